From an optimization exercise on the open Yosys and OpenROAD flow, aimed at small area, a short achievable clock period and few clock cycles per item; shortcuts taken in it are not production practice.
Where RTL was checked, it was by simulation tests only, not by an equivalence proof against the original.
The runs stand in the order in which they began. Some may have run side by side, so a run need not build on the results above it, and the first need not be the original design.
Not every run is shown, and edits may drop behaviour that the tests do not exercise.
The RTL of runs 2 to 8, 11 to 14 and 25 was laid out without a check of its function.

[design.v]
`timescale  1ns/1ps
module ascon_round (
	input  wire [7:0]   rc,
	input  wire [319:0] s_i,
	output wire [319:0] s_o
);
	wire [63:0] x0 = s_i[319:256];
	wire [63:0] x1 = s_i[255:192];
	wire [63:0] x2 = s_i[191:128] ^ {56'h0, rc};
	wire [63:0] x3 = s_i[127:64];
	wire [63:0] x4 = s_i[63:0];
	wire [63:0] a0 = x0 ^ x4;
	wire [63:0] a4 = x4 ^ x3;
	wire [63:0] a2 = x2 ^ x1;
	wire [63:0] t0 = a0 ^ (~x1 & a2);
	wire [63:0] t1 = x1 ^ (~a2 & x3);
	wire [63:0] t2 = a2 ^ (~x3 & a4);
	wire [63:0] t3 = x3 ^ (~a4 & a0);
	wire [63:0] t4 = a4 ^ (~a0 & x1);
	wire [63:0] y0 = t0 ^ t4;
	wire [63:0] y1 = t1 ^ t0;
	wire [63:0] y2 = ~t2;
	wire [63:0] y3 = t3 ^ t2;
	wire [63:0] y4 = t4;
	assign s_o[319:256] = y0 ^ {y0[18:0], y0[63:19]} ^ {y0[27:0], y0[63:28]};
	assign s_o[255:192] = y1 ^ {y1[60:0], y1[63:61]} ^ {y1[38:0], y1[63:39]};
	assign s_o[191:128] = y2 ^ {y2[0],    y2[63:1]}  ^ {y2[5:0],  y2[63:6]};
	assign s_o[127:64]  = y3 ^ {y3[9:0],  y3[63:10]} ^ {y3[16:0], y3[63:17]};
	assign s_o[63:0]    = y4 ^ {y4[6:0],  y4[63:7]}  ^ {y4[40:0], y4[63:41]};
endmodule
module ascon_rounds #(parameter NR = 4) (
	input  wire [1:0]   k,
	input  wire [319:0] s_i,
	output wire [319:0] s_o
);
	wire [319:0] s [0:NR];
	assign s[0] = s_i;
	genvar j;
	generate
		for (j = 0; j < NR; j = j + 1) begin : g_round
			wire [3:0] idx = k * NR + j;
			ascon_round u_round (.rc({4'hf - idx, idx}), .s_i(s[j]), .s_o(s[j+1]));
		end
	endgenerate
	assign s_o = s[NR];
endmodule
`timescale  1ns/1ps
module ascon_core (
	input wire clk,
	input wire rst_n,
	input wire [127:0] key,
	input wire [127:0] nonce,
	input wire [1:0] sel_type,
	input wire mode_sel_encrypt_decrypt,
	input wire [31:0] data_length,
	input wire [31:0] data_position,
	input wire [127:0] data_in,
	output wire [127:0] data_out,
	input wire process_en_init,
	input wire process_en_AD_AM,
	input wire process_en_encrypt_decrypt,
	input wire process_en_hash,
	input wire process_en_final,
	output wire [127:0] tag,
	output wire done,
	output wire err
);
localparam [63:0] IV_AEAD = 64'h00001000808c0001;
localparam [319:0] PRE_HASH = 320'h4740f245bc0c76ff_d578071adf1fb690_45ba4d506337ff24_8c4a8e07fbd955bb_d525610bfcfde575;
localparam [319:0] PRE_XOF  = 320'h0519bbffa8745179_c8a682bea352b71e_55a2131bc1115dac_d74a922e079c137a_1a3c0e8ba19b67b6;
localparam [319:0] PRE_CXOF = 320'h309b08246a320292_cf3993a8bbf5775b_52d6b4b4f664c208_0c64590081e89fe0_b073f5f7464b1ad6;
wire en_i = process_en_init;
wire en_a = process_en_AD_AM;
wire en_c = process_en_encrypt_decrypt;
wire en_h = process_en_hash;
wire en_f = process_en_final;
wire multi = (en_i & (en_a | en_c | en_h | en_f)) | (en_a & (en_c | en_h | en_f)) |
             (en_c & (en_h | en_f)) | (en_h & en_f);
assign err = (data_length < data_position) | multi;
reg  [1:0]   pend;    
reg          fin;     
reg          kx;      
reg          ds;      
reg  [319:0] S;
reg  [127:0] dout;
wire aead  = (sel_type == 2'b00);
wire [31:0] lmp = data_length - data_position;
wire full16 = |lmp[31:4];
wire full8  = |lmp[31:3];
wire len0   = ~|data_length;
wire p_le1  = ~pend[1];
wire spec   = en_h & fin;             
wire comp   = ~pend[1] & pend[0];     
wire adz    = en_a & aead & len0;                     
wire ab_ad  = en_a & p_le1 & ~(aead & len0);          
wire ab_c   = en_c & ~fin & p_le1;                    
wire ab_x   = ab_ad | ab_c;
wire last_c = ab_c & ~full16;                         
assign done = en_i | (en_a & (p_le1 | adz)) | ((en_c | en_h | en_f) & fin);
wire [1:0] k = spec ? 2'd0 : ~pend;   
wire [319:0] R;
ascon_rounds #(.NR(4)) u_rounds (.k(k), .s_i(S), .s_o(R));
wire kx_ap = comp & kx;
wire ds_ap = comp & (ds | adz);
wire [63:0] r3 = R[127:64] ^ ({64{kx_ap}} & key[127:64]) ^ ({64{last_c}} & key[63:0]);
wire [63:0] r4 = R[63:0]   ^ ({64{kx_ap}} & key[63:0])   ^ {ds_ap, 63'b0};
wire [63:0] r2 = R[191:128] ^ ({64{last_c}} & key[127:64]);
wire [3:0] n = aead ? lmp[3:0] : {1'b0, lmp[2:0]};
wire fl = aead ? full16 : full8;
wire dec = en_c & mode_sel_encrypt_decrypt;
wire [127:0] rate = R[319:192];
reg  [127:0] rate_n, out_n;
integer b;
always @(*) begin
	for (b = 0; b < 16; b = b + 1) begin : g_byte
		reg in_b, pd_b;
		reg [7:0] r_b, d_b;
		if (b < 8) begin
			r_b = rate[64 + 8*b +: 8];
			d_b = data_in[64 + 8*b +: 8];
			in_b = fl | (b < n);
			pd_b = ~fl & (b == n);
		end else begin
			r_b = rate[8*(b-8) +: 8];
			d_b = data_in[8*(b-8) +: 8];
			in_b = aead & (fl | (b < n));
			pd_b = aead & ~fl & (b == n);
		end
		if (b < 8) begin
			out_n[64 + 8*b +: 8] = in_b ? (r_b ^ d_b) : 8'h00;
			if (!ab_x)                rate_n[64 + 8*b +: 8] = r_b;
			else if (dec & in_b)      rate_n[64 + 8*b +: 8] = d_b;
			else                      rate_n[64 + 8*b +: 8] = r_b ^ (in_b ? d_b : 8'h00) ^ {7'b0, pd_b};
		end else begin
			out_n[8*(b-8) +: 8] = in_b ? (r_b ^ d_b) : 8'h00;
			if (!ab_x)                rate_n[8*(b-8) +: 8] = r_b;
			else if (dec & in_b)      rate_n[8*(b-8) +: 8] = d_b;
			else                      rate_n[8*(b-8) +: 8] = r_b ^ (in_b ? d_b : 8'h00) ^ {7'b0, pd_b};
		end
	end
end
wire [319:0] load = aead ? {IV_AEAD, key, nonce} :
                    (sel_type == 2'b01) ? PRE_HASH :
                    (sel_type == 2'b10) ? PRE_XOF : PRE_CXOF;
wire pass = en_a | en_c | en_h | en_f;
always @(posedge clk) begin
	if (en_i)
		S <= load;
	else if (pass)
		S <= {rate_n, r2, r3, r4};
	dout <= en_h ? {R[319:256], 64'h0} : out_n;
end
assign data_out = dout;
assign tag = {S[63:0] ^ key[63:0], S[127:64] ^ key[127:64]};
always @(posedge clk or negedge rst_n) begin
	if (~rst_n) begin
		pend <= 2'd0;
		fin  <= 1'b0;
		kx   <= 1'b0;
		ds   <= 1'b0;
	end else if (err) begin
		pend <= 2'd0;
		fin  <= 1'b0;
		kx   <= 1'b0;
		ds   <= 1'b0;
	end else if (en_i) begin
		pend <= aead ? 2'd3 : 2'd1;
		fin  <= 1'b0;
		kx   <= aead;
		ds   <= 1'b0;
	end else if (pass) begin
		if (comp) kx <= 1'b0;
		if (en_a) begin
			if (ab_ad) begin
				pend <= aead ? 2'd2 : 2'd3;
				ds   <= aead & ~full16;
			end else begin
				pend <= pend - (|pend);
				if (adz) ds <= ~comp;
				else if (comp) ds <= 1'b0;
			end
		end else if (en_c) begin
			if (fin) begin
				pend <= pend - 2'd1;
				fin  <= 1'b0;
			end else if (ab_c) begin
				pend <= full16 ? 2'd2 : 2'd3;
				fin  <= 1'b1;
				if (comp) ds <= 1'b0;
			end else begin
				pend <= pend - 2'd1;
			end
		end else if (en_h) begin
			if (fin) begin
				pend <= 2'd2;
				fin  <= 1'b0;
			end else begin
				pend <= pend - (|pend);
				fin  <= p_le1;
			end
		end else begin  
			if (fin) begin
				fin  <= 1'b0;
			end else begin
				pend <= pend - (|pend);
				fin  <= p_le1;
			end
		end
	end
end
endmodule
[run.sh]
#!/bin/bash
# synth_recipe.tcl (not shown) runs the flow's synth.tcl, then flattens the netlist and writes it again
# the make line also repeats each setting of config.mk as NAME=value (left out here)
make -C /OpenROAD-flow-scripts/flow DESIGN_CONFIG=/design/flow/config.mk WORK_HOME=/design/flow/orfs CLKGATE_MAP_FILE= SYNTH_SCRIPT=/design/flow/synth_recipe.tcl finish
[config.mk]
export PLATFORM = sky130hd
export DESIGN_NAME = ascon_core
export DESIGN_NICKNAME = ascon_core
export VERILOG_FILES = /design/flow/design.v
export SDC_FILE = /design/flow/constraint.sdc
export NUM_CORES = 8
export LEC_CHECK = 0
export CAP_MARGIN = 30
export CORE_MARGIN = 2
export CORE_UTILIZATION = 40
export SETUP_SLACK_MARGIN = 0.5
export SLEW_MARGIN = 30
[constraint.sdc]
create_clock -name core_clock -period 13.0 [get_ports {clk}]
set_input_delay 2.6000 -clock core_clock [delete_from_list [all_inputs] [get_ports {clk}]]
set_output_delay 2.6000 -clock core_clock [all_outputs]
set_load 0.01 [all_outputs]
==> results of run 1 <==
==> flip-flops by register name (all words and copies together) (netlist names) <==
| name | count |
|---|---|
| dout | 128 |
| kx | 1 |
| pend | 2 |
| fin | 1 |
| ds | 1 |
| S | 320 |
==> worst max-delay path by stage <==
| stage | from | to | slack [ns] | depth (start not counted) |
|---|---|---|---|---|
| finish | process_en_hash | S[103] | 0.70 | 28 |
| global placement | process_en_hash | S[103] | 0.30 | 26 |
| detailed placement | process_en_hash | S[308] | 0.94 | 25 |
| floorplan | process_en_encrypt_decrypt | S[0] | 2.28 | 3 |
| CTS | process_en_hash | S[308] | 1.65 | 25 |
| global route | process_en_hash | S[103] | 1.14 | 28 |
==> area by class of cell <==
| cell class | instances | area [sq um] | share of cell area |
|---|---|---|---|
| Antenna cell | 90 | 225 | 0.00199 |
| Clock buffer | 81 | 1680 | 0.0148 |
| Clock inverter | 29 | 339 | 0.00299 |
| Inverter | 594 | 2230 | 0.0197 |
| Multi-Input combinational cell | 8185 | 81200 | 0.717 |
| Sequential cell | 453 | 12300 | 0.108 |
| Tap cell | 3150 | 3940 | 0.0348 |
| Timing Repair Buffer | 1273 | 11400 | 0.101 |
==> cell families after synthesis <==
family                     Yosys count
and+or+nand+nor                   1637
muxes                              405
xor gates and xnor gates          4498
DFF                                453
buffers and inverters              786
adders and majority gates          737
AOI/OAI and AO/OA                  908
==> metrics by stage <==
stage | std cells | worst slack, ns
finish | 13900 | 0.697
detailed placement | 13600 | 0.943
CTS | 13800 | 1.65
global route | 13800 | 1.14
floorplan | 9424 | 2.28
global placement | 13600 | 0.300
==> layout by cell type (no fill, tap or decap), drive strengths merged, types with 143 or more instances in the layout <==
cell type         n
inv             600
clkdlybuf4s50   712
nand2           849
xor2           1128
a21oi           406
o21ai           184
nor2            403
nor2b           143
xnor3           630
buf             559
edfxtp          320
ha              553
maj3            183
mux2i           367
xnor2          2690
==> layer usage <==
layer | routed length (um) | vias up | share of wire | global-route usage
li1 | - | 33600 | - | -
met1 | 238000 | 44300 | 0.33 | 0.625
met2 | 266000 | 9585 | 0.36 | 0.757
met3 | 125000 | 3043 | 0.17 | 0.374
met4 | 99100 | 48 | 0.14 | 0.611
met5 | 2650 | - | 0.0036 | 0.0900
==> cells in the mapped netlist, drive strengths merged (17+ instances only) <==
library cell / instances
clkbuf: 172
xor3: 50
ha: 553
a21boi: 34
nor2: 403
a31oi: 23
mux2i: 367
nor3: 46
a211oi: 17
dfxtp: 128
mux2: 38
nor2b: 143
buf: 20
a21oi: 406
xor2: 1128
nor4: 18
inv: 593
maj3: 183
xnor3: 630
and2b: 24
a21o: 31
o22ai: 28
o21ai: 184
nand2: 849
edfxtp: 320
nand3: 36
a22o: 32
nand2b: 36
xnor2: 2690
==> worst reg2reg max path: cells and delay by family, from the launching register on <==
kind	cells	cell delay, ns
xor+xnor	13	7.93
fa+ha+maj	4	1.24
flops	1	0.88
buf+inv	5	0.88
compound gates	1	0.50
==> impl_metrics.env, run 1 <==
export IMPL_status="finished clean"
export IMPL_routedWlPerCell_um=52.8
export IMPL_hold_class="register to register"
export IMPL_synth_top_family_by_area="XOR/XNOR gates"
export IMPL_cts_sinks=453
export IMPL_start_util=0.401
export IMPL_fp_row_count=178
export IMPL_synth_seq_area_share=0.131
export IMPL_yosys_area_share_simple=0.0780
export IMPL_clk_pin_slew_ns=0.06
export IMPL_grt_total_usage=0.591
export IMPL_syn_area_sq_mm=0.0942
export IMPL_synth_xor_area_frac=0.563
export IMPL_ys_ff_latch=453
export IMPL_ys_warn_count=2
export IMPL_synth_cells=9424
export IMPL_vias_per_cell=6.54
export IMPL_hold_viol_final=0
export IMPL_slew_viol_final=0
export IMPL_synth_edf_count=320
export IMPL_place_hpwl_mm=634
export IMPL_via_count=90600
export IMPL_drt_initial_drc_count=16900
export IMPL_final_area_sq_mm=0.113
export IMPL_cpMostUsedCell="xnor2_1"
export IMPL_die_w_um=489
export IMPL_fin_skew_ns=0.0898
export IMPL_crit_fanout=8
export IMPL_grt_max_degree=75
export IMPL_cp_data_arrival_time_ns=12.75
export IMPL_postCtsHoldBufs=0
export IMPL_portBuffers=715
export IMPL_grt_setup_unrepaired="false"
export IMPL_cp_top_family="XOR/XNOR gates"
export IMPL_clock_latency_ns=0.78
export IMPL_overflow=0
export IMPL_post_cts_buffers=0
export IMPL_finalSetupViolations=0
export IMPL_synth_area_leaders="xnor2_1 (21%), xnor3_1 (14%), edfxtp_1 (10%)"
export IMPL_min_to="ds"
export IMPL_holdPathStages=2
export IMPL_max_freq_mhz=81.3
export IMPL_postPlaceCellArea_sq_mm=0.111
export IMPL_synth_largest_area_cell="xnor2_1"
export IMPL_wirelength_mm=731
export IMPL_cp_start_kind="input pin"
export IMPL_holdWs_ns=0.517
export IMPL_async_flop_share=0.0110
export IMPL_grt_pass1_vias=82700
export IMPL_ff2ff_setup_slack_ns=1.25
export IMPL_synthToLayoutAreaGrowth_pct=20.3
export IMPL_ios=716
export IMPL_maxCapViolCount=0
export IMPL_drive_gt1_frac=0.154
export IMPL_htree_num_levels=2
export IMPL_ant_nets=0
export IMPL_drc=0
export IMPL_crit_path_end_kind="register"
export IMPL_ys_types=114
export IMPL_cts_max_path_buffers=3
export IMPL_grt_pass1_wl_mm=898
export IMPL_cts_tree="yes"
export IMPL_root_buffer="clkbuf_16"
export IMPL_synthAdderAreaFrac=0.0934
export IMPL_cts_buffers=58
export IMPL_final_core_util=0.483
export IMPL_synth_compound_area_frac=0.0594
export IMPL_core_sq_mm=0.235
export IMPL_min_from="ds"
export IMPL_dieArea_sq_mm=0.239
export IMPL_slowest_stage="xnor2_1"
export IMPL_cp_required_ns=13.45
export IMPL_rr_startpoint="S[90]"
export IMPL_fin_tns_setup_ns=0
export IMPL_rr_worst_depth=23
export IMPL_die_h_um=489
export IMPL_path_class="input pin to register"
export IMPL_tightest_slew_ns=1.29
export IMPL_cp_slowest_stage_delay_ns=0.99
export IMPL_post_cts_resize_count=0
export IMPL_antenna_found_initial=76
export IMPL_synth_top_area_share=0.209
export IMPL_avgSynthCellArea_sq_um=10.0
export IMPL_yosys_mux_area_fraction=0.0438
export IMPL_nets=11600
export IMPL_fin_crit_ns=12.30
export IMPL_nFillCells=21800
export IMPL_firstDrtPassIters=14
export IMPL_max_slew_margin=0.133
export IMPL_crit_buf_inv=5
export IMPL_synth_main_ff_cell="edfxtp_1"
export IMPL_gp_congestion=1.27
export IMPL_worstReg2RegEnd="S[103]"
export IMPL_fin_crit_sh=0.946
Testbench counts, summed over its fixed seeds: cycles 5,441, bytes 24,606.
Power of run 1 is not shown: default switching activity piles up to over one toggle a cycle in this logic, so the estimate is an artifact.
==> run 2, diff against run 1 <==
--- a/design.v
+++ b/design.v
@@ -81,6 +81,7 @@
 reg          fin;     
 reg          kx;      
 reg          ds;      
+reg  [1:0]   kp;      
 reg  [319:0] S;
 reg  [127:0] dout;
 wire aead  = (sel_type == 2'b00);
@@ -89,7 +90,6 @@
 wire full8  = |lmp[31:3];
 wire len0   = ~|data_length;
 wire p_le1  = ~pend[1];
-wire spec   = en_h & fin;             
 wire comp   = ~pend[1] & pend[0];     
 wire adz    = en_a & aead & len0;                     
 wire ab_ad  = en_a & p_le1 & ~(aead & len0);          
@@ -97,9 +97,8 @@
 wire ab_x   = ab_ad | ab_c;
 wire last_c = ab_c & ~full16;                         
 assign done = en_i | (en_a & (p_le1 | adz)) | ((en_c | en_h | en_f) & fin);
-wire [1:0] k = spec ? 2'd0 : ~pend;   
 wire [319:0] R;
-ascon_rounds #(.NR(4)) u_rounds (.k(k), .s_i(S), .s_o(R));
+ascon_rounds #(.NR(4)) u_rounds (.k(kp), .s_i(S), .s_o(R));
 wire kx_ap = comp & kx;
 wire ds_ap = comp & (ds | adz);
 wire [63:0] r3 = R[127:64] ^ ({64{kx_ap}} & key[127:64]) ^ ({64{last_c}} & key[63:0]);
@@ -208,4 +207,20 @@
 		end
 	end
 end
+always @(posedge clk or negedge rst_n) begin
+	if (~rst_n)
+		kp <= 2'd0;
+	else if (en_i)
+		kp <= aead ? 2'd0 : 2'd2;
+	else if (pass) begin
+		if (ab_ad)
+			kp <= aead ? 2'd1 : 2'd0;
+		else if (ab_c)
+			kp <= full16 ? 2'd1 : 2'd0;
+		else if (en_h & ~fin & p_le1)
+			kp <= 2'd0;
+		else
+			kp <= kp + 2'd1;
+	end
+end
 endmodule
--- a/config.mk
+++ b/config.mk
@@ -8,5 +8,5 @@
 export CAP_MARGIN = 30
 export CORE_MARGIN = 2
 export CORE_UTILIZATION = 40
-export SETUP_SLACK_MARGIN = 0.5
+export SETUP_SLACK_MARGIN = 4
 export SLEW_MARGIN = 30
==> impl_metrics.env, run 2 <==
export IMPL_synthToLayoutAreaGrowth_pct=23.2
export IMPL_synth_seq_area_share=0.132
export IMPL_cts_tree="yes"
export IMPL_hold_class="register to register"
export IMPL_largest_reg_flops=320
export IMPL_fin_tns_setup_ns=0
export IMPL_cp_required_ns=13.45
export IMPL_drc=0
export IMPL_maxCapViolCount=0
export IMPL_synth_area_leaders="xnor2_1 (20%), xnor3_1 (16%), edfxtp_1 (10%)"
export IMPL_overflow=0
export IMPL_antenna_found_initial=71
export IMPL_die_h_um=487
export IMPL_crit_path_end_kind="register"
export IMPL_cpMostUsedCell="xnor2_1"
export IMPL_clock_latency_ns=0.75
export IMPL_async_flop_share=0.0154
export IMPL_max_freq_mhz=105
export IMPL_fin_crit_sh=0.735
export IMPL_cp_start_kind="register"
export IMPL_top_register="S"
export IMPL_crit_fanout=5
export IMPL_min_from="ds"
export IMPL_vias_per_cell=6.53
export IMPL_finalSetupViolations=0
export IMPL_dieArea_sq_mm=0.238
export IMPL_final_common_cell="xnor2_1"
export IMPL_synth_cells=9376
export IMPL_cp_slowest_stage_delay_ns=0.73
export IMPL_reg_largest_list="S: 320 flops, dout: 128 flops"
export IMPL_root_buffer="clkbuf_16"
export IMPL_max_slew_margin=0.125
export IMPL_fp_row_count=177
export IMPL_synth_main_ff_cell="edfxtp_1"
export IMPL_start_util=0.402
export IMPL_fin_crit_ns=9.56
export IMPL_slew_viol_final=0
export IMPL_fin_skew_ns=0.0439
export IMPL_synth_largest_area_cell="xnor2_1"
export IMPL_place_hpwl_mm=624
export IMPL_tightest_slew_ns=1.31
export IMPL_gp_congestion=1.25
export IMPL_nets=11400
export IMPL_avgSynthCellArea_sq_um=9.97
export IMPL_firstDrtPassIters=9
export IMPL_synth_edf_count=320
export IMPL_holdPathStages=2
export IMPL_synth_most_common_cell="xnor2_1"
export IMPL_routedWlPerCell_um=53.1
export IMPL_synthTopCellsByCount="xnor2_1 (2176), xor2_1 (1038), nand2_1 (813), xnor3_1 (669), inv_1 (581)"
export IMPL_cts_max_path_buffers=3
export IMPL_cts_buffers=56
export IMPL_wirelength_mm=717
export IMPL_grt_max_degree=155
export IMPL_grt_pass1_wl_mm=880
export IMPL_ys_types=96
export IMPL_drt_initial_drc_count=16100
export IMPL_hold_viol_final=0
export IMPL_ff2ff_setup_slack_ns=3.44
export IMPL_ant_nets=0
export IMPL_cp_data_arrival_time_ns=10.01
export IMPL_worstReg2RegEnd="S[250]"
export IMPL_grt_setup_unrepaired="true"
export IMPL_slowest_stage="edfxtp_1"
export IMPL_rr_startpoint="S[218]"
export IMPL_grt_pass1_vias=80500
export IMPL_portBuffers=715
export IMPL_synth_top_area_share=0.204
export IMPL_core_sq_mm=0.233
export IMPL_ys_ff_latch=455
export IMPL_ios=716
export IMPL_grt_total_usage=0.584
export IMPL_path_class="register to register"
export IMPL_die_w_um=487
export IMPL_min_to="ds"
export IMPL_ys_warn_count=2
export IMPL_layout_common_cells="xnor2_1 (1766), xor2_1 (920), nand2_1 (809), clkdlybuf4s50_1 (711), xnor2_2 (666)"
export IMPL_rr_worst_depth=23
export IMPL_via_count=88100
export IMPL_syn_area_sq_mm=0.0935
export IMPL_clk_pin_slew_ns=0.08
export IMPL_cp_cell_sequence="inv_1, ha_1, xnor2_4, xnor2_2, xnor3_1, inv_1, ha_1, xnor2_1, xnor2_1, xnor3_1, xor2_1, and2b_1, xnor2_1, xnor3_1, xor2_1, xnor3_2, xor2_1, xnor2_1, buf_4, mux2_1, a21oi_2, buf_4, o21ai_1"
export IMPL_drive_gt1_frac=0.170
export IMPL_cts_sinks=455
export IMPL_htree_num_levels=2
export IMPL_status="finished clean"
[run 2: final cells by class]
| type | instances | area, sq um |
|---|---|---|
| antenna | 65 | 163 |
| clock buffer | 74 | 1630 |
| clock inverter | 27 | 189 |
| fill | 21200 | 117000 |
| inverter | 609 | 2290 |
| multi-input combinational | 8113 | 84200 |
| sequential | 455 | 12300 |
| tap | 3043 | 3810 |
| timing repair buffer | 1112 | 10600 |
[run 2: through the flow]
stage                     setup WS, ns  utilization  instances  hold slack [ns]  cell area, sq um
after floorplan                   4.75            -       9376            0.525             93500
after global placement           0.473        0.460      13300            0.519            107000
after detailed placement          2.44        0.465      13300            0.559            108000
after CTS                         3.88        0.485      13400            0.566            113000
after global routing              3.77        0.495      13500            0.601            115000
final                             3.44        0.495      13500            0.579            115000
[run 2: how the worst max path moves through the flow]
stage,start,end,depth (start not counted)
after detailed placement,kp[1],S[220],24
after CTS,S[244],S[220],22
after global placement,S[307],S[287],22
after floorplan,data_length[0],err,19
final,S[218],S[250],23
after global routing,S[117],S[250],28
[run 2: what timing repair did]
action / in CTS / in global routing
setup buffers: 13 / 36
gates resized for setup: 332 / 176
pin swaps: 8 / 25
hold buffers: 0 / 0
setup endpoints to repair: 388 / 183
[run 2: cells by family after synthesis]
family                     synth area share
adders and majority gates            0.0972
muxes                                0.0362
buffers and inverters                0.0328
and+or+nand+nor                      0.0789
AOI/OAI and AO/OA                    0.0581
xor gates and xnor gates              0.565
DFF                                   0.132
[run 2: routing by layer]
metal  track usage  share of wire
met1         0.623           0.33
met2         0.744           0.36
met3         0.370           0.17
met4         0.606           0.13
met5        0.0614         0.0036
[run 2: critical path: cells and delay by family, from the launching register on]
family          cells  cell delay, ns
compound gates      2            0.51
xor+xnor           13            5.87
fa+ha+maj           2            0.74
buf+inv             4            0.80
flops               1            0.73
mux                 1            0.36
simple gates        1            0.22
Power of run 2 is left out for the same reason.
==> run 3, diff against run 2 <==
--- a/config.mk
+++ b/config.mk
@@ -5,8 +5,9 @@
 export SDC_FILE = /design/flow/constraint.sdc
 export NUM_CORES = 8
 export LEC_CHECK = 0
+export ABC_CLOCK_PERIOD_IN_PS = 6000
 export CAP_MARGIN = 30
 export CORE_MARGIN = 2
 export CORE_UTILIZATION = 40
-export SETUP_SLACK_MARGIN = 4
+export SETUP_SLACK_MARGIN = 5
 export SLEW_MARGIN = 30
==> impl_metrics.env, run 3 <==
export IMPL_synth_top_area_share=0.204
export IMPL_grt_max_degree=82
export IMPL_cp_depth=20
export IMPL_hold_viol_final=0
export IMPL_fin_crit_sh=0.682
export IMPL_cts_buffers=61
export IMPL_place_hpwl_mm=624
export IMPL_nFillCells=19800
export IMPL_syn_area_sq_mm=0.0935
export IMPL_synth_edf_count=320
export IMPL_reg_largest_list="S: 320 flops, dout: 128 flops"
export IMPL_synthTopCellsByCount="xnor2_1 (2176), xor2_1 (1038), nand2_1 (813), xnor3_1 (669), inv_1 (581)"
export IMPL_root_buffer="clkbuf_16"
export IMPL_synth_main_ff_cell="edfxtp_1"
export IMPL_synth_cells=9376
export IMPL_fin_crit_ns=8.87
export IMPL_cpMostUsedCell="xnor2_2"
export IMPL_clock_latency_ns=0.79
export IMPL_yosys_area_share_simple=0.0789
export IMPL_die_w_um=487
export IMPL_slew_viol_final=3
export IMPL_crit_buf_inv=1
export IMPL_path_class="register to register"
export IMPL_top_register="S"
export IMPL_routedWlPerCell_um=52.2
export IMPL_holdPathStages=2
export IMPL_dieArea_sq_mm=0.238
export IMPL_final_common_cell="xnor2_1"
export IMPL_final_core_util=0.556
export IMPL_cts_sinks=455
export IMPL_cts_tree="yes"
export IMPL_cp_required_ns=13.42
export IMPL_cts_max_path_buffers=3
export IMPL_crit_fanout=3
export IMPL_ys_ff_latch=455
export IMPL_start_util=0.402
export IMPL_grt_setup_unrepaired="true"
export IMPL_via_count=92400
export IMPL_fin_tns_setup_ns=0
export IMPL_post_place_ws_ns=2.29
export IMPL_slowest_stage="xnor2_2"
export IMPL_grt_total_usage=0.594
export IMPL_status="failed layout checks"
export IMPL_gp_congestion=1.24
export IMPL_vias_per_cell=6.56
export IMPL_largest_reg_flops=320
export IMPL_fp_row_count=177
export IMPL_finalSetupViolations=0
export IMPL_so_faults="capacitance limit, slew limit"
export IMPL_holdWs_ns=0.597
export IMPL_cp_slowest_stage_delay_ns=1.19
export IMPL_ant_nets=0
export IMPL_core_sq_mm=0.233
export IMPL_tightest_slew_ns=1.55
export IMPL_ios=716
export IMPL_nets=11900
export IMPL_antenna_found_initial=102
export IMPL_finalWorstSetupSlack_ns=4.13
export IMPL_yosys_mux_area_fraction=0.0362
export IMPL_layout_common_cells="xnor2_1 (1417), xor2_1 (834), nand2_1 (809), xnor2_2 (768), buf_4 (759)"
export IMPL_avgSynthCellArea_sq_um=9.97
export IMPL_ys_warn_count=2
export IMPL_drc=0
export IMPL_cp_cell_sequence="xnor2_2, nand2_1, xor2_2, xnor3_1, inv_1, ha_1, xor2_1, xnor2_2, xnor3_1, xor2_1, and2b_1, xnor2_2, xnor2_1, xnor2_1, ha_1, xnor2_2, xor2_1, xnor2_1, nor2_1, a21oi_2"
export IMPL_synthToLayoutAreaGrowth_pct=38.3
export IMPL_max_slew_margin=-0.0362
export IMPL_synth_area_leaders="xnor2_1 (20%), xnor3_1 (16%), edfxtp_1 (10%)"
export IMPL_grt_pass1_wl_mm=898
export IMPL_synthAdderAreaFrac=0.0972
export IMPL_synth_seq_area_share=0.132
export IMPL_drt_initial_drc_count=16000
export IMPL_synth_compound_area_frac=0.0581
export IMPL_cp_start_kind="register"
export IMPL_htree_num_levels=2
export IMPL_synth_xor_area_frac=0.565
export IMPL_crit_path_end_kind="register"
export IMPL_wirelength_mm=735
export IMPL_drive_gt1_frac=0.280
export IMPL_async_flop_share=0.0154
export IMPL_cp_data_arrival_time_ns=9.29
export IMPL_grt_pass1_vias=83800
export IMPL_synth_most_common_cell="xnor2_1"
export IMPL_clk_pin_slew_ns=0.07
export IMPL_firstDrtPassIters=15
export IMPL_rr_worst_depth=20
export IMPL_maxCapViolCount=1
export IMPL_die_h_um=487
export IMPL_synth_top_family_by_area="XOR/XNOR gates"
export IMPL_ys_types=96
export IMPL_cp_top_family="XOR/XNOR gates"
export IMPL_synth_largest_area_cell="xnor2_1"
export IMPL_portBuffers=715
export IMPL_max_freq_mhz=113
export IMPL_fin_skew_ns=0.0719
export IMPL_overflow=0
export IMPL_hold_class="register to register"
[run 3: cell counts after synthesis]
Identical to the previous run, type by type.
[run 3: final timing paths]
kind	to	slack, ns	from
max in group asynchronous	kp[0]	10.27	rst_n
min in group asynchronous	kp[1]	2.25	rst_n
max reg2reg	S[29]	4.13	S[265]
max	S[29]	4.13	S[265]
min	ds	0.60	ds
min reg2reg	ds	0.60	ds
[run 3: kinds of logic (layout without fill, tap and decap cells)]
group / Yosys count / in the layout
XOR/XNOR: 4425 / 4425
adder cells (fa/ha/maj): 765 / 765
other: 0 / 92
AO/OA/AOI/OAI: 937 / 937
buffers and inverters: 808 / 2385
flip-flops: 455 / 455
multiplexers: 329 / 329
AND/OR/NAND/NOR: 1657 / 1658
[run 3: worst register-to-register path, delay by kind of cell (launching register included)]
kind / cells / cell delay (ns)
flops: 1 / 0.63
compound gates: 1 / 0.69
fa+ha+maj: 2 / 0.81
buf+inv: 1 / 0.10
xor+xnor: 13 / 5.87
simple gates: 3 / 0.43
[run 3: per-layer routing]
metal / up-vias / global-route usage / routed length [um] / part of all wire
met5: - / 0.0847 / 2560 / 0.0035
li1: 34100 / - / - / -
met3: 3230 / 0.379 / 130000 / 0.18
met4: 66 / 0.638 / 103000 / 0.14
met2: 9757 / 0.759 / 267000 / 0.36
met1: 45300 / 0.619 / 233000 / 0.32
[run 3: cell type report]
class / count / area [sq um] / area share
Antenna cell: 92 / 230 / 0.00178
Clock buffer: 75 / 1740 / 0.0134
Clock inverter: 36 / 254 / 0.00196
Inverter: 609 / 2300 / 0.0178
Multi-Input combinational cell: 8114 / 92000 / 0.712
Sequential cell: 455 / 12400 / 0.0956
Tap cell: 3043 / 3810 / 0.0295
Timing Repair Buffer: 1665 / 16500 / 0.128
[run 3: what timing repair did]
item                        CTS  global route
pin swaps                   240           219
hold buffers                  0             0
cloned                        1             3
setup endpoints to repair   451           327
buffers inserted            351           265
gates resized for setup    1157           513
[run 3: through the flow]
stage,area (sq um),std cells
after detailed placement,108000,13300
after CTS,123000,13700
final,129000,14100
after floorplan,93500,9376
after global placement,107000,13200
after global routing,129000,14000
Power of run 3 is left out for the same reason.
==> run 4, diff against run 3 <==
--- a/design.v
+++ b/design.v
@@ -29,7 +29,7 @@
 	assign s_o[63:0]    = y4 ^ {y4[6:0],  y4[63:7]}  ^ {y4[40:0], y4[63:41]};
 endmodule
 module ascon_rounds #(parameter NR = 4) (
-	input  wire [1:0]   k,
+	input  wire [2:0]   k,
 	input  wire [319:0] s_i,
 	output wire [319:0] s_o
 );
@@ -65,10 +65,19 @@
 	output wire done,
 	output wire err
 );
+localparam NR  = 2;               
+localparam P12 = 12 / NR;         
+localparam P8  = 8 / NR;          
 localparam [63:0] IV_AEAD = 64'h00001000808c0001;
-localparam [319:0] PRE_HASH = 320'h4740f245bc0c76ff_d578071adf1fb690_45ba4d506337ff24_8c4a8e07fbd955bb_d525610bfcfde575;
-localparam [319:0] PRE_XOF  = 320'h0519bbffa8745179_c8a682bea352b71e_55a2131bc1115dac_d74a922e079c137a_1a3c0e8ba19b67b6;
-localparam [319:0] PRE_CXOF = 320'h309b08246a320292_cf3993a8bbf5775b_52d6b4b4f664c208_0c64590081e89fe0_b073f5f7464b1ad6;
+localparam [319:0] PRE_HASH = (NR == 2) ?
+	320'hd0dec9d479f0af4e_7f0feea630079ddc_2cf6dc20c037822f_948dfde831a83e05_dd78040e4043feae :
+	320'h4740f245bc0c76ff_d578071adf1fb690_45ba4d506337ff24_8c4a8e07fbd955bb_d525610bfcfde575;
+localparam [319:0] PRE_XOF  = (NR == 2) ?
+	320'he924e7d906926c2f_60584a8fcc003863_979d0158c8a59d3b_d433b017e5d03a4b_3927cd25b0d5185c :
+	320'h0519bbffa8745179_c8a682bea352b71e_55a2131bc1115dac_d74a922e079c137a_1a3c0e8ba19b67b6;
+localparam [319:0] PRE_CXOF = (NR == 2) ?
+	320'hdbe98318ee6adc1a_0203b625b2e4106c_c835fb883fad4657_068f9fbb0422d745_d75f32eab5baeec6 :
+	320'h309b08246a320292_cf3993a8bbf5775b_52d6b4b4f664c208_0c64590081e89fe0_b073f5f7464b1ad6;
 wire en_i = process_en_init;
 wire en_a = process_en_AD_AM;
 wire en_c = process_en_encrypt_decrypt;
@@ -77,11 +86,11 @@
 wire multi = (en_i & (en_a | en_c | en_h | en_f)) | (en_a & (en_c | en_h | en_f)) |
              (en_c & (en_h | en_f)) | (en_h & en_f);
 assign err = (data_length < data_position) | multi;
-reg  [1:0]   pend;    
+reg  [2:0]   pend;    
 reg          fin;     
 reg          kx;      
 reg          ds;      
-reg  [1:0]   kp;      
+reg  [2:0]   kp;      
 reg  [319:0] S;
 reg  [127:0] dout;
 wire aead  = (sel_type == 2'b00);
@@ -89,8 +98,8 @@
 wire full16 = |lmp[31:4];
 wire full8  = |lmp[31:3];
 wire len0   = ~|data_length;
-wire p_le1  = ~pend[1];
-wire comp   = ~pend[1] & pend[0];     
+wire p_le1  = (pend <= 3'd1);
+wire comp   = (pend == 3'd1);         
 wire adz    = en_a & aead & len0;                     
 wire ab_ad  = en_a & p_le1 & ~(aead & len0);          
 wire ab_c   = en_c & ~fin & p_le1;                    
@@ -98,8 +107,8 @@
 wire last_c = ab_c & ~full16;                         
 assign done = en_i | (en_a & (p_le1 | adz)) | ((en_c | en_h | en_f) & fin);
 wire [319:0] R;
-ascon_rounds #(.NR(4)) u_rounds (.k(kp), .s_i(S), .s_o(R));
-wire kx_ap = comp & kx;
+ascon_rounds #(.NR(NR)) u_rounds (.k(kp), .s_i(S), .s_o(R));
+wire kx_ap = comp & (kx | en_f);
 wire ds_ap = comp & (ds | adz);
 wire [63:0] r3 = R[127:64] ^ ({64{kx_ap}} & key[127:64]) ^ ({64{last_c}} & key[63:0]);
 wire [63:0] r4 = R[63:0]   ^ ({64{kx_ap}} & key[63:0])   ^ {ds_ap, 63'b0};
@@ -150,20 +159,20 @@
 	dout <= en_h ? {R[319:256], 64'h0} : out_n;
 end
 assign data_out = dout;
-assign tag = {S[63:0] ^ key[63:0], S[127:64] ^ key[127:64]};
+assign tag = {S[63:0], S[127:64]};
 always @(posedge clk or negedge rst_n) begin
 	if (~rst_n) begin
-		pend <= 2'd0;
+		pend <= 3'd0;
 		fin  <= 1'b0;
 		kx   <= 1'b0;
 		ds   <= 1'b0;
 	end else if (err) begin
-		pend <= 2'd0;
+		pend <= 3'd0;
 		fin  <= 1'b0;
 		kx   <= 1'b0;
 		ds   <= 1'b0;
 	end else if (en_i) begin
-		pend <= aead ? 2'd3 : 2'd1;
+		pend <= aead ? P12[2:0] : 3'd1;
 		fin  <= 1'b0;
 		kx   <= aead;
 		ds   <= 1'b0;
@@ -171,7 +180,7 @@
 		if (comp) kx <= 1'b0;
 		if (en_a) begin
 			if (ab_ad) begin
-				pend <= aead ? 2'd2 : 2'd3;
+				pend <= aead ? P8[2:0] : P12[2:0];
 				ds   <= aead & ~full16;
 			end else begin
 				pend <= pend - (|pend);
@@ -180,18 +189,18 @@
 			end
 		end else if (en_c) begin
 			if (fin) begin
-				pend <= pend - 2'd1;
+				pend <= pend - 3'd1;
 				fin  <= 1'b0;
 			end else if (ab_c) begin
-				pend <= full16 ? 2'd2 : 2'd3;
+				pend <= full16 ? P8[2:0] : P12[2:0];
 				fin  <= 1'b1;
 				if (comp) ds <= 1'b0;
 			end else begin
-				pend <= pend - 2'd1;
+				pend <= pend - 3'd1;
 			end
 		end else if (en_h) begin
 			if (fin) begin
-				pend <= 2'd2;
+				pend <= P12[2:0] - 3'd1;
 				fin  <= 1'b0;
 			end else begin
 				pend <= pend - (|pend);
@@ -209,18 +218,18 @@
 end
 always @(posedge clk or negedge rst_n) begin
 	if (~rst_n)
-		kp <= 2'd0;
+		kp <= 3'd0;
 	else if (en_i)
-		kp <= aead ? 2'd0 : 2'd2;
+		kp <= aead ? 3'd0 : P12[2:0] - 3'd1;
 	else if (pass) begin
 		if (ab_ad)
-			kp <= aead ? 2'd1 : 2'd0;
+			kp <= aead ? P12[2:0] - P8[2:0] : 3'd0;
 		else if (ab_c)
-			kp <= full16 ? 2'd1 : 2'd0;
+			kp <= full16 ? P12[2:0] - P8[2:0] : 3'd0;
 		else if (en_h & ~fin & p_le1)
-			kp <= 2'd0;
+			kp <= 3'd0;
 		else
-			kp <= kp + 2'd1;
+			kp <= kp + 3'd1;
 	end
 end
 endmodule
--- a/config.mk
+++ b/config.mk
@@ -5,7 +5,6 @@
 export SDC_FILE = /design/flow/constraint.sdc
 export NUM_CORES = 8
 export LEC_CHECK = 0
-export ABC_CLOCK_PERIOD_IN_PS = 6000
 export CAP_MARGIN = 30
 export CORE_MARGIN = 2
 export CORE_UTILIZATION = 40
==> impl_metrics.env, run 4 <==
export IMPL_status="finished clean"
export IMPL_cp_top_family="compound AO/OA/AOI/OAI gates"
export IMPL_fin_skew_ns=0.0363
export IMPL_synth_xor_area_frac=0.412
export IMPL_clock_latency_ns=0.73
export IMPL_die_h_um=389
export IMPL_ant_nets=0
export IMPL_synth_most_common_cell="xnor2_1"
export IMPL_maxCapViolCount=0
export IMPL_ys_warn_count=2
export IMPL_overflow=0
export IMPL_synth_compound_area_frac=0.107
export IMPL_place_hpwl_mm=336
export IMPL_final_common_cell="xnor2_1"
export IMPL_fp_row_count=141
export IMPL_cts_tree="yes"
export IMPL_grt_pass1_wl_mm=507
export IMPL_largest_reg_flops=320
export IMPL_ios=716
export IMPL_path_class="input pin to primary output"
export IMPL_via_count=58600
export IMPL_max_slew_margin=0.150
export IMPL_top_register="S"
export IMPL_grt_setup_unrepaired="true"
export IMPL_routedWlPerCell_um=42.6
export IMPL_avgSynthCellArea_sq_um=8.96
export IMPL_fin_crit_sh=0.614
export IMPL_vias_per_cell=6.27
export IMPL_yosys_mux_area_fraction=0.0389
export IMPL_hold_class="register to register"
export IMPL_gp_congestion=1.17
export IMPL_grt_total_usage=0.506
export IMPL_cp_slowest_stage_delay_ns=0.42
export IMPL_antenna_found_initial=36
export IMPL_layout_common_cells="xnor2_1 (1542), clkdlybuf4s50_1 (709), nand2_1 (587), xor2_1 (502), a21oi_1 (468)"
export IMPL_slew_viol_final=0
export IMPL_synth_largest_area_cell="xnor2_1"
export IMPL_dieArea_sq_mm=0.152
export IMPL_portBuffers=715
export IMPL_synth_main_ff_cell="edfxtp_1"
export IMPL_nets=8103
export IMPL_synth_cells=6625
export IMPL_syn_area_sq_mm=0.0594
export IMPL_slowest_stage="clkdlybuf4s50_1"
export IMPL_drive_gt1_frac=0.0990
export IMPL_firstDrtPassIters=9
export IMPL_drt_initial_drc_count=9626
export IMPL_cts_sinks=457
export IMPL_nFillCells=13900
export IMPL_cts_buffers=60
export IMPL_ys_ff_latch=457
export IMPL_regArea_sq_mm=0.0124
export IMPL_synthToLayoutAreaGrowth_pct=23.8
export IMPL_synth_top_area_share=0.252
export IMPL_tightest_slew_ns=1.28
export IMPL_max_freq_mhz=125
export IMPL_die_w_um=389
export IMPL_synthAdderAreaFrac=0.0792
export IMPL_crit_fanout=2
export IMPL_hold_viol_final=0
export IMPL_cts_max_path_buffers=3
export IMPL_cp_required_ns=10.40
export IMPL_start_util=0.403
export IMPL_drc=0
export IMPL_cp_start_kind="input pin"
export IMPL_crit_path_end_kind="primary output"
export IMPL_grt_max_degree=127
export IMPL_synth_seq_area_share=0.209
export IMPL_wirelength_mm=398
export IMPL_crit_buf_inv=2
export IMPL_synth_edf_count=320
export IMPL_ys_types=90
export IMPL_htree_num_levels=2
export IMPL_synth_area_leaders="xnor2_1 (25%), edfxtp_1 (16%), xor2_1 (7.8%)"
export IMPL_root_buffer="clkbuf_16"
export IMPL_cp_data_arrival_time_ns=5.38
export IMPL_multi_input_area_sq_mm=0.0459
export IMPL_fin_tns_setup_ns=0
export IMPL_synthTopCellsByCount="xnor2_1 (1710), nand2_1 (589), xor2_1 (532), a21oi_1 (470), nor2_1 (369)"
export IMPL_yosys_area_share_simple=0.102
export IMPL_async_flop_share=0.0197
export IMPL_fin_crit_ns=7.98
export IMPL_clk_pin_slew_ns=0.06
export IMPL_finalSetupViolations=0
export IMPL_cp_cell_sequence="clkdlybuf4s50_1, ha_2, fa_2, nand2b_4, a211oi_4, nor2b_2, o41ai_4, a21boi_2, o21a_1, o21ai_1, a21oi_1, nor2b_1, o21ai_2, buf_2"
export IMPL_grt_pass1_vias=54300
export IMPL_postCtsHoldBufs=0
export IMPL_reg_largest_list="S: 320 flops, dout: 128 flops"
export IMPL_core_sq_mm=0.147
export IMPL_synth_top_family_by_area="XOR/XNOR gates"
==> run 4: cell count changes in the layout (fill, tap and decap cells not counted), moves of 141 or more <==
| cell | change |
|---|---|
| xor2_1 | -332 |
| buf_12 | -162 |
| xnor3_2 | -213 |
| xnor2_4 | -350 |
| inv_1 | -245 |
| ha_1 | -246 |
| nand2_1 | -222 |
| xnor2_2 | -611 |
| xor2_2 | -141 |
| xnor3_1 | -337 |
| buf_4 | -465 |
==> run 4: metrics by stage <==
stage	utilization	setup WS [ns]	instances	hold slack, ns	area, sq um
finish	0.498	5.02	9349	0.575	73500
global route	0.498	4.89	9328	0.620	73400
CTS	0.496	4.95	9319	0.565	73200
detailed placement	0.482	3.85	9201	0.559	71100
global placement	0.476	3.87	9199	0.546	70200
floorplan	-	5.13	6625	0.513	59400
==> run 4: what timing repair did <==
action	in CTS	in global routing
setup buffers	7	1
gates resized for setup	15	7
pin swaps	6	10
setup endpoints to repair	2	35
gates cloned	0	1
hold endpoints to repair	0	0
==> run 4: tightest hold or removal path, delay by kind of cell (launching register included) <==
kind | cells | cell delay, ns
compound gates | 2 | 0.15
flops | 1 | 0.38
==> run 4: path summary, 6_finish.rpt <==
check	endpoint	startpoint	cells after the start	slack, ns
setup / recovery	err	data_position[0]	14	5.02
hold / removal	kx	kx	2	0.58
setup reg to reg	S[243]	S[240]	14	6.44
hold reg to reg	kx	kx	2	0.58
max in group asynchronous	fin	rst_n	1	10.46
min in group asynchronous	pend[2]	rst_n	1	2.21
==> run 4: routing by layer <==
metal	wire [um]	GRT usage	part of all wire	vias to the layer above
li1	-	-	-	23700
met1	144000	0.615	0.36	28600
met2	159000	0.716	0.40	5008
met3	54000	0.176	0.14	1267
met4	41500	0.418	0.10	16
met5	118	0	0.00030	-
==> run 4: cells by family (layout without fill, tap and decap cells) <==
| group | after synthesis | count (layout) |
|---|---|---|
| DFF | 457 | 457 |
| and+or+nand+nor | 1358 | 1359 |
| buffers and inverters | 688 | 1455 |
| other | 0 | 26 |
| xor gates and xnor gates | 2457 | 2457 |
| muxes | 224 | 224 |
| AOI/OAI and AO/OA | 1047 | 1047 |
| adders and majority gates | 394 | 394 |
==> run 4: cell type report <==
class | instances | share of cell area
inverters | 331 | 0.0169
well taps | 1930 | 0.0329
repair buffers | 1013 | 0.128
flip-flops and latches | 457 | 0.169
clock inverters | 30 | 0.00363
multi-input cells | 5481 | 0.625
diodes | 26 | 0.000885
clock buffers | 81 | 0.0238
Power of run 4 is left out for the same reason.
==> run 5, diff against run 4 <==
==> flow/run.sh (new file) <==
#!/bin/bash
# The standard layout, with timing repair aimed at a tighter period than the clock.
set -euo pipefail
bash standard.sh SETUP_SLACK_MARGIN=6.5 finish > standard_flow.log 2>&1
==> standard.sh (new file) <==
#!/bin/bash
# synth_recipe.tcl (not shown) runs the flow's synth.tcl, then flattens the netlist and writes it again
# the make line also repeats each setting of config.mk as NAME=value (left out here)
make -C /OpenROAD-flow-scripts/flow DESIGN_CONFIG=/design/flow/config.mk WORK_HOME=/design/flow/orfs CLKGATE_MAP_FILE= SYNTH_SCRIPT=/design/flow/synth_recipe.tcl "${@:-finish}"
--- a/config.mk
+++ b/config.mk
@@ -8,5 +8,4 @@
 export CAP_MARGIN = 30
 export CORE_MARGIN = 2
 export CORE_UTILIZATION = 40
-export SETUP_SLACK_MARGIN = 5
 export SLEW_MARGIN = 30
removed: run.sh
==> impl_metrics.env, run 5 <==
export IMPL_fin_skew_ns=0.0615
export IMPL_die_w_um=389
export IMPL_cp_required_ns=10.40
export IMPL_largest_reg_flops=320
export IMPL_async_flop_share=0.0197
export IMPL_via_count=60700
export IMPL_reg_largest_list="S: 320 flops, dout: 128 flops"
export IMPL_slowest_stage="clkdlybuf4s50_1"
export IMPL_hold_class="register to register"
export IMPL_cts_max_path_buffers=3
export IMPL_ys_ff_latch=457
export IMPL_gp_congestion=1.17
export IMPL_root_buffer="clkbuf_16"
export IMPL_core_sq_mm=0.147
export IMPL_finalSetupViolations=0
export IMPL_path_class="input pin to primary output"
export IMPL_cp_slowest_stage_delay_ns=0.51
export IMPL_synth_seq_area_share=0.209
export IMPL_grt_setup_unrepaired="true"
export IMPL_htree_num_levels=2
export IMPL_overflow=0
export IMPL_clock_latency_ns=0.74
export IMPL_antenna_found_initial=44
export IMPL_clk_pin_slew_ns=0.07
export IMPL_cts_buffers=58
export IMPL_grt_total_usage=0.519
export IMPL_dieArea_sq_mm=0.152
export IMPL_place_hpwl_mm=339
export IMPL_routedWlPerCell_um=44.0
export IMPL_postCtsHoldBufs=0
export IMPL_yosys_area_share_simple=0.102
export IMPL_synthAdderAreaFrac=0.0792
export IMPL_fin_crit_sh=0.585
export IMPL_grt_pass1_wl_mm=519
export IMPL_synth_cells=6625
export IMPL_cts_sinks=457
export IMPL_firstDrtPassIters=10
export IMPL_drt_initial_drc_count=10200
export IMPL_synth_largest_area_cell="xnor2_1"
export IMPL_start_util=0.403
export IMPL_synth_most_common_cell="xnor2_1"
export IMPL_ys_types=90
export IMPL_cp_data_arrival_time_ns=5.01
export IMPL_top_register="S"
export IMPL_tightest_slew_ns=1.29
export IMPL_hold_viol_final=0
export IMPL_final_area_sq_mm=0.0760
export IMPL_drive_gt1_frac=0.131
export IMPL_vias_per_cell=6.43
export IMPL_ant_nets=0
export IMPL_ys_warn_count=2
export IMPL_avgSynthCellArea_sq_um=8.96
export IMPL_ios=716
export IMPL_status="finished clean"
export IMPL_synth_xor_area_frac=0.412
export IMPL_yosys_mux_area_fraction=0.0389
export IMPL_met3_wirelength_mm=60.9
export IMPL_synth_top_family_by_area="XOR/XNOR gates"
export IMPL_cts_tree="yes"
export IMPL_wl_met2_mm=162
export IMPL_synthToLayoutAreaGrowth_pct=28.0
export IMPL_layout_common_cells="xnor2_1 (1520), clkdlybuf4s50_1 (683), nand2_1 (583), xor2_1 (497), a21oi_1 (453)"
export IMPL_crit_fanout=6
export IMPL_max_slew_margin=0.136
export IMPL_drc=0
export IMPL_fin_crit_ns=7.61
export IMPL_synth_main_ff_cell="edfxtp_1"
export IMPL_slew_viol_final=0
export IMPL_cp_start_kind="input pin"
export IMPL_grt_max_degree=115
export IMPL_synth_area_leaders="xnor2_1 (25%), edfxtp_1 (16%), xor2_1 (7.8%)"
export IMPL_final_common_cell="xnor2_1"
export IMPL_grt_pass1_vias=54900
export IMPL_portBuffers=715
export IMPL_synthTopCellsByCount="xnor2_1 (1710), nand2_1 (589), xor2_1 (532), a21oi_1 (470), nor2_1 (369)"
export IMPL_synth_compound_area_frac=0.107
export IMPL_synth_edf_count=320
export IMPL_wirelength_mm=416
export IMPL_synth_top_area_share=0.252
export IMPL_crit_path_end_kind="primary output"
export IMPL_max_freq_mhz=131
export IMPL_die_h_um=389
export IMPL_postPlaceCellArea_sq_mm=0.0712
export IMPL_maxCapViolCount=0
export IMPL_cp_cell_sequence="clkdlybuf4s50_1, ha_4, nand4_1, o41ai_4, a21boi_2, o21a_1, o21ai_1, a21oi_1, nor2b_1, o21ai_2, buf_2"
export IMPL_routed_top_layer="met5"
export IMPL_nets=8207
export IMPL_fp_row_count=141
export IMPL_m1WireLength_mm=146
export IMPL_syn_area_sq_mm=0.0594
export IMPL_fin_tns_setup_ns=0
==> run 5: worst max-delay path: cells and delay by family <==
family,cells,cell delay (ns)
AOI/OAI and AO/OA,6,1.03
buffers and inverters,2,0.66
adders and majority gates,1,0.36
and+or+nand+nor,2,0.36
==> run 5: cells by family (layout without fill, tap and decap cells) <==
family                   count (synthesis)  in the layout
other                                    0             26
buffers and inverters                  688           1554
AO/OA/AOI/OAI                         1047           1048
flip-flops                             457            457
AND/OR/NAND/NOR                       1358           1361
XOR/XNOR                              2457           2457
multiplexers                           224            224
adder cells (fa/ha/maj)                394            394
==> run 5: what timing repair did <==
action / in CTS / in global routing
gates cloned: 0 / 13
gates resized for setup: 164 / 162
pin swaps: 30 / 57
setup endpoints to repair: 349 / 286
buffers inserted: 57 / 46
==> run 5: final cells by class <==
class | count | area [sq um]
timing repair buffer | 1116 | 10600
sequential | 457 | 12400
fill | 13400 | 71500
clock buffer | 81 | 1740
clock inverter | 26 | 272
multi-input combinational | 5484 | 47200
tap | 1930 | 2410
antenna | 26 | 65.1
inverter | 331 | 1260
==> run 5: per-layer routing <==
metal	up-vias	global-route usage
li1	24000	-
met1	29300	0.610
met2	5751	0.726
met3	1687	0.221
met4	14	0.432
met5	-	0
==> run 5: final timing paths <==
check | cells past startpoint | from | slack [ns] | end
worst min register to register | 2 | kx | 0.58 | kx
worst min-delay path | 2 | kx | 0.58 | kx
max in group asynchronous | 1 | rst_n | 10.47 | pend[2]
worst max-delay path | 11 | data_length[6] | 5.39 | err
min in group asynchronous | 1 | rst_n | 2.20 | fin
worst max register to register | 13 | S[63] | 6.42 | S[241]
==> run 5: metrics by stage <==
step	worst slack, ns	hold slack (ns)	util	instances
2_1_floorplan	5.73	0.513	-	6625
3_3_place_gp	4.35	0.533	0.477	9199
3_5_place_dp	4.30	0.547	0.483	9202
4_1_cts	5.35	0.561	0.504	9366
5_1_grt	5.26	0.603	0.515	9429
6_report	5.39	0.582	0.515	9451
Power of run 5 is left out for the same reason.
==> run 6, diff against run 5 <==
==> flow/run.sh (replaced) <==
#!/bin/bash
# The standard layout, with timing repair aimed at a tighter period than the clock.
set -euo pipefail
bash standard.sh SETUP_SLACK_MARGIN=7.5 finish > standard_flow.log 2>&1
==> impl_metrics.env, run 6 <==
export IMPL_nFillCells=13700
export IMPL_drt_initial_drc_count=8825
export IMPL_core_sq_mm=0.147
export IMPL_synthToLayoutAreaGrowth_pct=29.1
export IMPL_max_slew_margin=0.161
export IMPL_cp_top_family="compound AO/OA/AOI/OAI gates"
export IMPL_synth_top_area_share=0.252
export IMPL_wirelength_mm=394
export IMPL_root_buffer="clkbuf_16"
export IMPL_cts_tree="yes"
export IMPL_cts_max_path_buffers=3
export IMPL_synth_largest_area_cell="xnor2_1"
export IMPL_ios=716
export IMPL_ant_nets=0
export IMPL_yosys_mux_area_fraction=0.0389
export IMPL_crit_buf_inv=3
export IMPL_grt_total_usage=0.505
export IMPL_slew_viol_final=0
export IMPL_path_class="input pin to primary output"
export IMPL_cts_sinks=457
export IMPL_cp_required_ns=10.40
export IMPL_layout_common_cells="xnor2_1 (1527), clkdlybuf4s50_1 (681), nand2_1 (526), xor2_1 (506), a21oi_1 (410)"
export IMPL_yosys_area_share_simple=0.102
export IMPL_fp_row_count=141
export IMPL_synth_seq_area_share=0.209
export IMPL_synthTopCellsByCount="xnor2_1 (1710), nand2_1 (589), xor2_1 (532), a21oi_1 (470), nor2_1 (369)"
export IMPL_clk_pin_slew_ns=0.06
export IMPL_drc=0
export IMPL_synthAdderAreaFrac=0.0792
export IMPL_synth_top_family_by_area="XOR/XNOR gates"
export IMPL_synth_edf_count=320
export IMPL_portBuffers=715
export IMPL_place_hpwl_mm=324
export IMPL_async_flop_share=0.0197
export IMPL_cp_slowest_stage_delay_ns=0.36
export IMPL_fin_tns_setup_ns=0
export IMPL_overflow=0
export IMPL_largest_reg_flops=320
export IMPL_crit_fanout=2
export IMPL_maxCapViolCount=0
export IMPL_grt_max_degree=103
export IMPL_grt_setup_unrepaired="true"
export IMPL_fin_crit_sh=0.582
export IMPL_clock_latency_ns=0.74
export IMPL_reg_largest_list="S: 320 flops, dout: 128 flops"
export IMPL_via_count=58700
export IMPL_antenna_found_initial=41
export IMPL_ys_ff_latch=457
export IMPL_start_util=0.403
export IMPL_dieArea_sq_mm=0.152
export IMPL_ys_warn_count=2
export IMPL_hold_viol_final=0
export IMPL_grt_pass1_wl_mm=509
export IMPL_hold_class="register to register"
export IMPL_synth_area_leaders="xnor2_1 (25%), edfxtp_1 (16%), xor2_1 (7.8%)"
export IMPL_nets=8200
export IMPL_grt_pass1_vias=55300
export IMPL_htree_num_levels=2
export IMPL_cp_data_arrival_time_ns=4.96
export IMPL_firstDrtPassIters=6
export IMPL_fin_skew_ns=0.0426
export IMPL_gp_congestion=1.20
export IMPL_cp_start_kind="input pin"
export IMPL_cts_buffers=59
export IMPL_postCtsHoldBufs=0
export IMPL_synth_compound_area_frac=0.107
export IMPL_die_h_um=389
export IMPL_synth_cells=6625
export IMPL_avgSynthCellArea_sq_um=8.96
export IMPL_drive_gt1_frac=0.147
export IMPL_top_register="S"
export IMPL_status="finished clean"
export IMPL_routedWlPerCell_um=41.7
export IMPL_fin_crit_ns=7.56
export IMPL_finalSetupViolations=0
export IMPL_synth_xor_area_frac=0.412
export IMPL_cp_cell_sequence="buf_8, inv_8, ha_4, fa_2, nand2b_4, a211oi_4, nor2b_4, o41ai_4, a21boi_2, o21a_1, o21ai_2, a21oi_2, nor2b_2, o21ai_4, buf_6"
export IMPL_die_w_um=389
export IMPL_syn_area_sq_mm=0.0594
export IMPL_synth_main_ff_cell="edfxtp_1"
export IMPL_vias_per_cell=6.21
export IMPL_tightest_slew_ns=1.25
export IMPL_slowest_stage="fa_2"
export IMPL_synth_most_common_cell="xnor2_1"
export IMPL_max_freq_mhz=132
export IMPL_final_common_cell="xnor2_1"
export IMPL_crit_path_end_kind="primary output"
export IMPL_ys_types=90
==> run 6: cell counts after synthesis <==
Identical to the previous run, type by type.
==> run 6: logic make-up after synthesis <==
group                      count (synthesis)
xor gates and xnor gates                2457
and+or+nand+nor                         1358
AOI/OAI and AO/OA                       1047
buffers and inverters                    688
DFF                                      457
adders and majority gates                394
muxes                                    224
==> run 6: metrics by stage <==
stage          instance area, sq um  hold slack [ns]   util  cells  setup WS [ns]
6_report                      76600            0.567  0.519   9446           5.44
5_1_grt                       76600            0.578  0.519   9426           5.28
4_1_cts                       76200            0.562  0.516   9411           5.30
3_5_place_dp                  71700            0.555  0.486   9194           4.34
3_3_place_gp                  70900            0.557  0.481   9192           4.33
2_1_floorplan                 60800            0.513      -   6625           5.73
==> run 6: final timing paths <==
| check | from | end | slack (ns) | cells after the start |
|---|---|---|---|---|
| max in group asynchronous | rst_n | kp[2] | 10.44 | 1 |
| min in group asynchronous | rst_n | pend[1] | 2.22 | 1 |
| max reg2reg | S[303] | S[214] | 6.86 | 12 |
| min | kx | kx | 0.57 | 2 |
| max | data_length[0] | err | 5.44 | 15 |
| min reg2reg | kx | kx | 0.57 | 2 |
==> run 6: repair_timing <==
| action | in CTS | in global routing |
|---|---|---|
| gates cloned | 16 | 0 |
| resized for setup | 277 | 18 |
| pin swaps | 60 | 14 |
| endpoints found under the setup margin | 461 | 393 |
| buffers inserted | 90 | 6 |
==> run 6: area by class of cell <==
class                      instances  area (sq um)  share of cell area
timing repair buffer            1110         10700               0.140
clock buffer                      86          1750              0.0228
tap                             1930          2410              0.0315
inverter                         331          1270              0.0166
sequential                       457         12400               0.162
antenna                           25          62.6            0.000817
clock inverter                    25           298             0.00389
multi-input combinational       5482         47700               0.623
==> run 6: per-layer routing <==
layer,vias up,share of wire,wire length (um),GRT usage
li1,24000,-,-,-
met1,28800,0.37,144000,0.613
met2,4593,0.40,158000,0.718
met3,1263,0.13,52700,0.186
met4,18,0.099,39000,0.397
met5,-,0.00033,129,0
==> run 6: worst min-delay path, delay by kind of cell (launching register included) <==
kind | cells | cell delay (ns)
flip-flops | 1 | 0.38
AO/OA/AOI/OAI | 2 | 0.15
Power of run 6 is left out for the same reason.
==> run 7, diff against run 6 <==
--- a/design.v
+++ b/design.v
@@ -65,7 +65,7 @@
 	output wire done,
 	output wire err
 );
-localparam NR  = 2;               
+localparam NR  = 4;               
 localparam P12 = 12 / NR;         
 localparam P8  = 8 / NR;          
 localparam [63:0] IV_AEAD = 64'h00001000808c0001;
==> flow/run.sh (replaced) <==
#!/bin/bash
# The standard layout with two changes: timing repair aims at a shorter
# period than the clock's, and the port buffers are buf_2 cells.
set -euo pipefail
bash standard.sh SETUP_SLACK_MARGIN=5 'BUFFER_PORTS_ARGS=-buffer_cell sky130_fd_sc_hd__buf_2' finish > standard_flow.log 2>&1
--- a/config.mk
+++ b/config.mk
@@ -7,5 +7,5 @@
 export LEC_CHECK = 0
 export CAP_MARGIN = 30
 export CORE_MARGIN = 2
-export CORE_UTILIZATION = 40
+export CORE_UTILIZATION = 60
 export SLEW_MARGIN = 30
==> impl_metrics.env, run 7 <==
export IMPL_die_h_um=400
export IMPL_grt_total_usage=0.811
export IMPL_syn_area_sq_mm=0.0942
export IMPL_grt_pass1_vias=93500
export IMPL_cts_max_path_buffers=3
export IMPL_synth_top_area_share=0.202
export IMPL_grt_max_degree=166
export IMPL_status="stopped before the end"
export IMPL_ys_ff_latch=456
export IMPL_synth_seq_area_share=0.131
export IMPL_ios=716
export IMPL_grt_pass1_wl_mm=889
export IMPL_stop_stage="5_1_grt"
export IMPL_fp_row_count=145
export IMPL_ys_warn_count=2
export IMPL_first_error="[ERROR GRT-0116] Global routing finished with congestion. Check the congestion regions in the DRC Viewer."
export IMPL_synth_edf_count=320
export IMPL_portBuffers=715
export IMPL_cts_sinks=456
export IMPL_die_w_um=400
export IMPL_synth_cells=9465
export IMPL_htree_num_levels=2
export IMPL_synth_largest_area_cell="xnor2_1"
export IMPL_avgSynthCellArea_sq_um=9.96
export IMPL_synth_main_ff_cell="edfxtp_1"
export IMPL_gp_congestion=1.36
export IMPL_postCtsHoldBufs=0
export IMPL_start_util=0.604
export IMPL_place_hpwl_mm=511
export IMPL_async_flop_share=0.0175
export IMPL_synthTopCellsByCount="xnor2_1 (2177), xor2_1 (902), nand2_1 (830), xnor3_1 (620), ha_1 (555)"
export IMPL_synth_area_leaders="xnor2_1 (20%), xnor3_1 (15%), edfxtp_1 (10%)"
export IMPL_synth_most_common_cell="xnor2_1"
export IMPL_overflow=354
export IMPL_cts_buffers=52
export IMPL_ys_types=108
export IMPL_root_buffer="clkbuf_16"
## run 7: changes by cell type after synthesis, sizes merged, moves of 86 or more
cell	previous run	this run
ha	300	555
inv	330	561
mux2i	169	333
nand2	590	831
nor2	371	457
xnor2	1725	2641
xnor3	139	663
xor2	534	961
## run 7: repair_timing
item	in CTS
buffers inserted	142
gates cloned	1
resized for setup	966
endpoints found under the setup margin	450
pin swaps	90
## run 7: worst max path at each step
stage,start,to
CTS,data_length[0],err
detailed placement,S[123],S[215]
global placement,S[123],S[218]
floorplan,data_length[0],err
## run 7: logic make-up after synthesis
| family | share of synthesized area |
|---|---|
| DFF | 0.131 |
| muxes | 0.0433 |
| buffers and inverters | 0.0406 |
| and+or+nand+nor | 0.0801 |
| AOI/OAI and AO/OA | 0.0611 |
| xor gates and xnor gates | 0.551 |
| adders and majority gates | 0.0924 |
## run 7: layer usage
| layer | overflow | global-route usage |
|---|---|---|
| met5 | 1 | 0.531 |
| met4 | 142 | 0.754 |
| met3 | 4 | 0.726 |
| met2 | 204 | 0.921 |
| met1 | 3 | 0.819 |
## run 7: per-stage QoR
| step | std cells | utilization | area [sq um] | setup slack (ns) |
|---|---|---|---|---|
| CTS | 12300 | 0.719 | 112000 | 4.26 |
| detailed placement | 12100 | 0.648 | 101000 | 2.70 |
| global placement | 12100 | 0.643 | 100000 | 2.18 |
| floorplan | 9465 | - | 94300 | 4.61 |
==> run 8, diff against run 7 <==
--- a/config.mk
+++ b/config.mk
@@ -7,5 +7,5 @@
 export LEC_CHECK = 0
 export CAP_MARGIN = 30
 export CORE_MARGIN = 2
-export CORE_UTILIZATION = 60
+export CORE_UTILIZATION = 45
 export SLEW_MARGIN = 30
==> impl_metrics.env, run 8 <==
export IMPL_status="failed layout checks"
export IMPL_ant_nets=0
export IMPL_fin_tns_setup_ns=0
export IMPL_layout_common_cells="xnor2_1 (1430), nand2_1 (823), xnor2_2 (775), xor2_1 (722), buf_2 (711)"
export IMPL_crit_path_end_kind="register"
export IMPL_finalSetupViolations=0
export IMPL_ios=716
export IMPL_slew_viol_final=2
export IMPL_hold_viol_final=0
export IMPL_overflow=0
export IMPL_synthTopCellsByCount="xnor2_1 (2177), xor2_1 (902), nand2_1 (830), xnor3_1 (620), ha_1 (555)"
export IMPL_grt_pass1_vias=81300
export IMPL_gr_max_usage_layer="met2"
export IMPL_ys_ff_latch=456
export IMPL_start_util=0.454
export IMPL_cts_tree="yes"
export IMPL_reg_largest_list="S: 320 flops, dout: 128 flops, pend: 3 flops"
export IMPL_top_register="S"
export IMPL_cts_sinks=456
export IMPL_synth_most_common_cell="xnor2_1"
export IMPL_maxCapViolCount=1
export IMPL_met3_usage=0.427
export IMPL_nets=11700
export IMPL_grt_total_usage=0.624
export IMPL_tightest_slew_ns=2.35
export IMPL_grt_pass1_wl_mm=850
export IMPL_crit_fanout=4
export IMPL_synth_top_area_share=0.202
export IMPL_nFillCells=17300
export IMPL_so_faults="capacitance limit, slew limit"
export IMPL_path_class="register to register"
export IMPL_rr_startpoint="S[37]"
export IMPL_fin_crit_sh=0.729
export IMPL_worstSetupStartpoint="S[37]"
export IMPL_via_count=91400
export IMPL_avgSynthCellArea_sq_um=9.96
export IMPL_placed_cells=12900
export IMPL_hold_class="register to register"
export IMPL_core_sq_mm=0.208
export IMPL_met1_usage=0.654
export IMPL_synth_largest_area_cell="xnor2_1"
export IMPL_synth_main_ff_cell="edfxtp_1"
export IMPL_drt_initial_drc_count=17300
export IMPL_synth_seq_area_share=0.131
export IMPL_synth_cells=9465
export IMPL_htree_num_levels=2
export IMPL_min_from="pend[1]"
export IMPL_antenna_found_initial=93
export IMPL_synthToLayoutAreaGrowth_pct=30.6
export IMPL_syn_area_sq_mm=0.0942
export IMPL_drive_gt1_frac=0.331
export IMPL_async_flop_share=0.0175
export IMPL_final_cell_count_no_fill=13600
export IMPL_die_w_um=462
export IMPL_max_freq_mhz=106
export IMPL_grt_max_degree=138
export IMPL_final_common_cell="xnor2_1"
export IMPL_cts_buffers=51
export IMPL_synth_area_leaders="xnor2_1 (20%), xnor3_1 (15%), edfxtp_1 (10%)"
export IMPL_ys_types=108
export IMPL_dieArea_sq_mm=0.213
export IMPL_cp_required_ns=13.32
export IMPL_die_h_um=462
export IMPL_postCtsHoldBufs=0
export IMPL_cp_data_arrival_time_ns=9.79
export IMPL_gp_congestion=1.28
export IMPL_clock_latency_ns=0.71
export IMPL_wirelength_mm=689
export IMPL_routedWlPerCell_um=50.5
export IMPL_met2_usage=0.783
export IMPL_max_slew_margin=-0.581
export IMPL_synth_edf_count=320
export IMPL_grt_setup_unrepaired="true"
export IMPL_fp_row_count=167
export IMPL_vias_per_cell=6.70
export IMPL_firstDrtPassIters=13
export IMPL_clk_pin_slew_ns=0.07
export IMPL_place_hpwl_mm=586
export IMPL_fin_skew_ns=0.0439
export IMPL_cts_max_path_buffers=3
export IMPL_fin_crit_ns=9.47
export IMPL_root_buffer="clkbuf_16"
export IMPL_ys_warn_count=2
export IMPL_cp_start_kind="register"
export IMPL_drc=0
export IMPL_portBuffers=715
export IMPL_largest_reg_flops=320
run 8: timing repair:
| action | in CTS | in global routing |
|---|---|---|
| buffers inserted | 267 | 257 |
| pin swaps | 167 | 161 |
| setup endpoints to repair | 449 | 338 |
| gates resized for setup | 1124 | 434 |
run 8: final timing paths:
check,to,slack (ns),cells after the start
max,S[235],3.53,19
min,pend[1],0.49,2
max reg2reg,S[235],3.53,19
min reg2reg,pend[1],0.49,2
max in group asynchronous,kp[1],10.81,1
min in group asynchronous,pend[1],1.85,1
run 8: layout make-up:
type	instances	area (sq um)	area share
diodes	94	235	0.00191
clock buffers	61	1450	0.0118
clock inverters	32	272	0.00221
inverters	562	2120	0.0173
multi-input cells	8125	91800	0.746
flip-flops and latches	456	12400	0.101
well taps	2788	3490	0.0283
repair buffers	1517	11300	0.0919
run 8: metrics by stage:
stage               setup slack (ns)   util  instance area (sq um)  hold WS [ns]
floorplan                       4.61      -                  94300         0.449
global placement                1.36  0.493                 102000         0.460
detailed placement              2.18  0.499                 104000         0.468
CTS                             4.10  0.563                 117000         0.484
global route                    3.97  0.592                 123000         0.526
finish                          3.53  0.592                 123000         0.494
run 8: critical path, stage by stage, from the launching register on:
cell and delay (ns):
edfxtp_1 0.47, ha_1 0.39, xor2_2 0.70, xnor3_1 1.18
inv_1 0.12, ha_1 0.42, xnor2_1 0.20, xnor2_2 0.37
xnor3_1 0.72, xor2_2 0.32, nor2b_4 0.23, xor2_2 0.37
xnor3_1 0.54, xnor3_1 0.44, xnor3_2 0.57, xnor2_2 0.23
xnor2_2 0.33, mux2i_1 0.22, a21oi_1 0.22, o21ai_1 0.99
run 8: logic make-up after synthesis:
group           count (synthesis)  share of synthesized area
simple gates                 1704                     0.0801
compound gates                975                     0.0611
buf+inv                       884                     0.0406
flops                         456                      0.131
fa+ha+maj                     727                     0.0924
mux                           398                     0.0433
xor+xnor                     4321                      0.551
run 8: per-layer routing:
layer / share of wire / vias to the layer above
li1: - / 33900
met1: 0.31 / 44200
met2: 0.36 / 9929
met3: 0.19 / 3326
met4: 0.14 / 74
met5: 0.0059 / -
Power of run 8 is left out for the same reason.
==> run 9, diff against run 8 <==
--- a/design.v
+++ b/design.v
@@ -29,8 +29,9 @@
 	assign s_o[63:0]    = y4 ^ {y4[6:0],  y4[63:7]}  ^ {y4[40:0], y4[63:41]};
 endmodule
 module ascon_rounds #(parameter NR = 4) (
-	input  wire [2:0]   k,
+	input  wire [3:0]   rs,
 	input  wire [319:0] s_i,
+	output wire [319:0] s_m,
 	output wire [319:0] s_o
 );
 	wire [319:0] s [0:NR];
@@ -38,10 +39,11 @@
 	genvar j;
 	generate
 		for (j = 0; j < NR; j = j + 1) begin : g_round
-			wire [3:0] idx = k * NR + j;
-			ascon_round u_round (.rc({4'hf - idx, idx}), .s_i(s[j]), .s_o(s[j+1]));
+			wire [3:0] idx = rs + j;
+			ascon_round u_round (.rc({~idx, idx}), .s_i(s[j]), .s_o(s[j+1]));
 		end
 	endgenerate
+	assign s_m = s[NR-1];
 	assign s_o = s[NR];
 endmodule
 `timescale  1ns/1ps
@@ -65,32 +67,36 @@
 	output wire done,
 	output wire err
 );
-localparam NR  = 4;               
+localparam NR  = 2;               
 localparam P12 = 12 / NR;         
-localparam P8  = 8 / NR;          
+localparam P8  = (8 + NR - 1) / NR;   
 localparam [63:0] IV_AEAD = 64'h00001000808c0001;
 localparam [319:0] PRE_HASH = (NR == 2) ?
-	320'hd0dec9d479f0af4e_7f0feea630079ddc_2cf6dc20c037822f_948dfde831a83e05_dd78040e4043feae :
+	320'hd0dec9d479f0af4e_7f0feea630079ddc_2cf6dc20c037822f_948dfde831a83e05_dd78040e4043feae : (NR == 3) ?
+	320'h68e7c04817fa1028_34d5a66ed67395ff_7decddb111155115_5cc7b9bc9847ff9e_2e031180ce14fa02 :
 	320'h4740f245bc0c76ff_d578071adf1fb690_45ba4d506337ff24_8c4a8e07fbd955bb_d525610bfcfde575;
 localparam [319:0] PRE_XOF  = (NR == 2) ?
-	320'he924e7d906926c2f_60584a8fcc003863_979d0158c8a59d3b_d433b017e5d03a4b_3927cd25b0d5185c :
+	320'he924e7d906926c2f_60584a8fcc003863_979d0158c8a59d3b_d433b017e5d03a4b_3927cd25b0d5185c : (NR == 3) ?
+	320'he933e79017a167c8_055e437ed5278b64_1a03ee3dcf9634af_d23498accdaaf40a_a26d7ce9b4192078 :
 	320'h0519bbffa8745179_c8a682bea352b71e_55a2131bc1115dac_d74a922e079c137a_1a3c0e8ba19b67b6;
 localparam [319:0] PRE_CXOF = (NR == 2) ?
-	320'hdbe98318ee6adc1a_0203b625b2e4106c_c835fb883fad4657_068f9fbb0422d745_d75f32eab5baeec6 :
+	320'hdbe98318ee6adc1a_0203b625b2e4106c_c835fb883fad4657_068f9fbb0422d745_d75f32eab5baeec6 : (NR == 3) ?
+	320'h6986ffeb003a0c41_790848de327de421_b04acfeedd8a5a88_9f7647711d3f6b00_c74ab073fc762ebe :
 	320'h309b08246a320292_cf3993a8bbf5775b_52d6b4b4f664c208_0c64590081e89fe0_b073f5f7464b1ad6;
 wire en_i = process_en_init;
 wire en_a = process_en_AD_AM;
 wire en_c = process_en_encrypt_decrypt;
 wire en_h = process_en_hash;
 wire en_f = process_en_final;
-wire multi = (en_i & (en_a | en_c | en_h | en_f)) | (en_a & (en_c | en_h | en_f)) |
-             (en_c & (en_h | en_f)) | (en_h & en_f);
-assign err = (data_length < data_position) | multi;
+ascon_err u_err (
+	.data_length(data_length), .data_position(data_position),
+	.en({en_i, en_a, en_c, en_h, en_f}), .err(err)
+);
 reg  [2:0]   pend;    
 reg          fin;     
 reg          kx;      
 reg          ds;      
-reg  [2:0]   kp;      
+reg  [3:0]   rs;      
 reg  [319:0] S;
 reg  [127:0] dout;
 wire aead  = (sel_type == 2'b00);
@@ -106,8 +112,9 @@
 wire ab_x   = ab_ad | ab_c;
 wire last_c = ab_c & ~full16;                         
 assign done = en_i | (en_a & (p_le1 | adz)) | ((en_c | en_h | en_f) & fin);
-wire [319:0] R;
-ascon_rounds #(.NR(NR)) u_rounds (.k(kp), .s_i(S), .s_o(R));
+wire [319:0] R, Rm, Ro;
+ascon_rounds #(.NR(NR)) u_rounds (.rs(rs), .s_i(S), .s_m(Rm), .s_o(Ro));
+assign R = (NR == 3 && rs == 4'd10) ? Rm : Ro;
 wire kx_ap = comp & (kx | en_f);
 wire ds_ap = comp & (ds | adz);
 wire [63:0] r3 = R[127:64] ^ ({64{kx_ap}} & key[127:64]) ^ ({64{last_c}} & key[63:0]);
@@ -166,11 +173,6 @@
 		fin  <= 1'b0;
 		kx   <= 1'b0;
 		ds   <= 1'b0;
-	end else if (err) begin
-		pend <= 3'd0;
-		fin  <= 1'b0;
-		kx   <= 1'b0;
-		ds   <= 1'b0;
 	end else if (en_i) begin
 		pend <= aead ? P12[2:0] : 3'd1;
 		fin  <= 1'b0;
@@ -218,18 +220,40 @@
 end
 always @(posedge clk or negedge rst_n) begin
 	if (~rst_n)
-		kp <= 3'd0;
+		rs <= 4'd0;
 	else if (en_i)
-		kp <= aead ? 3'd0 : P12[2:0] - 3'd1;
+		rs <= aead ? 4'd0 : 4'd12 - NR[3:0];
 	else if (pass) begin
 		if (ab_ad)
-			kp <= aead ? P12[2:0] - P8[2:0] : 3'd0;
+			rs <= aead ? 4'd4 : 4'd0;
 		else if (ab_c)
-			kp <= full16 ? P12[2:0] - P8[2:0] : 3'd0;
+			rs <= full16 ? 4'd4 : 4'd0;
 		else if (en_h & ~fin & p_le1)
-			kp <= 3'd0;
+			rs <= 4'd0;
 		else
-			kp <= kp + 3'd1;
-	end
-end
-endmodule
+			rs <= rs + NR[3:0];
+	end
+end
+endmodule
+module ascon_err (
+	input  wire [31:0] data_length,
+	input  wire [31:0] data_position,
+	input  wire [4:0]  en,
+	output wire        err
+);
+	wire multi = (en[4] & (|en[3:0])) | (en[3] & (|en[2:0])) | (en[2] & (|en[1:0])) | (en[1] & en[0]);
+	reg len_lt;
+	always @(*) begin : cmp
+		reg [31:0] lt, eq;
+		integer w, i;
+		lt = ~data_length & data_position;
+		eq = ~(data_length ^ data_position);
+		for (w = 1; w < 32; w = w * 2)
+			for (i = 0; i < 32; i = i + 2 * w) begin
+				lt[i] = lt[i + w] | (eq[i + w] & lt[i]);
+				eq[i] = eq[i + w] & eq[i];
+			end
+		len_lt = lt[0];
+	end
+	assign err = len_lt | multi;
+endmodule
==> run.sh (new file) <==
#!/bin/bash
# synth_recipe.tcl (not shown) runs the flow's synth.tcl, then flattens the netlist and writes it again
# the make line also repeats each setting of config.mk as NAME=value (left out here)
make -C /OpenROAD-flow-scripts/flow DESIGN_CONFIG=/design/flow/config.mk WORK_HOME=/design/flow/orfs CLKGATE_MAP_FILE= SYNTH_SCRIPT=/design/flow/synth_recipe.tcl finish
--- a/config.mk
+++ b/config.mk
@@ -7,5 +7,6 @@
 export LEC_CHECK = 0
 export CAP_MARGIN = 30
 export CORE_MARGIN = 2
-export CORE_UTILIZATION = 45
+export CORE_UTILIZATION = 40
+export SETUP_SLACK_MARGIN = 5
 export SLEW_MARGIN = 30
removed: flow/run.sh
removed: standard.sh
==> impl_metrics.env, run 9 <==
export IMPL_status="finished clean"
export IMPL_clock_latency_ns=0.74
export IMPL_synth_seq_area_share=0.205
export IMPL_cp_cell_sequence="clkdlybuf4s50_1, inv_1, ha_4, inv_1, o21bai_1, a21oi_1, o21bai_1, a21oi_1, nor3_2, a211oi_2, o41ai_2, a221oi_2, o311ai_1, buf_2"
export IMPL_synth_edf_count=320
export IMPL_layout_common_cells="xnor2_1 (1577), clkdlybuf4s50_1 (708), nand2_1 (699), xor2_1 (573), nor2_1 (444)"
export IMPL_min_from="pend[1]"
export IMPL_root_buffer="clkbuf_16"
export IMPL_cp_data_arrival_time_ns=5.35
export IMPL_drt_initial_drc_count=9671
export IMPL_core_sq_mm=0.150
export IMPL_fin_crit_sh=0.611
export IMPL_largest_reg_flops=320
export IMPL_vias_per_cell=6.12
export IMPL_grt_max_degree=131
export IMPL_final_common_cell="xnor2_1"
export IMPL_synth_largest_area_cell="xnor2_1"
export IMPL_grt_pass1_vias=55500
export IMPL_fin_crit_ns=7.95
export IMPL_synth_main_ff_cell="edfxtp_1"
export IMPL_hold_viol_final=0
export IMPL_multi_input_area_sq_mm=0.0467
export IMPL_fp_row_count=142
export IMPL_cts_buffers=61
export IMPL_place_hpwl_mm=345
export IMPL_die_w_um=392
export IMPL_grt_total_usage=0.514
export IMPL_wirelength_mm=406
export IMPL_regArea_sq_mm=0.0124
export IMPL_crit_buf_inv=4
export IMPL_start_util=0.403
export IMPL_reg_largest_list="S: 320 flops, dout: 128 flops"
export IMPL_cp_top_family="compound AO/OA/AOI/OAI gates"
export IMPL_ios=716
export IMPL_ys_warn_count=3
export IMPL_avgSynthCellArea_sq_um=8.71
export IMPL_tightest_slew_ns=1.19
export IMPL_max_freq_mhz=126
export IMPL_overflow=0
export IMPL_max_slew_margin=0.202
export IMPL_synth_most_common_cell="xnor2_1"
export IMPL_clk_pin_slew_ns=0.06
export IMPL_cts_max_path_buffers=3
export IMPL_cp_slowest_stage_delay_ns=0.55
export IMPL_syn_area_sq_mm=0.0603
export IMPL_die_h_um=392
export IMPL_async_flop_share=0.0197
export IMPL_dieArea_sq_mm=0.154
export IMPL_worstSetupStartpoint="data_length[4]"
export IMPL_synthTopCellsByCount="xnor2_1 (1738), nand2_1 (701), xor2_1 (604), nor2_1 (453), a21oi_1 (426)"
export IMPL_cts_tree="yes"
export IMPL_firstDrtPassIters=7
export IMPL_drive_gt1_frac=0.0953
export IMPL_path_class="input pin to primary output"
export IMPL_fin_tns_setup_ns=0
export IMPL_via_count=59600
export IMPL_synth_area_leaders="xnor2_1 (25%), edfxtp_1 (16%), xor2_1 (8.8%)"
export IMPL_ys_ff_latch=457
export IMPL_synth_cells=6932
export IMPL_gp_congestion=1.20
export IMPL_crit_path_end_kind="primary output"
export IMPL_fin_skew_ns=0.0469
export IMPL_cp_start_kind="input pin"
export IMPL_grt_setup_unrepaired="true"
export IMPL_nets=8423
export IMPL_slew_viol_final=0
export IMPL_crit_fanout=8
export IMPL_antenna_found_initial=52
export IMPL_cts_sinks=457
export IMPL_htree_num_levels=2
export IMPL_top_register="S"
export IMPL_rr_startpoint="S[285]"
export IMPL_maxCapViolCount=0
export IMPL_slowest_stage="clkdlybuf4s50_1"
export IMPL_portBuffers=715
export IMPL_grt_pass1_wl_mm=520
export IMPL_routedWlPerCell_um=41.8
export IMPL_nFillCells=14100
export IMPL_ys_types=101
export IMPL_finalSetupViolations=0
export IMPL_cp_required_ns=10.40
export IMPL_hold_class="register to register"
export IMPL_synthToLayoutAreaGrowth_pct=23.6
export IMPL_drc=0
export IMPL_synth_top_area_share=0.252
export IMPL_ant_nets=0
## run 9: changes by cell type in the layout (fill, tap and decap cells not counted), moves of 147 or more
cell	before	now
ha_1	552	319
buf_2	711	2
xnor2_4	436	33
xnor3_1	459	121
buf_4	661	272
xnor3_2	200	2
clkdlybuf4s50_1	0	708
xnor2_2	775	160
xnor2_1	1430	1577
xor2_1	722	573
mux2i_1	319	159
inv_1	541	380
## run 9: cell type report
type / count / area share
clock inverters: 32 / 0.00413
well taps: 2016 / 0.0338
multi-input cells: 5731 / 0.626
inverters: 386 / 0.0195
diodes: 28 / 0.000939
flip-flops and latches: 457 / 0.166
clock buffers: 83 / 0.0236
repair buffers: 996 / 0.125
## run 9: metrics by stage
stage | setup WS (ns) | instances | cell area [sq um] | utilization | hold slack, ns
finish | 5.05 | 9729 | 74600 | 0.498 | 0.519
floorplan | 5.52 | 6932 | 60300 | - | 0.481
detailed placement | 4.18 | 9575 | 72000 | 0.481 | 0.502
CTS | 4.96 | 9694 | 74200 | 0.495 | 0.515
global placement | 4.12 | 9572 | 70900 | 0.474 | 0.501
global route | 4.96 | 9713 | 74600 | 0.498 | 0.552
## run 9: kinds of logic after synthesis
| logic type | Yosys count | synth area share |
|---|---|---|
| AO/OA/AOI/OAI | 1094 | 0.110 |
| XOR/XNOR | 2525 | 0.405 |
| adder cells (fa/ha/maj) | 427 | 0.0847 |
| buffers and inverters | 744 | 0.0551 |
| flip-flops | 457 | 0.205 |
| multiplexers | 197 | 0.0335 |
| AND/OR/NAND/NOR | 1488 | 0.106 |
## run 9: worst paths after layout
path | end | slack [ns] | cells after the start
setup / recovery | err | 5.05 | 14
hold / removal | pend[1] | 0.52 | 1
setup reg to reg | S[239] | 6.48 | 12
hold reg to reg | pend[1] | 0.52 | 1
max in group asynchronous | pend[0] | 10.42 | 1
min in group asynchronous | pend[2] | 2.22 | 1
## run 9: worst reg2reg max path, stage by stage (launching register included)
cell      delay [ns]
edfxtp_1        0.71
xnor2_1         0.47
nand2_1         0.11
xor2_1          0.85
xnor3_1         0.62
xor2_1          0.33
xnor2_1         0.15
xnor2_2         0.85
xnor2_1         0.21
xnor2_1         0.83
a21boi_0        0.23
a221oi_1        0.76
a21oi_1         0.09
## run 9: metal layers
layer  wire, um  vias up  GRT usage  part of all wire
li1           -    24400          -                 -
met1     145000    28900      0.606              0.36
met2     161000     4863      0.718              0.40
met3      58600     1352      0.213              0.14
met4      41800       24      0.433              0.10
met5        208        -          0           0.00051
## run 9: timing repair
| item | 4_1_cts | 5_1_grt |
|---|---|---|
| buffers inserted | 4 | 5 |
| hold endpoints to repair | 0 | 0 |
| hold buffers | 0 | 0 |
| endpoints found under the setup margin | 2 | 2 |
| resized for setup | 25 | 16 |
| pin swaps | 10 | 11 |
Testbench counts for the RTL of run 9, summed over its fixed seeds: cycles 10,447, bytes 24,606.
Power of run 9 is left out for the same reason.
==> run 10, diff against run 9 <==
==> flow/run.sh (new file) <==
#!/bin/bash
# The standard layout with three changes: the err logic (module ascon_err)
# is mapped on its own, timing repair aims at a shorter period than the clock's,
# and the port buffers are buf_2 cells.
set -euo pipefail
bash standard.sh SYNTH_KEEP_MODULES=ascon_err SETUP_SLACK_MARGIN=6.5 \
	'BUFFER_PORTS_ARGS=-buffer_cell sky130_fd_sc_hd__buf_2' finish > standard_flow.log 2>&1
==> standard.sh (new file) <==
#!/bin/bash
# synth_recipe.tcl (not shown) runs the flow's synth.tcl, then flattens the netlist and writes it again
# the make line also repeats each setting of config.mk as NAME=value (left out here)
make -C /OpenROAD-flow-scripts/flow DESIGN_CONFIG=/design/flow/config.mk WORK_HOME=/design/flow/orfs CLKGATE_MAP_FILE= SYNTH_SCRIPT=/design/flow/synth_recipe.tcl "${@:-finish}"
--- a/config.mk
+++ b/config.mk
@@ -7,6 +7,5 @@
 export LEC_CHECK = 0
 export CAP_MARGIN = 30
 export CORE_MARGIN = 2
-export CORE_UTILIZATION = 40
-export SETUP_SLACK_MARGIN = 5
+export CORE_UTILIZATION = 45
 export SLEW_MARGIN = 30
removed: run.sh
==> impl_metrics.env, run 10 <==
export IMPL_fin_tns_setup_ns=0
export IMPL_hold_class="register to register"
export IMPL_grt_max_degree=145
export IMPL_cp_cell_sequence="buf_8, clkinv_2, o211ai_1, buf_2"
export IMPL_crit_fanout=67
export IMPL_clock_latency_ns=0.73
export IMPL_cp_slowest_stage_delay_ns=0.64
export IMPL_grt_setup_unrepaired="true"
export IMPL_die_w_um=367
export IMPL_clk_pin_slew_ns=0.07
export IMPL_status="finished clean"
export IMPL_rr_startpoint="S[75]"
export IMPL_crit_path_end_kind="primary output"
export IMPL_cts_max_path_buffers=3
export IMPL_hold_viol_final=0
export IMPL_avgSynthCellArea_sq_um=8.55
export IMPL_synth_area_leaders="xnor2_1 (27%), edfxtp_1 (16%), xor2_1 (10%)"
export IMPL_finalWorstSetupSlack_ns=6.10
export IMPL_grt_pass1_wl_mm=498
export IMPL_cp_top_family="buffers and inverters"
export IMPL_fp_row_count=133
export IMPL_fin_crit_ns=6.90
export IMPL_synth_edf_count=320
export IMPL_place_hpwl_mm=323
export IMPL_ys_warn_count=3
export IMPL_cp_data_arrival_time_ns=4.30
export IMPL_synth_top_area_share=0.271
export IMPL_synth_main_ff_cell="edfxtp_1"
export IMPL_cts_buffers=56
export IMPL_fin_skew_ns=0.0597
export IMPL_drc=0
export IMPL_max_freq_mhz=145
export IMPL_crit_buf_inv=3
export IMPL_ios=716
export IMPL_synth_cells=6943
export IMPL_postCtsHoldBufs=0
export IMPL_maxCapViolCount=0
export IMPL_syn_area_sq_mm=0.0594
export IMPL_synth_seq_area_share=0.209
export IMPL_fin_crit_sh=0.531
export IMPL_async_flop_share=0.0197
export IMPL_cts_tree="yes"
export IMPL_core_sq_mm=0.131
export IMPL_dieArea_sq_mm=0.135
export IMPL_cp_required_ns=10.40
export IMPL_tightest_slew_ns=1.30
export IMPL_antenna_found_initial=52
export IMPL_nets=8493
export IMPL_htree_num_levels=2
export IMPL_via_count=61200
export IMPL_drive_gt1_frac=0.198
export IMPL_slowest_stage="clkinv_2"
export IMPL_wirelength_mm=389
export IMPL_path_class="input pin to primary output"
export IMPL_gp_congestion=1.21
export IMPL_nFillCells=12100
export IMPL_vias_per_cell=6.41
export IMPL_top_register="S"
export IMPL_largest_reg_flops=320
export IMPL_cp_start_kind="input pin"
export IMPL_die_h_um=367
export IMPL_portBuffers=715
export IMPL_synth_largest_area_cell="xnor2_1"
export IMPL_drt_initial_drc_count=10700
export IMPL_final_common_cell="xnor2_1"
export IMPL_layout_common_cells="xnor2_1 (1674), nand2_1 (712), buf_2 (699), xor2_1 (678), a21oi_1 (503)"
export IMPL_ys_types=103
export IMPL_cts_sinks=457
export IMPL_post_place_ws_ns=5.24
export IMPL_reg_largest_list="S: 320 flops, dout: 128 flops"
export IMPL_overflow=0
export IMPL_grt_pass1_vias=56300
export IMPL_ys_ff_latch=457
export IMPL_root_buffer="clkbuf_16"
export IMPL_firstDrtPassIters=9
export IMPL_max_slew_margin=0.129
export IMPL_min_from="kx"
export IMPL_holdWs_ns=0.512
export IMPL_ant_nets=0
export IMPL_grt_total_usage=0.550
export IMPL_synthTopCellsByCount="xnor2_1 (1840), nand2_1 (719), xor2_1 (704), a21oi_1 (508), nor2_1 (410)"
export IMPL_finalSetupViolations=0
export IMPL_routedWlPerCell_um=40.7
export IMPL_slew_viol_final=0
export IMPL_synth_most_common_cell="xnor2_1"
export IMPL_start_util=0.452
export IMPL_worstSetupStartpoint="process_en_init"
export IMPL_synthToLayoutAreaGrowth_pct=18.8
run 10: changes by cell type after synthesis, moves of 23 or more:
cell	before	now
a21oi_1	426	508
a31oi_1	39	11
inv_1	386	343
nand2b_1	50	23
nor2_1	453	410
nor2b_1	45	68
xnor2_1	1738	1840
xnor3_1	121	41
xor2_1	604	704
run 10: Yosys stat by module (local to each module, per instance):
module | cell area (sq um) | copies in the design
ascon_err | 808 | 1
ascon_core | 58600 | 1
run 10: repair_timing:
item | 4_1_cts | 5_1_grt
buffers inserted | 33 | 17
resized for setup | 92 | 40
pin swaps | 20 | 19
endpoints found under the setup margin | 282 | 300
gates cloned | 1 | 3
run 10: stage by stage:
stage | util | instance area (sq um) | instances
final | 0.537 | 70600 | 9550
after CTS | 0.532 | 69800 | 9484
after global routing | 0.537 | 70500 | 9527
after detailed placement | 0.511 | 67100 | 9344
after floorplan | - | 59400 | 6943
after global placement | 0.505 | 66200 | 9343
run 10: routing by layer:
metal  up-vias  global-route usage  share of wire
met1     29200               0.637           0.34
met5         -              0.0128         0.0011
met4        24               0.517           0.12
met2      5675               0.752           0.38
li1      24500                   -              -
met3      1793               0.235           0.15
run 10: logic make-up after synthesis:
kind of cell / Yosys count / share of synthesized area
simple gates: 1455 / 0.105
mux: 195 / 0.0336
buf+inv: 690 / 0.0527
xor+xnor: 2632 / 0.406
fa+ha+maj: 411 / 0.0833
compound gates: 1103 / 0.111
flops: 457 / 0.209
run 10: worst register-to-register path, cell delays in order (launching register included):
cell and delay [ns]:
edfxtp_1 0.49, inv_1 0.14, ha_1 0.36, xnor2_1 0.18, xnor2_1 0.85, xnor2_1 0.24
xnor2_1 0.82, xor2_1 0.32, xor2_1 0.36, xor2_4 0.68, xnor2_1 0.18, xnor2_1 0.84
a21oi_1 0.21, o41ai_2 0.54
run 10: area by class of cell:
class	instances	area, sq um	area share
well taps	1755	2200	0.0311
clock buffers	68	1540	0.0218
inverters	344	1300	0.0185
repair buffers	1048	6380	0.0904
clock inverters	38	487	0.00690
multi-input cells	5797	46200	0.654
flip-flops and latches	457	12400	0.176
diodes	43	108	0.00152
run 10: worst paths after layout:
path / endpoint / slack (ns) / cells past startpoint
setup / recovery: done / 6.10 / 4
hold / removal: kx / 0.51 / 2
setup reg to reg: S[251] / 6.53 / 13
hold reg to reg: kx / 0.51 / 2
max in group asynchronous: pend[0] / 10.99 / 1
min in group asynchronous: pend[2] / 1.77 / 1
Power of run 10 is left out for the same reason.
==> run 11, diff against run 10 <==
==> design.v (replaced) <==
`timescale  1ns/1ps
module ascon_round (
	input  wire [7:0]   rc,
	input  wire [319:0] s_i,
	output wire [319:0] s_o
);
	wire [63:0] x0 = s_i[319:256];
	wire [63:0] x1 = s_i[255:192];
	wire [63:0] x2 = s_i[191:128] ^ {56'h0, rc};
	wire [63:0] x3 = s_i[127:64];
	wire [63:0] x4 = s_i[63:0];
	wire [63:0] a0 = x0 ^ x4;
	wire [63:0] a4 = x4 ^ x3;
	wire [63:0] a2 = x2 ^ x1;
	wire [63:0] t0 = a0 ^ (~x1 & a2);
	wire [63:0] t1 = x1 ^ (~a2 & x3);
	wire [63:0] t2 = a2 ^ (~x3 & a4);
	wire [63:0] t3 = x3 ^ (~a4 & a0);
	wire [63:0] t4 = a4 ^ (~a0 & x1);
	wire [63:0] y0 = t0 ^ t4;
	wire [63:0] y1 = t1 ^ t0;
	wire [63:0] y2 = ~t2;
	wire [63:0] y3 = t3 ^ t2;
	wire [63:0] y4 = t4;
	assign s_o[319:256] = y0 ^ {y0[18:0], y0[63:19]} ^ {y0[27:0], y0[63:28]};
	assign s_o[255:192] = y1 ^ {y1[60:0], y1[63:61]} ^ {y1[38:0], y1[63:39]};
	assign s_o[191:128] = y2 ^ {y2[0],    y2[63:1]}  ^ {y2[5:0],  y2[63:6]};
	assign s_o[127:64]  = y3 ^ {y3[9:0],  y3[63:10]} ^ {y3[16:0], y3[63:17]};
	assign s_o[63:0]    = y4 ^ {y4[6:0],  y4[63:7]}  ^ {y4[40:0], y4[63:41]};
endmodule
module ascon_rounds #(parameter NR = 4) (
	input  wire [3:0]   rs,
	input  wire [319:0] s_i,
	output wire [319:0] s_m,
	output wire [319:0] s_o
);
	wire [319:0] s [0:NR];
	assign s[0] = s_i;
	genvar j;
	generate
		for (j = 0; j < NR; j = j + 1) begin : g_round
			wire [3:0] idx = rs + j;
			ascon_round u_round (.rc({~idx, idx}), .s_i(s[j]), .s_o(s[j+1]));
		end
	endgenerate
	assign s_m = s[NR-1];
	assign s_o = s[NR];
endmodule
`timescale  1ns/1ps
module ascon_core (
	input wire clk,
	input wire rst_n,
	input wire [127:0] key,
	input wire [127:0] nonce,
	input wire [1:0] sel_type,
	input wire mode_sel_encrypt_decrypt,
	input wire [31:0] data_length,
	input wire [31:0] data_position,
	input wire [127:0] data_in,
	output wire [127:0] data_out,
	input wire process_en_init,
	input wire process_en_AD_AM,
	input wire process_en_encrypt_decrypt,
	input wire process_en_hash,
	input wire process_en_final,
	output wire [127:0] tag,
	output wire done,
	output wire err
);
localparam NR  = 2;               
localparam P12 = 12 / NR;         
localparam P8  = 8 / NR;          
localparam PH  = 3;               
localparam [63:0] IV_AEAD = 64'h00001000808c0001;
localparam [319:0] PRE_HASH = 320'h15fb923a68d7d3de_462065172816566f_34bd868de5fd2580_ada58450f66cd2b8_89afbd5136ee8453;
localparam [319:0] PRE_XOF  = 320'hf32572a345da5dfb_1de85723ee1a83ab_3b49b45b6808518c_274ce98048048859_85dda81f5c981e59;
localparam [319:0] PRE_CXOF = 320'ha5ccdb9a7cc3b277_10b25004f333df43_068625b167d8adb2_5de3c2aa2110bcee_befb38bcb5856749;
wire en_i = process_en_init;
wire en_a = process_en_AD_AM;
wire en_c = process_en_encrypt_decrypt;
wire en_h = process_en_hash;
wire en_f = process_en_final;
ascon_err u_err (
	.data_length(data_length), .data_position(data_position),
	.en({en_i, en_a, en_c, en_h, en_f}), .err(err)
);
reg  [2:0]   pend;    
reg  [3:0]   rs;      
reg          fin;     
reg          kx;      
reg          ds;      
reg          aead;    
reg  [319:0] S;
reg  [127:0] dout;
assign done = fin;
wire [31:0] lmp = data_length - data_position;
reg  [3:0]  n_r;      
reg         fl_r;     
reg         len0_r;   
reg         dec_r;    
always @(posedge clk) begin
	n_r    <= aead ? lmp[3:0] : {1'b0, lmp[2:0]};
	fl_r   <= aead ? |lmp[31:4] : |lmp[31:3];
	len0_r <= ~|data_length;
	dec_r  <= mode_sel_encrypt_decrypt;
end
wire pass   = en_a | en_c | en_h | en_f | (en_i & fin);
wire p_le1  = (pend <= 3'd1);
wire comp   = (pend == 3'd1);         
wire adz    = aead & ~|data_length;   
wire ab_ad  = en_a & ~fin & p_le1 & ~(aead & len0_r);   
wire ab_c   = en_c & ~fin & p_le1;                       
wire ab_x   = ab_ad | ab_c;
wire last_c = ab_c & ~fl_r;           
wire [319:0] R, Rm;
ascon_rounds #(.NR(NR)) u_rounds (.rs(rs), .s_i(S), .s_m(Rm), .s_o(R));
wire kx_ap = comp & (kx | en_f);
wire ds_ap = comp & ds;
wire [63:0] r2 = R[191:128] ^ ({64{last_c}} & key[127:64]);
wire [63:0] r3 = R[127:64]  ^ ({64{kx_ap}} & key[127:64]) ^ ({64{last_c}} & key[63:0]);
wire [63:0] r4 = R[63:0]    ^ ({64{kx_ap}} & key[63:0]) ^ {ds_ap, 63'b0};
wire dec = en_c & dec_r;
wire [127:0] rate = R[319:192];
reg  [127:0] rate_n, out_n;
integer b;
always @(*) begin
	for (b = 0; b < 16; b = b + 1) begin : g_byte
		reg in_b, pd_b;
		reg [7:0] r_b, d_b;
		if (b < 8) begin
			r_b = rate[64 + 8*b +: 8];
			d_b = data_in[64 + 8*b +: 8];
			in_b = fl_r | (b < n_r);
			pd_b = ~fl_r & (b == n_r);
		end else begin
			r_b = rate[8*(b-8) +: 8];
			d_b = data_in[8*(b-8) +: 8];
			in_b = aead & (fl_r | (b < n_r));
			pd_b = aead & ~fl_r & (b == n_r);
		end
		if (b < 8) begin
			out_n[64 + 8*b +: 8] = in_b ? (r_b ^ d_b) : 8'h00;
			if (!ab_x)                rate_n[64 + 8*b +: 8] = r_b;
			else if (dec & in_b)      rate_n[64 + 8*b +: 8] = d_b;
			else                      rate_n[64 + 8*b +: 8] = r_b ^ (in_b ? d_b : 8'h00) ^ {7'b0, pd_b};
		end else begin
			out_n[8*(b-8) +: 8] = in_b ? (r_b ^ d_b) : 8'h00;
			if (!ab_x)                rate_n[8*(b-8) +: 8] = r_b;
			else if (dec & in_b)      rate_n[8*(b-8) +: 8] = d_b;
			else                      rate_n[8*(b-8) +: 8] = r_b ^ (in_b ? d_b : 8'h00) ^ {7'b0, pd_b};
		end
	end
end
wire sel_aead = (sel_type == 2'b00);
wire [319:0] load = sel_aead ? {IV_AEAD, key, nonce} :
                    (sel_type == 2'b01) ? PRE_HASH :
                    (sel_type == 2'b10) ? PRE_XOF : PRE_CXOF;
always @(posedge clk) begin
	if (en_i & ~fin)
		S <= load;
	else if (pass)
		S <= {rate_n, r2, r3, r4};
	dout <= en_h ? {R[319:256], 64'h0} : out_n;
end
assign data_out = dout;
assign tag = {S[63:0], S[127:64]};
always @(posedge clk or negedge rst_n) begin
	if (~rst_n) begin
		pend <= 3'd0;
		rs   <= 4'd0;
		fin  <= 1'b0;
		kx   <= 1'b0;
		ds   <= 1'b0;
		aead <= 1'b0;
	end else begin
		if (en_i & ~fin) begin
			pend <= sel_aead ? P12[2:0] : PH[2:0];
			rs   <= sel_aead ? 4'd0 : 4'd12 - PH[3:0] * NR[3:0];
			kx   <= sel_aead;
			ds   <= 1'b0;
			aead <= sel_aead;
		end else if (pass) begin
			pend <= pend - 3'd1;
			rs   <= rs + NR[3:0];
			if (comp) begin
				kx <= 1'b0;
				ds <= 1'b0;
			end
			if (ab_x) begin
				if (aead & (en_a | fl_r)) begin
					pend <= P8[2:0];
					rs   <= 4'd12 - P8[3:0] * NR[3:0];
				end else begin
					pend <= P12[2:0];
					rs   <= 4'd0;
				end
				ds <= en_a & aead & ~fl_r;
			end
			if (en_a & ~fin & adz)
				ds <= 1'b1;
			if (en_h & ~fin & comp)
				rs <= 4'd0;   
			if (en_h & fin)
				pend <= P12[2:0] - 3'd1;
		end
		fin <= ~err & ~fin & (en_i | (en_a & adz) | ((en_a | en_c | en_h | en_f) & comp));
	end
end
endmodule
module ascon_err (
	input  wire [31:0] data_length,
	input  wire [31:0] data_position,
	input  wire [4:0]  en,
	output wire        err
);
	wire multi = (en[4] & (|en[3:0])) | (en[3] & (|en[2:0])) | (en[2] & (|en[1:0])) | (en[1] & en[0]);
	reg len_lt;
	always @(*) begin : cmp
		reg [31:0] lt, gt;
		integer w, i;
		lt = ~data_length & data_position;
		gt = data_length & ~data_position;
		for (w = 1; w < 32; w = w * 2)
			for (i = 0; i < 32; i = i + 2 * w) begin
				lt[i] = lt[i + w] | (~gt[i + w] & lt[i]);
				gt[i] = gt[i + w] | (~lt[i + w] & gt[i]);
			end
		len_lt = lt[0];
	end
	assign err = len_lt | multi;
endmodule
==> impl_metrics.env, run 11 <==
export IMPL_drc=0
export IMPL_die_w_um=368
export IMPL_ys_warn_count=3
export IMPL_slew_viol_final=0
export IMPL_postPlaceCellArea_sq_mm=0.0671
export IMPL_drt_initial_drc_count=10700
export IMPL_fin_tns_setup_ns=0
export IMPL_finalSetupViolations=0
export IMPL_fin_crit_sh=0.528
export IMPL_place_hpwl_mm=321
export IMPL_fin_crit_ns=6.86
export IMPL_max_freq_mhz=146
export IMPL_start_util=0.453
export IMPL_ant_nets=0
export IMPL_hold_viol_final=0
export IMPL_root_buffer="clkbuf_16"
export IMPL_regArea_sq_mm=0.0126
export IMPL_antenna_found_initial=59
export IMPL_hold_class="register to register"
export IMPL_grt_pass1_wl_mm=490
export IMPL_cts_sinks=465
export IMPL_crit_path_end_kind="primary output"
export IMPL_drive_gt1_frac=0.202
export IMPL_fp_row_count=133
export IMPL_maxCapViolCount=0
export IMPL_cts_tree="yes"
export IMPL_synth_top_area_share=0.238
export IMPL_grt_max_degree=130
export IMPL_cp_required_ns=10.40
export IMPL_cp_data_arrival_time_ns=4.26
export IMPL_synth_cells=6673
export IMPL_core_sq_mm=0.132
export IMPL_multi_input_area_sq_mm=0.0460
export IMPL_ios=716
export IMPL_nets=8113
export IMPL_async_flop_share=0.0215
export IMPL_firstDrtPassIters=8
export IMPL_synth_edf_count=320
export IMPL_avgSynthCellArea_sq_um=8.95
export IMPL_cts_max_path_buffers=3
export IMPL_vias_per_cell=6.46
export IMPL_die_h_um=368
export IMPL_final_common_cell="xnor2_1"
export IMPL_final_area_sq_mm=0.0697
export IMPL_synthTopCellsByCount="xnor2_1 (1624), nand2_1 (656), xor2_1 (606), nor2_1 (442), a21oi_1 (391)"
export IMPL_gp_congestion=1.19
export IMPL_wirelength_mm=382
export IMPL_reg_largest_list="S: 320 flops, dout: 128 flops, n_r: 4 flops"
export IMPL_tightest_slew_ns=1.24
export IMPL_clk_pin_slew_ns=0.06
export IMPL_synthToLayoutAreaGrowth_pct=16.7
export IMPL_dieArea_sq_mm=0.136
export IMPL_grt_setup_unrepaired="true"
export IMPL_portBuffers=715
export IMPL_synth_area_leaders="xnor2_1 (24%), edfxtp_1 (16%), xor2_1 (8.9%)"
export IMPL_routedWlPerCell_um=41.6
export IMPL_largest_reg_flops=320
export IMPL_via_count=59400
export IMPL_synth_main_ff_cell="edfxtp_1"
export IMPL_synth_most_common_cell="xnor2_1"
export IMPL_grt_pass1_vias=53800
export IMPL_path_class="input pin to primary output"
export IMPL_syn_area_sq_mm=0.0597
export IMPL_synth_seq_area_share=0.210
export IMPL_synth_largest_area_cell="xnor2_1"
export IMPL_grt_total_usage=0.544
export IMPL_layout_common_cells="xnor2_1 (1476), buf_2 (714), nand2_1 (653), xor2_1 (573), nor2_1 (436)"
export IMPL_fin_skew_ns=0.0451
export IMPL_overflow=0
export IMPL_htree_num_levels=2
export IMPL_max_slew_margin=0.169
export IMPL_status="finished clean"
export IMPL_crit_fanout=4
export IMPL_cts_buffers=59
export IMPL_top_register="S"
export IMPL_ys_ff_latch=465
export IMPL_nFillCells=11900
export IMPL_clock_latency_ns=0.74
export IMPL_ys_types=101
export IMPL_cp_start_kind="input pin"
[run 11: area by class of cell]
type / count / share of cell area
clock buffer: 81 / 0.0250
clock inverter: 29 / 0.00472
timing repair buffer: 950 / 0.0777
sequential: 465 / 0.180
tap: 1755 / 0.0315
inverter: 365 / 0.0198
antenna: 31 / 0.00111
multi-input combinational: 5517 / 0.660
[run 11: worst paths after layout]
check | start | to | slack [ns] | cells past startpoint
worst max-delay path | data_length[24] | err | 6.14 | 9
worst min-delay path | ds | ds | 0.53 | 2
worst max register to register | S[227] | S[213] | 6.17 | 14
worst min register to register | ds | ds | 0.53 | 2
max in group asynchronous | rst_n | pend[2] | 10.96 | 1
min in group asynchronous | rst_n | fin | 1.77 | 1
[run 11: modules after synthesis, one instance, submodules excluded]
module,cells,times used
ascon_err,104,1
ascon_core,6569,1
[run 11: cells by family (layout without fill, tap and decap cells)]
kind of cell,count (synthesis),after routing,synth area share
muxes,140,140,0.0242
and+or+nand+nor,1410,1410,0.101
buffers and inverters,691,1425,0.0516
DFF,465,465,0.210
adders and majority gates,401,401,0.0801
other,0,31,0
AOI/OAI and AO/OA,1040,1040,0.106
xor gates and xnor gates,2526,2526,0.427
[run 11: through the flow]
step	utilization	hold slack [ns]	cells	setup WS, ns
final	0.529	0.527	9193	6.14
after detailed placement	0.510	0.507	9050	5.98
after global placement	0.504	0.500	9047	5.97
after global routing	0.529	0.562	9171	6.06
after CTS	0.526	0.522	9160	6.14
after floorplan	-	0.473	6673	6.38
[run 11: worst max-delay path, stage by stage]
cell	delay (ns)
buf_6	0.10
nor2b_1	0.12
maj3_2	0.31
maj3_2	0.31
maj3_2	0.31
a21oi_2	0.15
nor2_2	0.06
a31oi_4	0.15
buf_2	0.16
[run 11: layer usage]
layer,wire length [um],vias to the layer above,global-route usage,part of all wire
met5,248,-,0.00321,0.00065
met4,44800,24,0.489,0.12
met3,59800,1737,0.246,0.16
met2,147000,5670,0.744,0.38
met1,130000,28300,0.631,0.34
li1,-,23600,-,-
[run 11: what timing repair did]
action	4_1_cts	5_1_grt
hold buffers	0	0
setup buffers	0	0
resized for setup	24	11
endpoints found under the hold margin	0	0
setup endpoints to repair	1	1
pin swaps	21	12
Power of run 11 is left out for the same reason.
==> run 12, diff against run 11 <==
==> flow/run.sh (replaced) <==
#!/bin/bash
# The standard layout with these changes:
# - module ascon_err (the logic of the err output, a path from the inputs to
#   an output) is mapped on its own by a delay-driven ABC script (premap.py)
#   and kept as a separate module until the final flatten;
# - timing repair aims at a shorter period than the clock's;
# - the port buffers are buf_2 cells.
set -euo pipefail
YOSYS="$FLOW_HOME/../tools/install/yosys/bin/yosys"
[[ -x "$YOSYS" ]] || YOSYS=yosys
LIB="$FLOW_HOME/platforms/sky130hd/lib/sky130_fd_sc_hd__tt_025C_1v80.lib"
python3 flow/premap.py "$PWD/design.v" "$YOSYS" "$LIB" "$PWD/design_premap.v" > premap.log 2>&1
bash standard.sh VERILOG_FILES="$PWD/design_premap.v" SYNTH_KEEP_MODULES=ascon_err SETUP_SLACK_MARGIN=6.5 \
	'BUFFER_PORTS_ARGS=-buffer_cell sky130_fd_sc_hd__buf_2' finish > standard_flow.log 2>&1
==> flow/dont_use.txt (new file) <==
sky130_fd_sc_hd__lpflow_bleeder_1
sky130_fd_sc_hd__lpflow_clkbufkapwr_1
sky130_fd_sc_hd__lpflow_clkbufkapwr_16
sky130_fd_sc_hd__lpflow_clkbufkapwr_2
sky130_fd_sc_hd__lpflow_clkbufkapwr_4
sky130_fd_sc_hd__lpflow_clkbufkapwr_8
sky130_fd_sc_hd__lpflow_clkinvkapwr_1
sky130_fd_sc_hd__lpflow_clkinvkapwr_16
sky130_fd_sc_hd__lpflow_clkinvkapwr_2
sky130_fd_sc_hd__lpflow_clkinvkapwr_4
sky130_fd_sc_hd__lpflow_clkinvkapwr_8
sky130_fd_sc_hd__lpflow_decapkapwr_12
sky130_fd_sc_hd__lpflow_decapkapwr_3
sky130_fd_sc_hd__lpflow_decapkapwr_4
sky130_fd_sc_hd__lpflow_decapkapwr_6
sky130_fd_sc_hd__lpflow_decapkapwr_8
sky130_fd_sc_hd__lpflow_inputiso0n_1
sky130_fd_sc_hd__lpflow_inputiso0p_1
sky130_fd_sc_hd__lpflow_inputiso1n_1
sky130_fd_sc_hd__lpflow_inputiso1p_1
sky130_fd_sc_hd__lpflow_inputisolatch_1
sky130_fd_sc_hd__lpflow_isobufsrc_1
sky130_fd_sc_hd__lpflow_isobufsrc_16
sky130_fd_sc_hd__lpflow_isobufsrc_2
sky130_fd_sc_hd__lpflow_isobufsrc_4
sky130_fd_sc_hd__lpflow_isobufsrc_8
sky130_fd_sc_hd__lpflow_isobufsrckapwr_16
sky130_fd_sc_hd__lpflow_lsbuf_lh_hl_isowell_tap_1
sky130_fd_sc_hd__lpflow_lsbuf_lh_hl_isowell_tap_2
sky130_fd_sc_hd__lpflow_lsbuf_lh_hl_isowell_tap_4
sky130_fd_sc_hd__lpflow_lsbuf_lh_isowell_4
sky130_fd_sc_hd__lpflow_lsbuf_lh_isowell_tap_1
sky130_fd_sc_hd__lpflow_lsbuf_lh_isowell_tap_2
sky130_fd_sc_hd__lpflow_lsbuf_lh_isowell_tap_4
sky130_fd_sc_hd__probe_p_8
sky130_fd_sc_hd__probec_p_8
==> flow/premap.py (new file) <==
#!/usr/bin/env python3
"""Maps module ascon_err (the err output's logic, a path from the inputs to an
output) on its own with a delay-driven ABC script, and writes design_premap.v:
design.v with that module replaced by its gate-level netlist.
usage: premap.py DESIGN_V YOSYS LIBERTY OUT_V   (writes err_*.v/ys/log in the cwd)"""
import re, subprocess, sys

design, yosys, lib, out = sys.argv[1:5]
src = open(design).read()
m = re.search(r"^module ascon_err\b.*?^endmodule\b", src, re.S | re.M)
assert m, "module ascon_err not found"
open("err_rtl.v", "w").write(src[:0] + m.group(0) + "\n")

dont_use = open(sys.argv[0].rsplit("/", 1)[0] + "/dont_use.txt").read().split()
abc_script = "strash; dch; map -D 300; topo; buffer -p; upsize -D 300; dnsize -D 300"
open("err_map.abc", "w").write(abc_script + "\n")
ys = f"""read_verilog err_rtl.v
synth -top ascon_err -flatten -nofsm -noshare
opt -purge
abc -script err_map.abc -liberty {lib} {' '.join('-dont_use ' + c for c in dont_use)}
opt_clean -purge
stat -liberty {lib}
write_verilog -noattr -noexpr err_map.v
"""
open("err_map.ys", "w").write(ys)
with open("err_map.log", "w") as log:
    subprocess.run([yosys, "-s", "err_map.ys"], stdout=log, stderr=subprocess.STDOUT, check=True)
net = open("err_map.v").read()
n = re.search(r"^module ascon_err\b.*?^endmodule\b", net, re.S | re.M)
assert n, "mapped module not found"
open(out, "w").write(src[:m.start()] + n.group(0) + src[m.end():])
==> impl_metrics.env, run 12 <==
export IMPL_cp_required_ns=13.46
export IMPL_postCtsHoldBufs=0
export IMPL_fin_skew_ns=0.0385
export IMPL_grt_pass1_wl_mm=491
export IMPL_fp_row_count=133
export IMPL_synth_largest_area_cell="xnor2_1"
export IMPL_drive_gt1_frac=0.200
export IMPL_place_hpwl_mm=324
export IMPL_syn_area_sq_mm=0.0596
export IMPL_m1WireLength_mm=130
export IMPL_ff2ff_setup_slack_ns=6.49
export IMPL_crit_path_end_kind="register"
export IMPL_htree_num_levels=2
export IMPL_avgSynthCellArea_sq_um=8.83
export IMPL_synth_cells=6753
export IMPL_met3_wirelength_mm=59.1
export IMPL_drc=0
export IMPL_gp_congestion=1.18
export IMPL_tightest_slew_ns=1.28
export IMPL_cts_tree="yes"
export IMPL_via_count=58700
export IMPL_routed_top_layer="met5"
export IMPL_start_util=0.453
export IMPL_synth_most_common_cell="xnor2_1"
export IMPL_synth_main_ff_cell="edfxtp_1"
export IMPL_dieArea_sq_mm=0.135
export IMPL_cts_buffers=60
export IMPL_final_common_cell="xnor2_1"
export IMPL_grt_pass1_vias=54500
export IMPL_cts_max_path_buffers=3
export IMPL_min_from="ds"
export IMPL_reg_largest_list="S: 320 flops, dout: 128 flops, n_r: 4 flops"
export IMPL_routedWlPerCell_um=41.2
export IMPL_finalSetupViolations=0
export IMPL_core_sq_mm=0.131
export IMPL_synth_edf_count=320
export IMPL_wirelength_mm=383
export IMPL_rr_startpoint="S[122]"
export IMPL_cp_data_arrival_time_ns=6.97
export IMPL_synthTopCellsByCount="xnor2_1 (1689), nand2_1 (726), xor2_1 (630), nor2_1 (455), a21oi_1 (388)"
export IMPL_placed_cells=9137
export IMPL_synth_seq_area_share=0.211
export IMPL_ys_ff_latch=465
export IMPL_status="finished clean"
export IMPL_clock_latency_ns=0.74
export IMPL_holdWs_ns=0.530
export IMPL_crit_fanout=4
export IMPL_grt_total_usage=0.545
export IMPL_worstSetupStartpoint="S[122]"
export IMPL_slew_viol_final=0
export IMPL_die_h_um=368
export IMPL_grt_max_degree=129
export IMPL_largest_reg_flops=320
export IMPL_ys_types=97
export IMPL_fin_crit_ns=6.51
export IMPL_async_flop_share=0.0215
export IMPL_vias_per_cell=6.32
export IMPL_layout_common_cells="xnor2_1 (1555), nand2_1 (724), buf_2 (715), xor2_1 (608), nor2_1 (451)"
export IMPL_synth_area_leaders="xnor2_1 (25%), edfxtp_1 (16%), xor2_1 (9.3%)"
export IMPL_wl_met2_mm=148
export IMPL_cts_sinks=465
export IMPL_final_cell_count_no_fill=9275
export IMPL_nets=8203
export IMPL_synth_top_area_share=0.248
export IMPL_portBuffers=715
export IMPL_drt_initial_drc_count=10000
export IMPL_root_buffer="clkbuf_16"
export IMPL_ant_nets=0
export IMPL_maxCapViolCount=0
export IMPL_ios=716
export IMPL_cp_start_kind="register"
export IMPL_fin_tns_setup_ns=0
export IMPL_synthToLayoutAreaGrowth_pct=16.3
export IMPL_antenna_found_initial=39
export IMPL_max_freq_mhz=154
export IMPL_firstDrtPassIters=9
export IMPL_path_class="register to register"
export IMPL_fin_crit_sh=0.501
export IMPL_hold_class="register to register"
export IMPL_overflow=0
export IMPL_max_slew_margin=0.139
export IMPL_clk_pin_slew_ns=0.06
export IMPL_top_register="S"
export IMPL_ys_warn_count=2
export IMPL_grt_setup_unrepaired="false"
export IMPL_die_w_um=368
export IMPL_hold_viol_final=0
-- run 12: modules after synthesis, one instance, submodules excluded --
module | times used | cells inside | flops+latches
ascon_core | 1 | 6591 | 465
ascon_err | 1 | 162 | 0
-- run 12: metal layers --
layer | up-vias | track usage
met3 | 1649 | 0.252
li1 | 23700 | -
met4 | 20 | 0.486
met5 | - | 0.00534
met1 | 28100 | 0.622
met2 | 5227 | 0.757
-- run 12: area by class of cell --
type	count	area [sq um]
Clock inverter	35	294
Tap cell	1755	2200
Timing Repair Buffer	955	5420
Antenna cell	21	52.6
Sequential cell	465	12600
Inverter	360	1400
Fill cell	12100	62100
Multi-Input combinational cell	5606	45700
Clock buffer	78	1710
-- run 12: worst max-delay path, cell delays in order, from the launching register on --
cell	delay [ns]
edfxtp_1	0.54
inv_1	0.13
ha_1	0.23
xnor2_1	0.82
xnor2_1	0.49
xor2_1	0.27
xnor2_1	0.84
mux2i_1	0.26
xnor2_2	0.67
xnor2_1	0.33
xnor2_1	0.78
mux2_1	0.40
o211ai_1	0.31
o21ai_1	0.14
-- run 12: final timing paths --
| path | end | cells after the start |
|---|---|---|
| max | S[233] | 13 |
| min | ds | 2 |
| max reg2reg | S[233] | 13 |
| min reg2reg | ds | 2 |
| max in group asynchronous | rs[1] | 1 |
| min in group asynchronous | pend[0] | 1 |
-- run 12: cells by family after synthesis --
group	count (synthesis)	share of synthesized area
simple gates	1488	0.106
buf+inv	682	0.0519
compound gates	1018	0.104
fa+ha+maj	361	0.0733
xor+xnor	2595	0.429
flops	465	0.211
mux	144	0.0249
-- run 12: timing repair --
item	CTS	global route
setup endpoints to repair	1	1
endpoints found under the hold margin	0	0
gates cloned	0	0
buffers inserted	0	1
pin swaps	0	1
resized for setup	2	8
-- run 12: stage by stage --
stage	area, sq um	setup WS (ns)	util
final	69400	6.49	0.528
after global routing	69300	6.49	0.527
after floorplan	59700	4.51	-
after global placement	66100	5.82	0.503
after CTS	69000	6.51	0.525
after detailed placement	67000	6.30	0.510
Power of run 12 is left out for the same reason.
==> run 13, diff against run 12 <==
--- a/flow/run.sh
+++ b/flow/run.sh
@@ -10,5 +10,5 @@
 [[ -x "$YOSYS" ]] || YOSYS=yosys
 LIB="$FLOW_HOME/platforms/sky130hd/lib/sky130_fd_sc_hd__tt_025C_1v80.lib"
 python3 flow/premap.py "$PWD/design.v" "$YOSYS" "$LIB" "$PWD/design_premap.v" > premap.log 2>&1
-bash standard.sh VERILOG_FILES="$PWD/design_premap.v" SYNTH_KEEP_MODULES=ascon_err SETUP_SLACK_MARGIN=6.5 \
+bash standard.sh VERILOG_FILES="$PWD/design_premap.v" SYNTH_KEEP_MODULES=ascon_err SETUP_SLACK_MARGIN=7.0 \
 	'BUFFER_PORTS_ARGS=-buffer_cell sky130_fd_sc_hd__buf_2' finish > standard_flow.log 2>&1
--- a/config.mk
+++ b/config.mk
@@ -7,5 +7,5 @@
 export LEC_CHECK = 0
 export CAP_MARGIN = 30
 export CORE_MARGIN = 2
-export CORE_UTILIZATION = 45
+export CORE_UTILIZATION = 52
 export SLEW_MARGIN = 30
==> impl_metrics.env, run 13 <==
export IMPL_cts_buffers=56
export IMPL_grt_max_degree=196
export IMPL_drive_gt1_frac=0.196
export IMPL_cp_cell_sequence="buf_8, clkinv_16, nand2_4, a21oi_4, a31oi_4, a21oi_2, o21ai_1, o21ai_1, buf_2"
export IMPL_nFillCells=9733
export IMPL_met3_usage=0.316
export IMPL_cp_required_ns=10.40
export IMPL_ys_types=97
export IMPL_crit_fanout=3
export IMPL_fin_crit_ns=6.38
export IMPL_synth_area_leaders="xnor2_1 (25%), edfxtp_1 (16%), xor2_1 (9.3%)"
export IMPL_yosys_area_share_simple=0.106
export IMPL_largest_reg_flops=320
export IMPL_grt_pass1_wl_mm=467
export IMPL_fin_tns_setup_ns=0
export IMPL_fp_row_count=124
export IMPL_slowest_stage="a21oi_4"
export IMPL_via_count=59200
export IMPL_layout_common_cells="xnor2_1 (1565), nand2_1 (721), buf_2 (704), xor2_1 (614), nor2_1 (446)"
export IMPL_crit_path_end_kind="primary output"
export IMPL_holdWs_ns=0.547
export IMPL_die_h_um=343
export IMPL_synth_edf_count=320
export IMPL_synthTopCellsByCount="xnor2_1 (1689), nand2_1 (726), xor2_1 (630), nor2_1 (455), a21oi_1 (388)"
export IMPL_crit_buf_inv=3
export IMPL_firstDrtPassIters=14
export IMPL_postCtsHoldBufs=0
export IMPL_synth_top_family_by_area="XOR/XNOR gates"
export IMPL_ys_ff_latch=465
export IMPL_core_sq_mm=0.114
export IMPL_max_freq_mhz=157
export IMPL_synth_cells=6753
export IMPL_cts_tree="yes"
export IMPL_final_common_cell="xnor2_1"
export IMPL_synthToLayoutAreaGrowth_pct=15.4
export IMPL_cp_data_arrival_time_ns=3.78
export IMPL_clk_pin_slew_ns=0.06
export IMPL_htree_num_levels=2
export IMPL_avgSynthCellArea_sq_um=8.83
export IMPL_tightest_slew_ns=1.29
export IMPL_grt_pass1_vias=54600
export IMPL_status="finished clean"
export IMPL_synth_seq_area_share=0.211
export IMPL_cp_top_family="compound AO/OA/AOI/OAI gates"
export IMPL_start_util=0.523
export IMPL_die_w_um=343
export IMPL_met1_usage=0.657
export IMPL_synth_compound_area_frac=0.104
export IMPL_cp_start_kind="input pin"
export IMPL_drc=0
export IMPL_slew_viol_final=0
export IMPL_place_hpwl_mm=300
export IMPL_gp_congestion=1.22
export IMPL_ios=716
export IMPL_min_from="ds"
export IMPL_worstSetupStartpoint="data_length[31]"
export IMPL_rr_startpoint="S[252]"
export IMPL_gr_max_usage_layer="met2"
export IMPL_hold_class="register to register"
export IMPL_synth_largest_area_cell="xnor2_1"
export IMPL_finalSetupViolations=0
export IMPL_routedWlPerCell_um=40.0
export IMPL_dieArea_sq_mm=0.117
export IMPL_syn_area_sq_mm=0.0596
export IMPL_met2_usage=0.799
export IMPL_synth_xor_area_frac=0.429
export IMPL_yosys_mux_area_fraction=0.0249
export IMPL_grt_total_usage=0.594
export IMPL_portBuffers=715
export IMPL_grt_setup_unrepaired="true"
export IMPL_async_flop_share=0.0215
export IMPL_cp_slowest_stage_delay_ns=0.20
export IMPL_wirelength_mm=360
export IMPL_synth_most_common_cell="xnor2_1"
export IMPL_hold_viol_final=0
export IMPL_top_register="S"
export IMPL_cts_sinks=465
export IMPL_vias_per_cell=6.58
export IMPL_clock_latency_ns=0.72
export IMPL_cts_max_path_buffers=3
export IMPL_maxCapViolCount=0
export IMPL_reg_largest_list="S: 320 flops, dout: 128 flops, n_r: 4 flops"
export IMPL_fin_crit_sh=0.491
export IMPL_nets=8168
export IMPL_fin_skew_ns=0.0543
export IMPL_ant_nets=0
export IMPL_synth_main_ff_cell="edfxtp_1"
export IMPL_root_buffer="clkbuf_16"
export IMPL_ys_warn_count=2
export IMPL_synth_top_area_share=0.248
export IMPL_overflow=0
export IMPL_path_class="input pin to primary output"
export IMPL_max_slew_margin=0.141
export IMPL_synthAdderAreaFrac=0.0733
export IMPL_cpMostUsedCell="o21ai_1"
export IMPL_drt_initial_drc_count=10800
export IMPL_antenna_found_initial=34
-- run 13: cell count changes in the layout (fill, tap and decap cells not counted), sizes merged --
cell      delta
diode        +5
buf         -33
clkbuf       -9
bufbuf       +2
clkinv       +1
inv          -7
bufinv       +3
clkinvlp     +4
-- run 13: final cells by class --
class / instances / area (sq um) / share of cell area
inverters: 360 / 1410 / 0.0204
flip-flops and latches: 465 / 12600 / 0.183
repair buffers: 923 / 5380 / 0.0782
multi-input cells: 5606 / 45500 / 0.662
well taps: 1512 / 1890 / 0.0275
clock buffers: 70 / 1580 / 0.0230
repair inverters: 1 / 5.00 / 0.0000728
diodes: 26 / 65.1 / 0.000946
clock inverters: 35 / 379 / 0.00551
-- run 13: per-module statistics from Yosys, one instance, submodules excluded --
module / copies in the design / flip-flops and latches
ascon_err: 1 / 0
ascon_core: 1 / 465
-- run 13: worst reg2reg max path, cell delays in order (launching register included) --
cell,delay (ns)
edfxtp_1,0.41
inv_1,0.11
ha_1,0.27
xnor2_2,0.86
xnor2_1,0.58
xnor2_1,0.49
xnor2_1,0.22
ha_1,0.39
xor2_1,0.19
xnor2_2,0.90
xor2_1,0.34
xnor2_1,0.52
a21oi_1,0.08
o31ai_1,0.58
-- run 13: final timing paths --
path                            endpoint  slack, ns  depth (start not counted)
worst max register to register    S[278]       6.75                         13
worst max-delay path                 err       6.62                          9
min in group asynchronous            fin       1.77                          1
worst min-delay path                  ds       0.55                          2
worst min register to register        ds       0.55                          2
max in group asynchronous          rs[3]      11.02                          1
-- run 13: through the flow --
step	util	instance area [sq um]	std cells	worst slack, ns
final	0.603	68800	8998	6.62
after global routing	0.603	68700	8981	6.53
after CTS	0.599	68400	8969	6.66
after detailed placement	0.580	66100	8859	6.00
after global placement	0.574	65400	8856	6.19
after floorplan	-	59700	6753	4.51
-- run 13: what timing repair did --
action / CTS / global route
cloned: 3 / 0
pin swaps: 12 / 5
setup buffers: 2 / 0
resized for setup: 48 / 6
setup endpoints to repair: 57 / 4
-- run 13: metal layers --
layer	wire, um	vias up
met5	808	-
met4	45000	22
met3	62200	1955
met2	136000	5913
met1	116000	27700
li1	-	23700
-- run 13: logic make-up (layout without fill, tap and decap cells) --
logic type               count (synthesis)  in the layout
buffers and inverters                  682           1389
adder cells (fa/ha/maj)                361            361
multiplexers                           144            144
XOR/XNOR                              2595           2595
AND/OR/NAND/NOR                       1488           1488
AO/OA/AOI/OAI                         1018           1018
other                                    0             26
flip-flops                             465            465
Power of run 13 is left out for the same reason.
==> run 14, diff against run 13 <==
--- a/config.mk
+++ b/config.mk
@@ -7,5 +7,5 @@
 export LEC_CHECK = 0
 export CAP_MARGIN = 30
 export CORE_MARGIN = 2
-export CORE_UTILIZATION = 52
+export CORE_UTILIZATION = 45
 export SLEW_MARGIN = 30
==> impl_metrics.env, run 14 <==
export IMPL_cts_buffers=60
export IMPL_start_util=0.453
export IMPL_routedWlPerCell_um=41.0
export IMPL_cts_tree="yes"
export IMPL_grt_pass1_vias=53300
export IMPL_rr_startpoint="S[56]"
export IMPL_grt_total_usage=0.543
export IMPL_synth_top_area_share=0.248
export IMPL_root_buffer="clkbuf_16"
export IMPL_cts_sinks=465
export IMPL_drt_initial_drc_count=10100
export IMPL_die_w_um=368
export IMPL_antenna_found_initial=33
export IMPL_fp_row_count=133
export IMPL_firstDrtPassIters=7
export IMPL_cp_start_kind="input pin"
export IMPL_synth_compound_area_frac=0.104
export IMPL_regArea_sq_mm=0.0126
export IMPL_die_h_um=368
export IMPL_path_class="input pin to primary output"
export IMPL_reg_largest_list="S: 320 flops, dout: 128 flops, n_r: 4 flops"
export IMPL_final_common_cell="xnor2_1"
export IMPL_crit_fanout=3
export IMPL_wirelength_mm=380
export IMPL_cp_cell_sequence="buf_2, inv_1, a22oi_1, a31oi_1, o21ai_1, a21oi_2, o21ai_2, buf_2"
export IMPL_cp_top_family="compound AO/OA/AOI/OAI gates"
export IMPL_holdWs_ns=0.540
export IMPL_post_place_ws_ns=6.51
export IMPL_ant_nets=0
export IMPL_postCtsHoldBufs=0
export IMPL_crit_path_end_kind="primary output"
export IMPL_synth_largest_area_cell="xnor2_1"
export IMPL_max_slew_margin=0.150
export IMPL_syn_area_sq_mm=0.0596
export IMPL_cp_data_arrival_time_ns=3.78
export IMPL_max_freq_mhz=157
export IMPL_synth_top_family_by_area="XOR/XNOR gates"
export IMPL_place_hpwl_mm=320
export IMPL_nFillCells=12200
export IMPL_cts_max_path_buffers=3
export IMPL_finalWorstSetupSlack_ns=6.62
export IMPL_vias_per_cell=6.33
export IMPL_cpMostUsedCell="buf_2"
export IMPL_drive_gt1_frac=0.201
export IMPL_top_register="S"
export IMPL_hold_viol_final=0
export IMPL_fin_crit_ns=6.38
export IMPL_clk_pin_slew_ns=0.06
export IMPL_overflow=0
export IMPL_worstSetupStartpoint="data_position[1]"
export IMPL_finalSetupViolations=0
export IMPL_synth_xor_area_frac=0.429
export IMPL_largest_reg_flops=320
export IMPL_cp_required_ns=10.40
export IMPL_fin_skew_ns=0.0316
export IMPL_gp_congestion=1.21
export IMPL_slew_viol_final=0
export IMPL_dieArea_sq_mm=0.135
export IMPL_ys_types=97
export IMPL_status="finished clean"
export IMPL_hold_class="register to register"
export IMPL_core_sq_mm=0.131
export IMPL_portBuffers=715
export IMPL_yosys_area_share_simple=0.106
export IMPL_ys_ff_latch=465
export IMPL_ios=716
export IMPL_maxCapViolCount=0
export IMPL_multi_input_area_sq_mm=0.0457
export IMPL_grt_setup_unrepaired="true"
export IMPL_fin_crit_sh=0.491
export IMPL_min_from="ds"
export IMPL_final_core_util=0.529
export IMPL_grt_pass1_wl_mm=489
export IMPL_synth_seq_area_share=0.211
export IMPL_ys_warn_count=2
export IMPL_synth_most_common_cell="xnor2_1"
export IMPL_grt_max_degree=153
export IMPL_synthAdderAreaFrac=0.0733
export IMPL_htree_num_levels=2
export IMPL_nets=8204
export IMPL_ff2ff_setup_slack_ns=6.80
export IMPL_async_flop_share=0.0215
export IMPL_slowest_stage="o21ai_1"
export IMPL_synthToLayoutAreaGrowth_pct=16.6
export IMPL_synth_cells=6753
export IMPL_synthTopCellsByCount="xnor2_1 (1689), nand2_1 (726), xor2_1 (630), nor2_1 (455), a21oi_1 (388)"
export IMPL_clock_latency_ns=0.73
export IMPL_synth_area_leaders="xnor2_1 (25%), edfxtp_1 (16%), xor2_1 (9.3%)"
export IMPL_layout_common_cells="xnor2_1 (1561), nand2_1 (720), buf_2 (704), xor2_1 (608), nor2_1 (448)"
export IMPL_tightest_slew_ns=1.27
export IMPL_synth_edf_count=320
export IMPL_avgSynthCellArea_sq_um=8.83
export IMPL_yosys_mux_area_fraction=0.0249
export IMPL_drc=0
export IMPL_cp_slowest_stage_delay_ns=0.24
export IMPL_via_count=58700
export IMPL_crit_buf_inv=3
export IMPL_fin_tns_setup_ns=0
export IMPL_synth_main_ff_cell="edfxtp_1"
==> run 14: cell counts after synthesis <==
No cell type changed its count.
==> run 14: layout make-up <==
type | count | area share
inverters | 360 | 0.0202
repair buffers | 956 | 0.0793
multi-input cells | 5606 | 0.658
clock buffers | 70 | 0.0223
clock inverters | 42 | 0.00723
diodes | 24 | 0.000864
well taps | 1755 | 0.0316
flip-flops and latches | 465 | 0.181
==> run 14: worst paths after layout <==
path / end / cells past startpoint
max in group asynchronous: rs[1] / 1
min: ds / 2
max: err / 8
max reg2reg: S[86] / 11
min in group asynchronous: ds / 1
min reg2reg: ds / 2
==> run 14: per-stage QoR <==
stage	area [sq um]	instances
floorplan	59700	6753
global placement	66100	9137
detailed placement	66900	9138
CTS	69200	9252
global route	69500	9261
finish	69500	9278
==> run 14: Yosys stat by module (local to each module, per instance) <==
| module | times used | area [sq um] | flops+latches |
|---|---|---|---|
| ascon_err | 1 | 897 | 0 |
| ascon_core | 1 | 58700 | 465 |
==> run 14: what timing repair did <==
| item | CTS | global route |
|---|---|---|
| resized for setup | 56 | 14 |
| setup endpoints to repair | 1 | 4 |
| pin swaps | 26 | 8 |
| setup buffers | 2 | 1 |
==> run 14: logic make-up after synthesis <==
logic type | after synthesis
AOI/OAI and AO/OA | 1018
xor gates and xnor gates | 2595
adders and majority gates | 361
buffers and inverters | 682
DFF | 465
muxes | 144
and+or+nand+nor | 1488
==> run 14: worst register-to-register path, delay by kind of cell (launching register included) <==
family	cells	cell delay [ns]
flops	1	0.93
compound gates	1	0.15
xor+xnor	8	4.17
fa+ha+maj	2	0.67
==> run 14: routing by layer <==
| metal | part of all wire | up-vias | global-route usage |
|---|---|---|---|
| met5 | 0.00036 | - | 0 |
| met4 | 0.11 | 18 | 0.445 |
| met3 | 0.15 | 1380 | 0.220 |
| met2 | 0.39 | 5341 | 0.750 |
| met1 | 0.35 | 28200 | 0.657 |
| li1 | - | 23700 | - |
Power of run 14 is left out for the same reason.
==> run 15, diff against run 14 <==
--- a/design.v
+++ b/design.v
@@ -155,11 +155,11 @@
 wire [319:0] load = sel_aead ? {IV_AEAD, key, nonce} :
                     (sel_type == 2'b01) ? PRE_HASH :
                     (sel_type == 2'b10) ? PRE_XOF : PRE_CXOF;
+wire ld = en_i & ~fin;
+wire hold = ~ld & ~pass;
+wire [319:0] S_n = ({320{ld}} & load) | ({320{pass}} & {rate_n, r2, r3, r4}) | ({320{hold}} & S);
 always @(posedge clk) begin
-	if (en_i & ~fin)
-		S <= load;
-	else if (pass)
-		S <= {rate_n, r2, r3, r4};
+	S    <= S_n;
 	dout <= en_h ? {R[319:256], 64'h0} : out_n;
 end
 assign data_out = dout;
==> impl_metrics.env, run 15 <==
export IMPL_cts_sinks=465
export IMPL_max_slew_margin=0.187
export IMPL_async_flop_share=0.0215
export IMPL_synth_top_area_share=0.260
export IMPL_synth_area_leaders="xnor2_1 (26%), dfxtp_1 (16%), xor2_1 (9.7%)"
export IMPL_rr_worst_depth=13
export IMPL_synthAdderAreaFrac=0.0765
export IMPL_fp_row_count=130
export IMPL_min_to="S[130]"
export IMPL_path_class="input pin to primary output"
export IMPL_overflow=0
export IMPL_ant_nets=0
export IMPL_grt_setup_unrepaired="true"
export IMPL_tightest_slew_ns=1.21
export IMPL_grt_total_usage=0.541
export IMPL_synth_main_ff_cell="dfxtp_1"
export IMPL_ys_types=95
export IMPL_crit_fanout=6
export IMPL_slew_viol_final=0
export IMPL_finalSetupViolations=0
export IMPL_ff2ff_setup_slack_ns=6.77
export IMPL_drt_initial_drc_count=10400
export IMPL_synth_cells=6921
export IMPL_cts_tree="yes"
export IMPL_avgSynthCellArea_sq_um=8.24
export IMPL_grt_pass1_wl_mm=475
export IMPL_drive_gt1_frac=0.185
export IMPL_postCtsHoldBufs=0
export IMPL_holdPathStages=2
export IMPL_ios=716
export IMPL_min_from="S[130]"
export IMPL_htree_num_levels=2
export IMPL_synth_xor_area_frac=0.425
export IMPL_grt_max_degree=118
export IMPL_cp_slowest_stage_delay_ns=0.26
export IMPL_cp_cell_sequence="buf_4, inv_1, nand3b_1, o21ai_1, o2111ai_2, a21oi_2, o21ai_2, buf_6"
export IMPL_ys_warn_count=2
export IMPL_ys_ff_latch=465
export IMPL_portBuffers=715
export IMPL_cp_required_ns=10.40
export IMPL_slowest_stage="o21ai_1"
export IMPL_fin_skew_ns=0.0594
export IMPL_start_util=0.453
export IMPL_wirelength_mm=366
export IMPL_die_w_um=360
export IMPL_top_register="S"
export IMPL_layout_common_cells="xnor2_1 (1569), nand2_1 (708), buf_2 (703), xor2_1 (596), dfxtp_1 (455)"
export IMPL_synthToLayoutAreaGrowth_pct=17.0
export IMPL_synth_edf_count=0
export IMPL_largest_reg_flops=320
export IMPL_hold_class="register to register"
export IMPL_synth_compound_area_frac=0.137
export IMPL_yosys_mux_area_fraction=0.0305
export IMPL_hold_viol_final=0
export IMPL_vias_per_cell=6.37
export IMPL_syn_area_sq_mm=0.0570
export IMPL_nets=8352
export IMPL_die_h_um=360
export IMPL_fin_crit_sh=0.490
export IMPL_reg_largest_list="S: 320 flops, dout: 128 flops, n_r: 4 flops"
export IMPL_antenna_found_initial=42
export IMPL_firstDrtPassIters=9
export IMPL_place_hpwl_mm=310
export IMPL_synthTopCellsByCount="xnor2_1 (1691), nand2_1 (716), xor2_1 (629), dfxtp_1 (455), o21ai_0 (439)"
export IMPL_cts_buffers=58
export IMPL_max_freq_mhz=157
export IMPL_cp_start_kind="input pin"
export IMPL_gp_congestion=1.22
export IMPL_synth_top_family_by_area="XOR/XNOR gates"
export IMPL_maxCapViolCount=0
export IMPL_core_sq_mm=0.126
export IMPL_worstReg2RegEnd="S[212]"
export IMPL_fin_tns_setup_ns=0
export IMPL_fin_crit_ns=6.37
export IMPL_rr_startpoint="S[276]"
export IMPL_synth_seq_area_share=0.164
export IMPL_yosys_area_share_simple=0.108
export IMPL_routedWlPerCell_um=39.2
export IMPL_cp_data_arrival_time_ns=3.77
export IMPL_clock_latency_ns=0.74
export IMPL_synth_largest_area_cell="xnor2_1"
export IMPL_status="finished clean"
export IMPL_clk_pin_slew_ns=0.06
export IMPL_grt_pass1_vias=54000
export IMPL_root_buffer="clkbuf_16"
export IMPL_synth_most_common_cell="xnor2_1"
export IMPL_dieArea_sq_mm=0.130
export IMPL_crit_path_end_kind="primary output"
export IMPL_final_common_cell="xnor2_1"
export IMPL_drc=0
export IMPL_cts_max_path_buffers=3
export IMPL_via_count=59300
-- run 15: worst max path at each step --
| stage | from | endpoint | depth (start not counted) |
|---|---|---|---|
| floorplan | data_length[31] | err | 7 |
| finish | process_en_hash | err | 8 |
| global route | process_en_hash | err | 8 |
| global placement | data_length[7] | err | 9 |
| CTS | data_length[25] | err | 9 |
| detailed placement | data_length[7] | err | 9 |
-- run 15: cell type report --
type	count	area [sq um]
diodes	24	60.1
multi-input cells	5719	46000
flip-flops and latches	465	9360
clock inverters	29	454
inverters	372	1450
fillers	11900	59000
well taps	1650	2060
clock buffers	79	1630
repair buffers	982	5660
-- run 15: Yosys stat by module, one instance, submodules excluded --
module / cell area, sq um / cells
ascon_core: 56100 / 6759
ascon_err: 897 / 162
-- run 15: cells by family after synthesis --
| group | count (synthesis) |
|---|---|
| AND/OR/NAND/NOR | 1440 |
| multiplexers | 171 |
| buffers and inverters | 737 |
| adder cells (fa/ha/maj) | 361 |
| AO/OA/AOI/OAI | 1234 |
| XOR/XNOR | 2513 |
| flip-flops | 465 |
-- run 15: what timing repair did --
item	CTS	global route
buffers inserted	1	1
endpoints found under the setup margin	1	5
pin swaps	16	14
cloned	0	0
gates resized for setup	46	31
-- run 15: worst max-delay path: cells and delay by family --
family	cells	cell delay, ns
AOI/OAI and AO/OA	4	0.68
buffers and inverters	3	0.38
and+or+nand+nor	1	0.12
-- run 15: routing by layer --
layer	track usage	vias up	share of wire	wire [um]
met4	0.504	22	0.12	42500
met1	0.658	28700	0.36	131000
met3	0.176	1195	0.14	50900
met5	0	-	0.00042	154
met2	0.748	5039	0.39	141000
li1	-	24400	-	-
-- run 15: through the flow --
step	hold WS (ns)	area (sq um)	utilization	instances	setup slack, ns
6_report	0.523	66700	0.531	9320	6.63
5_1_grt	0.557	66700	0.531	9312	6.57
4_1_cts	0.517	66400	0.528	9295	6.69
3_5_place_dp	0.503	64100	0.510	9186	6.49
3_3_place_gp	0.486	63400	0.504	9185	6.47
2_1_floorplan	0.451	57000	-	6921	7.00
Testbench counts for the RTL of run 15, summed over its fixed seeds: cycles 10,549, bytes 24,606.
Power of run 15 is left out for the same reason.
==> run 16, diff against run 15 <==
--- a/flow/run.sh
+++ b/flow/run.sh
@@ -10,5 +10,5 @@
 [[ -x "$YOSYS" ]] || YOSYS=yosys
 LIB="$FLOW_HOME/platforms/sky130hd/lib/sky130_fd_sc_hd__tt_025C_1v80.lib"
 python3 flow/premap.py "$PWD/design.v" "$YOSYS" "$LIB" "$PWD/design_premap.v" > premap.log 2>&1
-bash standard.sh VERILOG_FILES="$PWD/design_premap.v" SYNTH_KEEP_MODULES=ascon_err SETUP_SLACK_MARGIN=7.0 \
+bash standard.sh VERILOG_FILES="$PWD/design_premap.v" SYNTH_KEEP_MODULES=ascon_err SETUP_SLACK_MARGIN=7.5 \
 	'BUFFER_PORTS_ARGS=-buffer_cell sky130_fd_sc_hd__buf_2' finish > standard_flow.log 2>&1
==> impl_metrics.env, run 16 <==
export IMPL_status="finished clean"
export IMPL_overflow=0
export IMPL_die_w_um=360
export IMPL_clock_latency_ns=0.74
export IMPL_postCtsHoldBufs=0
export IMPL_max_slew_margin=0.149
export IMPL_cp_required_ns=10.40
export IMPL_htree_num_levels=2
export IMPL_max_freq_mhz=157
export IMPL_path_class="input pin to primary output"
export IMPL_synthToLayoutAreaGrowth_pct=19.0
export IMPL_synth_area_leaders="xnor2_1 (26%), dfxtp_1 (16%), xor2_1 (9.7%)"
export IMPL_place_hpwl_mm=314
export IMPL_synth_cells=6921
export IMPL_grt_total_usage=0.557
export IMPL_maxCapViolCount=0
export IMPL_start_util=0.453
export IMPL_crit_fanout=3
export IMPL_die_h_um=360
export IMPL_cts_max_path_buffers=3
export IMPL_largest_reg_flops=320
export IMPL_cpMostUsedCell="o21ai_2"
export IMPL_syn_area_sq_mm=0.0570
export IMPL_finalSetupViolations=0
export IMPL_cts_buffers=60
export IMPL_avgSynthCellArea_sq_um=8.24
export IMPL_reg_largest_list="S: 320 flops, dout: 128 flops, n_r: 4 flops"
export IMPL_firstDrtPassIters=9
export IMPL_ios=716
export IMPL_hold_class="register to register"
export IMPL_synth_top_area_share=0.260
export IMPL_routedWlPerCell_um=40.0
export IMPL_final_common_cell="xnor2_1"
export IMPL_synthTopCellsByCount="xnor2_1 (1691), nand2_1 (716), xor2_1 (629), dfxtp_1 (455), o21ai_0 (439)"
export IMPL_synth_main_ff_cell="dfxtp_1"
export IMPL_synth_seq_area_share=0.164
export IMPL_fin_crit_ns=6.36
export IMPL_slowest_stage="a21oi_2"
export IMPL_cts_tree="yes"
export IMPL_antenna_found_initial=40
export IMPL_vias_per_cell=6.39
export IMPL_synth_largest_area_cell="xnor2_1"
export IMPL_ys_ff_latch=465
export IMPL_root_buffer="clkbuf_16"
export IMPL_layout_common_cells="xnor2_1 (1536), nand2_1 (705), buf_2 (703), xor2_1 (588), dfxtp_1 (455)"
export IMPL_nFillCells=11800
export IMPL_slew_viol_final=0
export IMPL_crit_path_end_kind="primary output"
export IMPL_synth_most_common_cell="xnor2_1"
export IMPL_grt_pass1_vias=54800
export IMPL_async_flop_share=0.0215
export IMPL_core_sq_mm=0.126
export IMPL_cts_sinks=465
export IMPL_clk_pin_slew_ns=0.06
export IMPL_gp_congestion=1.18
export IMPL_cp_start_kind="input pin"
export IMPL_fp_row_count=130
export IMPL_cp_top_family="compound AO/OA/AOI/OAI gates"
export IMPL_fin_skew_ns=0.0437
export IMPL_ys_types=95
export IMPL_via_count=60100
export IMPL_crit_buf_inv=3
export IMPL_grt_max_degree=161
export IMPL_fin_crit_sh=0.489
export IMPL_ys_warn_count=2
export IMPL_grt_pass1_wl_mm=487
export IMPL_tightest_slew_ns=1.27
export IMPL_cp_cell_sequence="buf_8, clkinv_8, nor2_4, o21ai_2, o211ai_1, a21oi_2, o21ai_2, o21ai_2, buf_6"
export IMPL_nets=8407
export IMPL_portBuffers=715
export IMPL_top_register="S"
export IMPL_drive_gt1_frac=0.200
export IMPL_hold_viol_final=0
export IMPL_grt_setup_unrepaired="true"
export IMPL_drt_initial_drc_count=10300
export IMPL_fin_tns_setup_ns=0
export IMPL_cp_slowest_stage_delay_ns=0.24
export IMPL_dieArea_sq_mm=0.130
export IMPL_cp_data_arrival_time_ns=3.76
export IMPL_wirelength_mm=376
export IMPL_synth_edf_count=0
export IMPL_ant_nets=0
export IMPL_drc=0
## run 16: repair_timing
item                       4_1_cts  5_1_grt
resized for setup               54       93
buffers inserted                28        2
setup endpoints to repair       81       54
cloned                           0        0
pin swaps                       13       24
## run 16: per-layer routing
metal | vias to the layer above | GRT usage | wire (um)
met5 | - | 0.0107 | 225
met4 | 9 | 0.557 | 48000
met3 | 1464 | 0.218 | 53800
met2 | 5163 | 0.763 | 144000
met1 | 28900 | 0.645 | 130000
li1 | 24500 | - | -
## run 16: modules after synthesis (local to each module, per instance)
module      flip-flops and latches  cell area (sq um)  cells inside
ascon_core                     465              56100          6759
ascon_err                        0                897           162
## run 16: stage by stage
step / instance area (sq um) / setup WS [ns] / utilization / instances / hold slack (ns)
2_1_floorplan: 57000 / 7.05 / - / 6921 / 0.451
3_5_place_dp: 64300 / 6.47 / 0.512 / 9209 / 0.495
5_1_grt: 67800 / 6.56 / 0.539 / 9375 / 0.529
4_1_cts: 67000 / 6.66 / 0.533 / 9349 / 0.510
3_3_place_gp: 63600 / 6.55 / 0.506 / 9203 / 0.486
6_report: 67800 / 6.64 / 0.540 / 9396 / 0.513
## run 16: layout make-up
class                      count  area (sq um)  share of cell area
timing repair buffer        1035          6100              0.0900
multi-input combinational   5719         46500               0.686
antenna                       43           108             0.00159
sequential                   465          9360               0.138
clock inverter                36           527             0.00777
inverter                     372          1460              0.0215
clock buffer                  76          1690              0.0250
tap                         1650          2060              0.0304
## run 16: worst paths after layout
kind / startpoint / endpoint / slack, ns / cells past startpoint
max: data_length[27] / err / 6.64 / 9
min: kx / kx / 0.51 / 1
max reg2reg: S[290] / S[212] / 7.20 / 12
min reg2reg: kx / kx / 0.51 / 1
max in group asynchronous: rst_n / rs[2] / 10.86 / 1
min in group asynchronous: rst_n / pend[0] / 1.82 / 1
## run 16: logic make-up after synthesis
kind of cell	share of synthesized area
AND/OR/NAND/NOR	0.108
multiplexers	0.0305
adder cells (fa/ha/maj)	0.0765
flip-flops	0.164
XOR/XNOR	0.425
buffers and inverters	0.0579
AO/OA/AOI/OAI	0.137
Power of run 16 is left out for the same reason.
==> run 17, diff against run 16 <==
==> flow/run.sh (replaced) <==
#!/bin/bash
# The standard layout with these changes:
# - module ascon_err (the logic of the err output, a path from the inputs to
#   an output) is mapped on its own by a delay-driven ABC script (premap.py)
#   and kept as a separate module until the final flatten;
# - no adder cells are extracted before ABC maps the logic (ADDER_MAP_FILE
#   empty), which maps the rounds' XOR and AND gates together;
# - timing repair aims at a shorter period than the clock's;
# - the port buffers are buf_2 cells.
set -euo pipefail
YOSYS="$FLOW_HOME/../tools/install/yosys/bin/yosys"
[[ -x "$YOSYS" ]] || YOSYS=yosys
LIB="$FLOW_HOME/platforms/sky130hd/lib/sky130_fd_sc_hd__tt_025C_1v80.lib"
python3 flow/premap.py "$PWD/design.v" "$YOSYS" "$LIB" "$PWD/design_premap.v" > premap.log 2>&1
bash standard.sh VERILOG_FILES="$PWD/design_premap.v" SYNTH_KEEP_MODULES=ascon_err ADDER_MAP_FILE= SETUP_SLACK_MARGIN=7.0 \
	'BUFFER_PORTS_ARGS=-buffer_cell sky130_fd_sc_hd__buf_2' finish > standard_flow.log 2>&1
==> impl_metrics.env, run 17 <==
export IMPL_status="finished clean"
export IMPL_cts_tree="yes"
export IMPL_nFillCells=11800
export IMPL_cp_slowest_stage_delay_ns=0.23
export IMPL_synthToLayoutAreaGrowth_pct=17.7
export IMPL_hold_class="register to register"
export IMPL_ios=716
export IMPL_root_buffer="clkbuf_16"
export IMPL_grt_pass1_vias=55000
export IMPL_die_w_um=359
export IMPL_synth_top_area_share=0.260
export IMPL_ys_types=97
export IMPL_portBuffers=715
export IMPL_vias_per_cell=6.50
export IMPL_synth_edf_count=0
export IMPL_core_sq_mm=0.125
export IMPL_drc=0
export IMPL_grt_total_usage=0.565
export IMPL_routedWlPerCell_um=40.3
export IMPL_synth_main_ff_cell="dfxtp_1"
export IMPL_cts_max_path_buffers=3
export IMPL_cp_depth=8
export IMPL_holdPathStages=2
export IMPL_firstDrtPassIters=13
export IMPL_postCtsHoldBufs=0
export IMPL_place_hpwl_mm=317
export IMPL_ys_warn_count=2
export IMPL_die_h_um=359
export IMPL_grt_setup_unrepaired="true"
export IMPL_htree_num_levels=2
export IMPL_fp_row_count=130
export IMPL_regArea_sq_mm=0.00936
export IMPL_cp_required_ns=10.40
export IMPL_synth_area_leaders="xnor2_1 (26%), dfxtp_1 (16%), xor2_1 (11%)"
export IMPL_cp_start_kind="input pin"
export IMPL_path_class="input pin to primary output"
export IMPL_drt_initial_drc_count=11500
export IMPL_top_register="S"
export IMPL_maxCapViolCount=0
export IMPL_avgSynthCellArea_sq_um=7.94
export IMPL_cp_cell_sequence="buf_4, nor2_2, a31oi_4, a31oi_2, o21ai_2, a21oi_2, o21ai_2, buf_2"
export IMPL_hold_viol_final=0
export IMPL_cts_buffers=60
export IMPL_clock_latency_ns=0.76
export IMPL_layout_common_cells="xnor2_1 (1537), nand2_1 (814), buf_2 (694), xor2_1 (669), dfxtp_1 (453)"
export IMPL_max_slew_margin=0.172
export IMPL_via_count=61600
export IMPL_fin_crit_sh=0.489
export IMPL_crit_fanout=6
export IMPL_ant_nets=0
export IMPL_tightest_slew_ns=1.24
export IMPL_synth_most_common_cell="xnor2_1"
export IMPL_finalSetupViolations=0
export IMPL_largest_reg_flops=320
export IMPL_syn_area_sq_mm=0.0567
export IMPL_fin_tns_setup_ns=0
export IMPL_fin_skew_ns=0.0741
export IMPL_cp_data_arrival_time_ns=3.76
export IMPL_gp_congestion=1.20
export IMPL_cpMostUsedCell="o21ai_2"
export IMPL_reg_largest_list="S: 320 flops, dout: 128 flops, n_r: 4 flops"
export IMPL_rr_startpoint="S[276]"
export IMPL_rr_worst_depth=11
export IMPL_synth_seq_area_share=0.165
export IMPL_async_flop_share=0.0215
export IMPL_antenna_found_initial=76
export IMPL_drive_gt1_frac=0.195
export IMPL_ff2ff_setup_slack_ns=6.90
export IMPL_wirelength_mm=382
export IMPL_nets=8187
export IMPL_start_util=0.453
export IMPL_clk_pin_slew_ns=0.07
export IMPL_fin_crit_ns=6.36
export IMPL_crit_path_end_kind="primary output"
export IMPL_worstReg2RegEnd="S[202]"
export IMPL_cts_sinks=465
export IMPL_synth_cells=7143
export IMPL_max_freq_mhz=157
export IMPL_ys_ff_latch=465
export IMPL_cp_top_family="compound AO/OA/AOI/OAI gates"
export IMPL_min_from="ds"
export IMPL_synth_largest_area_cell="xnor2_1"
export IMPL_dieArea_sq_mm=0.129
export IMPL_slowest_stage="nor2_2"
export IMPL_overflow=0
export IMPL_multi_input_area_sq_mm=0.0464
export IMPL_grt_pass1_wl_mm=492
export IMPL_synthTopCellsByCount="xnor2_1 (1685), nand2_1 (821), xor2_1 (693), o21ai_0 (456), dfxtp_1 (455)"
export IMPL_min_to="ds"
export IMPL_grt_max_degree=164
export IMPL_crit_buf_inv=2
export IMPL_slew_viol_final=0
export IMPL_final_common_cell="xnor2_1"
-- run 17: area by class of cell --
| class | count | share of cell area |
|---|---|---|
| clock buffer | 77 | 0.0257 |
| clock inverter | 36 | 0.00783 |
| antenna | 48 | 0.00180 |
| tap | 1650 | 0.0309 |
| inverter | 110 | 0.00699 |
| multi-input combinational | 6078 | 0.695 |
| timing repair buffer | 1014 | 0.0913 |
| sequential | 465 | 0.140 |
-- run 17: worst register-to-register path, delay by kind of cell (launching register included) --
family / cells / cell delay, ns
xor+xnor: 6 / 3.54
flops: 1 / 0.88
mux: 1 / 0.20
compound gates: 3 / 1.09
simple gates: 1 / 0.20
-- run 17: worst max path at each step --
| stage | start | end | slack, ns |
|---|---|---|---|
| after floorplan | data_length[31] | err | 7.00 |
| after global routing | data_length[5] | err | 6.60 |
| after detailed placement | process_en_hash | err | 6.36 |
| after CTS | data_length[25] | err | 6.69 |
| final | data_position[7] | err | 6.64 |
| after global placement | process_en_hash | err | 6.29 |
-- run 17: what timing repair did --
item,CTS,global route
pin swaps,17,19
cloned,2,0
setup buffers,28,1
resized for setup,58,44
endpoints found under the setup margin,1,2
-- run 17: cells by family after synthesis --
kind of cell,after synthesis,share of synthesized area
and+or+nand+nor,1984,0.159
muxes,231,0.0415
AOI/OAI and AO/OA,1256,0.136
xor gates and xnor gates,2591,0.444
adders and majority gates,16,0.00282
DFF,465,0.165
buffers and inverters,600,0.0511
-- run 17: modules after synthesis (local to each module, per instance) --
module	flip-flops and latches	cells	area, sq um
ascon_core	465	6981	55900
ascon_err	0	162	897
-- run 17: metrics by stage --
stage	std cells	hold slack [ns]	utilization	area, sq um	setup slack, ns
2_1_floorplan	7143	0.451	-	56700	7.00
3_3_place_gp	9278	0.483	0.500	62700	6.29
3_5_place_dp	9282	0.513	0.506	63400	6.36
4_1_cts	9425	0.527	0.527	66100	6.69
5_1_grt	9448	0.579	0.532	66700	6.60
6_report	9478	0.534	0.532	66800	6.64
-- run 17: metal layers --
metal | up-vias | share of wire | global-route usage
li1 | 24900 | - | -
met1 | 29300 | 0.34 | 0.651
met2 | 5728 | 0.37 | 0.753
met3 | 1708 | 0.16 | 0.267
met4 | 40 | 0.12 | 0.546
met5 | - | 0.0011 | 0.0148
Power of run 17 is left out for the same reason.
==> run 18, diff against run 17 <==
--- a/design.v
+++ b/design.v
@@ -92,7 +92,8 @@
 reg          aead;    
 reg  [319:0] S;
 reg  [127:0] dout;
-assign done = fin;
+reg          err_r;   
+assign done = fin & ~err_r;
 wire [31:0] lmp = data_length - data_position;
 reg  [3:0]  n_r;      
 reg         fl_r;     
@@ -159,6 +160,7 @@
 wire hold = ~ld & ~pass;
 wire [319:0] S_n = ({320{ld}} & load) | ({320{pass}} & {rate_n, r2, r3, r4}) | ({320{hold}} & S);
 always @(posedge clk) begin
+	err_r <= err;
 	S    <= S_n;
 	dout <= en_h ? {R[319:256], 64'h0} : out_n;
 end
@@ -203,7 +205,7 @@
 			if (en_h & fin)
 				pend <= P12[2:0] - 3'd1;
 		end
-		fin <= ~err & ~fin & (en_i | (en_a & adz) | ((en_a | en_c | en_h | en_f) & comp));
+		fin <= ~fin & (en_i | (en_a & adz) | ((en_a | en_c | en_h | en_f) & comp));
 	end
 end
 endmodule
--- a/flow/run.sh
+++ b/flow/run.sh
@@ -6,11 +6,11 @@
 # - no adder cells are extracted before ABC maps the logic (ADDER_MAP_FILE
 #   empty), which maps the rounds' XOR and AND gates together;
 # - timing repair aims at a shorter period than the clock's;
-# - the port buffers are buf_2 cells.
+# - the port buffers are buf_1 cells.
 set -euo pipefail
 YOSYS="$FLOW_HOME/../tools/install/yosys/bin/yosys"
 [[ -x "$YOSYS" ]] || YOSYS=yosys
 LIB="$FLOW_HOME/platforms/sky130hd/lib/sky130_fd_sc_hd__tt_025C_1v80.lib"
 python3 flow/premap.py "$PWD/design.v" "$YOSYS" "$LIB" "$PWD/design_premap.v" > premap.log 2>&1
 bash standard.sh VERILOG_FILES="$PWD/design_premap.v" SYNTH_KEEP_MODULES=ascon_err ADDER_MAP_FILE= SETUP_SLACK_MARGIN=7.0 \
-	'BUFFER_PORTS_ARGS=-buffer_cell sky130_fd_sc_hd__buf_2' finish > standard_flow.log 2>&1
+	'BUFFER_PORTS_ARGS=-buffer_cell sky130_fd_sc_hd__buf_1' finish > standard_flow.log 2>&1
--- a/config.mk
+++ b/config.mk
@@ -7,5 +7,5 @@
 export LEC_CHECK = 0
 export CAP_MARGIN = 30
 export CORE_MARGIN = 2
-export CORE_UTILIZATION = 45
+export CORE_UTILIZATION = 50
 export SLEW_MARGIN = 30
==> impl_metrics.env, run 18 <==
export IMPL_synth_area_leaders="xnor2_1 (25%), dfxtp_1 (16%), xor2_1 (11%)"
export IMPL_cts_max_path_buffers=3
export IMPL_drive_gt1_frac=0.104
export IMPL_postCtsHoldBufs=0
export IMPL_cp_start_kind="input pin"
export IMPL_nFillCells=10300
export IMPL_tightest_slew_ns=1.27
export IMPL_ys_warn_count=2
export IMPL_antenna_found_initial=51
export IMPL_synth_main_ff_cell="dfxtp_1"
export IMPL_synth_top_area_share=0.253
export IMPL_met3_wirelength_mm=59.7
export IMPL_firstDrtPassIters=9
export IMPL_finalSetupViolations=0
export IMPL_crit_path_end_kind="primary output"
export IMPL_layout_common_cells="xnor2_1 (1521), nand2_1 (804), xor2_1 (692), buf_1 (655), nor2_1 (514)"
export IMPL_drt_initial_drc_count=10600
export IMPL_clock_latency_ns=0.72
export IMPL_ys_ff_latch=466
export IMPL_overflow=0
export IMPL_cts_buffers=55
export IMPL_vias_per_cell=6.58
export IMPL_nets=8142
export IMPL_largest_reg_flops=320
export IMPL_core_sq_mm=0.113
export IMPL_fin_crit_sh=0.493
export IMPL_final_common_cell="xnor2_1"
export IMPL_clk_pin_slew_ns=0.06
export IMPL_dieArea_sq_mm=0.117
export IMPL_start_util=0.505
export IMPL_synthToLayoutAreaGrowth_pct=13.9
export IMPL_final_core_util=0.575
export IMPL_wl_met2_mm=134
export IMPL_cp_required_ns=10.40
export IMPL_m1WireLength_mm=117
export IMPL_fin_tns_setup_ns=0
export IMPL_gp_congestion=1.23
export IMPL_root_buffer="clkbuf_16"
export IMPL_routedWlPerCell_um=38.3
export IMPL_syn_area_sq_mm=0.0570
export IMPL_fp_row_count=123
export IMPL_hold_viol_final=0
export IMPL_crit_fanout=5
export IMPL_status="finished clean"
export IMPL_synthTopCellsByCount="xnor2_1 (1644), nand2_1 (811), xor2_1 (715), nor2_1 (521), o21ai_0 (477)"
export IMPL_reg_largest_list="S: 320 flops, dout: 128 flops, n_r: 4 flops"
export IMPL_grt_setup_unrepaired="true"
export IMPL_top_register="S"
export IMPL_drc=0
export IMPL_cts_tree="yes"
export IMPL_avgSynthCellArea_sq_um=7.96
export IMPL_grt_total_usage=0.582
export IMPL_routed_top_layer="met5"
export IMPL_fin_crit_ns=6.41
export IMPL_grt_max_degree=89
export IMPL_synth_largest_area_cell="xnor2_1"
export IMPL_ios=716
export IMPL_fin_skew_ns=0.0461
export IMPL_slew_viol_final=0
export IMPL_async_flop_share=0.0215
export IMPL_synth_edf_count=0
export IMPL_ant_nets=0
export IMPL_maxCapViolCount=0
export IMPL_max_freq_mhz=156
export IMPL_cts_sinks=466
export IMPL_via_count=61000
export IMPL_synth_seq_area_share=0.165
export IMPL_path_class="input pin to primary output"
export IMPL_hold_class="register to register"
export IMPL_wirelength_mm=355
export IMPL_grt_pass1_wl_mm=461
export IMPL_cp_data_arrival_time_ns=3.81
export IMPL_portBuffers=715
export IMPL_grt_pass1_vias=54400
export IMPL_die_w_um=342
export IMPL_place_hpwl_mm=293
export IMPL_synth_most_common_cell="xnor2_1"
export IMPL_die_h_um=342
export IMPL_synth_cells=7157
export IMPL_htree_num_levels=2
export IMPL_max_slew_margin=0.146
export IMPL_ys_types=102
-- run 18: cell count changes in the layout (fill, tap and decap cells not counted), sizes merged, moves of 27 or more --
cell    before  now
o21ai      554  512
mux2i      222  263
a31oi       55   28
buf       1010  949
o211ai     190  241
nor2       450  527
-- run 18: through the flow --
stage	worst slack, ns	hold slack [ns]	cells	area (sq um)
global route	6.52	0.579	9252	64800
detailed placement	6.26	0.515	9120	62100
CTS	6.68	0.550	9224	64300
floorplan	7.01	0.476	7157	57000
global placement	6.27	0.495	9120	61400
finish	6.59	0.552	9273	64900
-- run 18: path summary, 6_finish.rpt --
check                              end  slack, ns  cells past startpoint           start
worst max-delay path               err       6.59                      9  data_length[5]
worst min-delay path            S[170]       0.55                      2          S[170]
worst max register to register  S[231]       7.24                     11          S[305]
worst min register to register  S[170]       0.55                      2          S[170]
max in group asynchronous        rs[3]      10.62                      1           rst_n
min in group asynchronous           ds       1.93                      1           rst_n
-- run 18: per-layer routing --
| layer | global-route usage | vias to the layer above |
|---|---|---|
| li1 | - | 24700 |
| met2 | 0.789 | 5822 |
| met5 | 0.0217 | - |
| met1 | 0.652 | 28600 |
| met4 | 0.540 | 26 |
| met3 | 0.297 | 1868 |
-- run 18: Yosys stat by module (local to each module, per instance) --
| module | area [sq um] | flops+latches |
|---|---|---|
| ascon_core | 56100 | 466 |
| ascon_err | 897 | 0 |
-- run 18: kinds of logic after synthesis --
kind of cell,share of synthesized area
xor+xnor,0.442
simple gates,0.159
compound gates,0.129
buf+inv,0.0518
flops,0.165
mux,0.0493
fa+ha+maj,0.00389
-- run 18: worst max-delay path, stage by stage --
cell and delay [ns]:
buf_2 0.13, inv_1 0.07, nand2_1 0.08, a31oi_1 0.26, o21ai_2 0.11, o21ai_2 0.17
a21oi_2 0.10, o21ai_2 0.15, buf_2 0.15
-- run 18: repair_timing --
item                                    CTS  global route
gates resized for setup                 109            38
endpoints found under the setup margin    1             1
cloned                                    0             2
setup buffers                             1             3
pin swaps                                19            12
-- run 18: area by class of cell --
cell class | instances | area, sq um | area share
well taps | 1500 | 1880 | 0.0289
inverters | 117 | 488 | 0.00752
diodes | 43 | 108 | 0.00166
repair buffers | 965 | 4780 | 0.0737
clock buffers | 62 | 1460 | 0.0225
multi-input cells | 6079 | 46300 | 0.713
clock inverters | 41 | 513 | 0.00791
flip-flops and latches | 466 | 9380 | 0.145
Testbench counts for the RTL of run 18, summed over its fixed seeds: cycles 10,549, bytes 24,606.
Power of run 18 is left out for the same reason.
==> run 19, diff against run 18 <==
--- a/flow/run.sh
+++ b/flow/run.sh
@@ -6,11 +6,12 @@
 # - no adder cells are extracted before ABC maps the logic (ADDER_MAP_FILE
 #   empty), which maps the rounds' XOR and AND gates together;
 # - timing repair aims at a shorter period than the clock's;
-# - the port buffers are buf_1 cells.
+# - the port buffers are buf_1 cells;
+# - the pins of the err output's cone are kept together (io.tcl).
 set -euo pipefail
 YOSYS="$FLOW_HOME/../tools/install/yosys/bin/yosys"
 [[ -x "$YOSYS" ]] || YOSYS=yosys
 LIB="$FLOW_HOME/platforms/sky130hd/lib/sky130_fd_sc_hd__tt_025C_1v80.lib"
 python3 flow/premap.py "$PWD/design.v" "$YOSYS" "$LIB" "$PWD/design_premap.v" > premap.log 2>&1
-bash standard.sh VERILOG_FILES="$PWD/design_premap.v" SYNTH_KEEP_MODULES=ascon_err ADDER_MAP_FILE= SETUP_SLACK_MARGIN=7.0 \
+bash standard.sh VERILOG_FILES="$PWD/design_premap.v" SYNTH_KEEP_MODULES=ascon_err ADDER_MAP_FILE= SETUP_SLACK_MARGIN=7.0 IO_CONSTRAINTS="$PWD/flow/io.tcl" \
 	'BUFFER_PORTS_ARGS=-buffer_cell sky130_fd_sc_hd__buf_1' finish > standard_flow.log 2>&1
==> flow/io.tcl (new file) <==
# Keeps the pins of the err output's cone together on the bottom edge:
# data_length and data_position bit by bit, with err in the middle.
set pins {}
for {set i 0} {$i < 16} {incr i} { lappend pins "data_length\[$i\]" "data_position\[$i\]" }
lappend pins err
for {set i 16} {$i < 32} {incr i} { lappend pins "data_length\[$i\]" "data_position\[$i\]" }
set_io_pin_constraint -group -order -pin_names $pins -region bottom:*
==> impl_metrics.env, run 19 <==
export IMPL_core_sq_mm=0.113
export IMPL_cts_buffers=56
export IMPL_portBuffers=715
export IMPL_vias_per_cell=6.64
export IMPL_cts_tree="yes"
export IMPL_ant_nets=0
export IMPL_synth_main_ff_cell="dfxtp_1"
export IMPL_dieArea_sq_mm=0.117
export IMPL_grt_total_usage=0.594
export IMPL_fin_crit_ns=6.44
export IMPL_finalSetupViolations=0
export IMPL_via_count=61700
export IMPL_grt_max_degree=149
export IMPL_die_h_um=342
export IMPL_status="finished clean"
export IMPL_cpMostUsedCell="buf_2"
export IMPL_fin_skew_ns=0.0893
export IMPL_grt_pass1_vias=54600
export IMPL_layout_common_cells="xnor2_1 (1521), nand2_1 (807), xor2_1 (694), buf_1 (664), nor2_1 (515)"
export IMPL_max_freq_mhz=155
export IMPL_ys_warn_count=2
export IMPL_cp_cell_sequence="buf_2, inv_1, nand2_1, o21ai_1, a41oi_2, o2111ai_2, a21oi_2, o21ai_2, buf_2"
export IMPL_path_class="input pin to primary output"
export IMPL_rr_worst_depth=13
export IMPL_synth_seq_area_share=0.165
export IMPL_max_slew_margin=0.105
export IMPL_grt_pass1_wl_mm=469
export IMPL_crit_path_end_kind="primary output"
export IMPL_cp_start_kind="input pin"
export IMPL_slew_viol_final=0
export IMPL_maxCapViolCount=0
export IMPL_synth_most_common_cell="xnor2_1"
export IMPL_syn_area_sq_mm=0.0570
export IMPL_wirelength_mm=362
export IMPL_ys_types=102
export IMPL_routedWlPerCell_um=39.0
export IMPL_root_buffer="clkbuf_16"
export IMPL_fp_row_count=123
export IMPL_largest_reg_flops=320
export IMPL_avgSynthCellArea_sq_um=7.96
export IMPL_synthTopCellsByCount="xnor2_1 (1644), nand2_1 (811), xor2_1 (715), nor2_1 (521), o21ai_0 (477)"
export IMPL_min_from="ds"
export IMPL_cp_slowest_stage_delay_ns=0.28
export IMPL_synth_top_area_share=0.253
export IMPL_grt_setup_unrepaired="true"
export IMPL_synth_cells=7157
export IMPL_synth_edf_count=0
export IMPL_slowest_stage="a41oi_2"
export IMPL_clk_pin_slew_ns=0.06
export IMPL_drc=0
export IMPL_drive_gt1_frac=0.102
export IMPL_synth_largest_area_cell="xnor2_1"
export IMPL_tightest_slew_ns=1.34
export IMPL_fin_tns_setup_ns=0
export IMPL_clock_latency_ns=0.76
export IMPL_cts_sinks=466
export IMPL_met1_usage=0.677
export IMPL_die_w_um=342
export IMPL_ys_ff_latch=466
export IMPL_synth_area_leaders="xnor2_1 (25%), dfxtp_1 (16%), xor2_1 (11%)"
export IMPL_overflow=0
export IMPL_met3_usage=0.318
export IMPL_reg_largest_list="S: 320 flops, dout: 128 flops, n_r: 4 flops"
export IMPL_cts_max_path_buffers=3
export IMPL_drt_initial_drc_count=10900
export IMPL_final_common_cell="xnor2_1"
export IMPL_gp_congestion=1.23
export IMPL_hold_class="register to register"
export IMPL_firstDrtPassIters=7
export IMPL_cp_data_arrival_time_ns=3.84
export IMPL_met2_usage=0.789
export IMPL_worstSetupStartpoint="data_length[25]"
export IMPL_fin_crit_sh=0.496
export IMPL_htree_num_levels=2
export IMPL_place_hpwl_mm=298
export IMPL_nFillCells=10200
export IMPL_hold_viol_final=0
export IMPL_rr_startpoint="S[280]"
export IMPL_top_register="S"
export IMPL_start_util=0.505
export IMPL_nets=8155
export IMPL_holdPathStages=2
export IMPL_gr_max_usage_layer="met2"
export IMPL_async_flop_share=0.0215
export IMPL_postCtsHoldBufs=0
export IMPL_synthToLayoutAreaGrowth_pct=14.1
export IMPL_antenna_found_initial=47
export IMPL_cp_required_ns=10.40
export IMPL_ios=716
export IMPL_crit_fanout=5
==> run 19: cell counts after synthesis <==
Identical to the previous run, type by type.
==> run 19: cell families after synthesis <==
kind of cell	share of synthesized area
AND/OR/NAND/NOR	0.159
buffers and inverters	0.0518
flip-flops	0.165
XOR/XNOR	0.442
multiplexers	0.0493
adder cells (fa/ha/maj)	0.00389
AO/OA/AOI/OAI	0.129
==> run 19: cell type report <==
type / count / area (sq um) / share of cell area
multi-input combinational: 6079 / 46200 / 0.711
antenna: 42 / 105 / 0.00162
tap: 1500 / 1880 / 0.0289
clock buffer: 75 / 1570 / 0.0242
sequential: 466 / 9380 / 0.144
inverter: 117 / 488 / 0.00751
clock inverter: 30 / 482 / 0.00741
timing repair buffer: 977 / 4880 / 0.0751
==> run 19: final timing paths <==
check / slack, ns / end
worst max-delay path: 6.56 / err
worst min-delay path: 0.53 / ds
worst max register to register: 7.12 / S[209]
worst min register to register: 0.53 / ds
max in group asynchronous: 10.72 / pend[0]
min in group asynchronous: 1.87 / fin
==> run 19: worst max-delay path: cells and delay by family <==
kind	cells	cell delay, ns
compound gates	5	0.80
buf+inv	3	0.36
simple gates	1	0.07
==> run 19: repair_timing <==
action / in CTS / in global routing
pin swaps: 10 / 3
resized for setup: 99 / 14
setup buffers: 2 / 1
cloned: 2 / 0
endpoints found under the hold margin: 0 / 0
setup endpoints to repair: 1 / 1
==> run 19: metrics by stage <==
stage / cell area, sq um / utilization / worst slack [ns] / hold slack (ns) / std cells
detailed placement: 62100 / 0.551 / 6.18 / 0.509 / 9131
floorplan: 57000 / - / 7.01 / 0.476 / 7157
global placement: 61500 / 0.545 / 6.15 / 0.498 / 9129
CTS: 64500 / 0.572 / 6.65 / 0.532 / 9240
finish: 65000 / 0.576 / 6.56 / 0.530 / 9286
global route: 64900 / 0.576 / 6.53 / 0.575 / 9261
==> run 19: metal layers <==
| layer | part of all wire | vias up |
|---|---|---|
| li1 | - | 24700 |
| met1 | 0.33 | 29100 |
| met2 | 0.37 | 5970 |
| met3 | 0.17 | 1840 |
| met4 | 0.12 | 28 |
| met5 | 0.0021 | - |
==> run 19: per-module statistics from Yosys (local to each module, per instance) <==
module	times used	flip-flops and latches
ascon_core	1	466
ascon_err	1	0
Power of run 19 is left out for the same reason.
==> run 20, diff against run 19 <==
==> flow/run.sh (replaced) <==
#!/bin/bash
# The standard layout with these changes:
# - module ascon_err (the logic of the err output, a path from the inputs to
#   an output) is mapped on its own by a delay-driven ABC script (premap.py)
#   and kept as a separate module until the final flatten;
# - no adder cells are extracted before ABC maps the logic (ADDER_MAP_FILE
#   empty), which maps the rounds' XOR and AND gates together;
# - timing repair aims at a shorter period than the clock's;
# - the port buffers are buf_1 cells.
set -euo pipefail
YOSYS="$FLOW_HOME/../tools/install/yosys/bin/yosys"
[[ -x "$YOSYS" ]] || YOSYS=yosys
LIB="$FLOW_HOME/platforms/sky130hd/lib/sky130_fd_sc_hd__tt_025C_1v80.lib"
python3 flow/premap.py "$PWD/design.v" "$YOSYS" "$LIB" "$PWD/design_premap.v" > premap.log 2>&1
bash standard.sh VERILOG_FILES="$PWD/design_premap.v" SYNTH_KEEP_MODULES=ascon_err ADDER_MAP_FILE= SETUP_SLACK_MARGIN=7.0 \
	'BUFFER_PORTS_ARGS=-buffer_cell sky130_fd_sc_hd__buf_1' finish > standard_flow.log 2>&1
--- a/config.mk
+++ b/config.mk
@@ -5,7 +5,7 @@
 export SDC_FILE = /design/flow/constraint.sdc
 export NUM_CORES = 8
 export LEC_CHECK = 0
-export CAP_MARGIN = 30
+export CAP_MARGIN = 10
 export CORE_MARGIN = 2
-export CORE_UTILIZATION = 50
-export SLEW_MARGIN = 30
+export CORE_UTILIZATION = 58
+export SLEW_MARGIN = 10
removed: flow/io.tcl
==> impl_metrics.env, run 20 <==
export IMPL_status="failed layout checks"
export IMPL_so_faults="capacitance limit, slew limit"
export IMPL_fin_tns_setup_ns=0
export IMPL_post_place_ws_ns=6.26
export IMPL_ant_nets=0
export IMPL_dieArea_sq_mm=0.101
export IMPL_crit_buf_inv=0
export IMPL_synth_top_area_share=0.253
export IMPL_nets=8102
export IMPL_die_w_um=317
export IMPL_root_buffer="clkbuf_16"
export IMPL_ys_types=102
export IMPL_cts_sinks=466
export IMPL_fp_row_count=114
export IMPL_max_freq_mhz=157
export IMPL_routedWlPerCell_um=37.8
export IMPL_synth_edf_count=0
export IMPL_synth_seq_area_share=0.165
export IMPL_cp_cell_sequence="xor2_1, o21ai_0, xor2_1, xnor3_1, xor2_1, xnor2_1, xnor2_1, xnor2_1, mux2i_1, a21oi_1, o211ai_1"
export IMPL_crit_fanout=5
export IMPL_finalSetupViolations=0
export IMPL_grt_max_degree=137
export IMPL_avgSynthCellArea_sq_um=7.96
export IMPL_cp_slowest_stage_delay_ns=1.07
export IMPL_grt_pass1_vias=55500
export IMPL_syn_area_sq_mm=0.0570
export IMPL_gp_congestion=1.29
export IMPL_cp_required_ns=13.54
export IMPL_htree_num_levels=2
export IMPL_reg_largest_list="S: 320 flops, dout: 128 flops, n_r: 4 flops"
export IMPL_final_common_cell="xnor2_1"
export IMPL_final_cell_count_no_fill=8980
export IMPL_synthToLayoutAreaGrowth_pct=11.0
export IMPL_max_slew_margin=-0.0514
export IMPL_die_h_um=317
export IMPL_drive_gt1_frac=0.0848
export IMPL_start_util=0.587
export IMPL_synth_area_leaders="xnor2_1 (25%), dfxtp_1 (16%), xor2_1 (11%)"
export IMPL_clk_pin_slew_ns=0.07
export IMPL_path_class="register to register"
export IMPL_largest_reg_flops=320
export IMPL_cts_max_path_buffers=3
export IMPL_fin_crit_sh=0.490
export IMPL_firstDrtPassIters=15
export IMPL_hold_class="register to register"
export IMPL_cp_data_arrival_time_ns=6.91
export IMPL_wirelength_mm=340
export IMPL_portBuffers=715
export IMPL_synth_largest_area_cell="xnor2_1"
export IMPL_grt_pass1_wl_mm=447
export IMPL_ios=716
export IMPL_layout_common_cells="xnor2_1 (1616), nand2_1 (804), xor2_1 (706), buf_1 (653), nor2_1 (514)"
export IMPL_finalWorstSetupSlack_ns=6.63
export IMPL_synth_cells=7157
export IMPL_maxCapViolCount=6
export IMPL_grt_setup_unrepaired="true"
export IMPL_synthTopCellsByCount="xnor2_1 (1644), nand2_1 (811), xor2_1 (715), nor2_1 (521), o21ai_0 (477)"
export IMPL_tightest_slew_ns=1.57
export IMPL_core_sq_mm=0.0970
export IMPL_antenna_found_initial=27
export IMPL_cp_top_family="XOR/XNOR gates"
export IMPL_fin_crit_ns=6.37
export IMPL_synth_most_common_cell="xnor2_1"
export IMPL_place_hpwl_mm=274
export IMPL_drt_initial_drc_count=12500
export IMPL_crit_path_end_kind="register"
export IMPL_placed_cells=8856
export IMPL_cp_start_kind="register"
export IMPL_grt_total_usage=0.640
export IMPL_vias_per_cell=6.92
export IMPL_fin_skew_ns=0.0600
export IMPL_slew_viol_final=12
export IMPL_via_count=62100
export IMPL_top_register="S"
export IMPL_cts_tree="yes"
export IMPL_clock_latency_ns=0.74
export IMPL_ys_ff_latch=466
export IMPL_drc=0
export IMPL_slowest_stage="xnor2_1"
export IMPL_hold_viol_final=0
export IMPL_synth_main_ff_cell="dfxtp_1"
export IMPL_ys_warn_count=2
export IMPL_overflow=0
export IMPL_cts_buffers=54
export IMPL_async_flop_share=0.0215
## run 20: modules after synthesis (local to each module, per instance)
module,times used,flip-flops and latches
ascon_err,1,0
ascon_core,1,466
## run 20: path summary, 6_finish.rpt
check	endpoint	start	cells after the start	slack [ns]
worst max register to register	S[212]	S[276]	11	6.63
worst min register to register	ds	ds	2	0.52
worst max-delay path	S[212]	S[276]	11	6.63
max in group asynchronous	rs[3]	rst_n	1	10.64
min in group asynchronous	fin	rst_n	1	1.90
worst min-delay path	ds	ds	2	0.52
## run 20: layer usage
| metal | routed length (um) | global-route usage | up-vias |
|---|---|---|---|
| met3 | 63500 | 0.386 | 2315 |
| met4 | 44900 | 0.634 | 14 |
| li1 | - | - | 24500 |
| met5 | 322 | 0.0227 | - |
| met2 | 125000 | 0.854 | 6618 |
| met1 | 106000 | 0.679 | 28600 |
## run 20: cell families (layout without fill, tap and decap cells)
logic type      Yosys count  count (layout)  share of synthesized area
flops                   466             466                      0.165
fa+ha+maj                22              22                    0.00389
xor+xnor               2585            2585                      0.442
compound gates         1183            1183                      0.129
other cells               0              14                          0
simple gates           2013            2013                      0.159
buf+inv                 612            1145                     0.0518
mux                     276             276                     0.0493
## run 20: cell type report
class	count	area [sq um]
tap	1276	1600
antenna	14	35.0
clock buffer	72	1520
inverter	117	495
clock inverter	30	435
sequential	466	9380
multi-input combinational	6079	45200
fill	8014	33800
timing repair buffer	926	4550
## run 20: what timing repair did
action,in CTS,in global routing
resized for setup,127,34
setup buffers,4,0
endpoints found under the setup margin,1,1
cloned,2,0
hold buffers,0,0
pin swaps,26,14
## run 20: through the flow
step                area (sq um)  hold slack [ns]  utilization
floorplan                  57000            0.476            -
global placement           60700            0.490        0.625
detailed placement         60700            0.499        0.625
CTS                        63000            0.514        0.650
global route               63200            0.569        0.652
finish                     63200            0.518        0.652
## run 20: worst reg2reg max path, delay by kind of cell, from the launching register on
family	cells	cell delay, ns
XOR/XNOR	7	3.78
AO/OA/AOI/OAI	3	1.29
flip-flops	1	0.97
multiplexers	1	0.15
Power of run 20 is left out for the same reason.
==> run 21, diff against run 20 <==
--- a/config.mk
+++ b/config.mk
@@ -5,7 +5,7 @@
 export SDC_FILE = /design/flow/constraint.sdc
 export NUM_CORES = 8
 export LEC_CHECK = 0
-export CAP_MARGIN = 10
+export CAP_MARGIN = 20
 export CORE_MARGIN = 2
-export CORE_UTILIZATION = 58
-export SLEW_MARGIN = 10
+export CORE_UTILIZATION = 55
+export SLEW_MARGIN = 20
==> impl_metrics.env, run 21 <==
export IMPL_place_hpwl_mm=281
export IMPL_tightest_slew_ns=1.42
export IMPL_synth_seq_area_share=0.165
export IMPL_htree_num_levels=2
export IMPL_post_place_ws_ns=6.23
export IMPL_synth_main_ff_cell="dfxtp_1"
export IMPL_routedWlPerCell_um=37.4
export IMPL_antenna_found_initial=32
export IMPL_vias_per_cell=6.66
export IMPL_top_register="S"
export IMPL_core_sq_mm=0.103
export IMPL_dieArea_sq_mm=0.106
export IMPL_cts_tree="yes"
export IMPL_drive_gt1_frac=0.0885
export IMPL_grt_max_degree=77
export IMPL_die_w_um=326
export IMPL_cts_max_path_buffers=3
export IMPL_synth_area_leaders="xnor2_1 (25%), dfxtp_1 (16%), xor2_1 (11%)"
export IMPL_synth_top_area_share=0.253
export IMPL_hold_class="register to register"
export IMPL_wirelength_mm=341
export IMPL_largest_reg_flops=320
export IMPL_cts_buffers=54
export IMPL_fin_skew_ns=0.0593
export IMPL_synth_edf_count=0
export IMPL_gr_max_usage_layer="met2"
export IMPL_synthToLayoutAreaGrowth_pct=11.6
export IMPL_maxCapViolCount=0
export IMPL_cp_required_ns=10.40
export IMPL_gp_congestion=1.26
export IMPL_firstDrtPassIters=12
export IMPL_max_freq_mhz=156
export IMPL_clk_pin_slew_ns=0.07
export IMPL_syn_area_sq_mm=0.0570
export IMPL_final_common_cell="xnor2_1"
export IMPL_finalSetupViolations=0
export IMPL_ios=716
export IMPL_overflow=0
export IMPL_max_slew_margin=0.0529
export IMPL_drc=0
export IMPL_portBuffers=715
export IMPL_cp_start_kind="input pin"
export IMPL_final_cell_count_no_fill=9126
export IMPL_crit_fanout=7
export IMPL_crit_path_end_kind="primary output"
export IMPL_avgSynthCellArea_sq_um=7.96
export IMPL_grt_pass1_wl_mm=446
export IMPL_cp_data_arrival_time_ns=3.80
export IMPL_grt_total_usage=0.611
export IMPL_slew_viol_final=0
export IMPL_root_buffer="clkbuf_16"
export IMPL_layout_common_cells="xnor2_1 (1596), nand2_1 (805), xor2_1 (707), buf_1 (659), nor2_1 (514)"
export IMPL_reg_largest_list="S: 320 flops, dout: 128 flops, n_r: 4 flops"
export IMPL_ys_types=102
export IMPL_postPlaceCellArea_sq_mm=0.0611
export IMPL_fin_tns_setup_ns=0
export IMPL_met2_usage=0.822
export IMPL_nets=8131
export IMPL_ant_nets=0
export IMPL_cts_sinks=466
export IMPL_grt_setup_unrepaired="true"
export IMPL_path_class="input pin to primary output"
export IMPL_synth_largest_area_cell="xnor2_1"
export IMPL_start_util=0.553
export IMPL_fin_crit_ns=6.40
export IMPL_finalWorstSetupSlack_ns=6.60
export IMPL_synthTopCellsByCount="xnor2_1 (1644), nand2_1 (811), xor2_1 (715), nor2_1 (521), o21ai_0 (477)"
export IMPL_hold_viol_final=0
export IMPL_met1_usage=0.688
export IMPL_async_flop_share=0.0215
export IMPL_status="finished clean"
export IMPL_grt_pass1_vias=53900
export IMPL_drt_initial_drc_count=11600
export IMPL_ys_warn_count=2
export IMPL_met3_usage=0.313
export IMPL_synth_cells=7157
export IMPL_die_h_um=326
export IMPL_clock_latency_ns=0.72
export IMPL_ys_ff_latch=466
export IMPL_via_count=60800
export IMPL_final_area_sq_mm=0.0636
export IMPL_postCtsHoldBufs=0
export IMPL_synth_most_common_cell="xnor2_1"
export IMPL_placed_cells=8995
export IMPL_fin_crit_sh=0.492
export IMPL_fp_row_count=118
export IMPL_nFillCells=9067
-- run 21: cell counts after synthesis --
Identical to the previous run, type by type.
-- run 21: layer usage --
metal	part of all wire	vias up
li1	-	24600
met1	0.33	28200
met2	0.37	5934
met3	0.17	1935
met4	0.12	22
met5	0.0022	-
-- run 21: final cells by class --
class,count,area (sq um),area share
Tap cell,1380,1730,0.0272
Clock inverter,30,407,0.00640
Multi-Input combinational cell,6079,45400,0.714
Timing Repair Buffer,955,4630,0.0728
Sequential cell,466,9380,0.148
Inverter,117,490,0.00772
Antenna cell,30,75.1,0.00118
Clock buffer,69,1500,0.0236
-- run 21: final timing paths --
path	startpoint	endpoint	slack [ns]	cells past startpoint
min reg2reg	ds	ds	0.53	2
max in group asynchronous	rst_n	rs[1]	10.68	1
min	ds	ds	0.53	2
max reg2reg	S[53]	S[231]	7.13	11
max	data_length[22]	err	6.60	9
min in group asynchronous	rst_n	kx	1.92	1
-- run 21: kinds of logic (layout without fill, tap and decap cells) --
| logic type | Yosys count | in the layout | share of synthesized area |
|---|---|---|---|
| xor+xnor | 2585 | 2585 | 0.442 |
| simple gates | 2013 | 2013 | 0.159 |
| compound gates | 1183 | 1183 | 0.129 |
| buf+inv | 612 | 1171 | 0.0518 |
| flops | 466 | 466 | 0.165 |
| mux | 276 | 276 | 0.0493 |
| fa+ha+maj | 22 | 22 | 0.00389 |
| other cells | 0 | 30 | 0 |
-- run 21: repair_timing --
action / 4_1_cts / 5_1_grt
resized for setup: 71 / 46
buffers inserted: 1 / 0
pin swaps: 15 / 12
setup endpoints to repair: 1 / 1
-- run 21: per-stage QoR --
step | utilization | hold WS [ns]
after global placement | 0.592 | 0.493
after CTS | 0.613 | 0.523
after floorplan | - | 0.476
final | 0.617 | 0.533
after global routing | 0.616 | 0.557
after detailed placement | 0.593 | 0.501
-- run 21: modules after synthesis (local to each module, per instance) --
module / cells / flip-flops and latches
ascon_err: 162 / 0
ascon_core: 6995 / 466
-- run 21: critical path, cell delays in order --
cell     delay (ns)
buf_2          0.14
inv_1          0.08
nand2_1        0.06
o21ai_2        0.20
o21ai_1        0.12
o21ai_0        0.21
a21oi_1        0.10
o21ai_1        0.11
buf_2          0.16
Power of run 21 is left out for the same reason.
==> run 22, diff against run 21 <==
--- a/config.mk
+++ b/config.mk
@@ -5,7 +5,7 @@
 export SDC_FILE = /design/flow/constraint.sdc
 export NUM_CORES = 8
 export LEC_CHECK = 0
-export CAP_MARGIN = 20
+export CAP_MARGIN = 30
 export CORE_MARGIN = 2
 export CORE_UTILIZATION = 55
-export SLEW_MARGIN = 20
+export SLEW_MARGIN = 30
==> impl_metrics.env, run 22 <==
export IMPL_status="finished clean"
export IMPL_slew_viol_final=0
export IMPL_routed_top_layer="met5"
export IMPL_antenna_found_initial=41
export IMPL_wl_met2_mm=127
export IMPL_grt_pass1_vias=54500
export IMPL_synth_seq_area_share=0.165
export IMPL_multi_input_area_sq_mm=0.0461
export IMPL_cp_data_arrival_time_ns=3.81
export IMPL_path_class="input pin to primary output"
export IMPL_synth_area_leaders="xnor2_1 (25%), dfxtp_1 (16%), xor2_1 (11%)"
export IMPL_syn_area_sq_mm=0.0570
export IMPL_post_place_ws_ns=6.24
export IMPL_slowest_stage="buf_1"
export IMPL_fin_crit_sh=0.493
export IMPL_crit_path_end_kind="primary output"
export IMPL_grt_max_degree=77
export IMPL_overflow=0
export IMPL_max_slew_margin=0.154
export IMPL_routedWlPerCell_um=37.5
export IMPL_synth_most_common_cell="xnor2_1"
export IMPL_drc=0
export IMPL_clk_pin_slew_ns=0.06
export IMPL_postPlaceCellArea_sq_mm=0.0616
export IMPL_ys_warn_count=2
export IMPL_m1WireLength_mm=112
export IMPL_maxCapViolCount=0
export IMPL_met3_wirelength_mm=60.0
export IMPL_postCtsHoldBufs=0
export IMPL_avgSynthCellArea_sq_um=7.96
export IMPL_synthTopCellsByCount="xnor2_1 (1644), nand2_1 (811), xor2_1 (715), nor2_1 (521), o21ai_0 (477)"
export IMPL_synth_xor_area_frac=0.442
export IMPL_core_sq_mm=0.103
export IMPL_cts_sinks=466
export IMPL_largest_reg_flops=320
export IMPL_finalWorstSetupSlack_ns=6.59
export IMPL_nFillCells=8986
export IMPL_dieArea_sq_mm=0.106
export IMPL_async_flop_share=0.0215
export IMPL_portBuffers=715
export IMPL_cp_start_kind="input pin"
export IMPL_synth_edf_count=0
export IMPL_grt_setup_unrepaired="true"
export IMPL_final_area_sq_mm=0.0644
export IMPL_ys_ff_latch=466
export IMPL_fin_tns_setup_ns=0
export IMPL_drive_gt1_frac=0.0983
export IMPL_fin_skew_ns=0.0691
export IMPL_via_count=61100
export IMPL_reg_largest_list="S: 320 flops, dout: 128 flops, n_r: 4 flops"
export IMPL_die_w_um=326
export IMPL_synth_main_ff_cell="dfxtp_1"
export IMPL_cts_buffers=55
export IMPL_synth_cells=7157
export IMPL_cp_cell_sequence="buf_1, inv_2, o21ai_1, nand2_1, o21ai_1, o21ai_0, a21oi_1, o21ai_1, buf_2"
export IMPL_yosys_area_share_simple=0.159
export IMPL_gp_congestion=1.26
export IMPL_max_freq_mhz=156
export IMPL_final_core_util=0.625
export IMPL_synth_largest_area_cell="xnor2_1"
export IMPL_synthToLayoutAreaGrowth_pct=13.0
export IMPL_cp_slowest_stage_delay_ns=0.20
export IMPL_tightest_slew_ns=1.26
export IMPL_cts_tree="yes"
export IMPL_hold_viol_final=0
export IMPL_layout_common_cells="xnor2_1 (1534), nand2_1 (806), xor2_1 (689), buf_1 (664), nor2_1 (516)"
export IMPL_die_h_um=326
export IMPL_ant_nets=0
export IMPL_drt_initial_drc_count=11800
export IMPL_final_common_cell="xnor2_1"
export IMPL_hold_class="register to register"
export IMPL_fin_crit_ns=6.41
export IMPL_ys_types=102
export IMPL_yosys_mux_area_fraction=0.0493
export IMPL_start_util=0.553
export IMPL_root_buffer="clkbuf_16"
export IMPL_vias_per_cell=6.69
export IMPL_grt_pass1_wl_mm=448
export IMPL_ios=716
export IMPL_synthAdderAreaFrac=0.00389
export IMPL_regArea_sq_mm=0.00938
export IMPL_nets=8136
export IMPL_synth_top_area_share=0.253
export IMPL_clock_latency_ns=0.73
export IMPL_wirelength_mm=343
export IMPL_htree_num_levels=2
export IMPL_fp_row_count=118
export IMPL_grt_total_usage=0.615
export IMPL_place_hpwl_mm=282
export IMPL_cts_max_path_buffers=3
export IMPL_top_register="S"
export IMPL_synth_top_family_by_area="XOR/XNOR gates"
export IMPL_cpMostUsedCell="o21ai_1"
export IMPL_cp_required_ns=10.40
export IMPL_synth_compound_area_frac=0.129
export IMPL_firstDrtPassIters=15
export IMPL_crit_fanout=4
export IMPL_finalSetupViolations=0
==> run 22: cell counts after synthesis <==
No cell type changed its count.
==> run 22: through the flow <==
stage          hold slack (ns)  instances
5_1_grt                  0.548       9114
4_1_cts                  0.517       9096
3_5_place_dp             0.502       8995
3_3_place_gp             0.493       8994
6_report                 0.524       9133
2_1_floorplan            0.476       7157
==> run 22: cell type report <==
class	count	area share
multi-input cells	6079	0.715
flip-flops and latches	466	0.146
clock inverters	28	0.00672
clock buffers	72	0.0238
well taps	1380	0.0268
inverters	117	0.00773
repair buffers	959	0.0727
diodes	32	0.00124
==> run 22: per-layer routing <==
metal | global-route usage | up-vias
met5 | 0.0169 | -
met1 | 0.679 | 28500
met4 | 0.587 | 22
met2 | 0.821 | 6051
li1 | - | 24600
met3 | 0.338 | 1950
==> run 22: cells by family after synthesis <==
kind of cell	Yosys count
and+or+nand+nor	2013
buffers and inverters	612
xor gates and xnor gates	2585
muxes	276
DFF	466
adders and majority gates	22
AOI/OAI and AO/OA	1183
==> run 22: timing repair <==
item / in CTS / in global routing
setup buffers: 1 / 2
resized for setup: 103 / 12
gates cloned: 0 / 0
setup endpoints to repair: 1 / 1
pin swaps: 17 / 5
==> run 22: critical path: cells and delay by family <==
family / cells / cell delay, ns
AND/OR/NAND/NOR: 1 / 0.07
AO/OA/AOI/OAI: 5 / 0.74
buffers and inverters: 3 / 0.41
==> run 22: final timing paths <==
check / startpoint / end / slack (ns) / cells after the start
min reg2reg: ds / ds / 0.52 / 2
max: data_length[20] / err / 6.59 / 9
max reg2reg: S[277] / S[252] / 7.29 / 12
min in group asynchronous: rst_n / kx / 1.91 / 1
max in group asynchronous: rst_n / pend[1] / 10.67 / 1
min: ds / ds / 0.52 / 2
==> run 22: Yosys stat by module, one instance, submodules excluded <==
module,copies in the design,flip-flops and latches,cells inside,area (sq um)
ascon_core,1,466,6995,56100
ascon_err,1,0,162,897
Power of run 22 is left out for the same reason.
==> run 23, diff against run 22 <==
--- a/config.mk
+++ b/config.mk
@@ -5,7 +5,7 @@
 export SDC_FILE = /design/flow/constraint.sdc
 export NUM_CORES = 8
 export LEC_CHECK = 0
-export CAP_MARGIN = 30
+export CAP_MARGIN = 25
 export CORE_MARGIN = 2
 export CORE_UTILIZATION = 55
-export SLEW_MARGIN = 30
+export SLEW_MARGIN = 25
==> impl_metrics.env, run 23 <==
export IMPL_status="finished clean"
export IMPL_fin_tns_setup_ns=0
export IMPL_clock_latency_ns=0.71
export IMPL_fin_crit_ns=6.38
export IMPL_synthToLayoutAreaGrowth_pct=12.2
export IMPL_start_util=0.553
export IMPL_maxCapViolCount=0
export IMPL_final_cell_count_no_fill=9131
export IMPL_async_flop_share=0.0215
export IMPL_cts_max_path_buffers=3
export IMPL_synth_seq_area_share=0.165
export IMPL_max_slew_margin=0.110
export IMPL_hold_viol_final=0
export IMPL_clk_pin_slew_ns=0.06
export IMPL_die_w_um=326
export IMPL_top_register="S"
export IMPL_grt_max_degree=77
export IMPL_overflow=0
export IMPL_syn_area_sq_mm=0.0570
export IMPL_ys_ff_latch=466
export IMPL_synth_area_leaders="xnor2_1 (25%), dfxtp_1 (16%), xor2_1 (11%)"
export IMPL_layout_common_cells="xnor2_1 (1573), nand2_1 (805), xor2_1 (699), buf_1 (663), nor2_1 (516)"
export IMPL_fin_skew_ns=0.0366
export IMPL_gp_congestion=1.26
export IMPL_fp_row_count=118
export IMPL_synthTopCellsByCount="xnor2_1 (1644), nand2_1 (811), xor2_1 (715), nor2_1 (521), o21ai_0 (477)"
export IMPL_antenna_found_initial=35
export IMPL_finalSetupViolations=0
export IMPL_grt_pass1_wl_mm=449
export IMPL_max_freq_mhz=157
export IMPL_grt_total_usage=0.616
export IMPL_firstDrtPassIters=14
export IMPL_dieArea_sq_mm=0.106
export IMPL_die_h_um=326
export IMPL_synth_main_ff_cell="dfxtp_1"
export IMPL_placed_cells=8995
export IMPL_synth_largest_area_cell="xnor2_1"
export IMPL_via_count=60900
export IMPL_place_hpwl_mm=281
export IMPL_core_sq_mm=0.103
export IMPL_crit_path_end_kind="primary output"
export IMPL_cp_start_kind="input pin"
export IMPL_ys_types=102
export IMPL_cp_data_arrival_time_ns=3.78
export IMPL_path_class="input pin to primary output"
export IMPL_vias_per_cell=6.67
export IMPL_ios=716
export IMPL_largest_reg_flops=320
export IMPL_cts_tree="yes"
export IMPL_htree_num_levels=2
export IMPL_synth_edf_count=0
export IMPL_grt_pass1_vias=54700
export IMPL_nets=8137
export IMPL_cts_buffers=55
export IMPL_crit_fanout=3
export IMPL_tightest_slew_ns=1.33
export IMPL_wirelength_mm=342
export IMPL_hold_class="register to register"
export IMPL_fin_crit_sh=0.491
export IMPL_drive_gt1_frac=0.0932
export IMPL_synth_most_common_cell="xnor2_1"
export IMPL_drt_initial_drc_count=11400
export IMPL_synth_cells=7157
export IMPL_reg_largest_list="S: 320 flops, dout: 128 flops, n_r: 4 flops"
export IMPL_slew_viol_final=0
export IMPL_drc=0
export IMPL_cp_required_ns=10.40
export IMPL_synth_top_area_share=0.253
export IMPL_ys_warn_count=2
export IMPL_cts_sinks=466
export IMPL_grt_setup_unrepaired="true"
export IMPL_ant_nets=0
export IMPL_final_common_cell="xnor2_1"
export IMPL_root_buffer="clkbuf_16"
export IMPL_avgSynthCellArea_sq_um=7.96
export IMPL_portBuffers=715
export IMPL_routedWlPerCell_um=37.5
[run 23: final timing paths]
kind / start / endpoint / slack (ns) / depth (start not counted)
worst max-delay path: data_length[31] / err / 6.62 / 9
worst min-delay path: ds / ds / 0.52 / 2
worst max register to register: S[277] / S[213] / 6.98 / 11
worst min register to register: ds / ds / 0.52 / 2
max in group asynchronous: rst_n / rs[1] / 10.66 / 1
min in group asynchronous: rst_n / kx / 1.91 / 1
[run 23: final cells by class]
cell class	instances	area [sq um]
Inverter	117	490
Fill cell	9020	39100
Tap cell	1380	1730
Clock buffer	67	1540
Sequential cell	466	9380
Clock inverter	34	454
Timing Repair Buffer	960	4660
Multi-Input combinational cell	6079	45600
Antenna cell	28	70.1
[run 23: metrics by stage]
| step | util | setup slack, ns | hold slack [ns] | area, sq um |
|---|---|---|---|---|
| final | 0.620 | 6.62 | 0.522 | 63900 |
| after global routing | 0.620 | 6.55 | 0.558 | 63900 |
| after global placement | 0.592 | 6.27 | 0.493 | 61000 |
| after detailed placement | 0.594 | 6.23 | 0.504 | 61300 |
| after CTS | 0.616 | 6.68 | 0.518 | 63500 |
| after floorplan | - | 7.01 | 0.476 | 57000 |
[run 23: worst max-delay path, stage by stage]
cell and delay, ns:
buf_12 0.12, clkinv_16 0.05, nand2_8 0.05, a21oi_4 0.23, a31oi_4 0.15, a21oi_2 0.21, o21ai_2 0.09, o21ai_2 0.13
buf_2 0.15
[run 23: routing by layer]
metal	vias up	part of all wire	track usage
met3	1965	0.18	0.335
met4	20	0.13	0.580
met5	-	0.0021	0.0222
met2	6007	0.37	0.822
li1	24600	-	-
met1	28300	0.33	0.686
[run 23: Yosys stat by module (local to each module, per instance)]
module      times used  cells
ascon_core           1   6995
ascon_err            1    162
[run 23: what timing repair did]
item                                    4_1_cts  5_1_grt
hold buffers                                  0        0
pin swaps                                    16       13
gates resized for setup                      88       18
endpoints found under the setup margin        1        1
buffers inserted                              1        2
[run 23: kinds of logic (layout without fill, tap and decap cells)]
logic type	count (synthesis)	after routing	share of synthesized area
and+or+nand+nor	2013	2013	0.159
AOI/OAI and AO/OA	1183	1183	0.129
other	0	28	0
xor gates and xnor gates	2585	2585	0.442
DFF	466	466	0.165
adders and majority gates	22	22	0.00389
buffers and inverters	612	1178	0.0518
muxes	276	276	0.0493
Power of run 23 is left out for the same reason.
==> run 24, diff against run 23 <==
--- a/flow/run.sh
+++ b/flow/run.sh
@@ -12,5 +12,5 @@
 [[ -x "$YOSYS" ]] || YOSYS=yosys
 LIB="$FLOW_HOME/platforms/sky130hd/lib/sky130_fd_sc_hd__tt_025C_1v80.lib"
 python3 flow/premap.py "$PWD/design.v" "$YOSYS" "$LIB" "$PWD/design_premap.v" > premap.log 2>&1
-bash standard.sh VERILOG_FILES="$PWD/design_premap.v" SYNTH_KEEP_MODULES=ascon_err ADDER_MAP_FILE= SETUP_SLACK_MARGIN=7.0 \
+bash standard.sh VERILOG_FILES="$PWD/design_premap.v" SYNTH_KEEP_MODULES=ascon_err ADDER_MAP_FILE= SETUP_SLACK_MARGIN=7.0 REMOVE_ABC_BUFFERS=1 \
 	'BUFFER_PORTS_ARGS=-buffer_cell sky130_fd_sc_hd__buf_1' finish > standard_flow.log 2>&1
==> impl_metrics.env, run 24 <==
export IMPL_status="finished clean"
export IMPL_syn_area_sq_mm=0.0570
export IMPL_hold_viol_final=0
export IMPL_cp_data_arrival_time_ns=3.81
export IMPL_ys_warn_count=2
export IMPL_grt_max_degree=181
export IMPL_reg_largest_list="S: 320 flops, dout: 128 flops, n_r: 4 flops"
export IMPL_firstDrtPassIters=10
export IMPL_clk_pin_slew_ns=0.06
export IMPL_cp_required_ns=10.40
export IMPL_rr_worst_depth=12
export IMPL_finalSetupViolations=0
export IMPL_cts_buffers=54
export IMPL_synth_edf_count=0
export IMPL_cp_cell_sequence="buf_4, nand2_4, o21ai_0, a31oi_1, o21ai_2, a21oi_2, o21ai_1, buf_2"
export IMPL_ios=716
export IMPL_crit_fanout=5
export IMPL_antenna_found_initial=29
export IMPL_clock_latency_ns=0.72
export IMPL_synthTopCellsByCount="xnor2_1 (1644), nand2_1 (811), xor2_1 (715), nor2_1 (521), o21ai_0 (477)"
export IMPL_fp_row_count=118
export IMPL_cts_tree="yes"
export IMPL_hold_class="register to register"
export IMPL_grt_total_usage=0.605
export IMPL_dieArea_sq_mm=0.106
export IMPL_core_sq_mm=0.103
export IMPL_grt_pass1_vias=55300
export IMPL_slew_viol_final=0
export IMPL_synth_main_ff_cell="dfxtp_1"
export IMPL_start_util=0.553
export IMPL_synth_cells=7157
export IMPL_place_hpwl_mm=276
export IMPL_synthToLayoutAreaGrowth_pct=12.6
export IMPL_overflow=0
export IMPL_post_place_ws_ns=6.23
export IMPL_cp_slowest_stage_delay_ns=0.23
export IMPL_grt_pass1_wl_mm=444
export IMPL_final_core_util=0.622
export IMPL_max_slew_margin=0.128
export IMPL_ant_nets=0
export IMPL_largest_reg_flops=320
export IMPL_postPlaceCellArea_sq_mm=0.0615
export IMPL_fin_crit_ns=6.41
export IMPL_fin_skew_ns=0.0505
export IMPL_synth_largest_area_cell="xnor2_1"
export IMPL_finalWorstSetupSlack_ns=6.59
export IMPL_fin_crit_sh=0.493
export IMPL_max_freq_mhz=156
export IMPL_wirelength_mm=337
export IMPL_synth_most_common_cell="xnor2_1"
export IMPL_synth_top_area_share=0.253
export IMPL_tightest_slew_ns=1.30
export IMPL_path_class="input pin to primary output"
export IMPL_drive_gt1_frac=0.0985
export IMPL_final_area_sq_mm=0.0641
export IMPL_grt_setup_unrepaired="true"
export IMPL_gp_congestion=1.23
export IMPL_final_common_cell="xnor2_1"
export IMPL_vias_per_cell=6.75
export IMPL_drc=0
export IMPL_die_h_um=326
export IMPL_cts_max_path_buffers=3
export IMPL_postCtsHoldBufs=0
export IMPL_synth_seq_area_share=0.165
export IMPL_root_buffer="clkbuf_16"
export IMPL_cp_start_kind="input pin"
export IMPL_avgSynthCellArea_sq_um=7.96
export IMPL_holdPathStages=2
export IMPL_drt_initial_drc_count=11000
export IMPL_top_register="S"
export IMPL_routedWlPerCell_um=36.9
export IMPL_via_count=61700
export IMPL_maxCapViolCount=0
export IMPL_crit_path_end_kind="primary output"
export IMPL_nets=8143
export IMPL_portBuffers=715
export IMPL_fin_tns_setup_ns=0
export IMPL_htree_num_levels=2
export IMPL_cts_sinks=466
export IMPL_async_flop_share=0.0215
export IMPL_die_w_um=326
export IMPL_slowest_stage="a31oi_1"
export IMPL_ys_types=102
export IMPL_ys_ff_latch=466
export IMPL_synth_area_leaders="xnor2_1 (25%), dfxtp_1 (16%), xor2_1 (11%)"
export IMPL_layout_common_cells="xnor2_1 (1572), nand2_1 (799), xor2_1 (699), buf_1 (654), nor2_1 (511)"
==> run 24: cell counts after synthesis <==
No cell type changed its count.
==> run 24: per-layer routing <==
metal	up-vias	GRT usage	wire length (um)
li1	24600	-	-
met1	28700	0.701	113000
met2	6308	0.832	128000
met3	2015	0.268	55300
met4	16	0.547	40500
met5	-	0.0146	328
==> run 24: layout make-up <==
cell class	count	area, sq um
Fill cell	8868	38900
Sequential cell	466	9380
Timing Repair Buffer	967	4840
Tap cell	1380	1730
Clock inverter	29	397
Antenna cell	30	75.1
Multi-Input combinational cell	6079	45700
Clock buffer	67	1460
Inverter	117	500
==> run 24: final timing paths <==
check                            startpoint      end  slack (ns)
min reg2reg                              ds       ds        0.53
max in group asynchronous             rst_n       ds       10.65
max                        data_position[5]      err        6.59
min in group asynchronous             rst_n  pend[2]        1.92
max reg2reg                          S[274]   S[210]        7.19
min                                      ds       ds        0.53
==> run 24: cells by family after synthesis <==
| logic type | after synthesis | synth area share |
|---|---|---|
| fa+ha+maj | 22 | 0.00389 |
| compound gates | 1183 | 0.129 |
| buf+inv | 612 | 0.0518 |
| flops | 466 | 0.165 |
| xor+xnor | 2585 | 0.442 |
| mux | 276 | 0.0493 |
| simple gates | 2013 | 0.159 |
==> run 24: critical path, delay by kind of cell <==
kind                   cells  cell delay (ns)
AO/OA/AOI/OAI              5             0.79
buffers and inverters      2             0.31
AND/OR/NAND/NOR            1             0.10
==> run 24: per-stage QoR <==
step | instances | hold WS [ns]
5_1_grt | 9108 | 0.544
3_5_place_dp | 9004 | 0.514
6_report | 9135 | 0.532
4_1_cts | 9101 | 0.527
3_3_place_gp | 9001 | 0.502
2_1_floorplan | 6662 | 0.476
==> run 24: repair_timing <==
action | 4_1_cts | 5_1_grt
endpoints found under the setup margin | 1 | 1
gates cloned | 0 | 0
pin swaps | 28 | 38
setup buffers | 1 | 2
resized for setup | 130 | 72
==> run 24: Yosys stat by module (local to each module, per instance) <==
module / cells inside / times used / cell area, sq um
ascon_err: 162 / 1 / 897
ascon_core: 6995 / 1 / 56100
Power of run 24 is left out for the same reason.
==> run 25, diff against run 24 <==
--- a/design.v
+++ b/design.v
@@ -70,11 +70,11 @@
 localparam NR  = 2;               
 localparam P12 = 12 / NR;         
 localparam P8  = 8 / NR;          
-localparam PH  = 3;               
+localparam PH  = 2;               
 localparam [63:0] IV_AEAD = 64'h00001000808c0001;
-localparam [319:0] PRE_HASH = 320'h15fb923a68d7d3de_462065172816566f_34bd868de5fd2580_ada58450f66cd2b8_89afbd5136ee8453;
-localparam [319:0] PRE_XOF  = 320'hf32572a345da5dfb_1de85723ee1a83ab_3b49b45b6808518c_274ce98048048859_85dda81f5c981e59;
-localparam [319:0] PRE_CXOF = 320'ha5ccdb9a7cc3b277_10b25004f333df43_068625b167d8adb2_5de3c2aa2110bcee_befb38bcb5856749;
+localparam [319:0] PRE_HASH = 320'h4740f245bc0c76ff_d578071adf1fb690_45ba4d506337ff24_8c4a8e07fbd955bb_d525610bfcfde575;
+localparam [319:0] PRE_XOF  = 320'h0519bbffa8745179_c8a682bea352b71e_55a2131bc1115dac_d74a922e079c137a_1a3c0e8ba19b67b6;
+localparam [319:0] PRE_CXOF = 320'h309b08246a320292_cf3993a8bbf5775b_52d6b4b4f664c208_0c64590081e89fe0_b073f5f7464b1ad6;
 wire en_i = process_en_init;
 wire en_a = process_en_AD_AM;
 wire en_c = process_en_encrypt_decrypt;
@@ -95,24 +95,18 @@
 reg          err_r;   
 assign done = fin & ~err_r;
 wire [31:0] lmp = data_length - data_position;
-reg  [3:0]  n_r;      
-reg         fl_r;     
-reg         len0_r;   
-reg         dec_r;    
-always @(posedge clk) begin
-	n_r    <= aead ? lmp[3:0] : {1'b0, lmp[2:0]};
-	fl_r   <= aead ? |lmp[31:4] : |lmp[31:3];
-	len0_r <= ~|data_length;
-	dec_r  <= mode_sel_encrypt_decrypt;
-end
+wire [3:0]  nby  = aead ? lmp[3:0] : {1'b0, lmp[2:0]};   
+wire        full = aead ? |lmp[31:4] : |lmp[31:3];       
+wire        len0 = ~|data_length;                       
+wire        dec_in = mode_sel_encrypt_decrypt;            
 wire pass   = en_a | en_c | en_h | en_f | (en_i & fin);
 wire p_le1  = (pend <= 3'd1);
 wire comp   = (pend == 3'd1);         
 wire adz    = aead & ~|data_length;   
-wire ab_ad  = en_a & ~fin & p_le1 & ~(aead & len0_r);   
+wire ab_ad  = en_a & ~fin & p_le1 & ~(aead & len0);   
 wire ab_c   = en_c & ~fin & p_le1;                       
 wire ab_x   = ab_ad | ab_c;
-wire last_c = ab_c & ~fl_r;           
+wire last_c = ab_c & ~full;           
 wire [319:0] R, Rm;
 ascon_rounds #(.NR(NR)) u_rounds (.rs(rs), .s_i(S), .s_m(Rm), .s_o(R));
 wire kx_ap = comp & (kx | en_f);
@@ -120,7 +114,7 @@
 wire [63:0] r2 = R[191:128] ^ ({64{last_c}} & key[127:64]);
 wire [63:0] r3 = R[127:64]  ^ ({64{kx_ap}} & key[127:64]) ^ ({64{last_c}} & key[63:0]);
 wire [63:0] r4 = R[63:0]    ^ ({64{kx_ap}} & key[63:0]) ^ {ds_ap, 63'b0};
-wire dec = en_c & dec_r;
+wire dec = en_c & dec_in;
 wire [127:0] rate = R[319:192];
 reg  [127:0] rate_n, out_n;
 integer b;
@@ -131,13 +125,13 @@
 		if (b < 8) begin
 			r_b = rate[64 + 8*b +: 8];
 			d_b = data_in[64 + 8*b +: 8];
-			in_b = fl_r | (b < n_r);
-			pd_b = ~fl_r & (b == n_r);
+			in_b = full | (b < nby);
+			pd_b = ~full & (b == nby);
 		end else begin
 			r_b = rate[8*(b-8) +: 8];
 			d_b = data_in[8*(b-8) +: 8];
-			in_b = aead & (fl_r | (b < n_r));
-			pd_b = aead & ~fl_r & (b == n_r);
+			in_b = aead & (full | (b < nby));
+			pd_b = aead & ~full & (b == nby);
 		end
 		if (b < 8) begin
 			out_n[64 + 8*b +: 8] = in_b ? (r_b ^ d_b) : 8'h00;
@@ -189,14 +183,14 @@
 				ds <= 1'b0;
 			end
 			if (ab_x) begin
-				if (aead & (en_a | fl_r)) begin
+				if (aead & (en_a | full)) begin
 					pend <= P8[2:0];
 					rs   <= 4'd12 - P8[3:0] * NR[3:0];
 				end else begin
 					pend <= P12[2:0];
 					rs   <= 4'd0;
 				end
-				ds <= en_a & aead & ~fl_r;
+				ds <= en_a & aead & ~full;
 			end
 			if (en_a & ~fin & adz)
 				ds <= 1'b1;
--- a/flow/run.sh
+++ b/flow/run.sh
@@ -12,5 +12,5 @@
 [[ -x "$YOSYS" ]] || YOSYS=yosys
 LIB="$FLOW_HOME/platforms/sky130hd/lib/sky130_fd_sc_hd__tt_025C_1v80.lib"
 python3 flow/premap.py "$PWD/design.v" "$YOSYS" "$LIB" "$PWD/design_premap.v" > premap.log 2>&1
-bash standard.sh VERILOG_FILES="$PWD/design_premap.v" SYNTH_KEEP_MODULES=ascon_err ADDER_MAP_FILE= SETUP_SLACK_MARGIN=7.0 REMOVE_ABC_BUFFERS=1 \
+bash standard.sh VERILOG_FILES="$PWD/design_premap.v" SYNTH_KEEP_MODULES=ascon_err ADDER_MAP_FILE= SETUP_SLACK_MARGIN=7.0 \
 	'BUFFER_PORTS_ARGS=-buffer_cell sky130_fd_sc_hd__buf_1' finish > standard_flow.log 2>&1
==> impl_metrics.env, run 25 <==
export IMPL_status="finished clean"
export IMPL_vias_per_cell=7.04
export IMPL_dieArea_sq_mm=0.105
export IMPL_cp_required_ns=13.59
export IMPL_ys_warn_count=2
export IMPL_ys_types=104
export IMPL_hold_viol_final=0
export IMPL_die_w_um=324
export IMPL_start_util=0.554
export IMPL_htree_num_levels=2
export IMPL_slew_viol_final=0
export IMPL_syn_area_sq_mm=0.0564
export IMPL_synthToLayoutAreaGrowth_pct=15.9
export IMPL_finalSetupViolations=0
export IMPL_multi_input_area_sq_mm=0.0463
export IMPL_die_h_um=324
export IMPL_synth_main_ff_cell="dfxtp_1"
export IMPL_fin_tns_setup_ns=0
export IMPL_grt_max_degree=141
export IMPL_routedWlPerCell_um=37.8
export IMPL_synth_area_leaders="xnor2_1 (30%), dfxtp_1 (16%), xor2_1 (11%)"
export IMPL_cts_sinks=459
export IMPL_ant_nets=0
export IMPL_fin_crit_ns=6.98
export IMPL_reg_largest_list="S: 320 flops, dout: 128 flops"
export IMPL_ios=716
export IMPL_postCtsHoldBufs=0
export IMPL_max_freq_mhz=143
export IMPL_path_class="input pin to register"
export IMPL_firstDrtPassIters=47
export IMPL_synth_most_common_cell="xnor2_1"
export IMPL_drt_initial_drc_count=14700
export IMPL_fin_skew_ns=0.0832
export IMPL_antenna_found_initial=37
export IMPL_async_flop_share=0.0218
export IMPL_synth_edf_count=0
export IMPL_wirelength_mm=361
export IMPL_max_slew_margin=0.0725
export IMPL_rr_startpoint="rs[1]"
export IMPL_synth_cells=7492
export IMPL_nFillCells=8549
export IMPL_fin_crit_sh=0.537
export IMPL_drc=0
export IMPL_synth_top_area_share=0.304
export IMPL_cts_max_path_buffers=3
export IMPL_cts_buffers=54
export IMPL_drive_gt1_frac=0.100
export IMPL_root_buffer="clkbuf_16"
export IMPL_cp_data_arrival_time_ns=7.57
export IMPL_layout_common_cells="xnor2_1 (1847), nand2_1 (798), xor2_1 (723), buf_1 (650), o21ai_0 (507)"
export IMPL_overflow=0
export IMPL_cp_start_kind="input pin"
export IMPL_min_from="ds"
export IMPL_hold_class="register to register"
export IMPL_fp_row_count=117
export IMPL_final_area_sq_mm=0.0653
export IMPL_top_register="S"
export IMPL_crit_path_end_kind="register"
export IMPL_grt_pass1_vias=57600
export IMPL_synth_largest_area_cell="xnor2_1"
export IMPL_grt_setup_unrepaired="true"
export IMPL_final_common_cell="xnor2_1"
export IMPL_ys_ff_latch=459
export IMPL_portBuffers=715
export IMPL_crit_fanout=15
export IMPL_regArea_sq_mm=0.00924
export IMPL_gp_congestion=1.27
export IMPL_clk_pin_slew_ns=0.07
export IMPL_synthTopCellsByCount="xnor2_1 (1956), nand2_1 (813), xor2_1 (739), o21ai_0 (542), nor2_1 (505)"
export IMPL_avgSynthCellArea_sq_um=7.52
export IMPL_nets=8552
export IMPL_grt_total_usage=0.647
export IMPL_postPlaceCellArea_sq_mm=0.0612
export IMPL_cts_tree="yes"
export IMPL_grt_pass1_wl_mm=466
export IMPL_core_sq_mm=0.102
export IMPL_worstSetupStartpoint="data_length[16]"
export IMPL_final_core_util=0.642
export IMPL_tightest_slew_ns=1.38
export IMPL_synth_seq_area_share=0.164
export IMPL_place_hpwl_mm=283
export IMPL_via_count=67100
export IMPL_clock_latency_ns=0.76
export IMPL_largest_reg_flops=320
export IMPL_maxCapViolCount=0
[run 25: what timing repair did]
action | CTS | global route
resized for setup | 135 | 131
setup buffers | 17 | 27
pin swaps | 13 | 35
gates cloned | 4 | 2
setup endpoints to repair | 374 | 373
[run 25: layout make-up]
cell class,count,share of cell area
Timing Repair Buffer,1031,0.0850
Clock buffer,72,0.0230
Multi-Input combinational cell,6427,0.709
Tap cell,1368,0.0262
Inverter,121,0.00782
Sequential cell,459,0.142
Clock inverter,29,0.00613
Antenna cell,34,0.00130
[run 25: critical path, stage by stage]
cell and delay [ns]:
buf_2 0.17, nor2b_1 0.16, maj3_2 0.35, maj3_1 0.38, o21ai_1 0.29, o21ai_0 0.20
a211o_1 0.33, nor4b_2 0.23, nand4_1 0.13, or4_4 0.55, or2_4 0.26, buf_12 0.17
o21ai_4 0.31, buf_12 0.16, mux2i_1 0.07, a21oi_1 1.01, o211ai_1 0.14
[run 25: per-module statistics from Yosys (local to each module, per instance)]
module | times used | cell area [sq um] | cells inside
ascon_core | 1 | 55500 | 7330
ascon_err | 1 | 897 | 162
[run 25: logic make-up after synthesis]
| family | after synthesis | share of synthesized area |
|---|---|---|
| AOI/OAI and AO/OA | 1416 | 0.156 |
| xor gates and xnor gates | 2703 | 0.422 |
| adders and majority gates | 21 | 0.00384 |
| buffers and inverters | 607 | 0.0509 |
| DFF | 459 | 0.164 |
| muxes | 169 | 0.0301 |
| and+or+nand+nor | 2117 | 0.173 |
[run 25: through the flow]
stage | hold WS [ns] | instances | setup slack (ns)
global route | 0.524 | 9522 | 6.13
global placement | 0.465 | 9347 | 4.59
detailed placement | 0.478 | 9350 | 4.48
finish | 0.494 | 9541 | 6.02
CTS | 0.494 | 9472 | 6.54
floorplan | 0.449 | 7492 | 6.87
[run 25: final timing paths]
check,end,slack (ns),depth (start not counted)
setup / recovery,S[233],6.02,17
min in group asynchronous,pend[1],1.86,1
max in group asynchronous,pend[0],10.70,1
hold / removal,ds,0.49,1
setup reg to reg,S[233],6.23,12
hold reg to reg,ds,0.49,1
[run 25: layer usage]
metal  routed length (um)  vias to the layer above  GRT usage  share of wire
met5                  808                        -     0.0755         0.0022
met4                48300                       30      0.633           0.13
met3                68500                     2594      0.388           0.19
met2               129000                     7478      0.834           0.36
met1               115000                    30900      0.709           0.32
li1                     -                    26100          -              -
Power of run 25 is left out for the same reason.
==> run 26, diff against run 25 <==
==> design.v: back to that of run 18 <==
--- a/flow/premap.py
+++ b/flow/premap.py
@@ -12,7 +12,7 @@
 open("err_rtl.v", "w").write(src[:0] + m.group(0) + "\n")
 
 dont_use = open(sys.argv[0].rsplit("/", 1)[0] + "/dont_use.txt").read().split()
-abc_script = "strash; dch; map -D 300; topo; buffer -p; upsize -D 300; dnsize -D 300"
+abc_script = "strash; dch; balance; map -D 100; topo; buffer -p; upsize -D 100; dnsize -D 100"
 open("err_map.abc", "w").write(abc_script + "\n")
 ys = f"""read_verilog err_rtl.v
 synth -top ascon_err -flatten -nofsm -noshare
==> impl_metrics.env, run 26 <==
export IMPL_finalWorstSetupSlack_ns=6.63
export IMPL_finalSetupViolations=0
export IMPL_path_class="input pin to primary output"
export IMPL_synth_most_common_cell="xnor2_1"
export IMPL_synth_edf_count=0
export IMPL_post_place_ws_ns=6.29
export IMPL_top_register="S"
export IMPL_wirelength_mm=342
export IMPL_firstDrtPassIters=10
export IMPL_core_sq_mm=0.102
export IMPL_cts_tree="yes"
export IMPL_cp_start_kind="input pin"
export IMPL_fin_tns_setup_ns=0
export IMPL_hold_class="register to register"
export IMPL_max_freq_mhz=157
export IMPL_tightest_slew_ns=1.34
export IMPL_cts_buffers=54
export IMPL_cts_max_path_buffers=3
export IMPL_dieArea_sq_mm=0.106
export IMPL_drive_gt1_frac=0.0956
export IMPL_max_slew_margin=0.106
export IMPL_nets=8115
export IMPL_die_w_um=326
export IMPL_synth_top_area_share=0.253
export IMPL_reg_largest_list="S: 320 flops, dout: 128 flops, n_r: 4 flops"
export IMPL_drc=0
export IMPL_start_util=0.557
export IMPL_fin_crit_ns=6.37
export IMPL_fp_row_count=117
export IMPL_synthTopCellsByCount="xnor2_1 (1644), nand2_1 (796), xor2_1 (715), nor2_1 (523), o21ai_0 (476)"
export IMPL_synthToLayoutAreaGrowth_pct=12.3
export IMPL_layout_common_cells="xnor2_1 (1556), nand2_1 (787), xor2_1 (696), buf_1 (658), nor2_1 (517)"
export IMPL_crit_fanout=4
export IMPL_async_flop_share=0.0215
export IMPL_nFillCells=9115
export IMPL_crit_path_end_kind="primary output"
export IMPL_synth_area_leaders="xnor2_1 (25%), dfxtp_1 (16%), xor2_1 (11%)"
export IMPL_ant_nets=0
export IMPL_regArea_sq_mm=0.00938
export IMPL_cts_sinks=466
export IMPL_clock_latency_ns=0.72
export IMPL_ys_ff_latch=466
export IMPL_place_hpwl_mm=279
export IMPL_grt_total_usage=0.615
export IMPL_htree_num_levels=2
export IMPL_holdWs_ns=0.550
export IMPL_antenna_found_initial=33
export IMPL_drt_initial_drc_count=11000
export IMPL_synth_cells=7144
export IMPL_ios=716
export IMPL_final_cell_count_no_fill=9104
export IMPL_portBuffers=715
export IMPL_cp_slowest_stage_delay_ns=0.21
export IMPL_avgSynthCellArea_sq_um=7.96
export IMPL_grt_pass1_vias=54800
export IMPL_fin_skew_ns=0.0531
export IMPL_overflow=0
export IMPL_cp_required_ns=10.40
export IMPL_postCtsHoldBufs=0
export IMPL_gp_congestion=1.26
export IMPL_die_h_um=326
export IMPL_cp_data_arrival_time_ns=3.77
export IMPL_placed_cells=8961
export IMPL_cp_cell_sequence="buf_2, inv_1, o22ai_1, a31oi_1, o21ai_2, a21oi_2, o21ai_1, buf_2"
export IMPL_largest_reg_flops=320
export IMPL_cpMostUsedCell="buf_2"
export IMPL_vias_per_cell=6.72
export IMPL_slowest_stage="o21ai_2"
export IMPL_synth_largest_area_cell="xnor2_1"
export IMPL_via_count=61200
export IMPL_grt_setup_unrepaired="true"
export IMPL_hold_viol_final=0
export IMPL_slew_viol_final=0
export IMPL_multi_input_area_sq_mm=0.0457
export IMPL_root_buffer="clkbuf_16"
export IMPL_ys_types=98
export IMPL_maxCapViolCount=0
export IMPL_status="finished clean"
export IMPL_synth_seq_area_share=0.165
export IMPL_synth_main_ff_cell="dfxtp_1"
export IMPL_ys_warn_count=2
export IMPL_routedWlPerCell_um=37.5
export IMPL_grt_max_degree=175
export IMPL_fin_crit_sh=0.490
export IMPL_grt_pass1_wl_mm=451
export IMPL_clk_pin_slew_ns=0.07
export IMPL_syn_area_sq_mm=0.0569
export IMPL_final_common_cell="xnor2_1"
==> run 26: per-module statistics from Yosys (local to each module, per instance) <==
| module | cells inside | times used | flip-flops and latches |
|---|---|---|---|
| ascon_err | 149 | 1 | 0 |
| ascon_core | 6995 | 1 | 466 |
==> run 26: cells by family (layout without fill, tap and decap cells) <==
logic type               after synthesis  in the layout  synth area share
AO/OA/AOI/OAI                       1188           1188             0.129
XOR/XNOR                            2585           2585             0.443
adder cells (fa/ha/maj)               22             22           0.00389
buffers and inverters                608           1164            0.0514
flip-flops                           466            466             0.165
multiplexers                         276            276            0.0494
other                                  0             36                 0
AND/OR/NAND/NOR                     1999           1999             0.158
==> run 26: what timing repair did <==
action,CTS,global route
resized for setup,98,19
setup endpoints to repair,1,1
cloned,2,0
setup buffers,3,0
pin swaps,22,15
endpoints found under the hold margin,0,0
==> run 26: critical path, delay by kind of cell <==
family,cells,cell delay (ns)
compound gates,5,0.80
buf+inv,3,0.36
==> run 26: worst paths after layout <==
check                      cells past startpoint  slack (ns)        startpoint       to
max                                            8        6.63  data_position[1]      err
min                                            2        0.55                ds       ds
min reg2reg                                    2        0.55                ds       ds
max in group asynchronous                      1       10.70             rst_n  pend[2]
max reg2reg                                   12        7.15            S[208]   S[211]
min in group asynchronous                      1        1.88             rst_n      fin
==> run 26: per-stage QoR <==
step,cell area (sq um),utilization
floorplan,56900,-
global placement,60900,0.596
detailed placement,61200,0.599
CTS,63400,0.621
global route,63800,0.625
finish,63900,0.625
==> run 26: per-layer routing <==
metal | share of wire | global-route usage | up-vias
met1 | 0.32 | 0.663 | 28500
li1 | - | - | 24600
met2 | 0.37 | 0.832 | 6062
met4 | 0.12 | 0.577 | 26
met3 | 0.18 | 0.352 | 2028
met5 | 0.0037 | 0.0617 | -
==> run 26: final cells by class <==
type                    count  share of cell area
multi-input cells        6070               0.715
flip-flops and latches    466               0.147
repair buffers            952              0.0733
well taps                1368              0.0268
clock buffers              71              0.0236
inverters                 113             0.00733
clock inverters            28             0.00564
diodes                     36             0.00141
Testbench counts for the RTL of run 26, summed over its fixed seeds: cycles 10,549, bytes 24,606.
Power of run 26 is left out for the same reason.

afterwards: timing with drivers on the ports:
Ports are ideal in the flow. The routed layouts listed here were re-timed in OpenROAD.
Step 1 (the two cells are an assumption about what drives the block):
set clk [get_ports {clk}]
set_driving_cell -lib_cell sky130_fd_sc_hd__clkbuf_16 $clk
set_driving_cell -lib_cell sky130_fd_sc_hd__buf_2 [delete_from_list [all_inputs] $clk]
Step 2 adds t to the input delays and takes it off the output delays; t is the mean of the earliest and latest rising clock arrival at the registers after step 1. Input paths then give back, and output paths get back, about the clock's delay inside the block.
Slacks: ideal / step 1 / step 2; pairs: ideal / step 1.
run	t (ns)	slack for setup (ns)	clock arrival spread, ns	worst data-port slew with drivers (ns)	cell pins on the clock port's net
run 1	0.839	0.697 / 0.773 / -0.066	0.089 / 0.090	0.27	1
run 2	0.838	3.440 / 3.440 / 3.264	0.044 / 0.044	0.24	1
run 3	0.862	4.133 / 4.133 / 4.133	0.072 / 0.072	0.27	1
run 4	0.790	5.023 / 4.996 / 4.459	0.036 / 0.036	0.21	1
run 5	0.791	5.393 / 5.312 / 4.689	0.062 / 0.062	0.21	1
run 6	0.820	5.437 / 5.356 / 5.356	0.043 / 0.043	0.24	1
run 8	0.773	3.528 / 3.528 / 3.528	0.044 / 0.044	0.23	1
run 9	0.815	5.054 / 5.030 / 4.556	0.047 / 0.047	0.23	1
run 10	0.793	6.098 / 6.048 / 5.727	0.059 / 0.060	0.17	1
run 11	0.805	6.140 / 6.102 / 6.102	0.046 / 0.045	0.13	1
run 12	0.818	6.487 / 6.487 / 6.156	0.039 / 0.039	0.16	1
run 13	0.785	6.623 / 6.579 / 6.289	0.054 / 0.054	0.15	1
run 14	0.802	6.622 / 6.563 / 6.341	0.031 / 0.031	0.22	1
run 15	0.795	6.630 / 6.561 / 6.561	0.062 / 0.062	0.17	1
run 16	0.805	6.637 / 6.586 / 5.885	0.044 / 0.044	0.17	1
run 17	0.816	6.643 / 6.586 / 5.953	0.075 / 0.074	0.33	1
run 18	0.778	6.592 / 6.570 / 6.570	0.046 / 0.047	0.14	1
run 19	0.801	6.557 / 6.528 / 6.528	0.089 / 0.089	0.14	1
run 20	0.794	6.630 / 6.571 / 6.571	0.060 / 0.060	0.13	1
run 21	0.768	6.602 / 6.566 / 6.566	0.059 / 0.059	0.11	1
run 22	0.784	6.587 / 6.553 / 6.553	0.069 / 0.069	0.12	1
run 23	0.786	6.615 / 6.559 / 6.559	0.037 / 0.037	0.12	1
run 24	0.783	6.590 / 6.568 / 6.568	0.050 / 0.050	0.11	1
run 25	0.800	6.022 / 6.091 / 5.290	0.083 / 0.083	0.18	1
run 26	0.782	6.633 / 6.612 / 6.612	0.053 / 0.053	0.14	1
Met with ideal ports but missed after step 2: setup timing in run 1. The setup slack of run 1, which loses most, moves by +0.076 ns with the drivers and by -0.763 ns with both steps.
